Background: an optimization exercise with open tools, aiming at small area. Do not read the settings as production practice.
At most, simulation tests tie the RTL to the original design; equivalence was not proved.
Runs are listed by start time; runs that overlapped did not see each other's results, and the first one shown may already differ from the original design.
The series may have gaps, and a smaller design here may also do less where the tests do not look.
No functional check of the RTL was part of runs 6 and 7.
No activity file was given, so power comes from the tool's default toggle rates. The flow treats the clock pin as an ideal source, which a real chip does not have.

==> flow/design.v <==
`timescale   1ns/1ps
module LDTU_BS(
	CLK,
	rst_b,
	DATA12_g01,
	DATA12_g10,
	shift_gain_10,
	BSL_VAL_g01,
	BSL_VAL_g10,
	DATA_gain_01,
	DATA_gain_10,
	SeuError
	);
	parameter    Nbits_12 = 12;
	parameter    Nbits_8 = 8;
	input CLK;
	input rst_b;
	input [Nbits_12-1:0] DATA12_g01;
	input [Nbits_12-1:0] DATA12_g10;
	input [Nbits_8-1:0] BSL_VAL_g01;
	input [Nbits_8-1:0] BSL_VAL_g10;
        input [1:0] shift_gain_10;
	output  [Nbits_12-1:0] DATA_gain_01;
	output  [Nbits_12-1:0] DATA_gain_10;
	output SeuError;
	wire [Nbits_12-1:0] b_val_g01;
	wire [Nbits_12-1:0] b_val_g10;
	reg	[Nbits_12-1:0] d_g01;
	reg	[Nbits_12-1:0] d_g10;
   	reg	[Nbits_12-1:0] dg01_synch;
	reg	[Nbits_12-1:0] dg10_synch;
	wire [Nbits_12-1:0] dg01;
	wire [Nbits_12-1:0] dg10;
	wire tmrError = 1'b0;
	assign SeuError = tmrError;
	assign b_val_g01 =  {4'b0,BSL_VAL_g01};
	assign b_val_g10 =  {4'b0,BSL_VAL_g10};
	always @ (posedge CLK) begin
		if (rst_b == 1'b0) d_g01 <= 12'b0;
		else d_g01 <= DATA12_g01;
	end
	always @ (posedge CLK) begin
		if (rst_b == 1'b0) d_g10 <= 12'b0;
		else d_g10 <= DATA12_g10  >> shift_gain_10;
	end
   assign dg01 = d_g01-b_val_g01;
   assign dg10 = d_g10-b_val_g10;
   always @ (posedge CLK) begin
      if(dg01 > d_g01) begin  
	 dg01_synch <= 12'b0;
      end
      else begin
	 dg01_synch <= dg01;
      end 
   end
   always @ (posedge CLK) begin
      if(dg10 > d_g10) begin  
	 dg10_synch <= 12'b0;
      end
      else begin
	 dg10_synch <= dg10;
      end
   end
   assign DATA_gain_01 = dg01_synch;
   assign DATA_gain_10 = dg10_synch;
endmodule
`timescale   1ns/1ps
module LDTU_iFIFO(
		  CLK,
		  rst_b,
		  GAIN_SEL_MODE,
		  DATA_gain_01,
		  DATA_gain_10,
		  SATURATION_value,
		  shift_gain_10,	     
		  DATA_to_enc,
		  baseline_flag,
		  SeuError
		  );
   parameter    Nbits_7 = 7;
   parameter    Nbits_12 = 12;
   parameter    FifoDepth2 = 16;
   parameter    FifoDepth = 8;
   parameter    NBitsCnt = 4; 
   parameter    RefSample = 4'b0011;
   parameter    RefSample2 = 4'b1001;
   parameter    LookAheadDepth = 16; 
   input CLK;
   input rst_b;
   input [1:0] GAIN_SEL_MODE;
   input [Nbits_12-1:0] DATA_gain_01;
   input [Nbits_12-1:0] DATA_gain_10;
   input [Nbits_12-1:0] SATURATION_value;
   input [1:0] 		shift_gain_10;
   output [Nbits_12:0] 	DATA_to_enc;
   output 		baseline_flag;
   output 		SeuError;
   wire 		tmrError = 1'b0;
   assign SeuError = tmrError;
   reg [NBitsCnt-1:0] 	wrH_ptr;	 
   reg [NBitsCnt-1:0] 	wrL_ptr;	 
   wire [NBitsCnt-1:0] 	wrH_ptrVoted = wrH_ptr;	 
   wire [NBitsCnt-1:0] 	wrL_ptrVoted = wrL_ptr;	 
   reg [Nbits_12-1:0] 	SATval;
   reg [Nbits_12-1:0] 	FIFO_g1 [LookAheadDepth-1:0];
   reg [Nbits_12-1:0] 	FIFO_g10 [LookAheadDepth-1:0];
   reg [NBitsCnt-1:0] 	rd_ptr;
   wire [NBitsCnt-1:0] 	rd_ptrVoted = rd_ptr;
   wire [NBitsCnt-1:0] 	ref_ptr;
   wire [Nbits_12-1:0] 	FIFO_g10_ref;
   wire 		ref_sat;
   reg [FifoDepth-1:0] 	gain_sel;
   reg [FifoDepth2-1:0] gain_sel2;
   wire [Nbits_12-1:0] 	dout_g1;
   wire [Nbits_12-1:0] 	dout_g10;
   wire [Nbits_12:0] 	d2enc;
   wire 		bsflag;
   wire [1:0] 		GAIN_SEL_MODE;
   integer 		iH;
   integer 		iL;
   always @(posedge CLK) begin
      if (rst_b == 1'b0) SATval <= 12'hfff;
      else SATval <= SATURATION_value >> shift_gain_10;
   end
   always @(posedge CLK) begin
      if (rst_b == 1'b0) wrH_ptr <= 4'b0000;
      else wrH_ptr <= wrH_ptrVoted+4'b0001;
   end
   always @(posedge CLK) begin
      if (rst_b == 1'b0) wrL_ptr <= 4'b0000;
      else wrL_ptr <= wrL_ptrVoted+4'b0001;
   end
   always @(posedge CLK) begin
      if (rst_b == 1'b0) begin
	 for (iL = 0; iL < LookAheadDepth; iL = iL +1) begin
	    FIFO_g1[iL] <= 12'b0;
	 end
      end else begin
	 FIFO_g1[wrL_ptrVoted] <= DATA_gain_01;
      end
   end
   always @(posedge CLK) begin
      if (rst_b == 1'b0) begin
	 for (iH = 0; iH < LookAheadDepth; iH = iH +1) begin
	    FIFO_g10[iH] <= 12'b0;
	 end
      end else begin
	 FIFO_g10[wrH_ptrVoted] <= DATA_gain_10;
      end
   end
   always @(posedge CLK) begin
      if (rst_b == 1'b0) rd_ptr <= 4'b0110;
      else rd_ptr <= rd_ptrVoted+4'b0001;
   end
   assign ref_ptr = (GAIN_SEL_MODE == 2'b01) ? (rd_ptrVoted + RefSample2) : (rd_ptrVoted + RefSample);
   assign FIFO_g10_ref = FIFO_g10[ref_ptr];
   assign ref_sat = (GAIN_SEL_MODE == 2'b11) ? 1'b1 : (GAIN_SEL_MODE == 2'b10) ? 1'b0 : (FIFO_g10_ref >= SATval) ? 1'b1 : 1'b0;
   always @(posedge CLK) begin
      if (rst_b == 1'b0) gain_sel <= 8'b0;
      else begin
	 if (GAIN_SEL_MODE == 2'b00) gain_sel <= {gain_sel[FifoDepth-2:0] ,ref_sat};
	 else begin
	    if (GAIN_SEL_MODE == 2'b11) gain_sel <= {gain_sel[FifoDepth-2:0] ,ref_sat};
	    else gain_sel <= 8'b0;
	 end
      end
   end
   always @(posedge CLK) begin
      if (rst_b == 1'b0) gain_sel2 <= 16'b0;
      else begin
	 if (GAIN_SEL_MODE == 2'b01) gain_sel2 <= {gain_sel2[FifoDepth2-2:0] ,ref_sat};
	 else gain_sel2 <= 16'b0;
      end
   end
   assign dout_g1 = FIFO_g1[rd_ptrVoted];
   assign dout_g10 = FIFO_g10[rd_ptrVoted];
   wire decision1, decision2;
   assign decision1 = (gain_sel == 8'b0) ? 1'b1 : 1'b0;
   assign decision2 = (gain_sel2 == 16'b0) ? 1'b1 : 1'b0;
   assign d2enc = (decision1 && decision2) ? {1'b0,dout_g10} : {1'b1,dout_g1};
   wire bas_flag;
   wire b_flag;
   assign bas_flag = (d2enc[12:6] == 7'b0) ? 1'b1 : 1'b0;
   assign b_flag 	= (d2enc[11:6] == 6'b0) ? 1'b1 : 1'b0;
   assign bsflag 	= (GAIN_SEL_MODE[1] == 1'b0) ? bas_flag : b_flag;
   assign DATA_to_enc = d2enc;
 assign baseline_flag = bsflag;
endmodule
`timescale	 1ns/1ps
module LDTU_FSM(
		   CLK,
		   rst_b,
		   fallback,
		   Orbit,
		   Orbit_FB,
		   baseline_flag,
		   Current_state,
		   Current_state_FB
		   );
   parameter SIZE=4;
   parameter IDLE=4'b0000;
   parameter bas_0=4'b0001;
   parameter bas_1=4'b0010;
   parameter bas_2=4'b0011;
   parameter bas_3=4'b0100;
   parameter bas_4=4'b0101;
   parameter sign_0=4'b0110;
   parameter sign_1=4'b0111;
   parameter bas_0_bis=4'b1000;
   parameter bas_1_bis=4'b1001;
   parameter bas_2_bis=4'b1010;
   parameter bas_3_bis=4'b1011;
   parameter bas_4_bis=4'b1100;
   parameter sign_0_bis=4'b1101;
   parameter sign_1_bis=4'b1110;
   parameter bc0_0      = 5'b01111;
   parameter bc0_1      = 5'b10000;
   parameter bc0_2      = 5'b10001;
   parameter bc0_3      = 5'b10010;
   parameter bc0_4      = 5'b10011;
   parameter header     = 5'b10100;
   parameter header_b0  = 5'b10101;
   parameter bc0_s0     = 5'b10110;
   parameter header_s0  = 5'b10111;
   parameter bc0_s0_bis = 5'b11000;
   input CLK;
   input rst_b;
   input fallback;
   input Orbit;
   input Orbit_FB;
   input baseline_flag;
   output reg[SIZE:0] Current_state;
   reg [SIZE:0]        nState;
   parameter SIZE_FB=3;
   output reg [SIZE_FB:0] Current_state_FB;
   reg [SIZE_FB:0]     nState_FB;
   parameter IDLE_FB=3'b000;
   parameter data_odd=3'b001;
   parameter latency1=3'b010;
   parameter data_even=3'b011;
   parameter latency2=3'b100;
   parameter data_odd_bc0=3'b101;
   parameter data_even_bc0=3'b110;
   always @( posedge CLK ) begin : FSM_SEQ
      if (rst_b==1'b0 || fallback==1'b1) begin
	 Current_state <= IDLE;
      end else begin
	 Current_state <= nState;
      end
   end
   always @( Current_state or baseline_flag or Orbit ) begin : FSM_COMB
      nState = IDLE;
       case (Current_state)		  
	IDLE : 
	  begin
	     if (baseline_flag==1'b1 && Orbit == 1'b0)
	       nState = bas_0;	     
	     else if (Orbit == 1'b1)
	       nState = header;	     
	     else
	       nState = sign_0;
	  end
	bas_0_bis :  
	  begin
	     if (baseline_flag==1'b1 && Orbit == 1'b0)
	       nState = sign_0_bis;
             else if(Orbit == 1'b1)
               nState = bc0_s0_bis;		        
	     else
	       nState = sign_0;
	  end
	bas_0 :  
	  begin
	     if (baseline_flag==1'b1 && Orbit == 1'b0)
	       nState = bas_1;
	     else if(Orbit == 1'b1)
	       nState = bc0_1;
	     else
	       nState = bas_1_bis;
	  end
	bas_1_bis :  
	  begin
	     if (baseline_flag==1'b1 && Orbit == 1'b0)
	       nState = sign_0_bis;
	     else if(Orbit == 1'b1)
               nState = bc0_s0_bis;
	     else
	       nState = sign_0;
	  end
	bas_1 :  
	  begin
	     if (baseline_flag==1'b1 && Orbit == 1'b0)
	       nState = bas_2;
	     else if(Orbit == 1'b1)
	       nState = bc0_2;
	     else
	       nState = bas_2_bis;
	  end
	bas_2_bis :  
	  begin
	     if (baseline_flag==1'b1  && Orbit == 1'b0)
	       nState = sign_0_bis;
	     else if(Orbit == 1'b1)
               nState = bc0_s0_bis;	     
	     else
	       nState = sign_0;
	  end
	bas_2 :  
	  begin
	     if (baseline_flag==1'b1  && Orbit == 1'b0)
	       nState = bas_3;
	     else if(Orbit == 1'b1)
	       nState = bc0_3;
	     else
	       nState = bas_3_bis;
	  end
	bas_3_bis :  
	  begin
	     if (baseline_flag==1'b1 && Orbit == 1'b0)
	       nState = sign_0_bis;
	     else if(Orbit == 1'b1)
               nState = bc0_s0_bis;
	     else
	       nState = sign_0;
	  end
	bas_3 :  
	  begin
	     if (baseline_flag==1'b1  && Orbit == 1'b0)
	       nState = bas_4;
	     else if(Orbit == 1'b1)
	       nState = bc0_4;
	     else
	       nState = bas_4_bis;
	  end
	bas_4_bis :  
	  begin
	     if (baseline_flag==1'b1  && Orbit == 1'b0)
	       nState = sign_0_bis;
	     else if(Orbit == 1'b1)
               nState = bc0_s0_bis;
	     else
	       nState = sign_0;
	  end
	bas_4 :  
	  begin
	     if (baseline_flag==1'b1  && Orbit == 1'b0)
	       nState = bas_0;
	     else if(Orbit == 1'b1)
	       nState = bc0_0;
	     else
	       nState = bas_0_bis;
	  end
	sign_0_bis :  
	  begin
	     if (baseline_flag==1'b0 && Orbit == 1'b0)
	       nState = bas_0_bis;	
             else if( Orbit == 1'b1)
               nState = bc0_0;	   
	     else
	       nState = bas_0;
	  end
	sign_0 :  
	  begin
	     if (baseline_flag==1'b0  && Orbit == 1'b0)
	       nState = sign_1;
             else if(Orbit == 1'b1)
               nState = bc0_s0;				
	     else
	       nState = sign_1_bis;
	  end
	sign_1_bis :  
	  begin
	     if (baseline_flag==1'b0 && Orbit == 1'b0)
	       nState = bas_0_bis;
             else if( Orbit == 1'b1)
               nState = bc0_0;			       
	     else
	       nState = bas_0;
	  end
	sign_1 :  
	  begin
	     if (baseline_flag==1'b0 && Orbit == 1'b0)
	       nState = sign_0;
	     else if( Orbit == 1'b1)
               nState = bc0_s0_bis;				     
	     else
	       nState = sign_0_bis;
	  end
	bc0_0 :
	  begin
	     if (baseline_flag==1'b0)
	       nState = header_s0;
	     else
	       nState = header_b0;
	  end
	bc0_1 :
	  begin
	     if (baseline_flag==1'b0)
	       nState = header_s0;
	     else
	       nState = header_b0;
	  end
	bc0_2 :
	  begin
	     if (baseline_flag==1'b0)
	       nState = header_s0;
	     else
	       nState = header_b0;
	  end
	bc0_3 :
	  begin
	     if (baseline_flag==1'b0)
	       nState = header_s0;
	     else
	       nState = header_b0;
	  end
	bc0_4 :
	  begin
	     if (baseline_flag==1'b0)
	       nState = header_s0;
	     else
	       nState = header_b0;
	  end		       
	bc0_s0:
	  begin
	       nState = header;
	  end
	bc0_s0_bis :
	  begin
	     if (baseline_flag==1'b0)
	       nState = header_s0;
	      else
	       nState = header_b0;	     
	  end
	header :
	  begin
	     if (baseline_flag==1'b0)
	       nState = sign_0;
	     else
	       nState = bas_0;
	  end
	header_s0 :
	  begin
	     if (baseline_flag==1'b0)
	       nState = sign_0;
	     else
	       nState = sign_0_bis;
	  end
	header_b0 :
	  begin
	     if (baseline_flag==1'b0)
	       nState = bas_0_bis;
	     else
	       nState = bas_0;
	  end
	default : nState = IDLE;
      endcase
   end
      always @( posedge CLK ) begin : FSM_SEQ_FB
      if (rst_b==1'b0 || fallback==1'b0) begin
	 Current_state_FB <= IDLE_FB;
      end else begin
	 Current_state_FB <= nState_FB;
      end
   end
   always @( Current_state_FB or Orbit_FB ) begin : FSM_COMB_FB
      nState_FB = IDLE_FB;
      case (Current_state_FB)
	IDLE_FB :
	  begin
		nState_FB = data_odd;
	  end 
	data_odd:
	  begin
	     nState_FB = latency1;
	  end
        latency1:
	  begin
	     if(Orbit_FB == 1'b0) begin
		nState_FB = data_even;
		end
	      else begin
		nState_FB = data_even_bc0;
	      end
	  end
	data_even:
	  begin
	     nState_FB = latency2;
	  end
	latency2:
	  begin
	     if(Orbit_FB == 1'b0) begin
		nState_FB = data_odd;
		end
	      else begin
		nState_FB = data_odd_bc0;
	      end
	  end
	default : nState_FB = IDLE_FB;
      endcase  
   end  
endmodule
`timescale	 1ns/1ps
module Delay_enc (clk, reset, D, Dd);
   input clk, reset;
   input [12:0] D;
   output reg [12:0] Dd;
   always @ (posedge clk) begin
      if (reset == 1'b0)
	Dd <= 13'b0;
      else
	Dd <= D;
   end	
endmodule  
module LDTU_Encoder(
		    CLK,
		    rst_b,
		    Orbit,
		    fallback,
		    baseline_flag,
		    DATA_to_enc,
		    DATA_32,
		    Load,
		    DATA_32_FB,
		    Load_FB,
		    SeuError
		    );
   parameter SIZE=4;
   parameter Nbits_6=6;
   parameter Nbits_12=12;
   parameter Nbits_32=32;
   parameter code_sel_sign1=6'b001010;
   parameter code_sel_sign2=6'b001011;
   parameter code_sel_bas1=2'b01;
   parameter code_sel_bas2=2'b10;
   parameter sync=13'b0101010101010;
   parameter one=24'b000001000000000000000000;
   parameter two=18'b000010000000000000;
   parameter three=12'b000011000000;
   parameter four=6'b000100;
   parameter Initial=32'b11110000000000000000000000000000;
   parameter Initial_FB=32'b00000000000000000000000000000000;
   parameter header_synch  = 13'b1111000001111;
   parameter IDLE=5'b00000;
   parameter bas_0=5'b00001;
   parameter bas_1=5'b00010;
   parameter bas_2=5'b00011;
   parameter bas_3=5'b00100;
   parameter bas_4=5'b00101;
   parameter sign_0=5'b00110;
   parameter sign_1=5'b00111;
   parameter bas_0_bis=5'b01000;
   parameter bas_1_bis=5'b01001;
   parameter bas_2_bis=5'b01010;
   parameter bas_3_bis=5'b01011;
   parameter bas_4_bis=5'b01100;
   parameter sign_0_bis=5'b01101;
   parameter sign_1_bis=5'b01110;
   parameter bc0_0     = 5'b01111;
   parameter bc0_1     = 5'b10000;
   parameter bc0_2     = 5'b10001;
   parameter bc0_3     = 5'b10010;
   parameter bc0_4     = 5'b10011;
   parameter header    = 5'b10100;
   parameter header_b0 = 5'b10101;
   parameter bc0_s0    = 5'b10110;
   parameter header_s0 = 5'b10111;
   parameter bc0_s0_bis= 5'b11000;
   parameter SIZE_FB=3;   
   parameter IDLE_FB=3'b000;
   parameter data_odd=3'b001;
   parameter latency1=3'b010;
   parameter data_even=3'b011;
   parameter latency2=3'b100;
   parameter data_odd_bc0=3'b101;
   parameter data_even_bc0=3'b110;
   input CLK;
   input rst_b;
   input Orbit;
   input fallback;
   input baseline_flag;
   input [Nbits_12:0] DATA_to_enc;
   output  [Nbits_32-1:0] DATA_32;    
   output 		 Load;
   output  [Nbits_32-1:0] DATA_32_FB;
   output 		 Load_FB;
   output 		 SeuError;
   wire [1:0] 		 code_sel_bas;
   wire [5:0] 		 code_sel_sign;
   wire Load_FB_synch;
   wire [Nbits_32-1:0] DATA_32_FB_synch;
   wire Load_synch;
   wire [Nbits_32-1:0] DATA_32_synch;
   reg [Nbits_6-1:0] 	 Ld_bas_1;
   reg [Nbits_6-1:0] 	 Ld_bas_2;
   reg [Nbits_6-1:0] 	 Ld_bas_3;
   reg [Nbits_6-1:0] 	 Ld_bas_4;
   reg [Nbits_6-1:0] 	 Ld_bas_5;
   reg [Nbits_12:0] 	 Ld_sign_1;
   reg [Nbits_12:0] 	 Ld_sign_2;
   reg [Nbits_32-1:0] 	 rDATA_32;
   reg 			 rLoad;
   wire [SIZE:0] 	 Current_state;
   wire [Nbits_12:0] 	 dDATA_to_enc;
   reg [Nbits_12:0] 	 Ld_sign_FB;
   reg [Nbits_32-1:0] 	 rDATA_32_FB;
   reg 			 rLoad_FB;
   wire                   OrbitFB;
   reg 			  Orbit_delay;
   wire [SIZE_FB:0] 	 Current_state_FB;
   wire 		 tmrError = 1'b0;
   assign                SeuError = tmrError;
   Delay_enc delay(
		   .clk(CLK), 
		   .reset(rst_b), 
		   .D(DATA_to_enc), 
		   .Dd(dDATA_to_enc));
   assign OrbitFB = Orbit | Orbit_delay;
   always @( posedge CLK) begin
      if (rst_b == 1'b0) begin 
	Orbit_delay <= 1'b0;
      end
      else begin
	Orbit_delay <= Orbit;
      end
   end
LDTU_FSM fsm(.CLK(CLK), .rst_b(rst_b), .baseline_flag(baseline_flag),.Orbit(Orbit), .Orbit_FB(OrbitFB), .fallback(fallback),
		.Current_state(Current_state), 
		.Current_state_FB(Current_state_FB));
   assign code_sel_bas = (baseline_flag==1'b1) ? code_sel_bas1 : code_sel_bas2;
   assign code_sel_sign = (baseline_flag==1'b0) ? code_sel_sign1 : code_sel_sign2;
   always @( posedge CLK)
     begin : FSM_seq_output
	if (rst_b==1'b0 || fallback==1'b1)
	  begin
	     Ld_bas_1 <= 6'b0;
	     Ld_bas_2 <= 6'b0;
	     Ld_bas_3 <= 6'b0;
	     Ld_bas_4 <= 6'b0;
	     Ld_bas_5 <= 6'b0;
	     Ld_sign_1 <= 13'b0;
	     Ld_sign_2 <= 13'b0;
	     rLoad <= 1'b0;
	     rDATA_32 <= Initial;
end
	else
	  begin
       	     case (Current_state)
       	       bc0_0 :  
       		 begin
       		    rLoad <= 1'b1;
       		    rDATA_32 <= {code_sel_bas2,one,Ld_bas_1};
       		    Ld_sign_1 <= dDATA_to_enc ;
       		 end 
       	       bc0_1 :  
       		 begin
       		    rLoad <= 1'b1;
       		    rDATA_32 <= {code_sel_bas2,two,Ld_bas_2,Ld_bas_1};
                    Ld_sign_1 <= dDATA_to_enc;
       	    	 end
       	       bc0_2 :  
       		 begin
       		    rLoad <= 1'b1;
       		    rDATA_32 <= {code_sel_bas2,three,Ld_bas_3,Ld_bas_2,Ld_bas_1};
                    Ld_sign_1 <= dDATA_to_enc;
       	    	 end
       	       bc0_3 :  
       		 begin
       		    rLoad <= 1'b1;
                    rDATA_32 <= {code_sel_bas2,four,Ld_bas_4,Ld_bas_3,Ld_bas_2,Ld_bas_1};
                    Ld_sign_1 <= dDATA_to_enc;
       	    	 end
       	       bc0_4 :  
       		 begin
       		    rLoad <= 1'b1;
                    rDATA_32 <= {code_sel_bas1,Ld_bas_5,Ld_bas_4,Ld_bas_3,Ld_bas_2,Ld_bas_1};
                    Ld_sign_1 <= dDATA_to_enc;
       	    	 end
       	       bc0_s0 :  
       		 begin
       		    rLoad <= 1'b1;
       		    rDATA_32 <= {code_sel_sign1,Ld_sign_2,Ld_sign_1};
       		    Ld_sign_1 <= dDATA_to_enc;
       		 end
       	       bc0_s0_bis :  
       		 begin
       		    rLoad <= 1'b1;
       		    rDATA_32 <= {code_sel_sign2,sync,Ld_sign_1};
       		    Ld_sign_1 <= dDATA_to_enc;
       		 end  
       	       header_s0 :  
       		 begin
       		    rLoad <= 1'b1;
       		    rDATA_32 <= {code_sel_sign2,header_synch,Ld_sign_1};
       		    Ld_bas_1 <= dDATA_to_enc;
       		    Ld_sign_1 <= dDATA_to_enc;
       		 end
       	       header :  
       		 begin
       		    rLoad <= 1'b1;
       		    rDATA_32 <= {code_sel_sign2,header_synch,Ld_sign_1};
       		    Ld_bas_1 <= dDATA_to_enc;
       		    Ld_sign_1 <= dDATA_to_enc;
       	 	 end
               header_b0 :  
       		 begin
       		    rLoad <= 1'b1;
       		    rDATA_32 <= {code_sel_sign2,header_synch,Ld_sign_1};
       		    Ld_bas_1 <= dDATA_to_enc;
       		    Ld_sign_1 <= dDATA_to_enc;
		 end
	       IDLE : 
		 begin
		    rLoad <= 1'b0;
		    rDATA_32 <= Initial;
end
	       bas_0 : 
		 begin
		    rLoad <= 1'b0;
		    Ld_bas_2 <= dDATA_to_enc;
		 end
	       bas_0_bis : 
		 begin
		    rLoad <= 1'b1;
		    rDATA_32 <= {code_sel_bas2,one,Ld_bas_1};
		    Ld_sign_1 <= dDATA_to_enc;
		 end
	       bas_1 : 
		 begin
		    rLoad <= 1'b0;
		    Ld_bas_3 <= dDATA_to_enc;
		 end
	       bas_1_bis : 
		 begin
		    rLoad <= 1'b1;
		    rDATA_32 <= {code_sel_bas2,two,Ld_bas_2,Ld_bas_1};
		    Ld_sign_1 <= dDATA_to_enc;
		 end
	       bas_2 : 
		 begin
		    rLoad <= 1'b0;
		    Ld_bas_4 <= dDATA_to_enc ;
		 end
	       bas_2_bis : 
		 begin
		    rLoad <= 1'b1;
		    rDATA_32 <= {code_sel_bas2,three,Ld_bas_3,Ld_bas_2,Ld_bas_1};
		    Ld_sign_1 <= dDATA_to_enc;
		 end
	       bas_3 : 
		 begin
		    rLoad <= 1'b0;
		    Ld_bas_5 <= dDATA_to_enc;
		 end
	       bas_3_bis : 
		 begin
		    rLoad <= 1'b1;
		    rDATA_32 <= {code_sel_bas2,four,Ld_bas_4,Ld_bas_3,Ld_bas_2,Ld_bas_1};
		    Ld_sign_1 <= dDATA_to_enc;
		 end
	       bas_4 : 
		 begin
		    rLoad <= 1'b1;
		    rDATA_32 <= {code_sel_bas1,Ld_bas_5,Ld_bas_4,Ld_bas_3,Ld_bas_2,Ld_bas_1};
		    Ld_bas_1 <= dDATA_to_enc;
		 end
	       bas_4_bis : 
		 begin
		    rLoad <= 1'b1;
		    rDATA_32 <= {code_sel_bas1,Ld_bas_5,Ld_bas_4,Ld_bas_3,Ld_bas_2,Ld_bas_1};
		    Ld_sign_1 <= dDATA_to_enc;
		 end
	       sign_0 : 
		 begin
		    rLoad <= 1'b0;
		    Ld_sign_2 <= dDATA_to_enc;
		 end
	       sign_0_bis : 
		 begin
		    rLoad <= 1'b1;
		    rDATA_32 <= {code_sel_sign2,sync,Ld_sign_1};
		    Ld_bas_1 <= dDATA_to_enc;
		 end
	       sign_1 : 
		 begin
		    rLoad <= 1'b1;
		    rDATA_32 <= {code_sel_sign1,Ld_sign_2,Ld_sign_1};
		    Ld_sign_1 <= dDATA_to_enc;
		 end
	       sign_1_bis : 
		 begin
		    rLoad <= 1'b1;
		    rDATA_32 <= {code_sel_sign1,Ld_sign_2,Ld_sign_1};
		    Ld_bas_1 <= dDATA_to_enc;
		 end
	       default : 
		 begin
		    rLoad <= 1'b0;
		    rDATA_32 <= Initial;
end
	     endcase
	  end
     end
   always @( posedge CLK )
     begin : FSM_seq_output_FB
	if (rst_b==1'b0 || fallback==1'b0)
	  begin
	     rLoad_FB <= 1'b0;
	     rDATA_32_FB <= Initial_FB;
             Ld_sign_FB<=13'b0;
          end
	else
	  begin
       	     case (Current_state_FB)
       	       data_odd :  
       		 begin
       		    rLoad_FB <= 1'b0;
       		    Ld_sign_FB <= dDATA_to_enc;
       		 end 
	       latency1 :
		 begin
		    rLoad_FB <=1'b0;
		 end
	       data_even :
		 begin
		    rLoad_FB<=1'b1;
	            rDATA_32_FB <= {2'b00,2'b01, ^dDATA_to_enc, ^Ld_sign_FB, dDATA_to_enc, Ld_sign_FB};
		 end
	       data_odd_bc0 :
		 begin
		    rLoad_FB<=1'b1;
	            rDATA_32_FB <= {2'b00,2'b11, ^dDATA_to_enc, ^Ld_sign_FB, dDATA_to_enc, Ld_sign_FB};
		 end
	       data_even_bc0 :
		 begin
		    rLoad_FB<=1'b1;
	            rDATA_32_FB <= {2'b00,2'b00, ^dDATA_to_enc, ^Ld_sign_FB, dDATA_to_enc, Ld_sign_FB};
		 end
	       latency2 :
		 begin
		    rLoad_FB <=1'b0;
		 end
	       default :
		 begin
		    rLoad_FB <= 1'b0;		    
		    rDATA_32_FB <= Initial_FB;
		 end
	     endcase  
	  end  
	end  
   assign  Load_FB_synch = rLoad_FB;
   assign  DATA_32_FB_synch = rDATA_32_FB;
   assign Load_synch = rLoad;
   assign DATA_32_synch = rDATA_32;
   assign DATA_32 = DATA_32_synch;
   assign DATA_32_FB = DATA_32_FB_synch;
   assign Load = Load_synch;
   assign Load_FB = Load_FB_synch;
endmodule
`timescale 1ns/1ps
module LDTU_CU(
	       CLK,
	       rst_b,
	       fallback,
	       Load_data,
	       DATA_32,
	       Load_data_FB,
	       DATA_32_FB,
	       full,
	       DATA_from_CU,
	       losing_data,
	       write_signal,
	       read_signal,
	       SeuError,
	       handshake
	       );
   parameter Nbits_32=32;
   parameter FifoDepth_buff=64;
   parameter bits_ptr=6;
   parameter limit=6'b110001;
   parameter crcBits=12;
   parameter Initial=32'b11110000000000000000000000000000;
   parameter bits_counter=2;
   input CLK;
   input rst_b;
   input fallback;
   input Load_data;
   input [Nbits_32-1:0] DATA_32;
   input 		Load_data_FB;
   input [Nbits_32-1:0] DATA_32_FB;
   input 		full;
   input 		handshake;
   output  		losing_data;
   output 		write_signal;
   output  [Nbits_32-1:0] DATA_from_CU;
   output 		     read_signal;
   output 		     SeuError;
   reg [7:0] 		     NSample;
   reg [5:0] 		     Nlimit;
   reg [7:0] 		     NFrame;
   reg [crcBits-1:0] 	     crc;
   reg 			     r_read_signal;
   reg 			     r_losing_data;
   reg 			     r_write_signal;
   reg [Nbits_32-1:0] 	     r_DATA_from_CU;
   wire 		     read_signal_synch;
   wire 		     losing_data_synch;
   wire 		     write_signal_synch;
   wire [Nbits_32-1:0] 	     DATA_from_CU_synch;
   wire [crcBits-1:0] 	     out_crc;
   wire 		     check_limit;
   wire [7:0] 		     NSamples;
   wire [Nbits_32-1:0] 	     wireTrailer;
   assign check_limit = (Nlimit>limit) ? 1'b1 : 1'b0;
   assign NSamples = (Nlimit==6'b0) ? 8'b0 : NSample;
   assign wireTrailer = {4'b1101,NSamples,crc,NFrame};
   wire [crcBits-1:0] 	     wcrc;
   assign wcrc = crc;
   wire 		     tmrError = 1'b0;   
   assign SeuError = tmrError;
   CRC_calc calc_crc (.reset(rst_b), .data(DATA_32), .crc(wcrc), .newcrc(out_crc));
   wire [7:0] 		     sum_val;
   SumValue SumValue ( .data(DATA_32[31:24]), .sum_val(sum_val));
   always @( posedge CLK ) begin
      if (rst_b==1'b0 || fallback==1'b1) begin
	 NSample <= 8'b0;
	 Nlimit <= 6'b0;
	 NFrame <= 8'b0;
	 crc <= 12'b0;
      end 
      else begin
	 if (Load_data == 1'b0) begin
	    if (check_limit==1'b1) begin
	       if (full==1'b0) begin
		  NSample <= 8'b0;
		  Nlimit <= 6'b0;
		  crc <= 12'b0;
		  NFrame <= NFrame+8'b1;
	       end
	    end
	 end 
	 else begin
	    if (full==1'b0) begin
	       Nlimit <= Nlimit+6'b1;
	       NSample <= NSample + sum_val;
	       crc <= out_crc;
	    end
	 end
      end
   end
   always @( posedge CLK ) begin
      if (rst_b==1'b0) begin
	 r_DATA_from_CU <= Initial;
   r_losing_data <= 1'b0;
   r_write_signal <= 1'b0;
end 
      else begin
	 if (Load_data == 1'b0 && Load_data_FB == 1'b0) begin
	    r_losing_data <= 1'b0;
	    if (check_limit==1'b1 && fallback==1'b0) begin
	       if (full==1'b0) begin
		  r_DATA_from_CU <= wireTrailer;
		  r_write_signal <= 1'b1;
	       end 
	       else begin
		  r_write_signal <= 1'b0;
	       end
	    end 
	    else begin
	       r_write_signal <= 1'b0;
	    end
	 end 
	 else begin
	    if (full==1'b0 && fallback==1'b0) begin
	       r_write_signal <= 1'b1;
	       r_losing_data <= 1'b0;
	       r_DATA_from_CU <= DATA_32;
	    end else if (full==1'b0 && fallback==1'b1) begin
	       r_write_signal <= 1'b1;
	       r_losing_data <= 1'b0;
	       r_DATA_from_CU <= DATA_32_FB;
	    end else begin
	       r_losing_data <= 1'b1;
	       r_write_signal <= 1'b0;
	    end
	 end
      end
   end
   always @( posedge CLK ) begin
      if (rst_b == 1'b0) r_read_signal <= 1'b0;
      else begin
	 if (handshake == 1'b1) begin
	    r_read_signal <= 1'b1;
	 end 
	 else r_read_signal <= 1'b0;
      end
   end
   assign	   read_signal_synch  = r_read_signal;
   assign	   write_signal_synch = r_write_signal;
   assign	   losing_data_synch  = r_losing_data;
   assign	   DATA_from_CU_synch = r_DATA_from_CU;	 
   assign read_signal  = read_signal_synch;
   assign write_signal = write_signal_synch;
   assign losing_data  = losing_data_synch;
   assign DATA_from_CU = DATA_from_CU_synch;
endmodule
module CRC_calc (reset,data,crc,newcrc);
   parameter Nbits_32=32;
   parameter crcBits=12;
   input reset;
   input [Nbits_32-1:0] data;
   input [crcBits-1:0] 	crc;
   output [crcBits-1:0] newcrc;
   wire 		bit_0, bit_1, bit_2, bit_3, bit_4, bit_5, bit_6, bit_7, bit_8, bit_9, bit_10, bit_11;
   assign bit_0 = (reset == 1'b0) ? 1'b0 : data[30] ^data[29] ^data[26] ^data[25] ^data[24] ^data[23] ^data[22] ^data[17] ^data[16] ^data[15] ^data[14] ^data[13] ^data[12] ^data[11] ^data[8] ^data[7] ^data[6] ^data[5] ^data[4] ^data[3] ^data[2] ^data[1] ^data[0] ^crc[2] ^crc[3] ^crc[4] ^crc[5] ^crc[6] ^crc[9] ^crc[10] ;
   assign bit_1 = (reset == 1'b0) ? 1'b0 : data[31] ^data[29] ^data[27] ^data[22] ^data[18] ^data[11] ^data[9] ^data[0] ^crc[2] ^crc[7] ^crc[9] ^crc[11] ;
   assign bit_2 = (reset == 1'b0) ? 1'b0 : data[29] ^data[28] ^data[26] ^data[25] ^data[24] ^data[22] ^data[19] ^data[17] ^data[16] ^data[15] ^data[14] ^data[13] ^data[11] ^data[10] ^data[8] ^data[7] ^data[6] ^data[5] ^data[4] ^data[3] ^data[2] ^data[0] ^crc[2] ^crc[4] ^crc[5] ^crc[6] ^crc[8] ^crc[9] ;
   assign bit_3 = (reset == 1'b0) ? 1'b0 : data[27] ^data[24] ^data[22] ^data[20] ^data[18] ^data[13] ^data[9] ^data[2] ^data[0] ^crc[0] ^crc[2] ^crc[4] ^crc[7] ;
   assign bit_4 = (reset == 1'b0) ? 1'b0 : data[28] ^data[25] ^data[23] ^data[21] ^data[19] ^data[14] ^data[10] ^data[3] ^data[1] ^crc[1] ^crc[3] ^crc[5] ^crc[8] ;
   assign bit_5 = (reset == 1'b0) ? 1'b0 : data[29] ^data[26] ^data[24] ^data[22] ^data[20] ^data[15] ^data[11] ^data[4] ^data[2] ^crc[0] ^crc[2] ^crc[4] ^crc[6] ^crc[9] ;
   assign bit_6 = (reset == 1'b0) ? 1'b0 : data[30] ^data[27] ^data[25] ^data[23] ^data[21] ^data[16] ^data[12] ^data[5] ^data[3] ^crc[1] ^crc[3] ^crc[5] ^crc[7] ^crc[10] ;
   assign bit_7 = (reset == 1'b0) ? 1'b0 : data[31] ^data[28] ^data[26] ^data[24] ^data[22] ^data[17] ^data[13] ^data[6] ^data[4] ^crc[2] ^crc[4] ^crc[6] ^crc[8] ^crc[11] ;
   assign bit_8 = (reset == 1'b0) ? 1'b0 : data[29] ^data[27] ^data[25] ^data[23] ^data[18] ^data[14] ^data[7] ^data[5] ^crc[3] ^crc[5] ^crc[7] ^crc[9] ;
   assign bit_9 = (reset == 1'b0) ? 1'b0 : data[30] ^data[28] ^data[26] ^data[24] ^data[19] ^data[15] ^data[8] ^data[6] ^crc[4] ^crc[6] ^crc[8] ^crc[10] ;
   assign bit_10 = (reset == 1'b0) ? 1'b0 : data[31] ^data[29] ^data[27] ^data[25] ^data[20] ^data[16] ^data[9] ^data[7] ^crc[0] ^crc[5] ^crc[7] ^crc[9] ^crc[11] ;
   assign bit_11 = (reset == 1'b0) ? 1'b0 : data[29] ^data[28] ^data[25] ^data[24] ^data[23] ^data[22] ^data[21] ^data[16] ^data[15] ^data[14] ^data[13] ^data[12] ^data[11] ^data[10] ^data[7] ^data[6] ^data[5] ^data[4] ^data[3] ^data[2] ^data[1] ^data[0] ^crc[1] ^crc[2] ^crc[3] ^crc[4] ^crc[5] ^crc[8] ^crc[9] ;
   assign newcrc = {bit_11,bit_10,bit_9,bit_8,bit_7,bit_6,bit_5,bit_4,bit_3,bit_2,bit_1,bit_0};
endmodule
module SumValue (data, sum_val);
   input [7:0] data;
   output reg [7:0] sum_val;
   always @(data) begin
      case (data[7:6])
	2'b01 : sum_val = 8'b101;
	2'b10 : sum_val = {2'b0,data[5:0]};
	2'b00 : begin
	   if (data[7:2] ==6'b001010) sum_val = 8'b10;
	   else sum_val = 8'b1;
	end
	default : sum_val = 8'b0;
      endcase
   end
endmodule
`timescale  1ns/1ps
module Hamm_TRX (
	CLK,
	reset,
	data_input,
	data_ham_in,
	write_signal,
	start_write
);
	parameter Nbits_32 = 32;
	parameter Nbits_ham = 38;
	input CLK;
	input reset;
	input [Nbits_32-1:0] data_input;
	input write_signal;
	output reg [Nbits_ham-1:0] data_ham_in;
	output reg start_write;
	wire p1, p2, p3, p4, p5, p6;  
	assign p1 = (reset == 1'b0) ? 1'b0 : data_input[0] ^ data_input[1] ^ data_input[3] ^ data_input[4] ^ data_input[6] ^ data_input[8] ^ data_input[10] ^ data_input[11] ^ data_input[13] ^ data_input[15] ^ data_input[17] ^ data_input[19] ^ data_input[21] ^ data_input[23] ^ data_input[25] ^ data_input[26] ^ data_input[28] ^ data_input[30];
	assign p2 = (reset == 1'b0) ? 1'b0 :  data_input[0] ^ data_input[2] ^ data_input[3] ^ data_input[5] ^ data_input[6] ^ data_input[9] ^ data_input[10] ^ data_input[12] ^ data_input[13] ^ data_input[16] ^ data_input[17] ^ data_input[20] ^ data_input[21] ^ data_input[24] ^ data_input[25] ^ data_input[27] ^ data_input[28] ^ data_input[31];
	assign p3 = (reset == 1'b0) ? 1'b0 : data_input[1] ^ data_input[2] ^ data_input[3] ^ data_input[7] ^ data_input[8] ^ data_input[9] ^ data_input[10] ^ data_input[14] ^ data_input[15] ^ data_input[16] ^ data_input[17] ^ data_input[22] ^ data_input[23] ^ data_input[24] ^ data_input[25] ^ data_input[29] ^ data_input[30] ^ data_input[31];
	assign p4 = (reset == 1'b0) ? 1'b0 : data_input[4] ^ data_input[5] ^ data_input[6] ^ data_input[7] ^ data_input[8] ^ data_input[9] ^ data_input[10] ^ data_input[18] ^ data_input[19] ^ data_input[20] ^ data_input[21] ^ data_input[22] ^ data_input[23] ^ data_input[24] ^ data_input[25];
	assign p5 = (reset == 1'b0) ? 1'b0 : data_input[11] ^ data_input[12] ^ data_input[13] ^ data_input[14] ^ data_input[15] ^ data_input[16] ^ data_input[17] ^ data_input[18] ^ data_input[19] ^ data_input[20] ^ data_input[21] ^ data_input[22] ^ data_input[23]^ data_input[24] ^ data_input[25];
	assign p6 = (reset == 1'b0) ? 1'b0 : data_input[26] ^ data_input[27] ^ data_input[28] ^ data_input[29] ^ data_input[30] ^ data_input[31];
	always @(posedge CLK) begin
		if (reset == 1'b0) begin
			data_ham_in <= 38'b01000000000000000000000000000000;
			start_write <= 1'b0;
		end else begin
			if (write_signal == 1'b1) begin
				data_ham_in <= {data_input[31], data_input[30], data_input[29], data_input[28], data_input[27], data_input[26], p6, data_input[25], data_input[24], data_input[23], data_input[22], data_input[21], data_input[20], data_input[19], data_input[18], data_input[17], data_input[16], data_input[15], data_input[14], data_input[13], data_input[12], data_input[11], p5, data_input[10], data_input[9], data_input[8], data_input[7], data_input[6], data_input[5], data_input[4], p4, data_input[3], data_input[2], data_input[1], p3, data_input[0], p2, p1};
				start_write <= 1'b1;
			end else begin
				start_write <= 1'b0;
			end
		end
	end
endmodule
`timescale	 1ns/1ps
module LDTU_oFIFO(
		  CLK,
		  rst_b,
		  start_write,
		  read_signal,
		  data_input,
		  data_output,
		  empty_signal,
		  full_signal,
		  decode_signal,
		  SeuError
		  );
   parameter	Nbits_ham=38;
   parameter	FifoDepth_buff=16;
   parameter	bits_ptr=4;
   output SeuError;
   output empty_signal;
   output full_signal;
   output reg [Nbits_ham-1:0] data_output;
   output 		      decode_signal;
   wire r_empty_signal;
   wire r_full_signal;
   reg 	r_decode_signal;
input 		      CLK;
   input 		      rst_b;
   input 		      start_write;
   input 		      read_signal;
   input [Nbits_ham-1:0]      data_input;
   reg [bits_ptr-1:0] 	      ptr_write;
   reg [bits_ptr-1:0] 	      ptr_read;
   wire [bits_ptr-1:0] 	      ptr_writeVoted = ptr_write;
   wire [bits_ptr-1:0] 	      ptr_readVoted = ptr_read;
   reg [Nbits_ham-1:0] 	      memory [ FifoDepth_buff-1 : 0 ] ;
   wire 		      tmrError = 1'b0;
   assign SeuError = tmrError;
   assign r_empty_signal = (ptr_readVoted == ptr_writeVoted);
   assign r_full_signal = ((ptr_readVoted == ptr_writeVoted + 4'b1)||((ptr_readVoted == 4'b0)&&(ptr_writeVoted == (4'b1111))));
   always @( posedge CLK ) begin
      if (rst_b==1'b0) ptr_write <= 4'b0;
      else begin
	 if (start_write ==1'b1) begin
	    if (r_full_signal ==1'b0) ptr_write <= ptr_writeVoted +4'b1;
	    else ptr_write <= ptr_writeVoted;
	 end else ptr_write <= ptr_writeVoted;
      end
   end
   always @( posedge CLK ) begin
      if (rst_b==1'b0) begin
	 ptr_read <= 4'b0;
	 r_decode_signal <= 1'b0;
      end else begin
	 if (read_signal ==1'b1) begin
	    if (r_empty_signal ==1'b0) begin
	       ptr_read <= ptr_readVoted + 4'b1;
	       r_decode_signal <= 1'b1;
	    end else begin
	       ptr_read <= ptr_readVoted;
	       r_decode_signal <= 1'b0;
	    end
	 end else begin
	    ptr_read <= ptr_readVoted;
	    r_decode_signal <= 1'b0;
	 end
      end
   end
   always @( posedge CLK ) begin
      if (rst_b==1'b0)
	memory[ptr_writeVoted]	<= 38'b0;
      else begin
	 if (start_write==1'b1) begin
	    if (r_full_signal==1'b0) memory[ptr_writeVoted] <= data_input;
	 end
      end
   end
   always @( posedge CLK ) begin
      if (rst_b==1'b0) data_output <= 38'b01000000000000000000000000000000;
      else data_output <= memory[ptr_readVoted] ;
   end
   assign empty_signal = r_empty_signal;
   assign full_signal = r_full_signal;
   assign decode_signal = r_decode_signal;
endmodule
`timescale  1ns/1ps
module Hamm_RX (
	CLK,
	reset,
	decode_signal,
	data_ham_out,
	data_output,
	HammError
	);
	parameter Nbits_32 = 32;
	parameter Nbits_ham = 38;
	input CLK;
	input reset;
	input [Nbits_ham-1:0] data_ham_out;
	input decode_signal;
	output reg [Nbits_32-1:0] data_output;
	output reg HammError;
	reg [Nbits_ham-1:0] data_ham_corrected;
	wire [5:0] error_position;  
	wire e0, e1, e2, e3, e4, e5;
assign e0 = (reset == 1'b0) ? 1'b0 : data_ham_out[0] ^ data_ham_out[2] ^ data_ham_out[4] ^ data_ham_out[6] ^ data_ham_out[8] ^ data_ham_out[10] ^ data_ham_out[12] ^ data_ham_out[14] ^ data_ham_out[16] ^ data_ham_out[18] ^ data_ham_out[20] ^ data_ham_out[22] ^ data_ham_out[24] ^ data_ham_out[26] ^ data_ham_out[28] ^ data_ham_out[30] ^ data_ham_out[32] ^ data_ham_out[34] ^ data_ham_out[36];
assign e1 = (reset == 1'b0) ? 1'b0 : data_ham_out[1] ^ data_ham_out[2] ^ data_ham_out[5] ^ data_ham_out[6] ^ data_ham_out[9] ^ data_ham_out[10] ^ data_ham_out[13] ^ data_ham_out[14] ^ data_ham_out[17] ^ data_ham_out[18] ^ data_ham_out[21] ^ data_ham_out[22] ^ data_ham_out[25] ^ data_ham_out[26] ^ data_ham_out[29] ^ data_ham_out[30] ^ data_ham_out[33] ^ data_ham_out[34] ^ data_ham_out[37];
assign e2 = (reset == 1'b0) ? 1'b0 : data_ham_out[3] ^ data_ham_out[4] ^ data_ham_out[5] ^ data_ham_out[6] ^ data_ham_out[11] ^ data_ham_out[12] ^ data_ham_out[13] ^ data_ham_out[14] ^ data_ham_out[19] ^ data_ham_out[20] ^ data_ham_out[21] ^ data_ham_out[22] ^ data_ham_out[27] ^ data_ham_out[28] ^ data_ham_out[29] ^ data_ham_out[30] ^ data_ham_out[35] ^ data_ham_out[36] ^ data_ham_out[37];
assign e3 = (reset == 1'b0) ? 1'b0 : data_ham_out[7] ^ data_ham_out[8] ^ data_ham_out[9] ^ data_ham_out[10] ^ data_ham_out[11] ^ data_ham_out[12] ^ data_ham_out[13] ^ data_ham_out[14] ^ data_ham_out[23] ^ data_ham_out[24] ^ data_ham_out[25] ^ data_ham_out[26] ^ data_ham_out[27] ^ data_ham_out[28] ^ data_ham_out[29] ^ data_ham_out[30];
assign e4 = (reset == 1'b0) ? 1'b0 : data_ham_out[15] ^ data_ham_out[16] ^ data_ham_out[17] ^ data_ham_out[18] ^ data_ham_out[19] ^ data_ham_out[20] ^ data_ham_out[21] ^ data_ham_out[22] ^ data_ham_out[23]^ data_ham_out[24] ^ data_ham_out[25] ^ data_ham_out[26] ^ data_ham_out[27] ^ data_ham_out[28] ^ data_ham_out[29] ^ data_ham_out[30];
assign e5 = (reset == 1'b0) ? 1'b0 : data_ham_out[31] ^ data_ham_out[32] ^ data_ham_out[33] ^ data_ham_out[34] ^ data_ham_out[35] ^ data_ham_out[36] ^ data_ham_out[37];
assign error_position = {e5, e4, e3, e2, e1, e0};
	always @(posedge CLK) begin
		if (reset == 1'b0) begin
			HammError <= 1'b0;
			data_output <= 32'b11101010101010101010101010101010;
		end else begin
			if (decode_signal == 1'b1) begin
				data_ham_corrected = data_ham_out;
				if (error_position == 6'b0) begin
					HammError <= 1'b0;
				end else begin
					HammError <= 1'b1;
					data_ham_corrected[error_position-6'b1] = ~ data_ham_out[error_position-6'b1];
				end
				data_output <= {data_ham_corrected[37], data_ham_corrected[36], data_ham_corrected[35], data_ham_corrected[34], data_ham_corrected[33], data_ham_corrected[32], data_ham_corrected[30], data_ham_corrected[29], data_ham_corrected[28], data_ham_corrected[27], data_ham_corrected[26], data_ham_corrected[25], data_ham_corrected[24], data_ham_corrected[23], data_ham_corrected[22], data_ham_corrected[21], data_ham_corrected[20], data_ham_corrected[19], data_ham_corrected[18], data_ham_corrected[17], data_ham_corrected[16], data_ham_corrected[14], data_ham_corrected[13], data_ham_corrected[12], data_ham_corrected[11], data_ham_corrected[10], data_ham_corrected[9], data_ham_corrected[8], data_ham_corrected[6], data_ham_corrected[5], data_ham_corrected[4], data_ham_corrected[2]};
			end
		end
	end
endmodule
`timescale  1ns/1ps
module LDTU_oFIFO_top (
		       CLK,
		       rst_b,
		       write_signal,
		       read_signal,
		       data_in_32,
		       flush_b,
		       synch,
		       synch_pattern,
		       DATA32_DTU,
		       full_signal,
		       SeuError
		       );
   parameter Nbits_32 = 32;
   parameter Nbits_ham = 38;
   parameter FifoDepth_buff = 16;
   parameter bits_ptr = 4; 
   parameter idle_patternEA = 32'b11101010101010101010101010101010;   
   parameter idle_pattern5A = 32'b01011010010110100101101001011010;
   input CLK;
   input rst_b;
   input write_signal;
   input read_signal;
   input [Nbits_32-1:0] data_in_32;
   input 		flush_b;
   input 		synch;
   input [Nbits_32-1:0] synch_pattern;
   output  [Nbits_32-1:0] DATA32_DTU;
   output 		 full_signal;
   output 		 SeuError;
   reg [Nbits_32-1:0] DATA32_DTU_synch;
   wire 		 CLK;
   wire 		 reset;
   wire [Nbits_ham-1:0]  data_in_38;
   wire [Nbits_ham-1:0]  data_out_38;  
   wire [Nbits_32-1:0] 	 data_out_32;
   wire 		 start_write;
   wire 		 HammError;
   wire 		 tmrError_oFIFO;
   wire 		 read_signal;
   wire 		 empty_signal; 
   wire 		 full_signal_synch;
   wire 		 decode_signal;
   wire 		 tmrError = 1'b0;
   assign SeuError = tmrError | tmrError_oFIFO;
   wire 		 fiforeset;
   assign fiforeset = (rst_b & flush_b & ~synch); 
   Hamm_TRX #(.Nbits_32(Nbits_32), .Nbits_ham(Nbits_ham))
   Hamming_32_38 (.CLK(CLK), .reset(fiforeset), 
		  .data_input(data_in_32), .data_ham_in(data_in_38), 
		  .write_signal(write_signal), .start_write(start_write));
   LDTU_oFIFO #(.Nbits_ham(Nbits_ham)) 
   FIFO (.CLK(CLK), .rst_b(fiforeset), 
	 .start_write(start_write), .read_signal(read_signal),
	 .data_input(data_in_38), .data_output(data_out_38), .full_signal(full_signal_synch), 
	 .decode_signal(decode_signal), .SeuError(tmrError_oFIFO), .empty_signal(empty_signal)); 
   Hamm_RX #(.Nbits_32(Nbits_32), .Nbits_ham(Nbits_ham))
   Hamming_38_32 (.CLK(CLK), .reset(fiforeset), .decode_signal(decode_signal), .data_ham_out(data_out_38), 
		  .data_output(data_out_32), .HammError(HammError));
   always @( posedge CLK ) begin
      if ( rst_b == 1'b0) begin 
	 DATA32_DTU_synch <= idle_patternEA;
      end else begin
	 if(flush_b==1'b0) begin
	    DATA32_DTU_synch <=  32'h2CF0F0F0;
	 end
	 else begin
	    if(synch==1'b1) begin
	       DATA32_DTU_synch <=  synch_pattern;
	    end
	 else begin
	   if (read_signal == 1'b1) begin
	      if (empty_signal == 1'b1) begin
		 DATA32_DTU_synch <= idle_patternEA;
	      end else begin
		 DATA32_DTU_synch <= data_out_32;
	      end
	   end
	 end  
	 end  
      end  
   end  
   assign DATA32_DTU = DATA32_DTU_synch;
   assign full_signal = full_signal_synch;
endmodule
`timescale    1ns/1ps
module LDTU_DATA32_ATU_DTU(
			   CLK,
			   RST,
			   CALIBRATION_BUSY,
			   TEST_ENABLE,
			   DATA32_ATU_0,
			   DATA32_ATU_1,
			   DATA32_ATU_2,
			   DATA32_ATU_3,
			   DATA32_DTU,
			   DATA32_0,
			   DATA32_1,
			   DATA32_2,
			   DATA32_3,
			   SeuError
  			   );
   parameter Nbits_32=32;
   parameter idle_patternEA = 32'b11101010101010101010101010101010;   
   parameter idle_pattern5A = 32'b01011010010110100101101001011010;
   parameter idle_patternRST =32'b00110101010101010101010101010101;
   input CLK;
   input RST;
   input CALIBRATION_BUSY;
   input TEST_ENABLE;
   input [Nbits_32-1:0] DATA32_ATU_0;
   input [Nbits_32-1:0] DATA32_ATU_1;
   input [Nbits_32-1:0] DATA32_ATU_2;
   input [Nbits_32-1:0] DATA32_ATU_3;
   input [Nbits_32-1:0] DATA32_DTU;
   output  [Nbits_32-1:0] DATA32_0;
   output  [Nbits_32-1:0] DATA32_1;
   output  [Nbits_32-1:0] DATA32_2;
   output  [Nbits_32-1:0] DATA32_3;
   output 		     SeuError;
   reg  [Nbits_32-1:0] r_DATA32_0;
   reg  [Nbits_32-1:0] r_DATA32_1;
   reg  [Nbits_32-1:0] r_DATA32_2;
   reg  [Nbits_32-1:0] r_DATA32_3;
   wire tmrError = 1'b0;
   assign SeuError = tmrError;
   always @(posedge CLK) begin
      if (RST == 1'b0) begin
	 if (TEST_ENABLE == 1'b0) r_DATA32_0 <= idle_patternRST;
	 else r_DATA32_0 <= idle_pattern5A;
	 r_DATA32_1 <= idle_pattern5A;
	 r_DATA32_2 <= idle_pattern5A;
	 r_DATA32_3 <= idle_pattern5A;
      end else begin
	 if (TEST_ENABLE == 1'b0) begin
	    if (CALIBRATION_BUSY == 1'b0) r_DATA32_0 <= DATA32_DTU;
	    else r_DATA32_0 <= idle_patternRST;
	    r_DATA32_1 <= idle_pattern5A;
	    r_DATA32_2 <= idle_pattern5A;
	    r_DATA32_3 <= idle_pattern5A;
	 end else begin
	    r_DATA32_0 <= DATA32_ATU_0;
	    r_DATA32_1 <= DATA32_ATU_1;
	    r_DATA32_2 <= DATA32_ATU_2;
	    r_DATA32_3 <= DATA32_ATU_3;
	 end  
      end  
   end  
   wire [Nbits_32-1:0] DATA32_0_synch; 
   wire [Nbits_32-1:0] DATA32_1_synch; 
   wire [Nbits_32-1:0] DATA32_2_synch; 
   wire [Nbits_32-1:0] DATA32_3_synch;
    assign DATA32_0_synch = r_DATA32_0; 
    assign DATA32_1_synch = r_DATA32_1; 
    assign DATA32_2_synch = r_DATA32_2; 
    assign DATA32_3_synch = r_DATA32_3;
   assign DATA32_0 =  DATA32_0_synch;
   assign DATA32_1 =  DATA32_1_synch;
   assign DATA32_2 =  DATA32_2_synch;
   assign DATA32_3 =  DATA32_3_synch;
endmodule
`timescale  1ps/1ps
module LiTE_DTU_160MHz_v2_0 (
			     CLK, 
			     RST_b, 
			     CALIBRATION_BUSY_1, 
			     CALIBRATION_BUSY_10, 
			     TEST_ENABLE, 
			     GAIN_SEL_MODE, 
			     fallback,
			     DATA12_g01, 
			     DATA12_g10, 
			     SATURATION_value, 
			     BSL_VAL_g01, 
			     BSL_VAL_g10, 
			     losing_data, 
			     DATA32_ATU_0, 
			     DATA32_ATU_1, 
			     DATA32_ATU_2, 
			     DATA32_ATU_3, 
			     Orbit, 
			     shift_gain_10,
			     flush_b,
			     synch,
			     synch_pattern,
			     DATA32_0, 
			     DATA32_1, 
			     DATA32_2, 
			     DATA32_3, 
			     handshake);
   parameter Nbits_8 	= 8;
   parameter Nbits_12 	= 12;
   parameter Nbits_32 	= 32;
   parameter FifoDepth = 8;
   parameter crcBits = 12;
   parameter FifoDepth_buff = 16;
   parameter bits_ptr = 4;
   input CLK;
   input RST_b;
   input fallback;
   input CALIBRATION_BUSY_1;
   input CALIBRATION_BUSY_10;
   input TEST_ENABLE;
   input [1:0] GAIN_SEL_MODE;
   input [Nbits_12-1:0] DATA12_g01;
   input [Nbits_12-1:0] DATA12_g10;
   input [Nbits_12-1:0] SATURATION_value;
   input [Nbits_8-1:0] 	BSL_VAL_g01;
   input [Nbits_8-1:0] 	BSL_VAL_g10;
   input 		handshake;
   input [Nbits_32-1:0] DATA32_ATU_0;
   input [Nbits_32-1:0] DATA32_ATU_1;
   input [Nbits_32-1:0] DATA32_ATU_2;
   input [Nbits_32-1:0] DATA32_ATU_3;
   input 		Orbit;
   input [1:0] 		shift_gain_10;
   input                flush_b;
   input 		synch;
   input [Nbits_32-1:0] synch_pattern;
   output 		losing_data;
   output [Nbits_32-1:0] DATA32_0;
   output [Nbits_32-1:0] DATA32_1;
   output [Nbits_32-1:0] DATA32_2;
   output [Nbits_32-1:0] DATA32_3;
   wire 		 totalError;
   wire [Nbits_32-1:0] 	 DATA32_DTU;
   wire [Nbits_12-1:0] 	 DATA_gain_01;			 
   wire [Nbits_12-1:0] 	 DATA_gain_10;			 
   wire [Nbits_12:0] 	 DATA_to_enc;				 
   wire 		 baseline_flag;					 
   wire [Nbits_32-1:0] 	 DATA_32;				 
   wire [Nbits_32-1:0] 	 DATA_32_FB;				 
   wire 		 Load;						 
   wire 		 Load_FB;						 
   wire 		 write_signal;					 
   wire [Nbits_32-1:0] 	 DATA_from_CU;			 
   wire 		 full;						 
   wire 		 reset_b;
   wire 		 CALIBRATION_BUSY;
   wire 		 RD_to_SERIALIZER;						 
   assign CALIBRATION_BUSY = CALIBRATION_BUSY_1 | CALIBRATION_BUSY_10;
   wire [2:0] 		 AA;
   assign AA = {RST_b, CALIBRATION_BUSY, TEST_ENABLE};
   assign reset_b = (AA == 3'b100) ? 1'b1 : 1'b0;
   wire 		 tmrError_BS;
   wire 		 tmrError_iFIFO;
   wire 		 tmrError_enc;
   wire 		 tmrError_oFIFO;
   wire 		 tmrError_CU;
   wire 		 tmrError_mux;
   assign totalError = tmrError_BS | tmrError_iFIFO | tmrError_enc | tmrError_CU | tmrError_oFIFO | tmrError_mux;
   wire 		 flushreset_b;
   assign flushreset_b = reset_b & flush_b;
   LDTU_BS #(.Nbits_12(Nbits_12), .Nbits_8(Nbits_8))
   B_subtraction (.CLK(CLK), .rst_b(reset_b), .DATA12_g01(DATA12_g01), .DATA12_g10(DATA12_g10), .BSL_VAL_g01(BSL_VAL_g01), .BSL_VAL_g10(BSL_VAL_g10), .DATA_gain_01(DATA_gain_01), .DATA_gain_10(DATA_gain_10), .shift_gain_10(shift_gain_10), .SeuError(tmrError_BS));
   LDTU_iFIFO #(.Nbits_12(Nbits_12), .FifoDepth(FifoDepth))
   Selection (.CLK(CLK), .rst_b(reset_b), .GAIN_SEL_MODE(GAIN_SEL_MODE), .DATA_gain_01(DATA_gain_01), .DATA_gain_10(DATA_gain_10), .SATURATION_value(SATURATION_value), .shift_gain_10(shift_gain_10), .DATA_to_enc(DATA_to_enc), .baseline_flag(baseline_flag), .SeuError(tmrError_iFIFO));
   LDTU_Encoder #(.Nbits_12(Nbits_12), .Nbits_32(Nbits_32))
   Encoder (.CLK(CLK), .rst_b(flushreset_b), .baseline_flag(baseline_flag), .Orbit(Orbit), .fallback(fallback),.DATA_to_enc(DATA_to_enc), .DATA_32(DATA_32), .DATA_32_FB(DATA_32_FB), .Load(Load),.Load_FB(Load_FB), .SeuError(tmrError_enc));
   LDTU_CU #(.Nbits_32(Nbits_32))
   Control_Unit (.CLK(CLK), 
		 .rst_b(flushreset_b), 
		 .fallback(fallback),
		 .Load_data(Load), .DATA_32(DATA_32), 
		 .Load_data_FB(Load_FB), .DATA_32_FB(DATA_32_FB), 
		 .full(full), .DATA_from_CU(DATA_from_CU), .losing_data(losing_data), .write_signal(write_signal), .read_signal(RD_to_SERIALIZER), .SeuError(tmrError_CU), .handshake(handshake)); 
   LDTU_oFIFO_top  #(.Nbits_32(Nbits_32), .FifoDepth_buff(FifoDepth_buff), .bits_ptr(bits_ptr))
   StorageFIFO (.CLK(CLK),
		.rst_b(reset_b),
		.flush_b(flush_b),
		.synch(synch),
		.synch_pattern(synch_pattern),
		.write_signal(write_signal), .read_signal(RD_to_SERIALIZER), 
		.data_in_32(DATA_from_CU), .full_signal(full), .DATA32_DTU(DATA32_DTU), 
		.SeuError(tmrError_oFIFO)
		);  
   LDTU_DATA32_ATU_DTU #(.Nbits_32(Nbits_32))
   DATA32_mux ( .CLK(CLK),
		.RST(RST_b),
		.CALIBRATION_BUSY(CALIBRATION_BUSY),
		.TEST_ENABLE(TEST_ENABLE),		
		.DATA32_ATU_0(DATA32_ATU_0), .DATA32_ATU_1(DATA32_ATU_1),
		.DATA32_ATU_2(DATA32_ATU_2), .DATA32_ATU_3(DATA32_ATU_3),
		.DATA32_DTU(DATA32_DTU),  
		.DATA32_0(DATA32_0), .DATA32_1(DATA32_1),
		.DATA32_2(DATA32_2), .DATA32_3(DATA32_3), .SeuError(tmrError_mux));
endmodule
==> flow/run.sh <==
#!/bin/bash
# synth_recipe.tcl (not shown) runs the flow's synth.tcl, then flattens the netlist and writes it again
# the make line also repeats each setting of config.mk as NAME=value (left out here)
make -C /OpenROAD-flow-scripts/flow DESIGN_CONFIG=/design/flow/config.mk WORK_HOME=/design/flow/orfs CLKGATE_MAP_FILE= SYNTH_SCRIPT=/design/flow/synth_recipe.tcl finish
==> flow/config.mk <==
export PLATFORM = sky130hd
export DESIGN_NAME = LiTE_DTU_160MHz_v2_0
export DESIGN_NICKNAME = LiTE_DTU_160MHz_v2_0
export VERILOG_FILES = /design/flow/design.v
export SDC_FILE = /design/flow/constraint.sdc
export NUM_CORES = 4
export LEC_CHECK = 0
export CAP_MARGIN = 20
export CORE_MARGIN = 2
export CORE_UTILIZATION = 40
export PLACE_DENSITY = 0.6
export SLEW_MARGIN = 20
==> flow/constraint.sdc <==
create_clock -name core_clock -period 6.25 [get_ports {CLK}]
set_input_delay 1.2500 -clock core_clock [delete_from_list [all_inputs] [get_ports {CLK}]]
set_output_delay 1.2500 -clock core_clock [all_outputs]
set_load 0.01 [all_outputs]
==> results of run 1 <==
[metrics by stage]
stage                     hold slack (ns)  instance area [sq um]  worst slack (ns)
after CTS                          0.4486                  81330            0.8753
after floorplan                    0.4198                  69470           0.08959
after detailed placement           0.4410                  75610           0.05767
after global placement             0.4411                  75600           0.05093
after global routing               0.4642                  81340            0.6520
final                              0.4515                  81340            0.7522
[per-layer routing]
metal,up-vias,track usage
li1,19448,-
met1,21645,0.2762
met2,1623,0.3654
met3,295,0.03650
met4,2,0.06579
met5,-,0
[power by group through the flow]
stage	Combinational, mW	Sequential (mW)	Clock (mW)
2_1_floorplan	0.387	11.4	0
5_1_grt	0.838	11.2	10.8
3_5_place_dp	0.780	11.4	0
4_1_cts	0.785	11.2	10.5
3_3_place_gp	0.779	11.4	0
6_report	0.779	11.2	10.3
[cells by family (layout without fill, tap and decap cells)]
| kind of cell | Yosys count | in the layout |
|---|---|---|
| flops | 1590 | 1590 |
| xor+xnor | 305 | 305 |
| mux | 515 | 515 |
| buf+inv | 433 | 861 |
| other cells | 0 | 2 |
| fa+ha+maj | 86 | 86 |
| compound gates | 606 | 606 |
| simple gates | 1610 | 1610 |
[cell type report]
| type | count | area, sq um |
|---|---|---|
| Antenna cell | 2 | 5.005 |
| Clock buffer | 249 | 4855 |
| Clock inverter | 69 | 867.1 |
| Fill cell | 15044 | 90770 |
| Inverter | 88 | 330.3 |
| Multi-Input combinational cell | 3122 | 26270 |
| Sequential cell | 1590 | 41780 |
| Tap cell | 2310 | 2890 |
| Timing Repair Buffer | 455 | 4349 |
[cells in the final DEF, fill, tap and decap left out, types with 13 or more instances in the layout]
master,instances
o22ai_1,17
clkbuf_8,21
nor3b_1,13
mux2i_1,120
a21o_1,26
clkinv_1,21
clkinv_2,16
and3_1,78
nor3_1,39
ha_1,82
clkdlybuf4s50_1,351
a211oi_1,51
a22oi_1,46
a221oi_1,18
xor2_1,72
dfxtp_1,590
inv_1,85
buf_4,96
nand2_1,309
o21ai_0,97
mux4_2,377
nor2b_1,29
xnor2_1,218
nor2_1,400
mux2_2,15
nand3_1,48
clkbuf_1,49
clkbuf_16,174
a222oi_1,21
nor4_1,18
edfxtp_1,992
and2_1,514
nand2b_1,84
a21oi_1,197
a22o_1,16
a31oi_1,19
[sequential cells by signal (all words and copies together) (netlist names), 38 cells and up]
signal / cells
Selection.FIFO_g1: 192
Selection.FIFO_g10: 192
StorageFIFO.FIFO.data_output: 38
StorageFIFO.FIFO.memory: 608
StorageFIFO.Hamming_32_38.data_ham_in: 38
[critical path, stage by stage]
cell	delay, ns
clkdlybuf4s50_1	0.47
buf_4	0.15
nand2b_1	0.13
inv_1	0.07
fa_2	0.69
buf_4	0.31
mux4_2	0.32
and2_1	0.16
a211oi_1	0.30
a31oi_1	0.08
ha_1	0.29
a21o_1	0.15
a21o_1	0.17
a21o_1	0.17
a21o_1	0.18
a21o_1	0.18
a21o_1	0.18
a21o_1	0.17
a21o_1	0.20
a2111oi_0	0.44
nor2_1	0.09
[worst paths after layout]
path	startpoint	endpoint	slack, ns	cells past startpoint
hold / removal	StorageFIFO.Hamming_38_32.data_output[18]	StorageFIFO.Hamming_38_32.data_output[18]	0.45	2
setup reg to reg	StorageFIFO.FIFO.data_output[29]	StorageFIFO.Hamming_38_32.data_output[24]	1.13	15
hold reg to reg	StorageFIFO.Hamming_38_32.data_output[18]	StorageFIFO.Hamming_38_32.data_output[18]	0.45	2
setup / recovery	GAIN_SEL_MODE[1]	Selection.gain_sel[0]	0.75	21
==> results.json, run 1 <==
{
  "muxShareOfSynthArea": 0.1429,
  "synth-xor-area-share": 0.04103,
  "endpoint_kind": "flip-flop",
  "slew_violations": 0,
  "grt_pass1_vias": 42525,
  "drt_first_iter_violations": 4155,
  "synth.cell_area_sq_um": 69470,
  "ys_seq_elements": 1590,
  "setup_violations": 0,
  "hp-class": "reg2reg",
  "synth_area_per_cell_sq_um": 13.50,
  "synthArstFlopShare": 0,
  "dr_wl_met2_mm": 94.78,
  "dp_hpwl_mm": 123.7,
  "p_int_mw": 17.49,
  "grt_pass1_wl_mm": 281.9,
  "post-route-period-util": 0.8797,
  "ys.flop_type": "edfxtp_1",
  "crit_fanout": 14,
  "criticalPathCategory": "in2reg",
  "switching_share": 0.2143,
  "comb_power_share": 0.035,
  "synth_top_family_by_area": "multiplexers",
  "netlist_instances": 5145,
  "route.vias.total": 43013,
  "seqPwrFrac": 0.504,
  "areaGrowthSynthToFinish_pct": 17.10,
  "yosysTopAreaCell": "edfxtp_1",
  "yosys.area_share.simple": 0.1181,
  "clock_latency_ns": 0.82,
  "drive_gt1_frac": 0.1486,
  "grt_max_degree": 107,
  "numCtsBuffers": 170,
  "finalCoreUtilization": 0.4726,
  "dp.cells": 7564,
  "dr.pass1.iters": 6,
  "cts_tree": "yes",
  "synth_seq_area_share": 0.6012,
  "drt-met1-wl_mm": 77.54,
  "synth_edf_count": 992,
  "power.density_nw_per_um2": 273.7,
  "synthTopCellsByArea": "edfxtp_1 (43%), dfxtp_1 (17%), mux4_2 (12%)",
  "cts_resized": 0,
  "die-area_sq_um": 177000,
  "track_usage": 0.2134,
  "synth_top_area_frac": 0.4288,
  "antenna_found_initial": 9,
  "cts.sink_count": 1590,
  "fin_skew_ns": 0.04569,
  "fin_setup_tns_ns": 0,
  "synth_common_cells": "edfxtp_1 (992), dfxtp_1 (598), and2_1 (515)",
  "place_congestion": 0.9151,
  "yosysWarnings": 12,
  "htree_levels": 4,
  "clk_pin_slew_ns": 0.06,
  "worstPathArrival_ns": 6.17,
  "grt_overflow": 0,
  "die_h_microns": 420.7,
  "fin_crit_ns": 5.498,
  "die_w_microns": 420.7,
  "cp-start-kind": "input port",
  "postCtsSetupBuffers": 0,
  "nets": 5739,
  "synth.most_common_cell": "edfxtp_1",
  "met3_wirelength_mm": 13.28,
  "rows": 152,
  "synthesis.nets": 5457,
  "io_buffer_count": 354,
  "vias_per_cell": 5.455,
  "cts_hold_repair.buffers": 0,
  "wl_per_cell_microns": 24.23,
  "drc": 0,
  "drtAntennaViolNets": 0,
  "routed.top_layer": "met5",
  "start_util": 0.4036,
  "required_ns": 6.92,
  "max_freq_ghz": 0.1819,
  "ir_drop_uv": 268.2,
  "max_slew.worst_pin.slew_ns": 1.162,
  "layoutNonFillerInstCount": 7885,
  "hold_viol": 0,
  "fp.coreArea_sq_um": 172100,
  "leakage_nw": 29.45,
  "synth_fa_ha_area_frac": 0.01592,
  "rsz0062_at_grt": "no",
  "p_total_mw": 22.27,
  "routed_wirelength_mm": 191.1,
  "relSlewSlack": 0.2227,
  "cts_root_buffer": "clkbuf_16",
  "synth-compound-area-share": 0.05677,
  "maxCapViolCount": 0,
  "p_switching_mw": 4.771,
  "synth_cell_types": 90,
  "io_pins": 355,
  "clk_path_buf_depth": 3,
  "power.share.clock": 0.461,
  "status": "timing/DRC/antenna clean"
}
==> run 2: changes to the inputs <==
==> flow/design.v (replaced) <==
`timescale  1ps/1ps
module LiTE_DTU_160MHz_v2_0 (
			     CLK,
			     RST_b,
			     CALIBRATION_BUSY_1,
			     CALIBRATION_BUSY_10,
			     TEST_ENABLE,
			     GAIN_SEL_MODE,
			     fallback,
			     DATA12_g01,
			     DATA12_g10,
			     SATURATION_value,
			     BSL_VAL_g01,
			     BSL_VAL_g10,
			     losing_data,
			     DATA32_ATU_0,
			     DATA32_ATU_1,
			     DATA32_ATU_2,
			     DATA32_ATU_3,
			     Orbit,
			     shift_gain_10,
			     flush_b,
			     synch,
			     synch_pattern,
			     DATA32_0,
			     DATA32_1,
			     DATA32_2,
			     DATA32_3,
			     handshake);
   input CLK;
   input RST_b;
   input fallback;
   input CALIBRATION_BUSY_1;
   input CALIBRATION_BUSY_10;
   input TEST_ENABLE;
   input [1:0] GAIN_SEL_MODE;
   input [11:0] DATA12_g01;
   input [11:0] DATA12_g10;
   input [11:0] SATURATION_value;
   input [7:0]  BSL_VAL_g01;
   input [7:0]  BSL_VAL_g10;
   input 	handshake;
   input [31:0] DATA32_ATU_0;
   input [31:0] DATA32_ATU_1;
   input [31:0] DATA32_ATU_2;
   input [31:0] DATA32_ATU_3;
   input 	Orbit;
   input [1:0] 	shift_gain_10;
   input 	flush_b;
   input 	synch;
   input [31:0] synch_pattern;
   output 	losing_data;
   output [31:0] DATA32_0;
   output [31:0] DATA32_1;
   output [31:0] DATA32_2;
   output [31:0] DATA32_3;
   localparam [31:0] IDLE_EA = 32'hEAAAAAAA;
   localparam [31:0] IDLE_5A = 32'h5A5A5A5A;
   localparam [31:0] IDLE_RST = 32'h35555555;
   localparam [31:0] FLUSH_W = 32'h2CF0F0F0;
   wire 	 cal = CALIBRATION_BUSY_1 | CALIBRATION_BUSY_10;
   wire 	 rb  = RST_b & ~cal & ~TEST_ENABLE;
   wire 	 frb = rb & flush_b;
   wire 	 ffr = frb & ~synch;
   reg [3:0] 	 mcnt;
   reg 		 prst;
   always @(posedge CLK) begin
      if (!rb) begin
	 mcnt <= 4'd0;
	 prst <= (mcnt == 4'd0);
      end else if (mcnt != 4'd15) mcnt <= mcnt + 4'd1;
   end
   wire v1 = (mcnt >= 4'd3)  | ((mcnt == 4'd1) & ~prst);
   wire v7 = (mcnt >= 4'd9)  | ((mcnt == 4'd7) & ~prst);
   wire v9 = (mcnt >= 4'd11) | ((mcnt == 4'd9) & ~prst);
   reg [11:0] 	 d_g01, d_g10, s01, s10;
   wire [11:0] 	 b01 = {4'b0, BSL_VAL_g01};
   wire [11:0] 	 b10 = {4'b0, BSL_VAL_g10};
   always @(posedge CLK) begin
      d_g01 <= DATA12_g01;
      d_g10 <= DATA12_g10 >> shift_gain_10;
      s01 <= (d_g01 < b01) ? 12'd0 : d_g01 - b01;
      s10 <= (d_g10 < b10) ? 12'd0 : d_g10 - b10;
   end
   reg [11:0] 	 dl01 [1:9];
   reg [11:0] 	 dl10 [1:9];
   integer 	 i;
   always @(posedge CLK) begin
      dl01[1] <= s01;
      dl10[1] <= s10;
      for (i = 2; i <= 9; i = i + 1) begin
	 dl01[i] <= dl01[i-1];
	 dl10[i] <= dl10[i-1];
      end
   end
   reg [11:0] 	 SATval;
   always @(posedge CLK) SATval <= SATURATION_value >> shift_gain_10;
   wire 	 m01 = (GAIN_SEL_MODE == 2'b01);
   wire [11:0] 	 ref_d = m01 ? dl10[1] : dl10[7];
   wire 	 ref_v = m01 ? v1 : v7;
   wire 	 cmp = ref_v ? (ref_d >= SATval) : ((SATval == 12'd0) & (mcnt != 4'd0));
   wire 	 ref_sat = GAIN_SEL_MODE[1] ? GAIN_SEL_MODE[0] : cmp;
   reg [4:0] 	 gage;
   reg 		 gwin;    
   wire 	 clsA = ~GAIN_SEL_MODE[0] ^ GAIN_SEL_MODE[1];  
   wire 	 same = m01 ? gwin : ~gwin;
   wire [4:0] 	 ginc = gage[4] ? gage : gage + 5'd1;
   wire [4:0] 	 gage_n = (!rb || !(clsA | m01)) ? 5'd16 :
			  ref_sat ? 5'd0 : (same ? ginc : 5'd16);
   wire 	 dec_n = gage_n[4] | (~m01 & gage_n[3]);
   always @(posedge CLK) begin
      gage <= gage_n;
      gwin <= m01;
   end
   reg [12:0] 	 d2enc;
   always @(posedge CLK)
     d2enc <= {~dec_n, (rb & v9) ? (dec_n ? dl10[9] : dl01[9]) : 12'd0};
   wire 	 baseline_flag = GAIN_SEL_MODE[1] ? (d2enc[11:6] == 6'd0) : (d2enc[12:6] == 7'd0);
   reg [12:0] 	 dd;        
   always @(posedge CLK) dd <= d2enc;
   localparam [4:0] IDLE=5'd0, bas_0=5'd1, bas_1=5'd2, bas_2=5'd3, bas_3=5'd4, bas_4=5'd5,
		    sign_0=5'd6, sign_1=5'd7, bas_0_bis=5'd8, bas_1_bis=5'd9, bas_2_bis=5'd10,
		    bas_3_bis=5'd11, bas_4_bis=5'd12, sign_0_bis=5'd13, sign_1_bis=5'd14,
		    bc0_0=5'd15, bc0_1=5'd16, bc0_2=5'd17, bc0_3=5'd18, bc0_4=5'd19,
		    header=5'd20, header_b0=5'd21, bc0_s0=5'd22, header_s0=5'd23, bc0_s0_bis=5'd24;
   localparam [2:0] IDLE_FB=3'd0, data_odd=3'd1, latency1=3'd2, data_even=3'd3, latency2=3'd4,
		    data_odd_bc0=3'd5, data_even_bc0=3'd6;
   reg [4:0] 	 cs;        
   reg 		 mfb;       
   reg 		 Orbit_delay;
   wire [4:0] 	 ns = mfb ? IDLE : cs;          
   wire [2:0] 	 fs = mfb ? cs[2:0] : IDLE_FB;  
   wire 	 OrbitFB = Orbit | Orbit_delay;
   wire 	 b = baseline_flag;
   wire 	 o = Orbit;
   reg [4:0] 	 nn;
   always @(*) begin
      case (ns)
	IDLE: nn = (b & ~o) ? bas_0 : o ? header : sign_0;
	bas_0: nn = (b & ~o) ? bas_1 : o ? bc0_1 : bas_1_bis;
	bas_1: nn = (b & ~o) ? bas_2 : o ? bc0_2 : bas_2_bis;
	bas_2: nn = (b & ~o) ? bas_3 : o ? bc0_3 : bas_3_bis;
	bas_3: nn = (b & ~o) ? bas_4 : o ? bc0_4 : bas_4_bis;
	bas_4: nn = (b & ~o) ? bas_0 : o ? bc0_0 : bas_0_bis;
	bas_0_bis, bas_1_bis, bas_2_bis, bas_3_bis, bas_4_bis:
	  nn = (b & ~o) ? sign_0_bis : o ? bc0_s0_bis : sign_0;
	sign_0_bis, sign_1_bis: nn = (~b & ~o) ? bas_0_bis : o ? bc0_0 : bas_0;
	sign_0: nn = (~b & ~o) ? sign_1 : o ? bc0_s0 : sign_1_bis;
	sign_1: nn = (~b & ~o) ? sign_0 : o ? bc0_s0_bis : sign_0_bis;
	bc0_0, bc0_1, bc0_2, bc0_3, bc0_4, bc0_s0_bis: nn = ~b ? header_s0 : header_b0;
	bc0_s0: nn = header;
	header: nn = ~b ? sign_0 : bas_0;
	header_s0: nn = ~b ? sign_0 : sign_0_bis;
	header_b0: nn = ~b ? bas_0_bis : bas_0;
	default: nn = IDLE;
      endcase
   end
   reg [2:0] 	 fn;
   always @(*) begin
      case (fs)
	IDLE_FB: fn = data_odd;
	data_odd: fn = latency1;
	latency1: fn = OrbitFB ? data_even_bc0 : data_even;
	data_even: fn = latency2;
	latency2: fn = OrbitFB ? data_odd_bc0 : data_odd;
	default: fn = IDLE_FB;
      endcase
   end
   always @(posedge CLK) begin
      mfb <= fallback;
      Orbit_delay <= frb & Orbit;
      if (!frb) cs <= 5'd0;
      else if (fallback) cs <= {2'b0, fn};
      else cs <= nn;
   end
   reg [5:0] 	 B1, B2, B3, B4, B5;
   reg [12:0] 	 S1, S2;
   wire 	 nrst = !frb | fallback;
   wire 	 wB1 = (ns == header_s0) | (ns == header) | (ns == header_b0) | (ns == bas_4) |
		       (ns == sign_0_bis) | (ns == sign_1_bis);
   wire 	 wS1 = (ns == bc0_0) | (ns == bc0_1) | (ns == bc0_2) | (ns == bc0_3) | (ns == bc0_4) |
		       (ns == bc0_s0) | (ns == bc0_s0_bis) | (ns == header_s0) | (ns == header) |
		       (ns == header_b0) | (ns == bas_0_bis) | (ns == bas_1_bis) | (ns == bas_2_bis) |
		       (ns == bas_3_bis) | (ns == bas_4_bis) | (ns == sign_1);
   always @(posedge CLK) begin
      if (nrst) begin
	 B1 <= 6'd0;
	 S1 <= 13'd0;
      end else begin
	 if (wB1) B1 <= dd[5:0];
	 if (wS1) S1 <= dd;
      end
      if (ns == bas_0) B2 <= dd[5:0];
      if (ns == bas_1) B3 <= dd[5:0];
      if (ns == bas_2) B4 <= dd[5:0];
      if (ns == bas_3) B5 <= dd[5:0];
      if (fallback ? (fs == data_odd) : (ns == sign_0)) S2 <= dd;
   end
   localparam [12:0] sync_w = 13'b0101010101010;
   localparam [12:0] hdr_w  = 13'b1111000001111;
   reg [31:0] 	 wn;
   reg 		 ln;
   always @(*) begin
      ln = 1'b1;
      if (fallback) begin
	 case (fs)
	   data_odd_bc0: wn = {4'b0011, ^dd, ^S2, dd, S2};
	   data_even_bc0: wn = {4'b0000, ^dd, ^S2, dd, S2};
	   default: begin
	      wn = {4'b0001, ^dd, ^S2, dd, S2};
	      ln = (fs == data_even);
	   end
	 endcase
      end else begin
	 case (ns)
	   bc0_0, bas_0_bis: wn = {2'b10, 6'b000001, 18'b0, B1};
	   bc0_1, bas_1_bis: wn = {2'b10, 6'b000010, 12'b0, B2, B1};
	   bc0_2, bas_2_bis: wn = {2'b10, 6'b000011, 6'b0, B3, B2, B1};
	   bc0_3, bas_3_bis: wn = {2'b10, 6'b000100, B4, B3, B2, B1};
	   bc0_4, bas_4, bas_4_bis: wn = {2'b01, B5, B4, B3, B2, B1};
	   bc0_s0_bis, sign_0_bis: wn = {6'b001011, sync_w, S1};
	   header_s0, header, header_b0: wn = {6'b001011, hdr_w, S1};
	   default: begin
	      wn = {6'b001010, S2, S1};
	      ln = (ns == bc0_s0) | (ns == sign_1) | (ns == sign_1_bis);
	   end
	 endcase
      end
   end
   reg [31:0] 	 rW;
   reg 		 rL;
   always @(posedge CLK) begin
      rW <= wn;
      rL <= frb & ln;
   end
   reg [7:0] 	 NSample;
   reg [5:0] 	 Nlimit;
   reg [7:0] 	 NFrame;
   reg [11:0] 	 crc;
   reg 		 r_losing_data, r_write_signal, r_read_signal;
   reg [31:0] 	 cuW;
   wire 	 full;
   wire 	 load_n = rL & ~mfb;      
   wire 	 check_limit = (Nlimit > 6'd49);
   wire [31:0] 	 wsel = (fallback == mfb) ? rW : (fallback ? 32'h0 : 32'hF0000000);
   wire [31:0] 	 d = rW;
   reg [7:0] 	 sum_val;
   always @(*) begin
      case (d[31:30])
	2'b01: sum_val = 8'd5;
	2'b10: sum_val = {2'b0, d[29:24]};
	2'b00: sum_val = (d[29:26] == 4'b1010) ? 8'd2 : 8'd1;
	default: sum_val = 8'd0;
      endcase
   end
   wire [11:0] 	 c = crc;
   wire [11:0] 	 newcrc;
   assign newcrc[0] = d[30]^d[29]^d[26]^d[25]^d[24]^d[23]^d[22]^d[17]^d[16]^d[15]^d[14]^d[13]^d[12]^d[11]^d[8]^d[7]^d[6]^d[5]^d[4]^d[3]^d[2]^d[1]^d[0]^c[2]^c[3]^c[4]^c[5]^c[6]^c[9]^c[10];
   assign newcrc[1] = d[31]^d[29]^d[27]^d[22]^d[18]^d[11]^d[9]^d[0]^c[2]^c[7]^c[9]^c[11];
   assign newcrc[2] = d[29]^d[28]^d[26]^d[25]^d[24]^d[22]^d[19]^d[17]^d[16]^d[15]^d[14]^d[13]^d[11]^d[10]^d[8]^d[7]^d[6]^d[5]^d[4]^d[3]^d[2]^d[0]^c[2]^c[4]^c[5]^c[6]^c[8]^c[9];
   assign newcrc[3] = d[27]^d[24]^d[22]^d[20]^d[18]^d[13]^d[9]^d[2]^d[0]^c[0]^c[2]^c[4]^c[7];
   assign newcrc[4] = d[28]^d[25]^d[23]^d[21]^d[19]^d[14]^d[10]^d[3]^d[1]^c[1]^c[3]^c[5]^c[8];
   assign newcrc[5] = d[29]^d[26]^d[24]^d[22]^d[20]^d[15]^d[11]^d[4]^d[2]^c[0]^c[2]^c[4]^c[6]^c[9];
   assign newcrc[6] = d[30]^d[27]^d[25]^d[23]^d[21]^d[16]^d[12]^d[5]^d[3]^c[1]^c[3]^c[5]^c[7]^c[10];
   assign newcrc[7] = d[31]^d[28]^d[26]^d[24]^d[22]^d[17]^d[13]^d[6]^d[4]^c[2]^c[4]^c[6]^c[8]^c[11];
   assign newcrc[8] = d[29]^d[27]^d[25]^d[23]^d[18]^d[14]^d[7]^d[5]^c[3]^c[5]^c[7]^c[9];
   assign newcrc[9] = d[30]^d[28]^d[26]^d[24]^d[19]^d[15]^d[8]^d[6]^c[4]^c[6]^c[8]^c[10];
   assign newcrc[10] = d[31]^d[29]^d[27]^d[25]^d[20]^d[16]^d[9]^d[7]^c[0]^c[5]^c[7]^c[9]^c[11];
   assign newcrc[11] = d[29]^d[28]^d[25]^d[24]^d[23]^d[22]^d[21]^d[16]^d[15]^d[14]^d[13]^d[12]^d[11]^d[10]^d[7]^d[6]^d[5]^d[4]^d[3]^d[2]^d[1]^d[0]^c[1]^c[2]^c[3]^c[4]^c[5]^c[8]^c[9];
   always @(posedge CLK) begin
      if (!frb || fallback) begin
	 NSample <= 8'b0;
	 Nlimit <= 6'b0;
	 NFrame <= 8'b0;
	 crc <= 12'b0;
      end else if (!load_n) begin
	 if (check_limit && !full) begin
	    NSample <= 8'b0;
	    Nlimit <= 6'b0;
	    crc <= 12'b0;
	    NFrame <= NFrame + 8'b1;
	 end
      end else if (!full) begin
	 Nlimit <= Nlimit + 6'b1;
	 NSample <= NSample + sum_val;
	 crc <= newcrc;
      end
   end
   always @(posedge CLK) begin
      cuW <= rL ? wsel : {4'b1101, NSample, crc, NFrame};
      if (!frb) begin
	 r_losing_data <= 1'b0;
	 r_write_signal <= 1'b0;
      end else if (!rL) begin
	 r_losing_data <= 1'b0;
	 r_write_signal <= check_limit & ~fallback & ~full;
      end else begin
	 r_losing_data <= full;
	 r_write_signal <= ~full;
      end
      r_read_signal <= frb & handshake;
   end
   assign losing_data = r_losing_data;
   reg [31:0] 	 tW;
   reg 		 start_write;
   reg [3:0] 	 wp, rp;
   reg 		 dec;
   reg 		 rxv;
   reg [31:0] 	 mem [0:15];
   wire 	 empty = (rp == wp);
   assign full = (rp == wp + 4'd1);
   wire 	 we = start_write & ~full;
   wire 	 pop = r_read_signal & ~empty;
   always @(posedge CLK) begin
      tW <= cuW;
      start_write <= ffr & r_write_signal;
      if (!ffr) begin
	 wp <= 4'd0;
	 rp <= 4'd0;
	 dec <= 1'b0;
	 rxv <= 1'b0;
      end else begin
	 if (we) wp <= wp + 4'd1;
	 if (pop) rp <= rp + 4'd1;
	 dec <= pop;
	 rxv <= rxv | dec;
      end
      if (we) mem[wp] <= tW;
   end
   wire [3:0] 	 ra = rp - {3'b0, dec} - 4'd1;
   wire [31:0] 	 rx = mem[ra];
   reg [31:0] 	 DTU;
   always @(posedge CLK) begin
      if (!rb) DTU <= IDLE_EA;
      else if (!flush_b) DTU <= FLUSH_W;
      else if (synch) DTU <= synch_pattern;
      else if (r_read_signal) DTU <= (empty | ~rxv) ? IDLE_EA : rx;
   end
   reg [31:0] 	 r0, r1, r2, r3;
   always @(posedge CLK) begin
      if (!RST_b) r0 <= TEST_ENABLE ? IDLE_5A : IDLE_RST;
      else if (TEST_ENABLE) r0 <= DATA32_ATU_0;
      else if (cal) r0 <= IDLE_RST;
      else r0 <= DTU;
      r1 <= (RST_b & TEST_ENABLE) ? DATA32_ATU_1 : IDLE_5A;
      r2 <= (RST_b & TEST_ENABLE) ? DATA32_ATU_2 : IDLE_5A;
      r3 <= (RST_b & TEST_ENABLE) ? DATA32_ATU_3 : IDLE_5A;
   end
   assign DATA32_0 = r0;
   assign DATA32_1 = r1;
   assign DATA32_2 = r2;
   assign DATA32_3 = r3;
endmodule
==> run 2 against run 1 <==
Net effect:
- fmax up 26%
- via count down 43%
- still clean
- sequential share of layout area up 5.3 points
- non-clock buffer count down 55
- worst setup slack better by 1.1 ns
- routed wire length down 46%
- register-to-register slack better by 1.1 ns
- synthesized area down 39%
- highest routed layer unchanged
- die area down 39%
- clock skew up 0.017 ns
- worst hold slack worse by 0.17 ns
==> results.json, run 2 <==
{
  "netlist_instances": 2942,
  "max_freq_ghz": 0.2284,
  "htree_levels": 3,
  "cp_common_cell": "inv_2",
  "drtAntennaViolNets": 0,
  "drc": 0,
  "vias_per_cell": 5.069,
  "use_met2": 0.3094,
  "track_usage": 0.1868,
  "fin_crit_ns": 4.379,
  "setup_violations": 0,
  "relSlewSlack": 0.2117,
  "cp_num_buf_inv": 4,
  "synth_common_cells": "dfxtp_1 (643), edfxtp_1 (550), nor2_1 (199)",
  "slew_violations": 0,
  "worstPathArrival_ns": 4.95,
  "dr.pass1.iters": 6,
  "power.density_nw_per_um2": 323.0,
  "nets": 3590,
  "start_util": 0.4031,
  "slowest_stage": "a211oi_2",
  "grt_pass1_wl_mm": 152.0,
  "place_congestion": 0.8612,
  "synthTopCellsByArea": "edfxtp_1 (39%), dfxtp_1 (30%), mux4_2 (8.5%)",
  "max_slew.worst_pin.slew_ns": 1.180,
  "busiest_layer": "met2",
  "fp.coreArea_sq_um": 105300,
  "largest_register_ffs": 512,
  "clock_latency_ns": 0.73,
  "routed_wirelength_mm": 103.1,
  "synthArstFlopShare": 0,
  "cts_root_buffer": "clkbuf_16",
  "drive_gt1_frac": 0.1311,
  "fin_skew_ns": 0.06299,
  "io_pins": 355,
  "hold_viol": 0,
  "synth_top_area_frac": 0.3892,
  "route.vias.total": 24376,
  "cts_hold_repair.buffers": 0,
  "drt_first_iter_violations": 2053,
  "met3_usage": 0.04276,
  "grt_max_degree": 58,
  "clk_pin_slew_ns": 0.06,
  "synth.cell_area_sq_um": 42440,
  "io_buffer_count": 354,
  "postCtsSetupBuffers": 0,
  "post-route-period-util": 0.7006,
  "fill_cells": 9029,
  "die_h_microns": 329.7,
  "final_cell_mix": "dfxtp_1 (643), edfxtp_1 (550), clkdlybuf4s50_1 (351)",
  "path_cells": "clkdlybuf4s50_1, inv_2, nand2_1, inv_2, mux2i_1, ha_1, nand2b_1, a21o_1, a211oi_1, o31a_1, o21ba_1, a211oi_2, inv_2, o21ai_0, a21oi_1",
  "die-area_sq_um": 108700,
  "setup_slack_ns": 1.871,
  "required_ns": 6.82,
  "ys_seq_elements": 1193,
  "mostFrequentLayoutCell": "dfxtp_1",
  "rsz0062_at_grt": "no",
  "top_regs": "mem (512), dl01 (108), dl10 (108)",
  "synth_cell_types": 73,
  "synth_seq_area_share": 0.6925,
  "top_register": "mem",
  "antenna_found_initial": 7,
  "dp_hpwl_mm": 68.38,
  "synthesis.nets": 3221,
  "die_w_microns": 329.7,
  "grt_pass1_vias": 24114,
  "crit_fanout": 18,
  "wl_per_cell_microns": 21.43,
  "cp-start-kind": "input port",
  "cts.sink_count": 1193,
  "ys.flop_type": "dfxtp_1",
  "yosysWarnings": 3,
  "yosysTopAreaCell": "edfxtp_1",
  "clk_path_buf_depth": 3,
  "cpLargestDelayFamily": "compound AO/OA/AOI/OAI gates",
  "criticalPathCategory": "in2reg",
  "endpoint_kind": "flip-flop",
  "numCtsBuffers": 118,
  "status": "timing/DRC/antenna clean",
  "maxCapViolCount": 0,
  "synth_edf_count": 550,
  "max_stage_delay_ns": 0.71,
  "synth_area_per_cell_sq_um": 14.42,
  "cts_resized": 0,
  "rows": 119,
  "place_ws_ns": 1.129,
  "grtUsageMet1": 0.2431,
  "areaGrowthSynthToFinish_pct": 22.20,
  "grt_overflow": 0,
  "ir_drop_uv": 249.0,
  "synth.most_common_cell": "dfxtp_1",
  "hp-class": "reg2reg",
  "fin_setup_tns_ns": 0,
  "leakage_nw": 17.13,
  "cts_tree": "yes"
}
[run 2: cell type report]
cell class | instances | area [sq um] | area share
diodes | 1 | 2.502 | 0.00004825
clock buffers | 162 | 3363 | 0.06485
clock inverters | 64 | 778.2 | 0.01501
inverters | 96 | 360.3 | 0.006949
multi-input cells | 1502 | 12260 | 0.2364
flip-flops and latches | 1193 | 29390 | 0.5667
well taps | 1391 | 1740 | 0.03356
repair buffers | 400 | 3964 | 0.07643
[run 2: kinds of logic after synthesis]
family                     share of synthesized area
DFF                                           0.6925
muxes                                        0.09848
adders and majority gates                    0.01639
buffers and inverters                        0.02264
AOI/OAI and AO/OA                            0.05891
and+or+nand+nor                              0.07530
xor gates and xnor gates                     0.03576
[run 2: metal layers]
layer  wire (microns)  vias up
li1                 -    11443
met1            43410    11874
met2            48840      874
met3             7880      179
met4             2906        6
met5               35        -
[run 2: stage by stage]
step	cells	power (mW)	utilization	hold WS (ns)	instance area (sq um)
after floorplan	2942	9.199	-	0.3096	42440
after global placement	4580	9.606	0.4527	0.3099	47650
after detailed placement	4581	9.614	0.4530	0.3121	47680
after CTS	4807	16.94	0.4923	0.2784	51830
after global routing	4809	17.35	0.4926	0.2821	51860
final	4809	16.75	0.4926	0.2821	51860
[run 2: path summary, 6_finish.rpt]
path / end / from / depth (start not counted) / slack (ns)
max: d2enc[3] / GAIN_SEL_MODE[1] / 15 / 1.87
min reg2reg: dl01[4][11] / dl01[3][11] / 0 / 0.28
max reg2reg: mem[15][26] / wp[0] / 9 / 2.25
min: dl01[4][11] / dl01[3][11] / 0 / 0.28
[run 2: power breakdown]
| part | leakage, nW | total (mW) | internal, mW | switching [mW] |
|---|---|---|---|---|
| registers | 9.28 | 8.64 | 8.50 | 0.144 |
| logic | 5.84 | 0.792 | 0.431 | 0.361 |
| clock network | 2.00 | 7.32 | 4.26 | 3.06 |
==> run 3: changes to the inputs <==
--- a/flow/config.mk
+++ b/flow/config.mk
@@ -5,6 +5,7 @@
 export SDC_FILE = /design/flow/constraint.sdc
 export NUM_CORES = 4
 export LEC_CHECK = 0
+export ABC_AREA = 1
 export CAP_MARGIN = 20
 export CORE_MARGIN = 2
 export CORE_UTILIZATION = 40
==> run 3 against run 2 <==
Net effect:
- sequential power barely moved
- sequential cell count did not move
- synthesized area rose by 3.1%
- critical path depth rose by 1
- synthesized cell count rose by 36%
- sequential share of layout area fell by 1.2 points
- combinational power fell by 1%
- power rose by 0.49%
- non-clock buffer count fell by 7
- clock skew fell by 0.017 ns
- final cell count rose by 21%
- core utilization fell by 0.52 points
==> results.json, run 3 <==
{
  "required_ns": 6.84,
  "drc": 0,
  "synthTopCellsByArea": "edfxtp_1 (38%), dfxtp_1 (29%), nand2_1 (5.2%)",
  "hold_viol": 0,
  "dr.pass1.iters": 6,
  "mostFrequentLayoutCell": "dfxtp_1",
  "rr_startpoint": "wp[0]",
  "htree_levels": 3,
  "die-area_sq_um": 112000,
  "start_util": 0.4025,
  "largest_register_ffs": 512,
  "route.vias.total": 29773,
  "cts_root_buffer": "clkbuf_16",
  "cts_resized": 0,
  "finalCoreUtilization": 0.4874,
  "io_pins": 355,
  "seq_area_sq_um": 29390,
  "setup_slack_ns": 1.899,
  "rows": 121,
  "wl_per_cell_microns": 20.37,
  "criticalPathCategory": "in2reg",
  "dp_hpwl_mm": 78.16,
  "multiInputGateArea_sq_um": 12690,
  "synth_cell_types": 58,
  "synth_top_area_frac": 0.3775,
  "cp_common_cell": "nand2_1",
  "antenna_found_initial": 5,
  "vias_per_cell": 5.114,
  "grt_overflow": 0,
  "routed_wirelength_mm": 118.6,
  "placed_area_sq_um": 48780,
  "grt_pass1_vias": 28514,
  "slew_violations": 0,
  "clk_pin_slew_ns": 0.06,
  "ys_seq_elements": 1193,
  "hp-start": "dl10[4][7]",
  "fin_setup_tns_ns": 0,
  "place_ws_ns": 1.225,
  "maxCapViolCount": 0,
  "fill_cells": 9707,
  "io_buffer_count": 354,
  "synthArstFlopShare": 0,
  "top_regs": "mem (512), dl01 (108), dl10 (108)",
  "ir_drop_uv": 266.8,
  "final_cell_mix": "dfxtp_1 (643), nand2_1 (604), edfxtp_1 (550)",
  "synth.cell_area_sq_um": 43750,
  "max_freq_ghz": 0.2298,
  "postCtsSetupBuffers": 0,
  "drtAntennaViolNets": 0,
  "cts_tree": "yes",
  "drt_first_iter_violations": 2740,
  "max_slew.worst_pin.slew_ns": 1.126,
  "cp-startpoint": "GAIN_SEL_MODE[1]",
  "post-route-period-util": 0.6962,
  "relSlewSlack": 0.2496,
  "die_h_microns": 334.7,
  "areaGrowthSynthToFinish_pct": 21.09,
  "clk_path_buf_depth": 3,
  "synth_edf_count": 550,
  "drive_gt1_frac": 0.08396,
  "synth_common_cells": "dfxtp_1 (643), nand2_1 (605), edfxtp_1 (550)",
  "synth_seq_area_share": 0.6717,
  "cp-start-kind": "input port",
  "status": "timing/DRC/antenna clean",
  "rsz0062_at_grt": "no",
  "numCtsBuffers": 117,
  "cts.sink_count": 1193,
  "place_congestion": 0.8835,
  "die_w_microns": 334.7,
  "endpoint_kind": "flip-flop",
  "hp-class": "reg2reg",
  "max_stage_delay_ns": 0.47,
  "fin_crit_ns": 4.351,
  "synth_area_per_cell_sq_um": 10.97,
  "nets": 4582,
  "setup_violations": 0,
  "crit_fanout": 16,
  "synth.most_common_cell": "dfxtp_1",
  "path_cells": "clkdlybuf4s50_1, inv_1, nand2_1, inv_1, nand2_1, nand2_1, ha_1, a21oi_1, o21a_1, nand4_1, a21oi_1, nand4_1, nand2_1, inv_1, nor2_1, nor2_1",
  "stdcell_area_sq_um": 52980,
  "fp.coreArea_sq_um": 108700,
  "grt_pass1_wl_mm": 176.9,
  "netlist_instances": 3990,
  "track_usage": 0.2072,
  "fin_skew_ns": 0.04572,
  "grt_max_degree": 217,
  "top_register": "mem",
  "ys.flop_type": "dfxtp_1",
  "slowest_stage": "clkdlybuf4s50_1",
  "yosysTopAreaCell": "edfxtp_1",
  "yosysWarnings": 3,
  "r2r_setup_slack_ns": 2.47,
  "power.density_nw_per_um2": 317.7,
  "clock_latency_ns": 0.73,
  "cts_hold_repair.buffers": 0,
  "worstPathArrival_ns": 4.94,
  "leakage_nw": 19.66,
  "synthesis.nets": 4269
}
[run 3: cell types whose count changed in the layout (fill, tap and decap cells not counted), sizes merged, moves of 59 or more]
cell    change
o21ai     +148
inv       +179
nand2     +446
nand2b     -65
and3       -59
nand3     +120
mux4      -161
a21oi     +197
nor2      +180
[run 3: per-layer routing]
metal,wire (microns),global-route usage,share of wire,vias up
li1,-,-,-,14288
met1,52740,0.2916,0.44,14260
met2,54600,0.3272,0.46,1008
met3,8025,0.03522,0.068,213
met4,3197,0.06383,0.027,4
met5,27,0,0.00023,-
[run 3: cells by family after synthesis]
kind of cell,Yosys count,synth area share
XOR/XNOR,169,0.03383
AO/OA/AOI/OAI,811,0.1094
adder cells (fa/ha/maj),53,0.01567
multiplexers,11,0.002517
flip-flops,1193,0.6717
buffers and inverters,478,0.04249
AND/OR/NAND/NOR,1275,0.1244
[run 3: cell type report]
cell class                      count  area share
Sequential cell                  1193      0.5547
Clock buffer                      176     0.06650
Clock inverter                     47     0.01275
Inverter                          279     0.02010
Tap cell                         1414     0.03339
Multi-Input combinational cell   2319      0.2394
Antenna cell                        1  0.00004723
Timing Repair Buffer              393     0.07311
[run 3: final timing paths]
path                                   end  depth (start not counted)
worst min register to register  dl10[5][7]                          0
worst max-delay path              d2enc[5]                         16
worst min-delay path            dl10[5][7]                          0
worst max register to register  mem[11][7]                         10
[run 3: through the flow]
stage / total power [mW] / hold slack, ns / instances
finish: 16.83 / 0.3025 / 5822
global route: 17.39 / 0.3035 / 5821
CTS: 16.97 / 0.2908 / 5821
detailed placement: 9.577 / 0.3121 / 5598
global placement: 9.564 / 0.3097 / 5598
floorplan: 9.147 / 0.3096 / 3990
[run 3: worst max-delay path, delay by kind of cell]
kind | cells | cell delay [ns]
compound gates | 3 | 0.54
fa+ha+maj | 1 | 0.30
simple gates | 8 | 1.68
buf+inv | 4 | 1.15
[run 3: power breakdown]
part | total (mW) | internal [mW] | switching (mW)
Clock | 7.43 | 4.38 | 3.05
Sequential | 8.62 | 8.47 | 0.148
Combinational | 0.784 | 0.389 | 0.395
Total | 16.8 | 13.2 | 3.59
==> run 4: changes to the inputs <==
--- a/flow/config.mk
+++ b/flow/config.mk
@@ -5,9 +5,11 @@
 export SDC_FILE = /design/flow/constraint.sdc
 export NUM_CORES = 4
 export LEC_CHECK = 0
-export ABC_AREA = 1
 export CAP_MARGIN = 20
 export CORE_MARGIN = 2
 export CORE_UTILIZATION = 40
+export CTS_BUF_LIST = sky130_fd_sc_hd__clkbuf_16
+export CTS_CLUSTER_DIAMETER = 100
+export CTS_CLUSTER_SIZE = 30
 export PLACE_DENSITY = 0.6
 export SLEW_MARGIN = 20
==> run 4 against run 3 <==
Net effect:
- still clean
- critical path depth fell by 1
- power fell by 21%
- worst setup slack worse by 0.019 ns
- routed wire length down 15%
- non-clock buffer count up 7
- sequential share of layout area rose by 4.3 points
- highest routed layer unchanged
==> results.json, run 4 <==
{
  "cts.sink_count": 1193,
  "yosysWarnings": 3,
  "fin_crit_ns": 4.370,
  "post-route-period-util": 0.6992,
  "drtAntennaViolNets": 0,
  "comb_power_share": 0.059,
  "p_int_mw": 10.45,
  "endpoint_kind": "flip-flop",
  "place_congestion": 0.8612,
  "vias_per_cell": 5.107,
  "clk_path_buf_depth": 3,
  "top_regs": "mem (512), dl01 (108), dl10 (108)",
  "met3_usage": 0.02937,
  "cts_root_buffer": "clkbuf_16",
  "layoutNonFillerInstCount": 4666,
  "seqPwrFrac": 0.648,
  "numCtsBuffers": 48,
  "grtUsageMet1": 0.2463,
  "dp.cells": 4581,
  "leakage_nw": 15.92,
  "seq_area_sq_um": 29390,
  "rows": 119,
  "synthTopCellsByArea": "edfxtp_1 (39%), dfxtp_1 (30%), mux4_2 (8.5%)",
  "synth_cell_types": 73,
  "ys_seq_elements": 1193,
  "drive_gt1_frac": 0.09499,
  "cp-start-kind": "input port",
  "route.vias.total": 23831,
  "power.density_nw_per_um2": 270.7,
  "setup_slack_ns": 1.880,
  "busiest_layer": "met2",
  "synth.most_common_cell": "dfxtp_1",
  "relSlewSlack": 0.2299,
  "routed_wirelength_mm": 101.3,
  "cts_tree": "yes",
  "synth_seq_area_share": 0.6925,
  "switching_share": 0.2153,
  "ys.flop_type": "dfxtp_1",
  "setup_violations": 0,
  "start_util": 0.4031,
  "rsz0062_at_grt": "no",
  "dr.pass1.iters": 5,
  "use_met2": 0.3077,
  "die_w_microns": 329.7,
  "io_pins": 355,
  "cts_resized": 0,
  "die_h_microns": 329.7,
  "synthArstFlopShare": 0,
  "p_switching_mw": 2.867,
  "finalCoreUtilization": 0.4672,
  "fin_setup_tns_ns": 0,
  "hp-class": "reg2reg",
  "largest_register_ffs": 512,
  "synth_top_area_frac": 0.3892,
  "die-area_sq_um": 108700,
  "grt_pass1_vias": 23412,
  "netlist_instances": 2942,
  "power.share.clock": 0.292,
  "postCtsSetupBuffers": 0,
  "antenna_found_initial": 4,
  "slew_violations": 0,
  "fill_cells": 9270,
  "grt_overflow": 0,
  "htree_levels": 2,
  "fp.coreArea_sq_um": 105300,
  "drt_first_iter_violations": 2064,
  "yosysTopAreaCell": "edfxtp_1",
  "areaGrowthSynthToFinish_pct": 15.89,
  "synth_edf_count": 550,
  "nets": 3520,
  "io_buffer_count": 354,
  "crit_fanout": 18,
  "grt_max_degree": 58,
  "criticalPathCategory": "in2reg",
  "multiInputGateArea_sq_um": 12260,
  "synthesis.nets": 3221,
  "status": "timing/DRC/antenna clean",
  "synth_common_cells": "dfxtp_1 (643), edfxtp_1 (550), nor2_1 (199)",
  "ir_drop_uv": 186.0,
  "required_ns": 6.79,
  "max_slew.worst_pin.slew_ns": 1.153,
  "place_ws_ns": 1.129,
  "top_register": "mem",
  "clock_latency_ns": 0.67,
  "fin_skew_ns": 0.03365,
  "hold_slack_ns": 0.3087,
  "grt_pass1_wl_mm": 149.5,
  "maxCapViolCount": 0,
  "track_usage": 0.1828,
  "cts_hold_repair.buffers": 0,
  "dp_hpwl_mm": 68.38,
  "synth.cell_area_sq_um": 42440,
  "wl_per_cell_microns": 21.71,
  "worstPathArrival_ns": 4.91,
  "max_freq_ghz": 0.2288,
  "final_cell_mix": "dfxtp_1 (643), edfxtp_1 (550), clkdlybuf4s50_1 (351)",
  "hold_viol": 0,
  "clk_pin_slew_ns": 0.12,
  "mostFrequentLayoutCell": "dfxtp_1",
  "drc": 0,
  "synth_area_per_cell_sq_um": 14.42
}
==> run 4: cell types whose count changed after synthesis, moves of 42 or more <==
cell | previous run | this run
nand2b_1 | 0 | 65
mux2i_1 | 11 | 53
and3_1 | 0 | 59
nand3_1 | 144 | 26
clkbuf_1 | 154 | 107
o21ai_0 | 259 | 90
or2_2 | 62 | 5
a21oi_1 | 295 | 99
nor2_1 | 365 | 199
nor2b_1 | 0 | 45
inv_1 | 258 | 91
mux4_2 | 0 | 161
nand2_1 | 605 | 169
==> run 4: per-layer routing <==
metal | wire (microns) | vias up
met5 | 35 | -
met4 | 2361 | 6
met3 | 6669 | 107
met2 | 48630 | 761
met1 | 43620 | 11738
li1 | - | 11219
==> run 4: cell type report <==
cell class | count | share of cell area
sequential | 1193 | 0.5975
inverter | 96 | 0.007327
timing repair buffer | 400 | 0.08059
antenna | 1 | 0.00005088
tap | 1391 | 0.03539
clock buffer | 51 | 0.02595
clock inverter | 32 | 0.003892
multi-input combinational | 1502 | 0.2493
==> run 4: cells by family (layout without fill, tap and decap cells) <==
| group | count (synthesis) | after routing | synth area share |
|---|---|---|---|
| other cells | 0 | 1 | 0 |
| fa+ha+maj | 54 | 54 | 0.01639 |
| compound gates | 394 | 394 | 0.05891 |
| mux | 216 | 216 | 0.09848 |
| buf+inv | 247 | 579 | 0.02264 |
| xor+xnor | 170 | 170 | 0.03576 |
| simple gates | 668 | 668 | 0.07530 |
| flops | 1193 | 1193 | 0.6925 |
==> run 4: power groups by stage <==
stage | sequential [mW] | combinational, mW | clock, mW
after CTS | 8.64 | 0.797 | 4.03
after global placement | 8.82 | 0.790 | 0
after floorplan | 8.76 | 0.435 | 0
after detailed placement | 8.82 | 0.792 | 0
after global routing | 8.68 | 0.866 | 4.28
final | 8.63 | 0.790 | 3.89
==> run 4: metrics by stage <==
stage / cell area, sq um / power, mW
after global placement: 47650 / 9.606
after floorplan: 42440 / 9.199
after global routing: 49180 / 13.82
final: 49180 / 13.32
after CTS: 49150 / 13.47
after detailed placement: 47680 / 9.614
==> run 4: final timing paths <==
path / start / end / slack, ns / cells after the start
min reg2reg: dl01[7][5] / dl01[8][5] / 0.31 / 0
max reg2reg: wp[0] / mem[15][2] / 2.24 / 9
max: GAIN_SEL_MODE[1] / d2enc[3] / 1.88 / 15
min: dl01[7][5] / dl01[8][5] / 0.31 / 0
==> run 4: critical path, cell delays in order <==
cell and delay [ns]:
clkdlybuf4s50_1 0.53, inv_2 0.09, nand2_1 0.31, inv_2 0.24, mux2i_1 0.17, ha_1 0.27, nand2b_1 0.09, a21o_1 0.12
a211oi_1 0.07, o31a_1 0.30, o21ba_1 0.20, a211oi_2 0.68, inv_2 0.27, o21ai_0 0.22, a21oi_1 0.09
==> run 5: changes to the inputs <==
--- a/flow/config.mk
+++ b/flow/config.mk
@@ -8,8 +8,8 @@
 export CAP_MARGIN = 20
 export CORE_MARGIN = 2
 export CORE_UTILIZATION = 40
-export CTS_BUF_LIST = sky130_fd_sc_hd__clkbuf_16
-export CTS_CLUSTER_DIAMETER = 100
-export CTS_CLUSTER_SIZE = 30
+export CTS_BUF_LIST = sky130_fd_sc_hd__clkbuf_8
+export CTS_CLUSTER_DIAMETER = 60
+export CTS_CLUSTER_SIZE = 20
 export PLACE_DENSITY = 0.6
 export SLEW_MARGIN = 20
==> run 5 against run 4 <==
Net effect:
- highest routed layer unchanged
- synthesized cell count unchanged
- largest cell class unchanged
- still clean on timing, DRC and antenna
- sequential share of layout area shrank 1.0 points
- final area grew 1.7%
==> results.json, run 5 <==
{
  "r2r_end": "mem[15][2]",
  "switching_share": 0.2311,
  "io_pins": 355,
  "leakage_nw": 16.31,
  "fp.coreArea_sq_um": 105300,
  "required_ns": 6.89,
  "start_util": 0.4031,
  "cts_resized": 0,
  "relSlewSlack": 0.2104,
  "rsz0062_at_grt": "no",
  "worstPathArrival_ns": 4.92,
  "die_h_microns": 329.7,
  "die-area_sq_um": 108700,
  "dp_hpwl_mm": 68.38,
  "cts.sink_count": 1193,
  "max_freq_ghz": 0.2334,
  "final_cell_mix": "dfxtp_1 (643), edfxtp_1 (550), clkdlybuf4s50_1 (351)",
  "synth_seq_area_share": 0.6925,
  "drc": 0,
  "synthesis.nets": 3221,
  "rows": 119,
  "cp-start-kind": "input port",
  "slew_violations": 0,
  "clk_path_buf_depth": 3,
  "criticalPathCategory": "in2reg",
  "top_regs": "mem (512), dl01 (108), dl10 (108)",
  "synth_cell_types": 73,
  "numCtsBuffers": 95,
  "clk_pin_slew_ns": 0.11,
  "grt_overflow": 0,
  "maxCapViolCount": 0,
  "grt_pass1_wl_mm": 150.2,
  "crit_end": "d2enc[3]",
  "yosysWarnings": 3,
  "status": "timing/DRC/antenna clean",
  "fin_setup_tns_ns": 0,
  "seqPwrFrac": 0.602,
  "grt_pass1_vias": 23778,
  "track_usage": 0.1847,
  "netlist_instances": 2942,
  "setup_slack_ns": 1.966,
  "cts_tree": "yes",
  "rr_startpoint": "wp[0]",
  "fin_skew_ns": 0.05559,
  "htree_levels": 3,
  "drtAntennaViolNets": 0,
  "synth_edf_count": 550,
  "synthTopCellsByArea": "edfxtp_1 (39%), dfxtp_1 (30%), mux4_2 (8.5%)",
  "hold_slack_ns": 0.3186,
  "nets": 3568,
  "areaGrowthSynthToFinish_pct": 17.91,
  "synth.most_common_cell": "dfxtp_1",
  "vias_per_cell": 5.085,
  "comb_power_share": 0.055,
  "holdPathStages": 0,
  "stdcell_area_sq_um": 50040,
  "post-route-period-util": 0.6855,
  "p_int_mw": 11.02,
  "drt_first_iter_violations": 2117,
  "p_switching_mw": 3.312,
  "power.density_nw_per_um2": 286.3,
  "place_ws_ns": 1.129,
  "antenna_found_initial": 7,
  "hp-class": "reg2reg",
  "placed_area_sq_um": 47680,
  "die_w_microns": 329.7,
  "cts_hold_repair.buffers": 0,
  "power.share.clock": 0.342,
  "mostFrequentLayoutCell": "dfxtp_1",
  "io_buffer_count": 354,
  "ys.flop_type": "dfxtp_1",
  "route.vias.total": 24200,
  "largest_register_ffs": 512,
  "hold_viol": 0,
  "r2r_setup_slack_ns": 2.26,
  "grt_max_degree": 58,
  "crit_fanout": 18,
  "reg2reg_depth": 9,
  "drive_gt1_frac": 0.1238,
  "synth.cell_area_sq_um": 42440,
  "ir_drop_uv": 164.7,
  "synthArstFlopShare": 0,
  "p_total_mw": 14.33,
  "routed_wirelength_mm": 102.2,
  "max_slew.worst_pin.slew_ns": 1.182,
  "endpoint_kind": "flip-flop",
  "fin_crit_ns": 4.284,
  "synth_top_area_frac": 0.3892,
  "top_register": "mem",
  "ys_seq_elements": 1193,
  "setup_violations": 0,
  "place_congestion": 0.8612,
  "postCtsSetupBuffers": 0,
  "synth_area_per_cell_sq_um": 14.42,
  "clock_latency_ns": 0.79,
  "synth_common_cells": "dfxtp_1 (643), edfxtp_1 (550), nor2_1 (199)",
  "yosysTopAreaCell": "edfxtp_1",
  "wl_per_cell_microns": 21.48,
  "dr.pass1.iters": 6,
  "cp-startpoint": "GAIN_SEL_MODE[1]",
  "cts_root_buffer": "clkbuf_8"
}
## run 5: changes by cell type in the layout (fill, tap and decap cells not counted), sizes merged
cell      delta
bufinv      +11
clkbuf      +51
clkinv      +25
clkinvlp     +4
inv          +2
## run 5: worst min-delay path by stage
stage                             end         from  slack [ns]
after floorplan                 dd[0]     d2enc[0]        0.31
after CTS                  dl01[5][7]   dl01[4][7]        0.32
final                      dl01[5][7]   dl01[4][7]        0.32
after global routing      dl10[5][11]  dl10[4][11]        0.32
after global placement     dl01[1][6]       s01[6]        0.31
after detailed placement  dl01[3][10]  dl01[2][10]        0.31
## run 5: power groups by stage
stage	clock, mW	combinational, mW	sequential [mW]
after floorplan	0	0.435	8.76
after global placement	0	0.790	8.82
after detailed placement	0	0.792	8.82
after CTS	5.06	0.797	8.64
after global routing	5.33	0.867	8.68
final	4.91	0.790	8.63
## run 5: metrics by stage
step,instances,util
floorplan,2942,-
detailed placement,4581,0.4530
global placement,4580,0.4527
finish,4759,0.4753
CTS,4756,0.4750
global route,4759,0.4753
## run 5: layer usage
metal / GRT usage / vias up / routed length (microns)
li1: - / 11364 / -
met1: 0.2419 / 11815 / 42850
met2: 0.3056 / 856 / 48560
met3: 0.04300 / 159 / 7905
met4: 0.05603 / 6 / 2859
met5: 0 / - / 40
## run 5: critical path, cell delays in order
cell	delay (ns)
clkdlybuf4s50_1	0.52
inv_2	0.08
nand2_1	0.32
inv_2	0.24
mux2i_1	0.17
ha_1	0.27
nand2b_1	0.09
a21o_1	0.12
a211oi_1	0.07
o31a_1	0.30
o21ba_1	0.21
a211oi_2	0.70
inv_2	0.27
o21ai_0	0.22
a21oi_1	0.09
## run 5: final cells by class
cell class	instances	area [sq um]
clock buffers	101	1390
inverters	96	360.3
diodes	1	2.502
clock inverters	74	930.9
well taps	1391	1740
flip-flops and latches	1193	29390
fillers	9235	55230
repair buffers	401	3969
multi-input cells	1502	12260
## run 5: logic make-up after synthesis
| kind of cell | after synthesis | synth area share |
|---|---|---|
| buf+inv | 247 | 0.02264 |
| fa+ha+maj | 54 | 0.01639 |
| compound gates | 394 | 0.05891 |
| simple gates | 668 | 0.07530 |
| mux | 216 | 0.09848 |
| flops | 1193 | 0.6925 |
| xor+xnor | 170 | 0.03576 |
==> run 6: changes to the inputs <==
--- a/flow/design.v
+++ b/flow/design.v
@@ -173,8 +173,10 @@
       else if (fallback) cs <= {2'b0, fn};
       else cs <= nn;
    end
-   reg [5:0] 	 B1, B2, B3, B4, B5;
-   reg [12:0] 	 S1, S2;
+   reg [5:0] 	 B1;
+   reg [12:0] 	 S1;
+   reg [31:0] 	 rW;
+   reg 		 rL;
    wire 	 nrst = !frb | fallback;
    wire 	 wB1 = (ns == header_s0) | (ns == header) | (ns == header_b0) | (ns == bas_4) |
 		       (ns == sign_0_bis) | (ns == sign_1_bis);
@@ -190,11 +192,6 @@
 	 if (wB1) B1 <= dd[5:0];
 	 if (wS1) S1 <= dd;
       end
-      if (ns == bas_0) B2 <= dd[5:0];
-      if (ns == bas_1) B3 <= dd[5:0];
-      if (ns == bas_2) B4 <= dd[5:0];
-      if (ns == bas_3) B5 <= dd[5:0];
-      if (fallback ? (fs == data_odd) : (ns == sign_0)) S2 <= dd;
    end
    localparam [12:0] sync_w = 13'b0101010101010;
    localparam [12:0] hdr_w  = 13'b1111000001111;
@@ -202,33 +199,34 @@
    reg 		 ln;
    always @(*) begin
       ln = 1'b1;
+      wn = rW;
       if (fallback) begin
 	 case (fs)
-	   data_odd_bc0: wn = {4'b0011, ^dd, ^S2, dd, S2};
-	   data_even_bc0: wn = {4'b0000, ^dd, ^S2, dd, S2};
-	   default: begin
-	      wn = {4'b0001, ^dd, ^S2, dd, S2};
-	      ln = (fs == data_even);
-	   end
+	   data_odd: begin wn[12:0] = dd; ln = 1'b0; end
+	   data_even: wn = {4'b0001, ^dd, ^rW[12:0], dd, rW[12:0]};
+	   data_odd_bc0: wn = {4'b0011, ^dd, ^rW[12:0], dd, rW[12:0]};
+	   data_even_bc0: wn = {4'b0000, ^dd, ^rW[12:0], dd, rW[12:0]};
+	   default: ln = 1'b0;
 	 endcase
       end else begin
 	 case (ns)
+	   bas_0: begin wn[11:6] = dd[5:0]; ln = 1'b0; end
+	   bas_1: begin wn[17:12] = dd[5:0]; ln = 1'b0; end
+	   bas_2: begin wn[23:18] = dd[5:0]; ln = 1'b0; end
+	   bas_3: begin wn[29:24] = dd[5:0]; ln = 1'b0; end
+	   sign_0: begin wn[25:13] = dd; ln = 1'b0; end
 	   bc0_0, bas_0_bis: wn = {2'b10, 6'b000001, 18'b0, B1};
-	   bc0_1, bas_1_bis: wn = {2'b10, 6'b000010, 12'b0, B2, B1};
-	   bc0_2, bas_2_bis: wn = {2'b10, 6'b000011, 6'b0, B3, B2, B1};
-	   bc0_3, bas_3_bis: wn = {2'b10, 6'b000100, B4, B3, B2, B1};
-	   bc0_4, bas_4, bas_4_bis: wn = {2'b01, B5, B4, B3, B2, B1};
+	   bc0_1, bas_1_bis: wn = {2'b10, 6'b000010, 12'b0, rW[11:6], B1};
+	   bc0_2, bas_2_bis: wn = {2'b10, 6'b000011, 6'b0, rW[17:6], B1};
+	   bc0_3, bas_3_bis: wn = {2'b10, 6'b000100, rW[23:6], B1};
+	   bc0_4, bas_4, bas_4_bis: wn = {2'b01, rW[29:6], B1};
+	   bc0_s0, sign_1, sign_1_bis: wn = {6'b001010, rW[25:13], S1};
 	   bc0_s0_bis, sign_0_bis: wn = {6'b001011, sync_w, S1};
 	   header_s0, header, header_b0: wn = {6'b001011, hdr_w, S1};
-	   default: begin
-	      wn = {6'b001010, S2, S1};
-	      ln = (ns == bc0_s0) | (ns == sign_1) | (ns == sign_1_bis);
-	   end
+	   default: ln = 1'b0;
 	 endcase
       end
    end
-   reg [31:0] 	 rW;
-   reg 		 rL;
    always @(posedge CLK) begin
       rW <= wn;
       rL <= frb & ln;
--- a/flow/config.mk
+++ b/flow/config.mk
@@ -9,7 +9,7 @@
 export CORE_MARGIN = 2
 export CORE_UTILIZATION = 40
 export CTS_BUF_LIST = sky130_fd_sc_hd__clkbuf_8
-export CTS_CLUSTER_DIAMETER = 60
-export CTS_CLUSTER_SIZE = 20
+export CTS_CLUSTER_DIAMETER = 50
+export CTS_CLUSTER_SIZE = 16
 export PLACE_DENSITY = 0.6
 export SLEW_MARGIN = 20
==> run 6 against run 5 <==
Net effect:
- still clean on timing, DRC and antenna
- core utilization is 0.17 points higher
- sequential share of layout area is 0.89 points lower
- combinational power is 8.6% lower
- worst hold slack worse by 0.020 ns
- worst setup slack better by 0.35 ns
- register-to-register slack better by 0.06 ns
- sequential power is 3.0% lower
- count of clock-buffer cells in the layout is 13 higher
- power is 1.9% lower
==> results.json, run 6 <==
{
  "status": "timing/DRC/antenna clean",
  "drive_gt1_frac": 0.1318,
  "synthesis.nets": 3198,
  "synth_common_cells": "dfxtp_1 (611), edfxtp_1 (545), nor2_1 (196)",
  "drc": 0,
  "fin_setup_tns_ns": 0,
  "numCtsBuffers": 109,
  "route.vias.total": 24003,
  "areaGrowthSynthToFinish_pct": 18.18,
  "grt_max_degree": 69,
  "yosysTopAreaCell": "edfxtp_1",
  "io_pins": 355,
  "setup_violations": 0,
  "postCtsSetupBuffers": 0,
  "top_register": "mem",
  "ys_seq_elements": 1156,
  "rsz0062_at_grt": "no",
  "rows": 118,
  "grt_pass1_wl_mm": 147.7,
  "seq_area_sq_um": 28600,
  "stdcell_area_sq_um": 49440,
  "criticalPathCategory": "reg2reg",
  "relSlewSlack": 0.3249,
  "cp_num_buf_inv": 2,
  "mostFrequentLayoutCell": "dfxtp_1",
  "cts_tree": "yes",
  "leakage_nw": 17.10,
  "die_w_microns": 327.4,
  "max_slew.worst_pin.slew_ns": 1.010,
  "ys.flop_type": "dfxtp_1",
  "power.density_nw_per_um2": 284.4,
  "dp_hpwl_mm": 65.85,
  "max_stage_delay_ns": 0.88,
  "yosysWarnings": 3,
  "cts_root_buffer": "clkbuf_8",
  "antenna_found_initial": 6,
  "fp.coreArea_sq_um": 103600,
  "synth_top_area_frac": 0.3912,
  "vias_per_cell": 5.061,
  "top_regs": "mem (512), dl01 (108), dl10 (108)",
  "cp-start-kind": "flip-flop",
  "required_ns": 6.70,
  "slowest_stage": "nor2_4",
  "htree_levels": 3,
  "synth_edf_count": 545,
  "nets": 3555,
  "routed_wirelength_mm": 99.08,
  "synthArstFlopShare": 0,
  "synth_area_per_cell_sq_um": 14.33,
  "layoutNonFillerInstCount": 4743,
  "wl_per_cell_microns": 20.89,
  "largest_register_ffs": 512,
  "drt_first_iter_violations": 1938,
  "endpoint_kind": "flip-flop",
  "cts.sink_count": 1156,
  "worstPathArrival_ns": 4.38,
  "path_cells": "inv_1, ha_1, xor2_1, nor2_1, and3_1, nor2b_1, nand2_1, nor2_4, buf_4",
  "start_util": 0.4036,
  "track_usage": 0.1817,
  "multiInputGateArea_sq_um": 12400,
  "clk_pin_slew_ns": 0.09,
  "drtAntennaViolNets": 0,
  "cts_hold_repair.buffers": 0,
  "ir_drop_uv": 185.3,
  "p_int_mw": 10.87,
  "die-area_sq_um": 107200,
  "grt_overflow": 0,
  "maxCapViolCount": 0,
  "netlist_instances": 2919,
  "dp.cells": 4545,
  "io_buffer_count": 354,
  "post-route-period-util": 0.6295,
  "grt_pass1_vias": 23744,
  "seqPwrFrac": 0.596,
  "final_cell_mix": "dfxtp_1 (611), edfxtp_1 (545), clkdlybuf4s50_1 (352)",
  "synthTopCellsByArea": "edfxtp_1 (39%), dfxtp_1 (29%), mux4_2 (8.7%)",
  "synth_cell_types": 85,
  "synth.cell_area_sq_um": 41840,
  "placed_area_sq_um": 46990,
  "switching_share": 0.2266,
  "finalCoreUtilization": 0.4770,
  "comb_power_share": 0.051,
  "synth_seq_area_share": 0.6836,
  "fin_crit_ns": 3.934,
  "crit_fanout": 19,
  "hold_viol": 0,
  "max_freq_ghz": 0.2542,
  "place_congestion": 0.8573,
  "hp-class": "reg2reg",
  "clk_path_buf_depth": 3,
  "cts_resized": 0,
  "die_h_microns": 327.4,
  "synth.most_common_cell": "dfxtp_1",
  "hold_slack_ns": 0.2991,
  "fin_skew_ns": 0.05603,
  "fill_cells": 9237,
  "cpLargestDelayFamily": "simple AND/OR/NAND/NOR gates",
  "clock_latency_ns": 0.80,
  "slew_violations": 0,
  "p_switching_mw": 3.186,
  "power.share.clock": 0.353,
  "dr.pass1.iters": 6
}
==> run 6: cell types whose count changed after synthesis, sizes merged, moves of 5 or more <==
cell	change
nand3	-6
mux2i	+11
o221ai	-6
dfxtp	-32
inv	-8
edfxtp	-5
o31ai	-5
nand2	+26
xnor2	-5
a21oi	+5
clkbuf	-7
nor3	-10
buf	+12
==> run 6: worst paths after layout <==
check | from | to | slack (ns) | depth (start not counted)
setup / recovery | wp[0] | mem[11][7] | 2.32 | 9
hold / removal | cuW[30] | tW[30] | 0.30 | 0
setup reg to reg | wp[0] | mem[11][7] | 2.32 | 9
hold reg to reg | cuW[30] | tW[30] | 0.30 | 0
==> run 6: power by group through the flow <==
| stage | registers [mW] | clock network, mW | logic (mW) |
|---|---|---|---|
| 2_1_floorplan | 8.51 | 0 | 0.384 |
| 3_3_place_gp | 8.55 | 0 | 0.724 |
| 3_5_place_dp | 8.56 | 0 | 0.725 |
| 4_1_cts | 8.38 | 5.12 | 0.730 |
| 5_1_grt | 8.42 | 5.40 | 0.798 |
| 6_report | 8.37 | 4.96 | 0.722 |
==> run 6: metrics by stage <==
stage | power (mW) | setup WS, ns
floorplan | 8.896 | 1.855
global placement | 9.277 | 1.582
detailed placement | 9.287 | 1.520
CTS | 14.23 | 2.283
global route | 14.61 | 2.021
finish | 14.06 | 2.316
==> run 6: logic make-up (layout without fill, tap and decap cells) <==
logic type / Yosys count / count (layout) / share of synthesized area
xor+xnor: 160 / 160 / 0.03386
other cells: 0 / 1 / 0
mux: 227 / 227 / 0.1025
fa+ha+maj: 55 / 55 / 0.01687
flops: 1156 / 1156 / 0.6836
buf+inv: 244 / 687 / 0.02378
simple gates: 687 / 687 / 0.07953
compound gates: 390 / 390 / 0.05988
==> run 6: routing by layer <==
metal | track usage | vias up | wire length, microns
met3 | 0.02985 | 151 | 5825
met4 | 0.04936 | 4 | 2120
met2 | 0.3169 | 747 | 49620
met1 | 0.2341 | 11782 | 41490
li1 | - | 11319 | -
met5 | 0 | - | 27
==> run 6: cell type report <==
class,instances,share of cell area
Antenna cell,1,0.00005062
Clock buffer,114,0.03174
Clock inverter,83,0.01769
Inverter,88,0.006732
Multi-Input combinational cell,1519,0.2509
Sequential cell,1156,0.5784
Tap cell,1380,0.03493
Timing Repair Buffer,402,0.07952
==> run 7: changes to the inputs <==
==> flow/flow/run.sh (new file) <==
#!/bin/bash
set -euo pipefail
CTS="-sink_clustering_enable -repair_clock_nets -sink_clustering_size 20 -sink_clustering_max_diameter 50 -buf_list sky130_fd_sc_hd__clkbuf_8 -dont_use_dummy_load"
bash standard.sh "BUFFER_PORTS_ARGS=-buffer_cell sky130_fd_sc_hd__buf_1" "CTS_ARGS=$CTS" finish > standard_flow.log 2>&1
==> flow/standard.sh (new file) <==
#!/bin/bash
# synth_recipe.tcl (not shown) runs the flow's synth.tcl, then flattens the netlist and writes it again
# the make line also repeats each setting of config.mk as NAME=value (left out here)
make -C /OpenROAD-flow-scripts/flow DESIGN_CONFIG=/design/flow/config.mk WORK_HOME=/design/flow/orfs CLKGATE_MAP_FILE= SYNTH_SCRIPT=/design/flow/synth_recipe.tcl "${@:-finish}"
--- a/flow/config.mk
+++ b/flow/config.mk
@@ -8,8 +8,5 @@
 export CAP_MARGIN = 20
 export CORE_MARGIN = 2
 export CORE_UTILIZATION = 40
-export CTS_BUF_LIST = sky130_fd_sc_hd__clkbuf_8
-export CTS_CLUSTER_DIAMETER = 50
-export CTS_CLUSTER_SIZE = 16
 export PLACE_DENSITY = 0.6
 export SLEW_MARGIN = 20
removed: flow/run.sh
==> run 7 against run 6 <==
Net effect:
- clock skew rose by 0.099 ns
- critical path depth fell by 1
- synthesized cell count did not move
- critical path type is now in2reg
- critical endpoint is now d2enc[9]
==> results.json, run 7 <==
{
  "status": "timing/DRC/antenna clean",
  "synth_area_per_cell_sq_um": 14.33,
  "dr.pass1.iters": 5,
  "rr_startpoint": "wp[0]",
  "synth.cell_area_sq_um": 41840,
  "p_switching_mw": 2.736,
  "synth_cell_types": 85,
  "r2r_setup_slack_ns": 2.25,
  "comb_power_share": 0.046,
  "yosysTopAreaCell": "edfxtp_1",
  "hold_viol": 0,
  "relSlewSlack": 0.2695,
  "seqPwrFrac": 0.657,
  "path_depth": 8,
  "drt_first_iter_violations": 1847,
  "place_congestion": 0.8470,
  "stdcell_area_sq_um": 46290,
  "grt_max_degree": 69,
  "die-area_sq_um": 107200,
  "cp_num_buf_inv": 3,
  "cts_root_buffer": "clkbuf_8",
  "criticalPathCategory": "in2reg",
  "required_ns": 6.86,
  "areaGrowthSynthToFinish_pct": 10.66,
  "cts.sink_count": 1156,
  "fin_setup_tns_ns": 0,
  "ir_drop_uv": 189.1,
  "numCtsBuffers": 107,
  "io_buffer_count": 354,
  "synthesis.nets": 3198,
  "worstPathArrival_ns": 5.02,
  "synth_common_cells": "dfxtp_1 (611), edfxtp_1 (545), nor2_1 (196)",
  "route.vias.total": 23722,
  "cpLargestDelayFamily": "buffers and inverters",
  "track_usage": 0.1782,
  "dp_hpwl_mm": 63.73,
  "nets": 3551,
  "holdPathStages": 0,
  "cts_hold_repair.buffers": 0,
  "max_stage_delay_ns": 1.03,
  "endpoint_kind": "flip-flop",
  "htree_levels": 3,
  "synthArstFlopShare": 0,
  "fin_skew_ns": 0.1555,
  "leakage_nw": 15.64,
  "fp.coreArea_sq_um": 103600,
  "ys.flop_type": "dfxtp_1",
  "hp-start": "cuW[10]",
  "clk_path_buf_depth": 3,
  "crit_fanout": 52,
  "max_slew.worst_pin.slew_ns": 1.089,
  "setup_slack_ns": 1.842,
  "grt_pass1_vias": 23876,
  "die_w_microns": 327.4,
  "postCtsSetupBuffers": 0,
  "synthTopCellsByArea": "edfxtp_1 (39%), dfxtp_1 (29%), mux4_2 (8.7%)",
  "rows": 118,
  "hp-class": "reg2reg",
  "reg2reg_depth": 9,
  "worstHoldEndpoint": "tW[10]",
  "cp-start-kind": "input port",
  "fin_crit_ns": 4.408,
  "vias_per_cell": 5.096,
  "p_int_mw": 10.02,
  "drc": 0,
  "netlist_instances": 2919,
  "grt_overflow": 0,
  "synth_seq_area_share": 0.6836,
  "top_register": "mem",
  "drtAntennaViolNets": 0,
  "slowest_stage": "clkinv_1",
  "placed_area_sq_um": 44800,
  "yosysWarnings": 3,
  "rsz0062_at_grt": "no",
  "io_pins": 355,
  "slew_violations": 0,
  "die_h_microns": 327.4,
  "maxCapViolCount": 0,
  "synth.most_common_cell": "dfxtp_1",
  "power.density_nw_per_um2": 275.4,
  "post-route-period-util": 0.7052,
  "hold_slack_ns": 0.2136,
  "setup_violations": 0,
  "grt_pass1_wl_mm": 145.7,
  "mostFrequentLayoutCell": "dfxtp_1",
  "synth_edf_count": 545,
  "finalCoreUtilization": 0.4467,
  "cts_tree": "yes",
  "path_cells": "clkbuf_2, buf_4, nand2_1, nor2_2, clkinv_1, a211o_2, a31oi_4, mux2i_1",
  "power.share.clock": 0.297,
  "clk_pin_slew_ns": 0.10,
  "r2r_end": "mem[8][14]",
  "cts_resized": 0,
  "layoutNonFillerInstCount": 4655,
  "routed_wirelength_mm": 97.23,
  "top_regs": "mem (512), dl01 (108), dl10 (108)",
  "max_freq_ghz": 0.2269,
  "ys_seq_elements": 1156,
  "place_ws_ns": 1.526,
  "largest_register_ffs": 512,
  "drive_gt1_frac": 0.1131,
  "wl_per_cell_microns": 20.89,
  "clock_latency_ns": 0.83,
  "dp.cells": 4542,
  "synth_top_area_frac": 0.3912,
  "switching_share": 0.2146,
  "p_total_mw": 12.75,
  "antenna_found_initial": 10,
  "start_util": 0.4036,
  "final_cell_mix": "dfxtp_1 (611), edfxtp_1 (545), buf_1 (349)"
}
==> run 7: cell counts after synthesis <==
No cell type changed its count.
==> run 7: power by group through the flow <==
stage | Sequential (mW) | Combinational (mW) | Clock [mW]
floorplan | 8.51 | 0.384 | 0
global placement | 8.55 | 0.579 | 0
detailed placement | 8.56 | 0.581 | 0
CTS | 8.39 | 0.584 | 3.94
global route | 8.42 | 0.651 | 4.19
finish | 8.38 | 0.580 | 3.79
==> run 7: how the worst max path moves through the flow <==
stage | start | endpoint
final | RST_b | d2enc[9]
after global routing | RST_b | d2enc[9]
after CTS | wp[0] | mem[8][14]
after detailed placement | RST_b | NFrame[1]
after global placement | RST_b | NSample[1]
after floorplan | wp[0] | mem[3][0]
==> run 7: cell type report <==
cell class              instances  area, sq um
flip-flops and latches       1156        28600
clock buffers                 107         1473
well taps                    1380         1727
multi-input cells            1519        12410
inverters                      88        332.8
fillers                      9392        57350
diodes                          5        12.51
repair buffers                400         1743
==> run 7: per-layer routing <==
layer	share of wire	vias up	track usage
li1	-	11211	-
met1	0.42	11608	0.2286
met2	0.50	736	0.3082
met3	0.056	163	0.03082
met5	0.00028	-	0
met4	0.026	4	0.05385
==> run 7: kinds of logic after synthesis <==
group	Yosys count	synth area share
buffers and inverters	244	0.02378
adders and majority gates	55	0.01687
and+or+nand+nor	687	0.07953
AOI/OAI and AO/OA	390	0.05988
DFF	1156	0.6836
muxes	227	0.1025
xor gates and xnor gates	160	0.03386
==> run 8: changes to the inputs <==
--- a/flow/design.v
+++ b/flow/design.v
@@ -236,7 +236,7 @@
    reg [7:0] 	 NFrame;
    reg [11:0] 	 crc;
    reg 		 r_losing_data, r_write_signal, r_read_signal;
-   reg [31:0] 	 cuW;
+   reg [30:0] 	 cuW;
    wire 	 full;
    wire 	 load_n = rL & ~mfb;      
    wire 	 check_limit = (Nlimit > 6'd49);
@@ -265,6 +265,11 @@
    assign newcrc[9] = d[30]^d[28]^d[26]^d[24]^d[19]^d[15]^d[8]^d[6]^c[4]^c[6]^c[8]^c[10];
    assign newcrc[10] = d[31]^d[29]^d[27]^d[25]^d[20]^d[16]^d[9]^d[7]^c[0]^c[5]^c[7]^c[9]^c[11];
    assign newcrc[11] = d[29]^d[28]^d[25]^d[24]^d[23]^d[22]^d[21]^d[16]^d[15]^d[14]^d[13]^d[12]^d[11]^d[10]^d[7]^d[6]^d[5]^d[4]^d[3]^d[2]^d[1]^d[0]^c[1]^c[2]^c[3]^c[4]^c[5]^c[8]^c[9];
+   wire [31:0] 	 wcu = rL ? wsel : {4'b1101, NSample, crc, NFrame};
+   wire 	 wfull = (wcu[31:30] == 2'b01);
+   wire 	 wfb = (wcu[31:30] == 2'b00) & (wcu[29:28] != 2'b10);
+   wire [2:0] 	 wcode = (wcu[29:28] == 2'b01) ? 3'b001 : (wcu[29:28] == 2'b11) ? 3'b100 : 3'b111;
+   wire [30:0] 	 wenc = {wfull, wfb ? wcode : wcu[29:27], wcu[26:0]};
    always @(posedge CLK) begin
       if (!frb || fallback) begin
 	 NSample <= 8'b0;
@@ -285,7 +290,7 @@
       end
    end
    always @(posedge CLK) begin
-      cuW <= rL ? wsel : {4'b1101, NSample, crc, NFrame};
+      cuW <= wenc;
       if (!frb) begin
 	 r_losing_data <= 1'b0;
 	 r_write_signal <= 1'b0;
@@ -299,12 +304,12 @@
       r_read_signal <= frb & handshake;
    end
    assign losing_data = r_losing_data;
-   reg [31:0] 	 tW;
+   reg [30:0] 	 tW;
    reg 		 start_write;
    reg [3:0] 	 wp, rp;
    reg 		 dec;
    reg 		 rxv;
-   reg [31:0] 	 mem [0:15];
+   reg [30:0] 	 mem [0:15];
    wire 	 empty = (rp == wp);
    assign full = (rp == wp + 4'd1);
    wire 	 we = start_write & ~full;
@@ -326,7 +331,12 @@
       if (we) mem[wp] <= tW;
    end
    wire [3:0] 	 ra = rp - {3'b0, dec} - 4'd1;
-   wire [31:0] 	 rx = mem[ra];
+   wire [30:0] 	 rxe = mem[ra];
+   wire 	 rfb = ~rxe[30] & ((rxe[29:27] == 3'b001) | (rxe[29:27] == 3'b100) | (rxe[29:27] == 3'b111));
+   wire [1:0] 	 rtop = rxe[30] ? 2'b01 : (rxe[29:27] == 3'b000) ? 2'b10 :
+			(rfb | (rxe[29:27] == 3'b101)) ? 2'b00 : 2'b11;
+   wire [1:0] 	 rc2 = (rxe[29:27] == 3'b001) ? 2'b01 : (rxe[29:27] == 3'b100) ? 2'b11 : 2'b00;
+   wire [31:0] 	 rx = rfb ? {2'b00, rc2, ^rxe[25:13], rxe[26:0]} : {rtop, rxe[29:0]};
    reg [31:0] 	 DTU;
    always @(posedge CLK) begin
       if (!rb) DTU <= IDLE_EA;
==> run 8 against run 7 <==
Net effect:
- synthesized cell count is 1.2% lower
- count of clock-buffer cells in the layout is 9 lower
- critical endpoint is now DTU[27]
- fmax is 4.4% higher
- routed wire length is 0.16% lower
- first-iteration DRC count is 16% higher
- core utilization is 0.064 points lower
- still clean on timing, DRC and antenna
==> results.json, run 8 <==
{
  "status": "timing/DRC/antenna clean",
  "netlist_instances": 2884,
  "grtUsageMet1": 0.2511,
  "power.density_nw_per_um2": 272.9,
  "max_slew.worst_pin.slew_ns": 1.049,
  "io_buffer_count": 354,
  "synth_area_per_cell_sq_um": 14.25,
  "hold_viol": 0,
  "synth_seq_area_share": 0.6833,
  "start_util": 0.4033,
  "path_cells": "ha_4, buf_4, mux4_2, mux4_2, xor2_1, xnor2_1, xnor2_1, xnor2_1, o21a_1, nor3_2, a2111oi_2, o21ai_1",
  "clk_path_buf_depth": 3,
  "max_stage_delay_ns": 0.71,
  "clk_pin_slew_ns": 0.10,
  "synthTopCellsByArea": "edfxtp_1 (39%), dfxtp_1 (30%), mux4_2 (8.8%)",
  "holdPathStages": 0,
  "cp_common_cell": "xnor2_1",
  "route.vias.total": 23677,
  "worstPathArrival_ns": 4.83,
  "max_freq_ghz": 0.2369,
  "ir_drop_uv": 190.9,
  "synth_common_cells": "dfxtp_1 (609), edfxtp_1 (529), nor2_1 (208)",
  "top_regs": "mem (496), dl01 (108), dl10 (108)",
  "yosysWarnings": 3,
  "grt_pass1_wl_mm": 145.4,
  "place_congestion": 0.8599,
  "setup_violations": 0,
  "htree_levels": 3,
  "p_total_mw": 12.40,
  "post-route-period-util": 0.6754,
  "multiInputGateArea_sq_um": 12210,
  "mostFrequentLayoutCell": "dfxtp_1",
  "largest_register_ffs": 496,
  "io_pins": 355,
  "yosysTopAreaCell": "edfxtp_1",
  "clock_latency_ns": 0.75,
  "areaGrowthSynthToFinish_pct": 10.59,
  "slew_violations": 0,
  "drive_gt1_frac": 0.1084,
  "fill_cells": 9238,
  "dp_hpwl_mm": 63.25,
  "power.share.clock": 0.289,
  "required_ns": 6.86,
  "comb_power_share": 0.047,
  "cts_tree": "yes",
  "grt_max_degree": 70,
  "top_register": "mem",
  "fin_setup_tns_ns": 0,
  "p_int_mw": 9.765,
  "synthArstFlopShare": 0,
  "fp.coreArea_sq_um": 101900,
  "nets": 3518,
  "grt_overflow": 0,
  "slowest_stage": "ha_4",
  "r2r_setup_slack_ns": 2.03,
  "synth.cell_area_sq_um": 41090,
  "cts.sink_count": 1138,
  "ys_seq_elements": 1138,
  "die_w_microns": 324.5,
  "use_met2": 0.2942,
  "synth.most_common_cell": "dfxtp_1",
  "vias_per_cell": 5.137,
  "rows": 117,
  "track_usage": 0.1812,
  "hp-class": "reg2reg",
  "final_cell_mix": "dfxtp_1 (609), edfxtp_1 (529), buf_1 (349)",
  "synthesis.nets": 3163,
  "synth_top_area_frac": 0.3866,
  "switching_share": 0.2127,
  "maxCapViolCount": 0,
  "rsz0062_at_grt": "no",
  "criticalPathCategory": "reg2reg",
  "die-area_sq_um": 105300,
  "postCtsSetupBuffers": 0,
  "drtAntennaViolNets": 0,
  "routed_wirelength_mm": 97.07,
  "fin_skew_ns": 0.1558,
  "leakage_nw": 16.22,
  "dr.pass1.iters": 6,
  "reg2reg_depth": 12,
  "cts_hold_repair.buffers": 0,
  "met3_usage": 0.02827,
  "endpoint_kind": "flip-flop",
  "busiest_layer": "met2",
  "drc": 0,
  "seq_area_sq_um": 28080,
  "wl_per_cell_microns": 21.06,
  "die_h_microns": 324.5,
  "drt_first_iter_violations": 2148,
  "numCtsBuffers": 98,
  "antenna_found_initial": 11,
  "crit_fanout": 29,
  "p_switching_mw": 2.638,
  "grt_pass1_vias": 23292,
  "cts_root_buffer": "clkbuf_8",
  "cp-start-kind": "flip-flop",
  "synth_cell_types": 66,
  "ys.flop_type": "dfxtp_1",
  "synth_edf_count": 529,
  "fin_crit_ns": 4.222,
  "relSlewSlack": 0.2997,
  "seqPwrFrac": 0.665,
  "cts_resized": 0
}
run 8: changes by cell type after synthesis, moves of 8 or more:
cell	delta
a21o_1	+16
xnor2_1	+10
clkbuf_1	+17
o21ai_0	+11
edfxtp_1	-16
a211oi_1	-8
a21oi_1	-10
nor2_1	+12
nor2b_1	-15
buf_2	-23
run 8: critical path: cells and delay by family, from the launching register on:
family                   cells  cell delay (ns)
AO/OA/AOI/OAI                3             0.56
adder cells (fa/ha/maj)      1             0.71
XOR/XNOR                     4             0.85
buffers and inverters        1             0.39
AND/OR/NAND/NOR              1             0.04
flip-flops                   1             0.40
multiplexers                 2             1.11
run 8: cell families after synthesis:
logic type,count (synthesis),synth area share
AOI/OAI and AO/OA,396,0.06087
buffers and inverters,238,0.02357
muxes,221,0.1029
and+or+nand+nor,665,0.07579
xor gates and xnor gates,173,0.03687
adders and majority gates,53,0.01669
DFF,1138,0.6833
run 8: area by class of cell:
cell class | count | share of cell area
multi-input cells | 1508 | 0.2687
clock buffers | 98 | 0.02968
well taps | 1368 | 0.03767
flip-flops and latches | 1138 | 0.6178
repair buffers | 408 | 0.03885
diodes | 4 | 0.0002203
inverters | 85 | 0.007021
run 8: power by group through the flow:
| stage | logic (mW) | clock network, mW | registers [mW] |
|---|---|---|---|
| 6_report | 0.577 | 3.58 | 8.24 |
| 5_1_grt | 0.641 | 3.97 | 8.28 |
| 4_1_cts | 0.581 | 3.72 | 8.25 |
| 3_5_place_dp | 0.577 | 0 | 8.42 |
| 3_3_place_gp | 0.576 | 0 | 8.41 |
| 2_1_floorplan | 0.373 | 0 | 8.38 |
run 8: path summary, 6_finish.rpt:
path / startpoint / endpoint
max reg2reg: rp[0] / DTU[27]
min: dl01[5][3] / dl01[6][3]
min reg2reg: dl01[5][3] / dl01[6][3]
max: rp[0] / DTU[27]
run 8: through the flow:
step / worst slack [ns] / utilization / cell area [sq um] / hold slack (ns) / instances
after floorplan: 2.098 / - / 41090 / 0.3096 / 2884
after global placement: 1.476 / 0.4327 / 44080 / 0.3097 / 4507
after detailed placement: 1.454 / 0.4327 / 44080 / 0.3121 / 4507
after CTS: 1.967 / 0.4459 / 45430 / 0.1963 / 4605
after global routing: 1.636 / 0.4460 / 45440 / 0.2063 / 4609
final: 2.028 / 0.4460 / 45440 / 0.2079 / 4609
run 8: per-layer routing:
| metal | vias up | part of all wire | wire length [microns] |
|---|---|---|---|
| met3 | 156 | 0.064 | 6232 |
| met4 | 2 | 0.027 | 2604 |
| li1 | 11059 | - | - |
| met5 | - | 0.00013 | 13 |
| met2 | 757 | 0.48 | 46160 |
| met1 | 11703 | 0.43 | 42060 |
==> run 9: changes to the inputs <==
--- a/flow/design.v
+++ b/flow/design.v
@@ -74,11 +74,22 @@
    wire v7 = (mcnt >= 4'd9)  | ((mcnt == 4'd7) & ~prst);
    wire v9 = (mcnt >= 4'd11) | ((mcnt == 4'd9) & ~prst);
    reg [11:0] 	 d_g01, d_g10, s01, s10;
+   wire [14:0] 	 dgx = {3'b0, DATA12_g10};
+   reg [11:0] 	 dgsh;
+   integer 	 q2;
+   always @(*) for (q2 = 0; q2 < 12; q2 = q2 + 1) begin
+      case (shift_gain_10)
+	2'd0: dgsh[q2] = dgx[q2];
+	2'd1: dgsh[q2] = dgx[q2+1];
+	2'd2: dgsh[q2] = dgx[q2+2];
+	default: dgsh[q2] = dgx[q2+3];
+      endcase
+   end
    wire [11:0] 	 b01 = {4'b0, BSL_VAL_g01};
    wire [11:0] 	 b10 = {4'b0, BSL_VAL_g10};
    always @(posedge CLK) begin
       d_g01 <= DATA12_g01;
-      d_g10 <= DATA12_g10 >> shift_gain_10;
+      d_g10 <= dgsh;
       s01 <= (d_g01 < b01) ? 12'd0 : d_g01 - b01;
       s10 <= (d_g10 < b10) ? 12'd0 : d_g10 - b10;
    end
@@ -94,7 +105,18 @@
       end
    end
    reg [11:0] 	 SATval;
-   always @(posedge CLK) SATval <= SATURATION_value >> shift_gain_10;
+   wire [14:0] satx = {3'b0, SATURATION_value};
+   reg [11:0] satsh;
+   integer q;
+   always @(*) for (q = 0; q < 12; q = q + 1) begin
+      case (shift_gain_10)
+        2'd0: satsh[q] = satx[q];
+        2'd1: satsh[q] = satx[q+1];
+        2'd2: satsh[q] = satx[q+2];
+        default: satsh[q] = satx[q+3];
+      endcase
+   end
+   always @(posedge CLK) SATval <= satsh;
    wire 	 m01 = (GAIN_SEL_MODE == 2'b01);
    wire [11:0] 	 ref_d = m01 ? dl10[1] : dl10[7];
    wire 	 ref_v = m01 ? v1 : v7;
@@ -118,11 +140,13 @@
    wire 	 baseline_flag = GAIN_SEL_MODE[1] ? (d2enc[11:6] == 6'd0) : (d2enc[12:6] == 7'd0);
    reg [12:0] 	 dd;        
    always @(posedge CLK) dd <= d2enc;
-   localparam [4:0] IDLE=5'd0, bas_0=5'd1, bas_1=5'd2, bas_2=5'd3, bas_3=5'd4, bas_4=5'd5,
-		    sign_0=5'd6, sign_1=5'd7, bas_0_bis=5'd8, bas_1_bis=5'd9, bas_2_bis=5'd10,
-		    bas_3_bis=5'd11, bas_4_bis=5'd12, sign_0_bis=5'd13, sign_1_bis=5'd14,
-		    bc0_0=5'd15, bc0_1=5'd16, bc0_2=5'd17, bc0_3=5'd18, bc0_4=5'd19,
-		    header=5'd20, header_b0=5'd21, bc0_s0=5'd22, header_s0=5'd23, bc0_s0_bis=5'd24;
+   localparam [4:0] IDLE=5'b00000, sign_0=5'b00001, sign_1=5'b00010, sign_0_bis=5'b00011,
+		    sign_1_bis=5'b00100, header=5'b00101, header_b0=5'b00110, header_s0=5'b00111,
+		    bas_0=5'b01000, bas_1=5'b01001, bas_2=5'b01010, bas_3=5'b01011, bas_4=5'b01100,
+		    bas_0_bis=5'b10000, bas_1_bis=5'b10001, bas_2_bis=5'b10010, bas_3_bis=5'b10011,
+		    bas_4_bis=5'b10100,
+		    bc0_0=5'b11000, bc0_1=5'b11001, bc0_2=5'b11010, bc0_3=5'b11011, bc0_4=5'b11100,
+		    bc0_s0=5'b11101, bc0_s0_bis=5'b11110;
    localparam [2:0] IDLE_FB=3'd0, data_odd=3'd1, latency1=3'd2, data_even=3'd3, latency2=3'd4,
 		    data_odd_bc0=3'd5, data_even_bc0=3'd6;
    reg [4:0] 	 cs;        
==> flow/flow/run.sh (replaced) <==
#!/bin/bash
set -euo pipefail
CTS="-sink_clustering_enable -repair_clock_nets -sink_clustering_size 16 -sink_clustering_max_diameter 45 -buf_list sky130_fd_sc_hd__clkbuf_8 -dont_use_dummy_load"
bash standard.sh "BUFFER_PORTS_ARGS=-buffer_cell sky130_fd_sc_hd__buf_1" "CTS_ARGS=$CTS" finish > standard_flow.log 2>&1
--- a/flow/config.mk
+++ b/flow/config.mk
@@ -7,6 +7,6 @@
 export LEC_CHECK = 0
 export CAP_MARGIN = 20
 export CORE_MARGIN = 2
-export CORE_UTILIZATION = 40
-export PLACE_DENSITY = 0.6
+export CORE_UTILIZATION = 60
+export PLACE_DENSITY = 0.7
 export SLEW_MARGIN = 20
==> run 9 against run 8 <==
Net effect:
- combinational power fell by 1%
- core utilization rose by 22 points
- via count rose by 1.0%
- worst hold slack improved by 0.085 ns
- register-to-register slack improved by 0.32 ns
- synthesized cell count fell by 0.59%
- largest cell class unchanged
- critical path depth rose by 2
==> results.json, run 9 <==
{
  "status": "timing/DRC/antenna clean",
  "seqPwrFrac": 0.654,
  "postCtsSetupBuffers": 0,
  "clk_path_buf_depth": 3,
  "slew_violations": 0,
  "required_ns": 6.85,
  "die_w_microns": 265.6,
  "rsz0062_at_grt": "no",
  "wl_per_cell_microns": 22.45,
  "setup_violations": 0,
  "synth_cell_types": 76,
  "top_register": "mem",
  "p_int_mw": 9.915,
  "endpoint_kind": "flip-flop",
  "cts_hold_repair.buffers": 0,
  "dr.pass1.iters": 5,
  "synthesis.nets": 3146,
  "max_freq_ghz": 0.2221,
  "synthTopCellsByArea": "edfxtp_1 (39%), dfxtp_1 (30%), mux4_2 (7.9%)",
  "synthArstFlopShare": 0,
  "fin_setup_tns_ns": 0,
  "p_switching_mw": 2.658,
  "rr_startpoint": "rp[0]",
  "holdPathStages": 0,
  "antenna_found_initial": 2,
  "criticalPathCategory": "in2reg",
  "synth_edf_count": 529,
  "vias_per_cell": 5.828,
  "synth_common_cells": "dfxtp_1 (609), edfxtp_1 (529), nor2_1 (185)",
  "setup_slack_ns": 1.748,
  "comb_power_share": 0.045,
  "io_pins": 355,
  "clock_latency_ns": 0.75,
  "grt_overflow": 0,
  "placed_area_sq_um": 43330,
  "drc": 0,
  "die-area_sq_um": 70520,
  "die_h_microns": 265.6,
  "start_util": 0.6091,
  "ys_seq_elements": 1138,
  "stdcell_area_sq_um": 44890,
  "drtAntennaViolNets": 0,
  "htree_levels": 3,
  "switching_share": 0.2114,
  "hp-start": "dl10[2][9]",
  "io_buffer_count": 354,
  "maxCapViolCount": 0,
  "p_total_mw": 12.57,
  "relSlewSlack": 0.2318,
  "top_regs": "mem (496), dl01 (108), dl10 (108)",
  "worstHoldEndpoint": "dl10[3][9]",
  "place_congestion": 0.9091,
  "power.share.clock": 0.301,
  "crit_fanout": 16,
  "ir_drop_uv": 229.3,
  "max_slew.worst_pin.slew_ns": 1.145,
  "route.vias.total": 23918,
  "cts.sink_count": 1138,
  "synth_top_area_frac": 0.3870,
  "synth_seq_area_share": 0.6840,
  "fin_crit_ns": 4.502,
  "fp.coreArea_sq_um": 67400,
  "fill_cells": 4850,
  "worstPathArrival_ns": 5.10,
  "drive_gt1_frac": 0.1074,
  "drt_first_iter_violations": 1981,
  "cts_root_buffer": "clkbuf_8",
  "ys.flop_type": "dfxtp_1",
  "routed_wirelength_mm": 92.14,
  "yosysWarnings": 3,
  "post-route-period-util": 0.7203,
  "cts_tree": "yes",
  "clk_pin_slew_ns": 0.09,
  "grt_max_degree": 68,
  "fin_skew_ns": 0.1028,
  "r2r_end": "DTU[27]",
  "hold_viol": 0,
  "grt_pass1_vias": 24056,
  "final_cell_mix": "dfxtp_1 (609), edfxtp_1 (529), buf_1 (351)",
  "hp-class": "reg2reg",
  "cts_resized": 0,
  "leakage_nw": 16.32,
  "track_usage": 0.2597,
  "r2r_setup_slack_ns": 2.35,
  "netlist_instances": 2867,
  "synth_area_per_cell_sq_um": 14.32,
  "nets": 3511,
  "grt_pass1_wl_mm": 138.9,
  "power.density_nw_per_um2": 280.1,
  "rows": 95,
  "largest_register_ffs": 496,
  "yosysTopAreaCell": "edfxtp_1",
  "dp_hpwl_mm": 61.92,
  "hold_slack_ns": 0.2925,
  "numCtsBuffers": 112,
  "mostFrequentLayoutCell": "dfxtp_1",
  "cp-start-kind": "input port",
  "synth.cell_area_sq_um": 41050,
  "areaGrowthSynthToFinish_pct": 9.358,
  "place_ws_ns": 1.029,
  "reg2reg_depth": 11,
  "synth.most_common_cell": "dfxtp_1"
}
run 9: cell types whose count changed after synthesis, moves of 12 or more:
cell      delta
clkbuf_1    -13
xnor2_1     -14
mux4_1      +14
mux4_2      -17
a21o_1      -16
a21oi_1     +17
nor2_1      -23
inv_1       +12
nand2_1     -16
run 9: how the worst max path moves through the flow:
stage | startpoint | to | slack (ns) | cells after the start
2_1_floorplan | wp[0] | mem[3][0] | 2.12 | 8
3_3_place_gp | GAIN_SEL_MODE[0] | d2enc[5] | 1.17 | 14
3_5_place_dp | GAIN_SEL_MODE[0] | d2enc[9] | 1.03 | 14
4_1_cts | GAIN_SEL_MODE[0] | d2enc[9] | 1.79 | 14
5_1_grt | GAIN_SEL_MODE[0] | d2enc[7] | 1.39 | 14
6_report | GAIN_SEL_MODE[0] | d2enc[4] | 1.75 | 14
run 9: through the flow:
step,utilization,cells
CTS,0.6658,4102
floorplan,-,2867
global route,0.6661,4104
finish,0.6661,4104
detailed placement,0.6429,3990
global placement,0.6428,3989
run 9: power by group through the flow:
| stage | registers [mW] | logic [mW] | clock network, mW |
|---|---|---|---|
| finish | 8.22 | 0.570 | 3.78 |
| global route | 8.25 | 0.638 | 4.14 |
| CTS | 8.23 | 0.572 | 3.89 |
| detailed placement | 8.39 | 0.568 | 0 |
| global placement | 8.39 | 0.555 | 0 |
| floorplan | 8.34 | 0.374 | 0 |
run 9: logic make-up after synthesis:
family                   share of synthesized area
flip-flops                                  0.6840
AND/OR/NAND/NOR                            0.07733
AO/OA/AOI/OAI                              0.05965
buffers and inverters                      0.02560
multiplexers                                0.1005
XOR/XNOR                                   0.03618
adder cells (fa/ha/maj)                    0.01670
run 9: critical path, stage by stage:
cell	delay (ns)
buf_1	0.23
nand2_1	0.37
inv_2	0.36
mux2i_1	0.23
ha_1	0.24
nand2b_1	0.14
a21o_1	0.18
a21o_1	0.17
a21oi_1	0.12
o21ai_0	0.09
a2111oi_0	0.79
o211ai_1	0.55
nand4_1	0.29
a21oi_1	0.08
run 9: routing by layer:
layer  share of wire  up-vias  track usage
li1                -    11075            -
met1            0.40    11806       0.3382
met2            0.50      865       0.4473
met3           0.062      172      0.03796
met4           0.033        0      0.09238
met5               0        -            0
run 9: final cells by class:
type | instances | area (sq um) | area share
Sequential cell | 1138 | 28080 | 0.6255
Multi-Input combinational cell | 1478 | 12080 | 0.2691
Timing Repair Buffer | 404 | 1728 | 0.03849
Clock buffer | 112 | 1541 | 0.03434
Tap cell | 873 | 1092 | 0.02433
Inverter | 98 | 367.9 | 0.008195
Antenna cell | 1 | 2.502 | 0.00005575
==> run 10: changes to the inputs <==
==> flow/flow/run.sh (replaced) <==
#!/bin/bash
set -euo pipefail
CTS="-sink_clustering_enable -repair_clock_nets -sink_clustering_size 20 -sink_clustering_max_diameter 50 -buf_list sky130_fd_sc_hd__clkbuf_8 -dont_use_dummy_load"
bash standard.sh "BUFFER_PORTS_ARGS=-buffer_cell sky130_fd_sc_hd__buf_1" "CTS_ARGS=$CTS" finish > standard_flow.log 2>&1
--- a/flow/config.mk
+++ b/flow/config.mk
@@ -7,6 +7,6 @@
 export LEC_CHECK = 0
 export CAP_MARGIN = 20
 export CORE_MARGIN = 2
-export CORE_UTILIZATION = 60
-export PLACE_DENSITY = 0.7
+export CORE_UTILIZATION = 40
+export PLACE_DENSITY = 0.6
 export SLEW_MARGIN = 20
==> run 10 against run 9 <==
Net effect:
- register-to-register slack got worse by 0.11 ns
- sequential cell count did not move
- combinational power is essentially flat
- synthesized cell count did not move
- largest cell class unchanged
- first-iteration DRC count down 21%
- still clean on timing, DRC and antenna
- synthesized area unchanged
- power decreased by 0.93%
- highest routed layer is now met5
- final cell count rose by 12%
==> results.json, run 10 <==
{
  "leakage_nw": 16.24,
  "power.density_nw_per_um2": 274.4,
  "place_congestion": 0.8929,
  "worstPathArrival_ns": 4.88,
  "mostFrequentLayoutCell": "dfxtp_1",
  "power.share.clock": 0.296,
  "ys_seq_elements": 1138,
  "holdPathStages": 0,
  "synth_seq_area_share": 0.6840,
  "synth.most_common_cell": "dfxtp_1",
  "synth_edf_count": 529,
  "comb_power_share": 0.046,
  "synth.cell_area_sq_um": 41050,
  "netlist_instances": 2867,
  "r2r_setup_slack_ns": 2.24,
  "yosysWarnings": 3,
  "ys.flop_type": "dfxtp_1",
  "reg2reg_depth": 9,
  "synth_cell_types": 76,
  "setup_violations": 0,
  "die_w_microns": 324.3,
  "rr_startpoint": "wp[0]",
  "p_total_mw": 12.46,
  "start_util": 0.4035,
  "fin_crit_ns": 4.322,
  "endpoint_kind": "flip-flop",
  "synth_top_area_frac": 0.3870,
  "nets": 3497,
  "synthTopCellsByArea": "edfxtp_1 (39%), dfxtp_1 (30%), mux4_2 (7.9%)",
  "slew_violations": 0,
  "placed_area_sq_um": 43950,
  "drtAntennaViolNets": 0,
  "clk_pin_slew_ns": 0.08,
  "hold_viol": 0,
  "cts.sink_count": 1138,
  "grt_pass1_wl_mm": 141.5,
  "clk_path_buf_depth": 3,
  "numCtsBuffers": 105,
  "top_register": "mem",
  "drt_first_iter_violations": 1572,
  "io_buffer_count": 354,
  "drc": 0,
  "maxCapViolCount": 0,
  "largest_register_ffs": 496,
  "wl_per_cell_microns": 20.39,
  "grt_overflow": 0,
  "criticalPathCategory": "in2reg",
  "rows": 117,
  "synth_common_cells": "dfxtp_1 (609), edfxtp_1 (529), nor2_1 (185)",
  "post-route-period-util": 0.6915,
  "fp.coreArea_sq_um": 101700,
  "hold_slack_ns": 0.2313,
  "clock_latency_ns": 0.78,
  "stdcell_area_sq_um": 45400,
  "dp_hpwl_mm": 62.31,
  "io_pins": 355,
  "die_h_microns": 324.3,
  "grt_pass1_vias": 22991,
  "die-area_sq_um": 105200,
  "final_cell_mix": "dfxtp_1 (609), edfxtp_1 (529), buf_1 (349)",
  "seqPwrFrac": 0.659,
  "p_int_mw": 9.817,
  "max_slew.worst_pin.slew_ns": 1.121,
  "cts_hold_repair.buffers": 0,
  "synthesis.nets": 3146,
  "cts_resized": 0,
  "ir_drop_uv": 170.4,
  "required_ns": 6.81,
  "hp-class": "reg2reg",
  "route.vias.total": 23356,
  "relSlewSlack": 0.2508,
  "synth_area_per_cell_sq_um": 14.32,
  "yosysTopAreaCell": "edfxtp_1",
  "areaGrowthSynthToFinish_pct": 10.60,
  "cts_tree": "yes",
  "cp-start-kind": "input port",
  "dr.pass1.iters": 5,
  "track_usage": 0.1751,
  "r2r_end": "mem[11][14]",
  "grt_max_degree": 69,
  "p_switching_mw": 2.639,
  "cts_root_buffer": "clkbuf_8",
  "drive_gt1_frac": 0.1042,
  "rsz0062_at_grt": "no",
  "fin_setup_tns_ns": 0,
  "status": "timing/DRC/antenna clean",
  "max_freq_ghz": 0.2314,
  "fin_skew_ns": 0.1422,
  "top_regs": "mem (496), dl01 (108), dl10 (108)",
  "antenna_found_initial": 6,
  "crit_fanout": 16,
  "worstHoldEndpoint": "tW[30]",
  "synthArstFlopShare": 0,
  "vias_per_cell": 5.094,
  "routed_wirelength_mm": 93.49,
  "hp-start": "cuW[30]",
  "postCtsSetupBuffers": 0,
  "htree_levels": 3,
  "switching_share": 0.2119
}
[run 10: cell counts after synthesis]
No cell type changed its count.
[run 10: power by group through the flow]
stage	Clock, mW	Combinational (mW)	Sequential, mW
2_1_floorplan	0	0.374	8.34
3_3_place_gp	0	0.567	8.38
3_5_place_dp	0	0.569	8.38
4_1_cts	3.84	0.573	8.21
5_1_grt	4.09	0.638	8.24
6_report	3.68	0.567	8.20
[run 10: metrics by stage]
stage / cells / utilization / setup WS, ns
final: 4585 / 0.4462 / 1.928
after global placement: 4479 / 0.4319 / 1.217
after detailed placement: 4479 / 0.4320 / 1.213
after CTS: 4584 / 0.4462 / 1.977
after floorplan: 2867 / - / 2.120
after global routing: 4585 / 0.4462 / 1.463
[run 10: layer usage]
metal,share of wire,track usage
met5,0.00032,0
met4,0.028,0.05187
met3,0.054,0.03047
met2,0.50,0.3069
met1,0.42,0.2212
[run 10: kinds of logic (layout without fill, tap and decap cells)]
group | after synthesis | in the layout | share of synthesized area
buffers and inverters | 251 | 600 | 0.02560
XOR/XNOR | 164 | 164 | 0.03618
AO/OA/AOI/OAI | 391 | 391 | 0.05965
adder cells (fa/ha/maj) | 53 | 53 | 0.01670
multiplexers | 209 | 209 | 0.1005
AND/OR/NAND/NOR | 661 | 661 | 0.07733
flip-flops | 1138 | 1138 | 0.6840
other | 0 | 1 | 0
[run 10: worst max path at each step]
| stage | start | to | slack, ns | cells past startpoint |
|---|---|---|---|---|
| floorplan | wp[0] | mem[3][0] | 2.12 | 8 |
| global placement | GAIN_SEL_MODE[0] | d2enc[9] | 1.22 | 14 |
| detailed placement | GAIN_SEL_MODE[0] | d2enc[7] | 1.21 | 14 |
| CTS | GAIN_SEL_MODE[0] | d2enc[5] | 1.98 | 14 |
| global route | GAIN_SEL_MODE[0] | d2enc[5] | 1.46 | 14 |
| finish | GAIN_SEL_MODE[0] | d2enc[5] | 1.93 | 14 |
[run 10: worst max-delay path, cell delays in order]
cell       delay [ns]
buf_1            0.20
nand2_1          0.29
inv_2            0.31
mux2i_1          0.23
ha_1             0.24
nand2b_1         0.14
a21o_1           0.18
a21o_1           0.17
a21oi_1          0.13
o21ai_0          0.09
a2111oi_0        0.73
o211ai_1         0.56
nand4_1          0.26
a21oi_1          0.08
[run 10: layout make-up]
| type | instances | area (sq um) |
|---|---|---|
| repair buffers | 397 | 1708 |
| diodes | 1 | 2.502 |
| inverters | 98 | 367.9 |
| fillers | 9189 | 56340 |
| clock buffers | 105 | 1445 |
| multi-input cells | 1478 | 12090 |
| flip-flops and latches | 1138 | 28080 |
| well taps | 1368 | 1712 |
==> run 11: changes to the inputs <==
--- a/flow/config.mk
+++ b/flow/config.mk
@@ -5,8 +5,8 @@
 export SDC_FILE = /design/flow/constraint.sdc
 export NUM_CORES = 4
 export LEC_CHECK = 0
-export CAP_MARGIN = 20
+export CAP_MARGIN = 0
 export CORE_MARGIN = 2
 export CORE_UTILIZATION = 40
 export PLACE_DENSITY = 0.6
-export SLEW_MARGIN = 20
+export SLEW_MARGIN = 0
==> run 11 against run 10 <==
Net effect:
- worst hold slack improved by 0.00098 ns
- first-iteration DRC count increased by 5.8%
- routed wire length decreased by 0.14%
- clock skew fell by 0.0032 ns
- synthesized area unchanged
- non-clock buffer count is 1 higher
- worst setup slack got worse by 0.0082 ns
- critical path depth unchanged
- register-to-register slack got worse by 0.07 ns
- highest routed layer unchanged
==> results.json, run 11 <==
{
  "synth_common_cells": "dfxtp_1 (609), edfxtp_1 (529), nor2_1 (185)",
  "layoutNonFillerInstCount": 4588,
  "cts_tree": "yes",
  "place_congestion": 0.8929,
  "ir_drop_uv": 177.9,
  "hold_slack_ns": 0.2323,
  "grt_overflow": 0,
  "synth_cell_types": 76,
  "met3_usage": 0.03230,
  "busiest_layer": "met2",
  "areaGrowthSynthToFinish_pct": 10.61,
  "grt_max_degree": 69,
  "die_h_microns": 324.3,
  "rr_startpoint": "wp[0]",
  "slew_violations": 0,
  "yosysTopAreaCell": "edfxtp_1",
  "fin_setup_tns_ns": 0,
  "worstPathArrival_ns": 4.92,
  "yosysWarnings": 3,
  "dp_hpwl_mm": 62.33,
  "top_regs": "mem (496), dl01 (108), dl10 (108)",
  "reg2reg_depth": 9,
  "antenna_found_initial": 7,
  "die_w_microns": 324.3,
  "routed_wirelength_mm": 93.36,
  "fp.coreArea_sq_um": 101700,
  "synthTopCellsByArea": "edfxtp_1 (39%), dfxtp_1 (30%), mux4_2 (7.9%)",
  "leakage_nw": 16.26,
  "synth.most_common_cell": "dfxtp_1",
  "netlist_instances": 2867,
  "io_buffer_count": 354,
  "synthArstFlopShare": 0,
  "fin_crit_ns": 4.330,
  "clock_latency_ns": 0.80,
  "drive_gt1_frac": 0.1044,
  "nets": 3498,
  "fin_skew_ns": 0.1390,
  "final_cell_mix": "dfxtp_1 (609), edfxtp_1 (529), buf_1 (349)",
  "setup_violations": 0,
  "crit_fanout": 16,
  "rsz0062_at_grt": "no",
  "setup_slack_ns": 1.920,
  "use_met2": 0.3047,
  "start_util": 0.4035,
  "drtAntennaViolNets": 0,
  "synth_edf_count": 529,
  "synth.cell_area_sq_um": 41050,
  "dp.cells": 4480,
  "htree_levels": 3,
  "fill_cells": 9202,
  "grtUsageMet1": 0.2177,
  "hold_viol": 0,
  "status": "timing/DRC/antenna clean",
  "holdPathStages": 0,
  "endpoint_kind": "flip-flop",
  "criticalPathCategory": "in2reg",
  "rows": 117,
  "cts_hold_repair.buffers": 0,
  "maxCapViolCount": 0,
  "synth_top_area_frac": 0.3870,
  "synth_area_per_cell_sq_um": 14.32,
  "max_slew.worst_pin.slew_ns": 1.337,
  "place_ws_ns": 1.203,
  "ys_seq_elements": 1138,
  "wl_per_cell_microns": 20.35,
  "grt_pass1_wl_mm": 141.0,
  "relSlewSlack": 0.1038,
  "track_usage": 0.1747,
  "clk_pin_slew_ns": 0.08,
  "drc": 0,
  "die-area_sq_um": 105200,
  "post-route-period-util": 0.6928,
  "clk_path_buf_depth": 3,
  "cp-startpoint": "GAIN_SEL_MODE[0]",
  "route.vias.total": 23405,
  "numCtsBuffers": 105,
  "finalCoreUtilization": 0.4463,
  "mostFrequentLayoutCell": "dfxtp_1",
  "largest_register_ffs": 496,
  "cts_root_buffer": "clkbuf_8",
  "drt_first_iter_violations": 1663,
  "hp-start": "cuW[30]",
  "grt_pass1_vias": 23083,
  "synthesis.nets": 3146,
  "ys.flop_type": "dfxtp_1",
  "top_register": "mem",
  "vias_per_cell": 5.101,
  "cts.sink_count": 1138,
  "power.density_nw_per_um2": 274.6,
  "synth_seq_area_share": 0.6840,
  "io_pins": 355,
  "max_freq_ghz": 0.2310,
  "hp-class": "reg2reg",
  "cp-start-kind": "input port",
  "postCtsSetupBuffers": 0,
  "required_ns": 6.85,
  "dr.pass1.iters": 6,
  "cts_resized": 0
}
[run 11: cell types whose count changed in the layout (fill, tap and decap cells not counted), sizes merged]
cell   change
diode      +2
buf        +1
[run 11: worst paths after layout]
check                           slack, ns    endpoint
worst max-delay path                 1.92    d2enc[0]
worst min-delay path                 0.23      tW[30]
worst max register to register       2.17  mem[2][30]
worst min register to register       0.23      tW[30]
[run 11: stage by stage]
step	instance area, sq um	power, mW
2_1_floorplan	41050	8.711
3_3_place_gp	43940	8.943
3_5_place_dp	43950	8.952
4_1_cts	45400	12.63
5_1_grt	45400	12.97
6_report	45400	12.47
[run 11: layout make-up]
type	instances	area, sq um	share of cell area
sequential	1138	28080	0.6184
multi-input combinational	1478	12070	0.2659
timing repair buffer	398	1723	0.03795
tap	1368	1712	0.03770
clock buffer	105	1445	0.03183
inverter	98	367.9	0.008102
antenna	3	7.507	0.0001653
[run 11: critical path: stages]
cell	delay [ns]
buf_1	0.20
nand2_1	0.29
inv_2	0.31
mux2i_1	0.23
ha_1	0.24
nand2b_1	0.14
a21o_1	0.18
a21o_1	0.17
a21oi_1	0.14
o21ai_0	0.09
a2111oi_0	0.78
o211ai_1	0.57
nand4_1	0.26
a21oi_1	0.08
[run 11: cells by family after synthesis]
group	count (synthesis)	share of synthesized area
flops	1138	0.6840
simple gates	661	0.07733
compound gates	391	0.05965
buf+inv	251	0.02560
mux	209	0.1005
xor+xnor	164	0.03618
fa+ha+maj	53	0.01670
[run 11: routing by layer]
layer  vias to the layer above  part of all wire
met5                         -           0.00050
met4                         8             0.032
met3                       167             0.054
met2                       759              0.50
met1                     11453              0.41
li1                      11018                 -
[run 11: report_power, final]
group / switching (mW) / internal [mW] / total [mW]
clock network: 2.21 / 1.49 / 3.70
registers: 0.125 / 8.08 / 8.20
logic: 0.316 / 0.250 / 0.566
==> run 12: changes to the inputs <==
==> flow/flow/run.sh (replaced) <==
#!/bin/bash
set -euo pipefail
CTS="-sink_clustering_enable -repair_clock_nets -sink_clustering_size 32 -sink_clustering_max_diameter 80 -root_buf sky130_fd_sc_hd__clkbuf_16 -buf_list sky130_fd_sc_hd__clkbuf_16 -sink_clustering_buffer sky130_fd_sc_hd__clkbuf_16 -dont_use_dummy_load"
bash standard.sh "BUFFER_PORTS_ARGS=-buffer_cell sky130_fd_sc_hd__buf_1" "CTS_ARGS=$CTS" finish > standard_flow.log 2>&1
--- a/flow/config.mk
+++ b/flow/config.mk
@@ -5,8 +5,8 @@
 export SDC_FILE = /design/flow/constraint.sdc
 export NUM_CORES = 4
 export LEC_CHECK = 0
-export CAP_MARGIN = 0
+export CAP_MARGIN = 20
 export CORE_MARGIN = 2
 export CORE_UTILIZATION = 40
 export PLACE_DENSITY = 0.6
-export SLEW_MARGIN = 0
+export SLEW_MARGIN = 20
==> run 12 against run 11 <==
Net effect:
- still clean
- final area shrank 0.50%
- count of clock-buffer cells in the layout is 56 lower
- clock skew decreased by 0.050 ns
- register-to-register slack gained 0.12 ns
- global-route usage fell by 0.13 points
- final cell count fell by 1.3%
- critical path depth is the same
- fmax decreased by 0.49%
- sequential cell count did not move
- power shrank 1.4%
- sequential share of layout area increased by 0.31 points
- largest power group unchanged
- highest routed layer unchanged
==> results.json, run 12 <==
{
  "status": "timing/DRC/antenna clean",
  "start_util": 0.4035,
  "fin_crit_ns": 4.351,
  "worstPathArrival_ns": 4.87,
  "synth_area_per_cell_sq_um": 14.32,
  "die-area_sq_um": 105200,
  "io_pins": 355,
  "route.vias.total": 23110,
  "mostFrequentLayoutCell": "dfxtp_1",
  "hold_viol": 0,
  "vias_per_cell": 5.104,
  "areaGrowthSynthToFinish_pct": 10.06,
  "numCtsBuffers": 49,
  "ir_drop_uv": 187.5,
  "r2r_setup_slack_ns": 2.29,
  "drive_gt1_frac": 0.08829,
  "cts_root_buffer": "clkbuf_16",
  "grt_max_degree": 69,
  "max_freq_ghz": 0.2298,
  "track_usage": 0.1734,
  "busiest_layer": "met2",
  "yosysTopAreaCell": "edfxtp_1",
  "clock_latency_ns": 0.68,
  "dr.pass1.iters": 6,
  "synth_top_area_frac": 0.3870,
  "grt_overflow": 0,
  "yosysWarnings": 3,
  "die_h_microns": 324.3,
  "grtUsageMet1": 0.2229,
  "p_total_mw": 12.30,
  "ys_seq_elements": 1138,
  "cts_hold_repair.buffers": 0,
  "relSlewSlack": 0.2593,
  "cp-start-kind": "input port",
  "multiInputGateArea_sq_um": 12090,
  "synthTopCellsByArea": "edfxtp_1 (39%), dfxtp_1 (30%), mux4_2 (7.9%)",
  "fin_setup_tns_ns": 0,
  "power.density_nw_per_um2": 272.2,
  "synth_common_cells": "dfxtp_1 (609), edfxtp_1 (529), nor2_1 (185)",
  "leakage_nw": 16.09,
  "cts_resized": 0,
  "routed_wirelength_mm": 92.90,
  "use_met2": 0.3074,
  "drc": 0,
  "fin_skew_ns": 0.08878,
  "die_w_microns": 324.3,
  "synth.most_common_cell": "dfxtp_1",
  "grt_pass1_wl_mm": 140.4,
  "clk_pin_slew_ns": 0.10,
  "largest_register_ffs": 496,
  "met3_usage": 0.02589,
  "synthArstFlopShare": 0,
  "synth_edf_count": 529,
  "required_ns": 6.76,
  "fp.coreArea_sq_um": 101700,
  "setup_violations": 0,
  "netlist_instances": 2867,
  "wl_per_cell_microns": 20.52,
  "antenna_found_initial": 5,
  "nets": 3441,
  "grt_pass1_vias": 22531,
  "final_cell_mix": "dfxtp_1 (609), edfxtp_1 (529), buf_1 (349)",
  "rows": 117,
  "max_slew.worst_pin.slew_ns": 1.108,
  "crit_fanout": 16,
  "top_regs": "mem (496), dl01 (108), dl10 (108)",
  "top_register": "mem",
  "synth_seq_area_share": 0.6840,
  "cts.sink_count": 1138,
  "postCtsSetupBuffers": 0,
  "clk_path_buf_depth": 3,
  "endpoint_kind": "flip-flop",
  "seq_area_sq_um": 28080,
  "synthesis.nets": 3146,
  "rsz0062_at_grt": "no",
  "dp_hpwl_mm": 62.31,
  "place_congestion": 0.8929,
  "ys.flop_type": "dfxtp_1",
  "synth.cell_area_sq_um": 41050,
  "fill_cells": 9166,
  "insertedDiodeCount": 0,
  "post-route-period-util": 0.6962,
  "cts_tree": "yes",
  "htree_levels": 2,
  "slew_violations": 0,
  "criticalPathCategory": "in2reg",
  "maxCapViolCount": 0,
  "hold_slack_ns": 0.2817,
  "hp-class": "reg2reg",
  "synth_cell_types": 76,
  "io_buffer_count": 354,
  "drtAntennaViolNets": 0,
  "drt_first_iter_violations": 1601
}
run 12: area by class of cell:
type / count / share of cell area
well taps: 1368 / 0.03789
repair buffers: 397 / 0.03781
multi-input cells: 1478 / 0.2675
inverters: 98 / 0.008143
clock buffers: 49 / 0.02714
flip-flops and latches: 1138 / 0.6215
run 12: cell families after synthesis:
logic type | count (synthesis) | synth area share
buffers and inverters | 251 | 0.02560
multiplexers | 209 | 0.1005
AO/OA/AOI/OAI | 391 | 0.05965
XOR/XNOR | 164 | 0.03618
flip-flops | 1138 | 0.6840
adder cells (fa/ha/maj) | 53 | 0.01670
AND/OR/NAND/NOR | 661 | 0.07733
run 12: final timing paths:
path | from | endpoint | cells past startpoint
hold / removal | cuW[30] | tW[30] | 0
setup reg to reg | wp[0] | mem[11][30] | 9
setup / recovery | GAIN_SEL_MODE[0] | d2enc[3] | 14
hold reg to reg | cuW[30] | tW[30] | 0
run 12: metrics by stage:
stage	utilization	std cells	worst slack, ns	instance area, sq um
finish	0.4440	4528	1.899	45180
global route	0.4440	4528	1.386	45180
CTS	0.4440	4528	1.887	45180
detailed placement	0.4320	4479	1.213	43950
global placement	0.4319	4479	1.217	43940
floorplan	-	2867	2.120	41050
run 12: worst max-delay path: stages:
cell	delay, ns
buf_1	0.20
nand2_1	0.29
inv_2	0.31
mux2i_1	0.23
ha_1	0.24
nand2b_1	0.14
a21o_1	0.18
a21o_1	0.17
a21oi_1	0.13
o21ai_0	0.09
a2111oi_0	0.73
o211ai_1	0.55
nand4_1	0.27
a21oi_1	0.08
run 12: layer usage:
metal,vias to the layer above,share of wire
met2,682,0.50
li1,10929,-
met1,11371,0.42
met4,6,0.023
met3,122,0.051
met5,-,0.00032
run 12: power breakdown:
group / switching, mW / internal [mW] / leakage (nW)
clock network: 2.12 / 1.41 / 0.604
logic: 0.317 / 0.250 / 5.01
registers: 0.125 / 8.08 / 10.5
==> run 13: changes to the inputs <==
==> flow/flow/run.sh (replaced) <==
#!/bin/bash
set -euo pipefail
CTS="-sink_clustering_enable -repair_clock_nets -sink_clustering_size 36 -sink_clustering_max_diameter 70 -root_buf sky130_fd_sc_hd__clkbuf_16 -buf_list sky130_fd_sc_hd__clkbuf_16 -sink_clustering_buffer sky130_fd_sc_hd__clkbuf_16 -dont_use_dummy_load"
bash standard.sh "BUFFER_PORTS_ARGS=-buffer_cell sky130_fd_sc_hd__buf_1" "CTS_ARGS=$CTS" finish > standard_flow.log 2>&1
--- a/flow/config.mk
+++ b/flow/config.mk
@@ -7,6 +7,6 @@
 export LEC_CHECK = 0
 export CAP_MARGIN = 20
 export CORE_MARGIN = 2
-export CORE_UTILIZATION = 40
-export PLACE_DENSITY = 0.6
+export CORE_UTILIZATION = 55
+export PLACE_DENSITY = 0.7
 export SLEW_MARGIN = 20
==> run 13 against run 12 <==
Net effect:
- count of clock-buffer cells in the layout unchanged
- highest routed layer unchanged
- routed wire length rose by 0.26%
- critical endpoint is now d2enc[7]
- synthesized area is the same
- synthesized cell count is the same
- critical path depth did not move
- clock power is 1% lower
- sequential cell count stayed put
- via count rose by 3.6%
- sequential share of layout area rose by 0.66 points
==> results.json, run 13 <==
{
  "yosysWarnings": 3,
  "yosysTopAreaCell": "edfxtp_1",
  "grt_max_degree": 69,
  "cp-start-kind": "input port",
  "worstPathArrival_ns": 5.13,
  "grt_pass1_wl_mm": 140.0,
  "areaGrowthSynthToFinish_pct": 8.900,
  "drtAntennaViolNets": 0,
  "multiInputGateArea_sq_um": 12110,
  "synth.most_common_cell": "dfxtp_1",
  "synth_cell_types": 76,
  "top_regs": "mem (496), dl01 (108), dl10 (108)",
  "clk_pin_slew_ns": 0.11,
  "netlist_instances": 2867,
  "synth.cell_area_sq_um": 41050,
  "synth_fa_ha_area_frac": 0.01670,
  "hold_viol": 0,
  "synth_edf_count": 529,
  "p_int_mw": 9.736,
  "fin_crit_ns": 4.639,
  "ir_drop_uv": 225.6,
  "htree_levels": 2,
  "synth-xor-area-share": 0.03618,
  "finalCoreUtilization": 0.6025,
  "criticalPathCategory": "in2reg",
  "synth-compound-area-share": 0.05965,
  "die_h_microns": 277.2,
  "top_register": "mem",
  "comb_power_share": 0.048,
  "synth_top_family_by_area": "multiplexers",
  "drc": 0,
  "drt_first_iter_violations": 2411,
  "place_congestion": 0.8946,
  "endpoint_kind": "flip-flop",
  "synthTopCellsByArea": "edfxtp_1 (39%), dfxtp_1 (30%), mux4_2 (7.9%)",
  "route.vias.total": 23940,
  "yosys.area_share.simple": 0.07733,
  "routed_wirelength_mm": 93.14,
  "vias_per_cell": 5.788,
  "die-area_sq_um": 76830,
  "numCtsBuffers": 49,
  "ys_seq_elements": 1138,
  "wl_per_cell_microns": 22.52,
  "start_util": 0.5532,
  "seq_area_sq_um": 28080,
  "rows": 100,
  "nets": 3445,
  "dp_hpwl_mm": 61.83,
  "synth_common_cells": "dfxtp_1 (609), edfxtp_1 (529), nor2_1 (185)",
  "io_buffer_count": 354,
  "antenna_found_initial": 3,
  "dr.pass1.iters": 5,
  "drive_gt1_frac": 0.08976,
  "max_slew.worst_pin.slew_ns": 1.147,
  "cts_tree": "yes",
  "synth_top_area_frac": 0.3870,
  "fin_setup_tns_ns": 0,
  "clk_path_buf_depth": 3,
  "synth_area_per_cell_sq_um": 14.32,
  "synth_seq_area_share": 0.6840,
  "post-route-period-util": 0.7423,
  "seqPwrFrac": 0.668,
  "crit_fanout": 16,
  "maxCapViolCount": 0,
  "required_ns": 6.74,
  "clock_latency_ns": 0.65,
  "leakage_nw": 16.09,
  "io_pins": 355,
  "muxShareOfSynthArea": 0.1005,
  "p_switching_mw": 2.549,
  "max_stage_delay_ns": 0.86,
  "hold_slack_ns": 0.2998,
  "status": "timing/DRC/antenna clean",
  "largest_register_ffs": 496,
  "relSlewSlack": 0.2345,
  "path_cells": "buf_1, nand2_1, inv_2, mux2i_1, ha_1, nand2b_1, a21o_1, a21o_1, a21oi_1, o21ai_0, a2111oi_0, o211ai_1, nand4_1, a21oi_1",
  "track_usage": 0.2386,
  "mostFrequentLayoutCell": "dfxtp_1",
  "rsz0062_at_grt": "no",
  "final_cell_mix": "dfxtp_1 (609), edfxtp_1 (529), buf_1 (350)",
  "postCtsSetupBuffers": 0,
  "switching_share": 0.2075,
  "max_freq_ghz": 0.2156,
  "setup_violations": 0,
  "die_w_microns": 277.2,
  "cts_hold_repair.buffers": 0,
  "ys.flop_type": "dfxtp_1",
  "fp.coreArea_sq_um": 74200,
  "slew_violations": 0,
  "cts_root_buffer": "clkbuf_16",
  "fin_skew_ns": 0.07039,
  "cts_resized": 0,
  "synthArstFlopShare": 0,
  "cts.sink_count": 1138,
  "power.density_nw_per_um2": 274.8,
  "fill_cells": 5670,
  "p_total_mw": 12.28,
  "hp-class": "reg2reg",
  "synthesis.nets": 3146,
  "slowest_stage": "a2111oi_0",
  "grt_pass1_vias": 23499,
  "grt_overflow": 0,
  "power.share.clock": 0.284
}
[run 13: cell types whose count changed in the layout (fill, tap and decap cells not counted), moves of 2 or more]
cell | previous run | this run
buf_4 | 39 | 46
nor3_2 | 2 | 0
buf_12 | 4 | 1
nor3_4 | 2 | 4
diode_2 | 0 | 3
[run 13: area by class of cell]
| type | count | area share |
|---|---|---|
| timing repair buffer | 401 | 0.03801 |
| multi-input combinational | 1478 | 0.2709 |
| antenna | 3 | 0.0001679 |
| clock buffer | 49 | 0.02743 |
| sequential | 1138 | 0.6281 |
| tap | 969 | 0.02712 |
| inverter | 98 | 0.008229 |
[run 13: metal layers]
layer,up-vias,wire length [microns],GRT usage
met5,-,27,0
met3,151,7025,0.03332
li1,10925,-,-
met4,4,2567,0.06550
met2,1001,44350,0.3920
met1,11859,39170,0.3360
[run 13: power by group through the flow]
stage                     logic [mW]  clock network [mW]  registers [mW]
after CTS                      0.584                3.58            8.21
after floorplan                0.374                   0            8.34
after global routing           0.650                3.82            8.24
after global placement         0.568                   0            8.37
final                          0.586                3.49            8.21
after detailed placement       0.580                   0            8.38
[run 13: cells by family after synthesis]
family / after synthesis
muxes: 209
and+or+nand+nor: 661
DFF: 1138
adders and majority gates: 53
xor gates and xnor gates: 164
buffers and inverters: 251
AOI/OAI and AO/OA: 391
[run 13: worst max-delay path, delay by kind of cell]
family,cells,cell delay (ns)
adder cells (fa/ha/maj),1,0.24
AO/OA/AOI/OAI,7,2.12
multiplexers,1,0.23
AND/OR/NAND/NOR,3,0.74
buffers and inverters,2,0.55
[run 13: worst paths after layout]
| kind | start | end | slack, ns | cells after the start |
|---|---|---|---|---|
| worst max-delay path | GAIN_SEL_MODE[0] | d2enc[7] | 1.61 | 14 |
| worst max register to register | rp[0] | DTU[27] | 2.27 | 11 |
| worst min-delay path | dl10[2][7] | dl10[3][7] | 0.30 | 0 |
| worst min register to register | dl10[2][7] | dl10[3][7] | 0.30 | 0 |
[run 13: per-stage QoR]
step,std cells,area [sq um],setup WS [ns]
6_report,4136,44700,1.611
5_1_grt,4133,44690,1.249
4_1_cts,4133,44690,1.713
3_5_place_dp,4084,43460,1.073
3_3_place_gp,4084,43460,1.222
2_1_floorplan,2867,41050,2.120
==> run 14: changes to the inputs <==
==> flow/flow/run.sh (replaced) <==
#!/bin/bash
# The standard layout, with three changes to how the layout is made:
#  1. after the standard synthesis, its combinational logic is mapped again
#     for area (ABC deepsyn + area mapping); every register keeps its name,
#     its cell type and its connections, and the netlist is checked for that
#  2. port buffers use the smallest buffer cell (buf_1)
#  3. clock tree: clkbuf_16 buffers, sink clusters of up to 32, no dummy loads
# Each tool writes its full output to a log file in this folder.
set -euo pipefail
WORK=$(pwd)
FLOWDIR=$WORK/flow
R=$WORK/orfs/results/$FLOW_PLATFORM/LiTE_DTU_160MHz_v2_0/base
LIB=$FLOW_HOME/platforms/$FLOW_PLATFORM/lib/sky130_fd_sc_hd__tt_025C_1v80.lib
YOSYS=$(command -v yosys || true)
[[ -x "$YOSYS" ]] || YOSYS=$FLOW_HOME/../tools/install/yosys/bin/yosys

CTS="-sink_clustering_enable -repair_clock_nets -sink_clustering_size 32 -sink_clustering_max_diameter 80 -root_buf sky130_fd_sc_hd__clkbuf_16 -buf_list sky130_fd_sc_hd__clkbuf_16 -sink_clustering_buffer sky130_fd_sc_hd__clkbuf_16 -dont_use_dummy_load"
ARGS=("BUFFER_PORTS_ARGS=-buffer_cell sky130_fd_sc_hd__buf_1" "CTS_ARGS=$CTS")

# 1. standard synthesis
bash standard.sh "${ARGS[@]}" synth > standard_synth.log 2>&1
cp "$R/1_2_yosys.v" "$WORK/netlist_standard.v"

# 2. re-map the combinational logic
remap() {
  local seq
  seq=$(grep -oE "sky130_fd_sc_hd__[a-z0-9_]*df[a-z0-9_]*" netlist_standard.v | sort -u | tr '\n' ' ')
  [[ "$seq" == "sky130_fd_sc_hd__dfxtp_1 sky130_fd_sc_hd__edfxtp_1 " ]] || { echo "unexpected register cells: $seq"; return 1; }
  sed -E 's/\bsky130_fd_sc_hd__(e?dfxtp_1) /KEEP__\1 /' netlist_standard.v > netlist_keep.v
  local du
  du=$(grep -o -- "-dont_use [^ ]*" "$WORK/orfs/logs/$FLOW_PLATFORM/LiTE_DTU_160MHz_v2_0/base/1_2_yosys.log" | sort -u | tr '\n' ' ')
  [[ -n "$du" ]] || { echo "no dont_use list"; return 1; }
  cat > remap.ys <<EOY
read_liberty -wb -ignore_miss_func $LIB
read_verilog -lib $FLOWDIR/keep_cells.v
read_verilog netlist_keep.v
hierarchy -check -top $FLOW_TOP
flatten -wb
opt -purge
techmap
opt -fast
abc -liberty $LIB $du -script $FLOWDIR/area.abc
splitnets
opt_clean -purge
hilomap -singleton -hicell sky130_fd_sc_hd__conb_1 HI -locell sky130_fd_sc_hd__conb_1 LO
insbuf -buf sky130_fd_sc_hd__buf_4 A X
opt_clean -purge
check -assert
stat -liberty $LIB
write_verilog -noattr -nohex -nodec netlist_remap_keep.v
EOY
  "$YOSYS" -s remap.ys > remap_yosys.log 2>&1 || { echo "yosys failed"; return 1; }
  sed -E 's/\bKEEP__(e?dfxtp_1) /sky130_fd_sc_hd__\1 /' netlist_remap_keep.v > netlist_remap.v
  # the registers must be the same: names, cell types and count
  grep -E "^\s*sky130_fd_sc_hd__e?dfxtp_1 " netlist_standard.v | awk '{print $1, $2}' | sort > regs_standard.txt
  grep -E "^\s*sky130_fd_sc_hd__e?dfxtp_1 " netlist_remap.v | awk '{print $1, $2}' | sort > regs_remap.txt
  cmp -s regs_standard.txt regs_remap.txt || { echo "registers differ"; return 1; }
  [[ $(wc -l < regs_standard.txt) -gt 0 ]] || { echo "no registers found"; return 1; }
  ! grep -q "KEEP__" netlist_remap.v || { echo "stand-in left"; return 1; }
  return 0
}
if remap > remap.log 2>&1; then
  cp netlist_remap.v "$R/1_2_yosys.v"
  rm -f "$R/1_synth.odb" "$R/1_synth.sdc"
  echo "remapped netlist in use" >> remap.log
else
  echo "remap failed; standard netlist kept" >> remap.log
fi

# 3. the rest of the standard flow
bash standard.sh "${ARGS[@]}" finish > standard_finish.log 2>&1
==> flow/flow/area.abc (new file) <==
&get -n
&st
&deepsyn -T 120
&dch -f
&nf -a -R 1000
&put
==> flow/flow/keep_cells.v (new file) <==
// Stand-ins for the registers while the combinational logic is re-mapped:
// they are left untouched and renamed back to their library cells afterwards.
(* blackbox *)
module KEEP__dfxtp_1(input CLK, input D, output Q);
endmodule
(* blackbox *)
module KEEP__edfxtp_1(input CLK, input D, input DE, output Q);
endmodule
--- a/flow/config.mk
+++ b/flow/config.mk
@@ -7,6 +7,6 @@
 export LEC_CHECK = 0
 export CAP_MARGIN = 20
 export CORE_MARGIN = 2
-export CORE_UTILIZATION = 55
-export PLACE_DENSITY = 0.7
+export CORE_UTILIZATION = 40
+export PLACE_DENSITY = 0.6
 export SLEW_MARGIN = 20
==> run 14 against run 13 <==
Net effect:
- synthesized cell count stayed put
- sequential cell count stayed put
- first-iteration DRC count is 34% lower
- register-to-register slack better by 0.02 ns
- core utilization is 16 points lower
- non-clock buffer count is 4 lower
- power is 0.11% higher
- clock power is 1% higher
- clock skew is 0.018 ns higher
- via count is 3.5% lower
- final cell count is 9.5% higher
- sequential share of layout area is 0.66 points lower
==> results.json, run 14 <==
{
  "top_regs": "mem (496), dl01 (108), dl10 (108)",
  "synth_fa_ha_area_frac": 0.01670,
  "final_cell_mix": "dfxtp_1 (609), edfxtp_1 (529), buf_1 (349)",
  "hp-start": "cuW[30]",
  "muxShareOfSynthArea": 0.1005,
  "dp.cells": 4479,
  "drc": 0,
  "start_util": 0.4035,
  "ys.flop_type": "dfxtp_1",
  "rows": 117,
  "die-area_sq_um": 105200,
  "yosysTopAreaCell": "edfxtp_1",
  "ys_seq_elements": 1138,
  "synth_top_family_by_area": "multiplexers",
  "synth_seq_area_share": 0.6840,
  "rsz0062_at_grt": "no",
  "stdcell_area_sq_um": 45180,
  "drive_gt1_frac": 0.08829,
  "clock_latency_ns": 0.68,
  "insertedDiodeCount": 0,
  "nets": 3441,
  "crit_fanout": 16,
  "rr_startpoint": "wp[0]",
  "synthesis.nets": 3146,
  "dp_hpwl_mm": 62.31,
  "die_h_microns": 324.3,
  "leakage_nw": 16.09,
  "cp_num_buf_inv": 2,
  "required_ns": 6.76,
  "r2r_setup_slack_ns": 2.29,
  "cpLargestDelayFamily": "compound AO/OA/AOI/OAI gates",
  "reg2reg_depth": 9,
  "criticalPathCategory": "in2reg",
  "io_buffer_count": 354,
  "synth-xor-area-share": 0.03618,
  "synth.cell_area_sq_um": 41050,
  "top_register": "mem",
  "routed_wirelength_mm": 92.90,
  "p_total_mw": 12.30,
  "synthTopCellsByArea": "edfxtp_1 (39%), dfxtp_1 (30%), mux4_2 (7.9%)",
  "mostFrequentLayoutCell": "dfxtp_1",
  "path_cells": "buf_1, nand2_1, inv_2, mux2i_1, ha_1, nand2b_1, a21o_1, a21o_1, a21oi_1, o21ai_0, a2111oi_0, o211ai_1, nand4_1, a21oi_1",
  "track_usage": 0.1734,
  "maxCapViolCount": 0,
  "r2r_end": "mem[11][30]",
  "fp.coreArea_sq_um": 101700,
  "postCtsSetupBuffers": 0,
  "hold_viol": 0,
  "cts_tree": "yes",
  "synth-compound-area-share": 0.05965,
  "cts.sink_count": 1138,
  "setup_violations": 0,
  "grt_pass1_vias": 22531,
  "htree_levels": 2,
  "antenna_found_initial": 5,
  "synth_edf_count": 529,
  "clk_pin_slew_ns": 0.10,
  "wl_per_cell_microns": 20.52,
  "layoutNonFillerInstCount": 4528,
  "netlist_instances": 2867,
  "cts_resized": 0,
  "hold_slack_ns": 0.2817,
  "ir_drop_uv": 187.5,
  "status": "timing/DRC/antenna clean",
  "die_w_microns": 324.3,
  "yosys.area_share.simple": 0.07733,
  "fin_skew_ns": 0.08878,
  "slowest_stage": "a2111oi_0",
  "worstPathArrival_ns": 4.87,
  "grt_overflow": 0,
  "post-route-period-util": 0.6962,
  "route.vias.total": 23110,
  "largest_register_ffs": 496,
  "cts_root_buffer": "clkbuf_16",
  "path_depth": 14,
  "grt_pass1_wl_mm": 140.4,
  "worstHoldEndpoint": "tW[30]",
  "place_congestion": 0.8929,
  "vias_per_cell": 5.104,
  "hp-class": "reg2reg",
  "max_stage_delay_ns": 0.73,
  "grt_max_degree": 69,
  "synth_top_area_frac": 0.3870,
  "endpoint_kind": "flip-flop",
  "max_freq_ghz": 0.2298,
  "cts_hold_repair.buffers": 0,
  "slew_violations": 0,
  "yosysWarnings": 3,
  "drt_first_iter_violations": 1601,
  "holdPathStages": 0,
  "io_pins": 355,
  "areaGrowthSynthToFinish_pct": 10.06,
  "clk_path_buf_depth": 3,
  "numCtsBuffers": 49,
  "synth_area_per_cell_sq_um": 14.32,
  "max_slew.worst_pin.slew_ns": 1.108,
  "synthArstFlopShare": 0,
  "synth_cell_types": 76,
  "placed_area_sq_um": 43950,
  "dr.pass1.iters": 6,
  "drtAntennaViolNets": 0,
  "power.density_nw_per_um2": 272.2,
  "relSlewSlack": 0.2593,
  "synth.most_common_cell": "dfxtp_1",
  "fin_crit_ns": 4.351,
  "fin_setup_tns_ns": 0,
  "synth_common_cells": "dfxtp_1 (609), edfxtp_1 (529), nor2_1 (185)",
  "cp-start-kind": "input port"
}
## run 14: cell counts after synthesis
No cell type changed its count.
## run 14: layout make-up
cell class	count	area, sq um
Sequential cell	1138	28080
Multi-Input combinational cell	1478	12090
Inverter	98	367.9
Fill cell	9166	56570
Clock buffer	49	1226
Tap cell	1368	1712
Timing Repair Buffer	397	1708
## run 14: worst max path at each step
| stage | slack (ns) | from | end |
|---|---|---|---|
| global placement | 1.22 | GAIN_SEL_MODE[0] | d2enc[9] |
| detailed placement | 1.21 | GAIN_SEL_MODE[0] | d2enc[7] |
| floorplan | 2.12 | wp[0] | mem[3][0] |
| CTS | 1.89 | GAIN_SEL_MODE[0] | d2enc[7] |
| finish | 1.90 | GAIN_SEL_MODE[0] | d2enc[3] |
| global route | 1.39 | GAIN_SEL_MODE[0] | d2enc[0] |
## run 14: logic make-up (layout without fill, tap and decap cells)
kind of cell	after synthesis	count (layout)
flip-flops	1138	1138
AND/OR/NAND/NOR	661	661
AO/OA/AOI/OAI	391	391
buffers and inverters	251	544
multiplexers	209	209
XOR/XNOR	164	164
adder cells (fa/ha/maj)	53	53
## run 14: stage by stage
stage	util	worst slack [ns]
4_1_cts	0.4440	1.887
5_1_grt	0.4440	1.386
2_1_floorplan	-	2.120
3_3_place_gp	0.4319	1.217
3_5_place_dp	0.4320	1.213
6_report	0.4440	1.899
## run 14: routing by layer
layer	up-vias	routed length [microns]	track usage
met2	682	46880	0.3074
met5	-	30	0
met4	6	2110	0.04146
met1	11371	39120	0.2229
li1	10929	-	-
met3	122	4757	0.02589
## run 14: power breakdown
part / switching, mW / total (mW) / internal, mW / leakage [nW]
combinational: 0.317 / 0.567 / 0.250 / 5.01
sequential: 0.125 / 8.20 / 8.08 / 10.5
clock: 2.12 / 3.53 / 1.41 / 0.604
==> run 15: changes to the inputs <==
--- a/flow/flow/run.sh
+++ b/flow/flow/run.sh
@@ -30,6 +30,7 @@
   local du
   du=$(grep -o -- "-dont_use [^ ]*" "$WORK/orfs/logs/$FLOW_PLATFORM/LiTE_DTU_160MHz_v2_0/base/1_2_yosys.log" | sort -u | tr '\n' ' ')
   [[ -n "$du" ]] || { echo "no dont_use list"; return 1; }
+  # the re-mapping, on the cells' library functions
   cat > remap.ys <<EOY
 read_liberty -wb -ignore_miss_func $LIB
 read_verilog -lib $FLOWDIR/keep_cells.v
@@ -40,6 +41,16 @@
 techmap
 opt -fast
 abc -liberty $LIB $du -script $FLOWDIR/area.abc
+opt_clean -purge
+write_verilog -noattr -nohex -nodec netlist_abc_keep.v
+EOY
+  "$YOSYS" -s remap.ys > remap_yosys.log 2>&1 || { echo "yosys remap failed"; return 1; }
+  # the finishing steps of the standard synthesis, on the library cells
+  cat > finish.ys <<EOY
+read_liberty -lib $LIB
+read_verilog -lib $FLOWDIR/keep_cells.v
+read_verilog netlist_abc_keep.v
+hierarchy -check -top $FLOW_TOP
 splitnets
 opt_clean -purge
 hilomap -singleton -hicell sky130_fd_sc_hd__conb_1 HI -locell sky130_fd_sc_hd__conb_1 LO
@@ -49,7 +60,7 @@
 stat -liberty $LIB
 write_verilog -noattr -nohex -nodec netlist_remap_keep.v
 EOY
-  "$YOSYS" -s remap.ys > remap_yosys.log 2>&1 || { echo "yosys failed"; return 1; }
+  "$YOSYS" -s finish.ys > finish_yosys.log 2>&1 || { echo "yosys finish failed"; return 1; }
   sed -E 's/\bKEEP__(e?dfxtp_1) /sky130_fd_sc_hd__\1 /' netlist_remap_keep.v > netlist_remap.v
   # the registers must be the same: names, cell types and count
   grep -E "^\s*sky130_fd_sc_hd__e?dfxtp_1 " netlist_standard.v | awk '{print $1, $2}' | sort > regs_standard.txt
==> run 15 against run 14 <==
Net effect:
- synthesized area down 8.0%
- fmax down 3.6%
- combinational power down 22%
- non-clock buffer count up 7
- power down 2.4%
- sequential cell count unchanged
- via count up 3.7%
- register-to-register slack worse by 0.55 ns
- final area down 6.4%
- worst setup slack worse by 0.16 ns
- global-route usage up 2.9 points
==> results.json, run 15 <==
{
  "setup_violations": 0,
  "dp_hpwl_mm": 69.72,
  "drt_first_iter_violations": 2753,
  "yosysWarnings": 3,
  "cts_resized": 0,
  "areaGrowthSynthToFinish_pct": 11.98,
  "drc": 0,
  "fp.coreArea_sq_um": 93470,
  "die_h_microns": 311.2,
  "ir_drop_uv": 206.0,
  "power.share.clock": 0.280,
  "synth_area_per_cell_sq_um": 13.76,
  "io_buffer_count": 354,
  "mostFrequentLayoutCell": "dfxtp_1",
  "grt_pass1_wl_mm": 149.3,
  "worstPathArrival_ns": 5.09,
  "switching_share": 0.2052,
  "place_congestion": 0.9164,
  "holdPathStages": 0,
  "fin_skew_ns": 0.07609,
  "routed_wirelength_mm": 101.1,
  "io_pins": 355,
  "largest_register_ffs": 496,
  "cp-start-kind": "flip-flop",
  "cts_hold_repair.buffers": 0,
  "fin_crit_ns": 4.513,
  "max_freq_ghz": 0.2216,
  "fin_setup_tns_ns": 0,
  "track_usage": 0.2024,
  "start_util": 0.4039,
  "postCtsSetupBuffers": 0,
  "synthesis.nets": 2970,
  "grt_max_degree": 69,
  "setup_slack_ns": 1.737,
  "final_cell_mix": "dfxtp_1 (609), edfxtp_1 (529), buf_1 (352)",
  "cts.sink_count": 1138,
  "required_ns": 6.82,
  "cts_root_buffer": "clkbuf_16",
  "post-route-period-util": 0.7221,
  "leakage_nw": 13.92,
  "reg2reg_depth": 15,
  "path_cells": "nand2b_1, buf_4, nand2_1, nor2_1, nand2_1, o22ai_1, nor3_1, a2111oi_0, buf_4, nor2b_1, nand2_1, a21oi_1, nor2_1, nor2_1, o21a_1",
  "grt_overflow": 0,
  "max_slew.worst_pin.slew_ns": 1.197,
  "hold_viol": 0,
  "drtAntennaViolNets": 0,
  "dr.pass1.iters": 8,
  "maxCapViolCount": 0,
  "rows": 112,
  "criticalPathCategory": "reg2reg",
  "p_switching_mw": 2.464,
  "clk_pin_slew_ns": 0.12,
  "die-area_sq_um": 96850,
  "status": "timing/DRC/antenna clean",
  "clk_path_buf_depth": 3,
  "antenna_found_initial": 2,
  "p_int_mw": 9.544,
  "slowest_stage": "dfxtp_1",
  "power.density_nw_per_um2": 284.1,
  "crit_fanout": 19,
  "place_ws_ns": 1.573,
  "top_register": "mem",
  "comb_power_share": 0.037,
  "route.vias.total": 23965,
  "cts_tree": "yes",
  "slew_violations": 0,
  "vias_per_cell": 5.390,
  "top_regs": "mem (496), dl01 (108), dl10 (108)",
  "relSlewSlack": 0.2020,
  "hold_slack_ns": 0.3073,
  "netlist_instances": 2744,
  "synth.cell_area_sq_um": 37750,
  "clock_latency_ns": 0.65,
  "seqPwrFrac": 0.683,
  "endpoint_kind": "flip-flop",
  "nets": 3420,
  "htree_levels": 2,
  "die_w_microns": 311.2,
  "p_total_mw": 12.01,
  "grt_pass1_vias": 23043,
  "drive_gt1_frac": 0.03697,
  "wl_per_cell_microns": 22.74,
  "max_stage_delay_ns": 0.91,
  "rsz0062_at_grt": "no",
  "insertedDiodeCount": 0,
  "numCtsBuffers": 44,
  "hp-class": "reg2reg"
}
-- run 15: path summary, 6_finish.rpt --
check	startpoint	to	slack [ns]
max	rp[3]	DTU[27]	1.74
min	dl01[3][0]	dl01[4][0]	0.31
max reg2reg	rp[3]	DTU[27]	1.74
min reg2reg	dl01[3][0]	dl01[4][0]	0.31
-- run 15: routing by layer --
layer / routed length, microns / global-route usage / up-vias
met5: 0 / 0 / -
met2: 48260 / 0.3395 / 970
met4: 2074 / 0.04513 / 0
met1: 42990 / 0.2786 / 11763
met3: 7763 / 0.02893 / 108
li1: - / - / 11124
-- run 15: cell type report --
| class | instances | area, sq um |
|---|---|---|
| repair buffers | 404 | 1719 |
| clock buffers | 44 | 1101 |
| well taps | 1254 | 1569 |
| flip-flops and latches | 1138 | 28080 |
| fillers | 8532 | 51200 |
| inverters | 57 | 214.0 |
| multi-input cells | 1549 | 9589 |
-- run 15: power by group through the flow --
stage	Clock, mW	Sequential, mW	Combinational, mW
2_1_floorplan	0	8.34	0.249
3_3_place_gp	0	8.37	0.440
3_5_place_dp	0	8.37	0.440
4_1_cts	3.44	8.20	0.443
5_1_grt	3.68	8.24	0.489
6_report	3.37	8.20	0.444
-- run 15: worst max-delay path: cells and delay by family (launching register included) --
family                 cells  cell delay, ns
AO/OA/AOI/OAI              4            1.25
AND/OR/NAND/NOR            9            1.70
buffers and inverters      2            0.56
flip-flops                 1            0.91
-- run 15: per-stage QoR --
stage               std cells  cell area (sq um)    util
global route             4446              42270  0.4522
floorplan                2744              37760       -
CTS                      4445              42250  0.4520
finish                   4446              42270  0.4522
global placement         4401              41150  0.4402
detailed placement       4401              41150  0.4402
==> run 16: changes to the inputs <==
--- a/flow/flow/run.sh
+++ b/flow/flow/run.sh
@@ -1,7 +1,8 @@
 #!/bin/bash
 # The standard layout, with three changes to how the layout is made:
 #  1. after the standard synthesis, its combinational logic is mapped again
-#     for area (ABC deepsyn + area mapping); every register keeps its name,
+#     for area (ABC deepsyn + area mapping, four scripts in parallel, the
+#     smallest result kept); every register keeps its name,
 #     its cell type and its connections, and the netlist is checked for that
 #  2. port buffers use the smallest buffer cell (buf_1)
 #  3. clock tree: clkbuf_16 buffers, sink clusters of up to 32, no dummy loads
@@ -30,8 +31,10 @@
   local du
   du=$(grep -o -- "-dont_use [^ ]*" "$WORK/orfs/logs/$FLOW_PLATFORM/LiTE_DTU_160MHz_v2_0/base/1_2_yosys.log" | sort -u | tr '\n' ' ')
   [[ -n "$du" ]] || { echo "no dont_use list"; return 1; }
-  # the re-mapping, on the cells' library functions
-  cat > remap.ys <<EOY
+  # the re-mapping, on the cells' library functions, with each script
+  local best="" best_area=""
+  for k in 1 2 3 4; do
+    cat > remap$k.ys <<EOY
 read_liberty -wb -ignore_miss_func $LIB
 read_verilog -lib $FLOWDIR/keep_cells.v
 read_verilog netlist_keep.v
@@ -40,11 +43,24 @@
 opt -purge
 techmap
 opt -fast
-abc -liberty $LIB $du -script $FLOWDIR/area.abc
+abc -liberty $LIB $du -script $FLOWDIR/area$k.abc
 opt_clean -purge
-write_verilog -noattr -nohex -nodec netlist_abc_keep.v
+stat -liberty $LIB
+write_verilog -noattr -nohex -nodec netlist_abc_keep$k.v
 EOY
-  "$YOSYS" -s remap.ys > remap_yosys.log 2>&1 || { echo "yosys remap failed"; return 1; }
+    "$YOSYS" -s remap$k.ys > remap_yosys$k.log 2>&1 &
+  done
+  wait || true
+  for k in 1 2 3 4; do
+    local a
+    a=$(grep "Chip area" remap_yosys$k.log 2>/dev/null | tail -1 | awk '{print $NF}')
+    [[ -n "$a" && -s netlist_abc_keep$k.v ]] || continue
+    echo "script $k: area $a"
+    if [[ -z "$best" ]] || awk -v a="$a" -v b="$best_area" 'BEGIN {exit !(a < b)}'; then best=$k; best_area=$a; fi
+  done
+  [[ -n "$best" ]] || { echo "yosys remap failed"; return 1; }
+  echo "kept script $best"
+  cp netlist_abc_keep$best.v netlist_abc_keep.v
   # the finishing steps of the standard synthesis, on the library cells
   cat > finish.ys <<EOY
 read_liberty -lib $LIB
==> flow/flow/area1.abc (new file) <==
&get -n
&st
&deepsyn -T 120
&dch -f
&nf -a -R 1000
&put
==> flow/flow/area2.abc (new file) <==
&get -n
&st
&deepsyn -T 120 -S 1
&dch -f
&nf -a -R 1000
&put
==> flow/flow/area3.abc (new file) <==
&get -n
&st
&deepsyn -T 60
&deepsyn -T 60 -S 3
&dch -f
&nf -a -R 1000
&put
==> flow/flow/area4.abc (new file) <==
&get -n
&st
&deepsyn -T 120 -S 2
&dch -f
&nf -a -R 1000
&put
removed: flow/flow/area.abc
==> run 16 against run 15 <==
Net effect:
- still clean
- routed wire length shrank 3.6%
- largest power group unchanged
- fmax shrank 8.0%
- critical path depth grew 1
- clock skew grew 0.019 ns
- power grew 0.60%
- clock power grew 1%
- final cell count is essentially flat
- synthesized cell count shrank 0.51%
- global-route usage shrank 0.80 points
- non-clock buffer count grew 10
- combinational power shrank 2%
- sequential share of layout area shrank 0.12 points
==> results.json, run 16 <==
{
  "fin_crit_ns": 4.905,
  "ir_drop_uv": 194.4,
  "clk_pin_slew_ns": 0.12,
  "cp-start-kind": "flip-flop",
  "antenna_found_initial": 1,
  "fp.coreArea_sq_um": 93470,
  "max_freq_ghz": 0.2039,
  "synth_area_per_cell_sq_um": 13.82,
  "wl_per_cell_microns": 21.93,
  "clk_path_buf_depth": 3,
  "grt_pass1_wl_mm": 144.4,
  "cp_num_buf_inv": 2,
  "max_slew.worst_pin.slew_ns": 1.033,
  "setup_violations": 0,
  "track_usage": 0.1943,
  "clock_latency_ns": 0.67,
  "io_pins": 355,
  "max_stage_delay_ns": 0.76,
  "netlist_instances": 2730,
  "fin_setup_tns_ns": 0,
  "drive_gt1_frac": 0.04077,
  "rsz0062_at_grt": "no",
  "largest_register_ffs": 496,
  "cts_tree": "yes",
  "maxCapViolCount": 0,
  "top_regs": "mem (496), dl01 (108), dl10 (108)",
  "die_h_microns": 311.1,
  "dp.cells": 4398,
  "worstPathArrival_ns": 5.44,
  "leakage_nw": 13.98,
  "io_buffer_count": 354,
  "die-area_sq_um": 96810,
  "cts_root_buffer": "clkbuf_16",
  "place_ws_ns": 1.333,
  "place_congestion": 0.8732,
  "required_ns": 6.79,
  "numCtsBuffers": 45,
  "final_cell_mix": "dfxtp_1 (609), edfxtp_1 (529), buf_1 (352)",
  "dp_hpwl_mm": 65.79,
  "fill_cells": 8563,
  "slowest_stage": "nor3_1",
  "die_w_microns": 311.1,
  "routed_wirelength_mm": 97.43,
  "drt_first_iter_violations": 2566,
  "fin_skew_ns": 0.09532,
  "routed.top_layer": "met4",
  "crit_fanout": 11,
  "synth.cell_area_sq_um": 37730,
  "postCtsSetupBuffers": 0,
  "areaGrowthSynthToFinish_pct": 12.22,
  "p_total_mw": 12.08,
  "endpoint_kind": "flip-flop",
  "grt_max_degree": 69,
  "path_cells": "clkinv_1, nor2_1, nor2_1, xnor2_1, buf_4, nor3_1, nand2_1, o221ai_1, nor3_1, o21ai_0, xnor2_1, xnor2_1, xnor2_1, xnor3_1, xnor2_1, a21oi_1",
  "grt_pass1_vias": 22806,
  "dr_wl_met2_mm": 47.22,
  "mostFrequentLayoutCell": "dfxtp_1",
  "setup_slack_ns": 1.345,
  "htree_levels": 2,
  "drtAntennaViolNets": 0,
  "drc": 0,
  "criticalPathCategory": "reg2reg",
  "slew_violations": 0,
  "grt_overflow": 0,
  "hp-class": "reg2reg",
  "nets": 3417,
  "stdcell_area_sq_um": 42340,
  "synthesis.nets": 2956,
  "cts_hold_repair.buffers": 0,
  "start_util": 0.4037,
  "drt-met1-wl_mm": 40.27,
  "layoutNonFillerInstCount": 4443,
  "cts_resized": 0,
  "dr.pass1.iters": 8,
  "rows": 112,
  "top_register": "mem",
  "cpLargestDelayFamily": "simple AND/OR/NAND/NOR gates",
  "yosysWarnings": 3,
  "power.density_nw_per_um2": 285.3,
  "status": "timing/DRC/antenna clean",
  "met3_wirelength_mm": 7.288,
  "placed_area_sq_um": 41200,
  "cts.sink_count": 1138,
  "insertedDiodeCount": 0,
  "hold_viol": 0,
  "vias_per_cell": 5.379,
  "route.vias.total": 23900,
  "cp_common_cell": "xnor2_1",
  "relSlewSlack": 0.3047,
  "post-route-period-util": 0.7847
}
-- run 16: changes by cell type in the layout (fill, tap and decap cells not counted), sizes merged, moves of 11 or more --
cell / previous run / this run
nand2: 188 / 175
nor3: 53 / 64
a21oi: 125 / 95
clkinv: 57 / 70
nor2: 185 / 200
a221oi: 9 / 26
a22oi: 63 / 33
-- run 16: worst register-to-register path, stage by stage, from the launching register on --
cell and delay (ns):
dfxtp_1 0.37, clkinv_1 0.15, nor2_1 0.29, nor2_1 0.17, xnor2_1 0.34, buf_4 0.28
nor3_1 0.76, nand2_1 0.64, o221ai_1 0.40, nor3_1 0.08, o21ai_0 0.19, xnor2_1 0.16
xnor2_1 0.16, xnor2_1 0.25, xnor3_1 0.27, xnor2_1 0.20, a21oi_1 0.09
-- run 16: report_power, final --
part | leakage (nW) | switching [mW] | total [mW] | internal, mW
combinational | 3.89 | 0.240 | 0.433 | 0.193
clock | 0.555 | 2.12 | 3.42 | 1.30
sequential | 9.53 | 0.127 | 8.22 | 8.10
total | 14.0 | 2.49 | 12.1 | 9.59
-- run 16: worst paths after layout --
path | start | end | slack [ns] | cells after the start
min reg2reg | dl01[4][2] | dl01[5][2] | 0.30 | 0
max reg2reg | rp[0] | DTU[27] | 1.35 | 16
min | dl01[4][2] | dl01[5][2] | 0.30 | 0
max | rp[0] | DTU[27] | 1.35 | 16
-- run 16: per-layer routing --
metal / up-vias / GRT usage
li1: 11144 / -
met2: 970 / 0.3293
met3: 142 / 0.02966
met1: 11644 / 0.2587
met5: - / 0
met4: 0 / 0.05556
-- run 16: cell type report --
cell class | count | area (sq um) | area share
Clock buffer | 45 | 1126 | 0.02659
Inverter | 70 | 262.8 | 0.006205
Multi-Input combinational cell | 1522 | 9528 | 0.2250
Sequential cell | 1138 | 28080 | 0.6631
Tap cell | 1254 | 1569 | 0.03705
Timing Repair Buffer | 414 | 1782 | 0.04208
-- run 16: through the flow --
step	utilization	hold slack, ns
after CTS	0.4529	0.3045
after floorplan	-	0.3096
after detailed placement	0.4408	0.3121
after global placement	0.4408	0.3097
final	0.4530	0.2991
after global routing	0.4530	0.3018
==> run 17: changes to the inputs <==
--- a/flow/flow/run.sh
+++ b/flow/flow/run.sh
@@ -1,8 +1,7 @@
 #!/bin/bash
 # The standard layout, with three changes to how the layout is made:
 #  1. after the standard synthesis, its combinational logic is mapped again
-#     for area (ABC deepsyn + area mapping, four scripts in parallel, the
-#     smallest result kept); every register keeps its name,
+#     for area (ABC deepsyn + area mapping); every register keeps its name,
 #     its cell type and its connections, and the netlist is checked for that
 #  2. port buffers use the smallest buffer cell (buf_1)
 #  3. clock tree: clkbuf_16 buffers, sink clusters of up to 32, no dummy loads
@@ -31,10 +30,8 @@
   local du
   du=$(grep -o -- "-dont_use [^ ]*" "$WORK/orfs/logs/$FLOW_PLATFORM/LiTE_DTU_160MHz_v2_0/base/1_2_yosys.log" | sort -u | tr '\n' ' ')
   [[ -n "$du" ]] || { echo "no dont_use list"; return 1; }
-  # the re-mapping, on the cells' library functions, with each script
-  local best="" best_area=""
-  for k in 1 2 3 4; do
-    cat > remap$k.ys <<EOY
+  # the re-mapping, on the cells' library functions
+  cat > remap.ys <<EOY
 read_liberty -wb -ignore_miss_func $LIB
 read_verilog -lib $FLOWDIR/keep_cells.v
 read_verilog netlist_keep.v
@@ -43,24 +40,11 @@
 opt -purge
 techmap
 opt -fast
-abc -liberty $LIB $du -script $FLOWDIR/area$k.abc
+abc -liberty $LIB $du -script $FLOWDIR/area.abc
 opt_clean -purge
-stat -liberty $LIB
-write_verilog -noattr -nohex -nodec netlist_abc_keep$k.v
+write_verilog -noattr -nohex -nodec netlist_abc_keep.v
 EOY
-    "$YOSYS" -s remap$k.ys > remap_yosys$k.log 2>&1 &
-  done
-  wait || true
-  for k in 1 2 3 4; do
-    local a
-    a=$(grep "Chip area" remap_yosys$k.log 2>/dev/null | tail -1 | awk '{print $NF}')
-    [[ -n "$a" && -s netlist_abc_keep$k.v ]] || continue
-    echo "script $k: area $a"
-    if [[ -z "$best" ]] || awk -v a="$a" -v b="$best_area" 'BEGIN {exit !(a < b)}'; then best=$k; best_area=$a; fi
-  done
-  [[ -n "$best" ]] || { echo "yosys remap failed"; return 1; }
-  echo "kept script $best"
-  cp netlist_abc_keep$best.v netlist_abc_keep.v
+  "$YOSYS" -s remap.ys > remap_yosys.log 2>&1 || { echo "yosys remap failed"; return 1; }
   # the finishing steps of the standard synthesis, on the library cells
   cat > finish.ys <<EOY
 read_liberty -lib $LIB
==> flow/flow/area.abc (new file) <==
&get -n
&st
&deepsyn -T 120
&dch -f
&nf -a -R 1000
&put
--- a/flow/config.mk
+++ b/flow/config.mk
@@ -8,5 +8,6 @@
 export CAP_MARGIN = 20
 export CORE_MARGIN = 2
 export CORE_UTILIZATION = 40
+export GPL_TIMING_DRIVEN = 0
 export PLACE_DENSITY = 0.6
 export SLEW_MARGIN = 20
removed: flow/flow/area1.abc
removed: flow/flow/area2.abc
removed: flow/flow/area3.abc
removed: flow/flow/area4.abc
==> run 17 against run 16 <==
Net effect:
- clock skew increased by 0.0061 ns
- worst hold slack got worse by 0.044 ns
- worst setup slack lost 0.49 ns
- combinational power grew 4%
- count of clock-buffer cells in the layout is 1 higher
- fmax is 9.1% lower
- sequential cell count did not move
==> results.json, run 17 <==
{
  "drtAntennaViolNets": 0,
  "fin_crit_ns": 5.394,
  "hold_viol": 0,
  "grt_pass1_vias": 23127,
  "cts_root_buffer": "clkbuf_16",
  "dp.cells": 4417,
  "rows": 112,
  "insertedDiodeCount": 0,
  "die_h_microns": 311.2,
  "cts.sink_count": 1138,
  "io_buffer_count": 354,
  "synth_area_per_cell_sq_um": 13.76,
  "ir_drop_uv": 231.3,
  "maxCapViolCount": 0,
  "nets": 3437,
  "fill_cells": 8416,
  "path_depth": 12,
  "areaGrowthSynthToFinish_pct": 13.64,
  "switching_share": 0.2046,
  "drc": 0,
  "p_switching_mw": 2.469,
  "placed_area_sq_um": 41750,
  "synthesis.nets": 2970,
  "setup_violations": 0,
  "holdPathStages": 0,
  "status": "timing/DRC/antenna clean",
  "die-area_sq_um": 96850,
  "cts_hold_repair.buffers": 0,
  "drive_gt1_frac": 0.04643,
  "hp-class": "reg2reg",
  "max_stage_delay_ns": 0.95,
  "power.share.clock": 0.284,
  "cp_common_cell": "xnor2_1",
  "fin_skew_ns": 0.1014,
  "path_cells": "nand2b_1, nand2_1, nor2_1, nand2_1, o22ai_1, a2111oi_0, o21ai_0, xor2_1, xnor2_1, xnor2_1, xnor2_1, o21a_1",
  "slew_violations": 0,
  "mostFrequentLayoutCell": "dfxtp_1",
  "grt_pass1_wl_mm": 149.1,
  "fp.coreArea_sq_um": 93470,
  "p_int_mw": 9.599,
  "rsz0062_at_grt": "no",
  "largest_register_ffs": 496,
  "max_freq_ghz": 0.1854,
  "grt_overflow": 0,
  "antenna_found_initial": 1,
  "cts_tree": "yes",
  "worstPathArrival_ns": 5.94,
  "r2r_setup_slack_ns": 0.86,
  "worstHoldEndpoint": "tW[17]",
  "post-route-period-util": 0.8631,
  "postCtsSetupBuffers": 0,
  "criticalPathCategory": "reg2reg",
  "cp-start-kind": "flip-flop",
  "io_pins": 355,
  "stdcell_area_sq_um": 42900,
  "numCtsBuffers": 46,
  "setup_slack_ns": 0.8555,
  "place_ws_ns": 0.8627,
  "clk_pin_slew_ns": 0.12,
  "layoutNonFillerInstCount": 4463,
  "hp-start": "cuW[17]",
  "final_cell_mix": "dfxtp_1 (607), edfxtp_1 (529), buf_1 (351)",
  "r2r_end": "DTU[27]",
  "top_register": "mem",
  "dr.pass1.iters": 6,
  "route.vias.total": 24029,
  "yosysWarnings": 3,
  "clk_path_buf_depth": 3,
  "cp_num_buf_inv": 0,
  "endpoint_kind": "flip-flop",
  "place_congestion": 0.8971,
  "synth.cell_area_sq_um": 37750,
  "htree_levels": 2,
  "power.density_nw_per_um2": 281.3,
  "grt_max_degree": 49,
  "max_slew.worst_pin.slew_ns": 1.094,
  "vias_per_cell": 5.384,
  "top_regs": "mem (496), dl01 (108), dl10 (108)",
  "seqPwrFrac": 0.679,
  "wl_per_cell_microns": 22.52,
  "dp_hpwl_mm": 71.67,
  "drt_first_iter_violations": 2706,
  "track_usage": 0.2022,
  "cts_resized": 0,
  "routed_wirelength_mm": 100.5,
  "relSlewSlack": 0.2705,
  "required_ns": 6.80,
  "cpLargestDelayFamily": "simple AND/OR/NAND/NOR gates",
  "leakage_nw": 14.19,
  "reg2reg_depth": 12,
  "clock_latency_ns": 0.63,
  "start_util": 0.4039,
  "comb_power_share": 0.037,
  "crit_fanout": 19,
  "slowest_stage": "dfxtp_1",
  "die_w_microns": 311.2,
  "netlist_instances": 2744,
  "rr_startpoint": "rp[3]"
}
-- run 17: cell types whose count changed in the layout (fill, tap and decap cells not counted), sizes merged, moves of 9 or more --
cell / before / now
a21oi: 95 / 125
a22oi: 33 / 63
a221oi: 26 / 9
nor2: 200 / 185
clkinv: 70 / 57
nand2: 175 / 188
nor3: 64 / 53
a222oi: 38 / 29
-- run 17: final cells by class --
cell class	count	area (sq um)	area share
timing repair buffer	419	2220	0.05174
inverter	57	214.0	0.004987
multi-input combinational	1549	9666	0.2253
tap	1254	1569	0.03657
sequential	1138	28080	0.6546
clock buffer	46	1151	0.02683
-- run 17: power by group through the flow --
stage               registers, mW  logic (mW)  clock network (mW)
floorplan                    8.34       0.249                   0
detailed placement           8.37       0.448                   0
finish                       8.19       0.449                3.43
CTS                          8.20       0.450                3.50
global route                 8.23       0.497                3.73
global placement             8.36       0.440                   0
-- run 17: per-layer routing --
layer,vias to the layer above,global-route usage,part of all wire
met5,-,0,0
met4,0,0.04370,0.020
met3,115,0.02359,0.065
met2,871,0.3461,0.49
met1,11869,0.2765,0.43
li1,11174,-,-
-- run 17: metrics by stage --
| step | power, mW | setup TNS (ns) | util | hold WS, ns |
|---|---|---|---|---|
| after floorplan | 8.586 | 0 | - | 0.3096 |
| after global placement | 8.800 | -991.74 | 0.4349 | 0.3103 |
| after detailed placement | 8.813 | 0 | 0.4466 | 0.3121 |
| after CTS | 12.15 | 0 | 0.4589 | 0.2651 |
| after global routing | 12.46 | 0 | 0.4590 | 0.2567 |
| final | 12.07 | 0 | 0.4590 | 0.2555 |
-- run 17: worst max path at each step --
stage | from | end | slack, ns
CTS | rp[3] | DTU[27] | 0.83
global route | rp[3] | DTU[27] | 0.61
detailed placement | rp[3] | DTU[27] | 0.86
finish | rp[3] | DTU[27] | 0.86
floorplan | rp[2] | mem[1][0] | 0.85
global placement | rp[2] | mem[1][12] | -4.52
==> run 18: changes to the inputs <==
--- a/flow/flow/run.sh
+++ b/flow/flow/run.sh
@@ -4,7 +4,7 @@
 #     for area (ABC deepsyn + area mapping); every register keeps its name,
 #     its cell type and its connections, and the netlist is checked for that
 #  2. port buffers use the smallest buffer cell (buf_1)
-#  3. clock tree: clkbuf_16 buffers, sink clusters of up to 32, no dummy loads
+#  3. clock tree: clkbuf_16 buffers, sink clusters of up to 28, no dummy loads
 # Each tool writes its full output to a log file in this folder.
 set -euo pipefail
 WORK=$(pwd)
@@ -14,7 +14,7 @@
 YOSYS=$(command -v yosys || true)
 [[ -x "$YOSYS" ]] || YOSYS=$FLOW_HOME/../tools/install/yosys/bin/yosys
 
-CTS="-sink_clustering_enable -repair_clock_nets -sink_clustering_size 32 -sink_clustering_max_diameter 80 -root_buf sky130_fd_sc_hd__clkbuf_16 -buf_list sky130_fd_sc_hd__clkbuf_16 -sink_clustering_buffer sky130_fd_sc_hd__clkbuf_16 -dont_use_dummy_load"
+CTS="-sink_clustering_enable -repair_clock_nets -sink_clustering_size 28 -sink_clustering_max_diameter 75 -root_buf sky130_fd_sc_hd__clkbuf_16 -buf_list sky130_fd_sc_hd__clkbuf_16 -sink_clustering_buffer sky130_fd_sc_hd__clkbuf_16 -dont_use_dummy_load"
 ARGS=("BUFFER_PORTS_ARGS=-buffer_cell sky130_fd_sc_hd__buf_1" "CTS_ARGS=$CTS")
 
 # 1. standard synthesis
--- a/flow/config.mk
+++ b/flow/config.mk
@@ -8,6 +8,5 @@
 export CAP_MARGIN = 20
 export CORE_MARGIN = 2
 export CORE_UTILIZATION = 40
-export GPL_TIMING_DRIVEN = 0
 export PLACE_DENSITY = 0.6
 export SLEW_MARGIN = 20
==> run 18 against run 17 <==
Net effect:
- still clean on timing, DRC and antenna
- register-to-register slack better by 0.88 ns
- clock skew is 0.036 ns lower
- sequential share of layout area is 0.81 points higher
- worst setup slack better by 0.88 ns
- core utilization is 0.56 points lower
- combinational power is 1% lower
- fmax is 19% higher
- worst hold slack better by 0.0022 ns
- count of clock-buffer cells in the layout is 2 higher
- final area is 1.2% lower
- clock power is 2% higher
- largest cell class unchanged
- highest routed layer is now met5
==> results.json, run 18 <==
{
  "drtAntennaViolNets": 0,
  "rows": 112,
  "die-area_sq_um": 96850,
  "drive_gt1_frac": 0.03817,
  "cts.sink_count": 1138,
  "worstPathArrival_ns": 5.04,
  "place_congestion": 0.9164,
  "io_buffer_count": 354,
  "nets": 3424,
  "setup_violations": 0,
  "cts_root_buffer": "clkbuf_16",
  "clock_latency_ns": 0.63,
  "route.vias.total": 24012,
  "status": "timing/DRC/antenna clean",
  "fin_skew_ns": 0.06518,
  "die_w_microns": 311.2,
  "relSlewSlack": 0.2193,
  "p_total_mw": 12.13,
  "cts_hold_repair.buffers": 0,
  "setup_slack_ns": 1.736,
  "clk_pin_slew_ns": 0.11,
  "slew_violations": 0,
  "final_cell_mix": "dfxtp_1 (609), edfxtp_1 (529), buf_1 (352)",
  "yosysWarnings": 3,
  "antenna_found_initial": 2,
  "dr.pass1.iters": 7,
  "netlist_instances": 2744,
  "synth_area_per_cell_sq_um": 13.76,
  "wl_per_cell_microns": 22.72,
  "areaGrowthSynthToFinish_pct": 12.25,
  "top_regs": "mem (496), dl01 (108), dl10 (108)",
  "place_ws_ns": 1.573,
  "postCtsSetupBuffers": 0,
  "clk_path_buf_depth": 3,
  "io_pins": 355,
  "stdcell_area_sq_um": 42370,
  "post-route-period-util": 0.7223,
  "grt_max_degree": 69,
  "mostFrequentLayoutCell": "dfxtp_1",
  "required_ns": 6.78,
  "cts_resized": 0,
  "finalCoreUtilization": 0.4533,
  "cts_tree": "yes",
  "rsz0062_at_grt": "no",
  "die_h_microns": 311.2,
  "dp_hpwl_mm": 69.72,
  "power.density_nw_per_um2": 286.4,
  "max_slew.worst_pin.slew_ns": 1.171,
  "fp.coreArea_sq_um": 93470,
  "htree_levels": 2,
  "hold_viol": 0,
  "synth.cell_area_sq_um": 37750,
  "hold_slack_ns": 0.2577,
  "synthesis.nets": 2970,
  "cp-start-kind": "flip-flop",
  "drc": 0,
  "largest_register_ffs": 496,
  "maxCapViolCount": 0,
  "dp.cells": 4401,
  "fin_crit_ns": 4.514,
  "grt_pass1_wl_mm": 149.6,
  "grt_pass1_vias": 23033,
  "start_util": 0.4039,
  "placed_area_sq_um": 41150,
  "drt_first_iter_violations": 2802,
  "endpoint_kind": "flip-flop",
  "numCtsBuffers": 48,
  "top_register": "mem",
  "layoutNonFillerInstCount": 4451,
  "fin_setup_tns_ns": 0,
  "track_usage": 0.2026,
  "criticalPathCategory": "reg2reg",
  "routed_wirelength_mm": 101.1,
  "ir_drop_uv": 201.1,
  "vias_per_cell": 5.395,
  "hp-class": "reg2reg",
  "leakage_nw": 13.97,
  "crit_fanout": 16,
  "grt_overflow": 0,
  "max_freq_ghz": 0.2215
}
-- run 18: cell count changes in the layout (fill, tap and decap cells not counted), sizes merged --
cell / before / now
diode: 0 / 1
clkbuf: 46 / 50
buf: 419 / 402
-- run 18: layout make-up --
cell class	instances	area (sq um)
fillers	8501	51100
multi-input cells	1549	9589
diodes	1	2.502
flip-flops and latches	1138	28080
repair buffers	404	1719
inverters	57	214.0
clock buffers	48	1201
well taps	1254	1569
-- run 18: report_power, final --
part           internal, mW  total (mW)  switching (mW)  leakage (nW)
Combinational         0.194       0.444           0.250          3.88
Clock                  1.38        3.49            2.11         0.592
Sequential             8.07        8.20           0.121          9.51
Total                  9.65        12.1            2.48          14.0
-- run 18: worst max-delay path, cell delays in order, from the launching register on --
cell	delay [ns]
dfxtp_1	0.36
clkinv_1	0.15
nor2_1	0.33
nor2_1	0.18
xnor2_1	0.63
nor2_1	0.19
nand2_1	0.68
o22ai_1	0.18
a2111oi_0	0.40
o21ai_0	0.30
xor2_1	0.24
xnor2_1	0.32
xnor2_1	0.18
xnor2_1	0.09
o21a_1	0.16
-- run 18: metal layers --
layer	part of all wire	routed length, microns	track usage
met2	0.48	48690	0.3407
met5	0.00013	13	0
met3	0.074	7500	0.02779
met1	0.43	42990	0.2810
met4	0.019	1913	0.04018
-- run 18: path summary, 6_finish.rpt --
path              slack (ns)  cells past startpoint        from    endpoint
hold reg to reg         0.26                      0  dl01[3][0]  dl01[4][0]
setup reg to reg        1.74                     14       rp[0]     DTU[27]
hold / removal          0.26                      0  dl01[3][0]  dl01[4][0]
setup / recovery        1.74                     14       rp[0]     DTU[27]

port drivers added, routing unchanged:
Ports are ideal in the flow. The routed layouts listed here were re-timed in OpenROAD. Step 1 sets driving cells, clkbuf_16 on the clock port and buf_2 on the other inputs (assumed; they add their load-dependent delay and slew). Step 2 times the ports against the registers' clock, not the clock port: input delays grow and output delays shrink by t, the midpoint of the rising clock arrivals with the driver on. a / b / c = ideal ports / drivers / drivers and shift; a / b = the first two.
| run | t, ns | setup slack, ns | hold WS [ns] | clock arrival spread, ns | pins driven straight from the clock port |
|---|---|---|---|---|---|
| run 1 | 0.886 | 0.752 / 0.789 / -0.097 | 0.452 / 0.452 / 0.452 | 0.048 / 0.048 | 1 |
| run 2 | 0.768 | 1.871 / 1.916 / 1.148 | 0.282 / 0.282 / 0.282 | 0.076 / 0.076 | 1 |
| run 3 | 0.782 | 1.899 / 1.934 / 1.152 | 0.302 / 0.302 / 0.302 | 0.047 / 0.047 | 1 |
| run 4 | 0.720 | 1.880 / 1.921 / 1.201 | 0.309 / 0.309 / 0.309 | 0.033 / 0.033 | 1 |
| run 5 | 0.834 | 1.966 / 2.011 / 1.177 | 0.319 / 0.319 / 0.319 | 0.056 / 0.056 | 1 |
| run 6 | 0.835 | 2.316 / 2.316 / 1.539 | 0.299 / 0.299 / 0.299 | 0.067 / 0.067 | 1 |
| run 7 | 0.792 | 1.842 / 1.880 / 1.088 | 0.214 / 0.214 / 0.214 | 0.194 / 0.194 | 1 |
| run 8 | 0.728 | 2.028 / 2.028 / 1.461 | 0.208 / 0.208 / 0.208 | 0.178 / 0.177 | 1 |
| run 9 | 0.758 | 1.748 / 1.769 / 1.011 | 0.292 / 0.292 / 0.292 | 0.116 / 0.117 | 1 |
| run 10 | 0.779 | 1.928 / 1.937 / 1.158 | 0.231 / 0.231 / 0.231 | 0.143 / 0.143 | 1 |
| run 11 | 0.791 | 1.920 / 1.930 / 1.139 | 0.232 / 0.232 / 0.232 | 0.146 / 0.145 | 1 |
| run 12 | 0.699 | 1.899 / 1.909 / 1.210 | 0.282 / 0.282 / 0.282 | 0.090 / 0.090 | 1 |
| run 13 | 0.674 | 1.611 / 1.592 / 0.918 | 0.300 / 0.300 / 0.300 | 0.086 / 0.086 | 1 |
| run 14 | 0.699 | 1.899 / 1.909 / 1.210 | 0.282 / 0.282 / 0.282 | 0.090 / 0.090 | 1 |
| run 15 | 0.676 | 1.737 / 1.737 / 1.612 | 0.307 / 0.307 / 0.307 | 0.078 / 0.078 | 1 |
| run 16 | 0.686 | 1.345 / 1.345 / 1.332 | 0.299 / 0.299 / 0.299 | 0.105 / 0.105 | 1 |
| run 17 | 0.651 | 0.856 / 0.856 / 0.856 | 0.255 / 0.255 / 0.255 | 0.108 / 0.108 | 1 |
| run 18 | 0.665 | 1.736 / 1.736 / 1.570 | 0.258 / 0.258 / 0.258 | 0.075 / 0.075 | 1 |
Met with ideal ports but missed after step 2: setup timing in run 1. For run 1, which loses most, drivers alone change the setup slack by +0.037 ns; drivers and shift together by -0.849 ns.
